This design comes from an exercise in tuning for small area on the open sky130 flow, not from production work.
Where RTL was checked, it was by simulation tests only, not by an equivalence proof against the original.
Order is by start time. A run may have started before the one above it ended, and the first run may already hold edits.
Not every run is shown, and edits may drop behaviour that the tests do not exercise.
Function not checked in runs 5, 19, 22, 23 and 25: the RTL went through the layout flow alone.
No driver is modelled on the clock port, so clocking that relies on it looks cheaper here than on a real chip.
No activity file was given, so power comes from the tool's default toggle rates.

**run.sh**
```bash
#!/bin/bash
# synth_recipe.tcl (not shown) runs the flow's synth.tcl, then flattens the netlist and writes it again
# the make line also repeats each setting of config.mk as NAME=value (left out here)
make -C /OpenROAD-flow-scripts/flow DESIGN_CONFIG=/design/flow/config.mk WORK_HOME=/design/flow/orfs CLKGATE_MAP_FILE= SYNTH_SCRIPT=/design/flow/synth_recipe.tcl finish
```
**config.mk**
```make
export PLATFORM = sky130hd
export DESIGN_NAME = warmup
export DESIGN_NICKNAME = warmup
export VERILOG_FILES = /design/flow/design.v
export SDC_FILE = /design/flow/constraint.sdc
export NUM_CORES = 4
export LEC_CHECK = 0
export CAP_MARGIN = 20
export CORE_MARGIN = 2
export CORE_UTILIZATION = 40
export SLEW_MARGIN = 20
```
**constraint.sdc**
```tcl
create_clock -name core_clock -period 30.0 [get_ports {clk}]
set_input_delay 6.0000 -clock core_clock [delete_from_list [all_inputs] [get_ports {clk}]]
set_output_delay 6.0000 -clock core_clock [all_outputs]
set_load 0.01 [all_outputs]
```
**design.v**
```verilog
module uart #(
	parameter CLK_FREQ = 50,		 
	parameter SER_FREQ = 9600		 
) (
	input  wire       clk,			 
	input  wire       rst,			 
	input  wire       rx,			 
	output reg        rx_ready,		 
	output reg  [7:0] rx_data		 
);
	localparam integer DIV = (CLK_FREQ*1000000)/SER_FREQ-1;
	localparam IDLE = 1'b0;
	localparam DATA = 1'b1;
	reg        rx_fsm;				 
	reg        rx_clk_en;			 
	reg        rx_rcv_init;			 
	reg        rx_data_deb;			 
	reg  [7:0] rx_data_tmp;			 
	reg  [2:0] rx_data_cnt;			 
	reg  [3:0] deb_buf;
	reg        rx_data_old;
	reg [12:0] counter;
	always @(posedge clk) begin
		if (deb_buf == 4'b0000)
			rx_data_deb <= 1'b0;
		else if (deb_buf == 4'b1111)
			rx_data_deb <= 1'b1;
		deb_buf <= {deb_buf[2:0], rx};
	end
	always @(posedge clk) begin
		if (!rst) begin
			rx_data_old <= 1'b0;
			rx_rcv_init <= 1'b0;
		end else begin
			rx_rcv_init <= rx_data_old && !rx_data_deb && (rx_fsm == IDLE);
			rx_data_old <= rx_data_deb;
		end
	end
	always @(posedge clk) begin
		if (!rst) begin
			rx_clk_en <= 1'b0;
			counter   <= 13'd0;
		end else if (counter == DIV || rx_rcv_init) begin
			rx_clk_en <= 1'b1;
			counter   <= 13'd0;
		end else begin
			rx_clk_en <= 1'b0;
			counter   <= counter + 13'd1;
		end
	end
	always @(posedge clk) begin
		if (!rst) begin
			rx_fsm      <= IDLE;
			rx_ready    <= 1'b0;
			rx_data     <= 8'd0;
			rx_data_tmp <= 8'd0;
			rx_data_cnt <= 3'd0;
		end else begin
			rx_ready <= 1'b0;
			if (rx_clk_en) begin
				case (rx_fsm)
					IDLE: begin
						if (rx_data_deb == 1'b0)
							rx_fsm <= DATA;
						rx_data_cnt <= 3'd0;
					end
					DATA: begin
						if (rx_data_cnt == 3'd7) begin
							rx_data  <= {rx, rx_data_tmp[0], rx_data_tmp[1], rx_data_tmp[2],
							             rx_data_tmp[3], rx_data_tmp[4], rx_data_tmp[5], rx_data_tmp[6]};
							rx_ready <= 1'b1;
							rx_fsm   <= IDLE;
						end
						rx_data_tmp <= {rx_data_tmp[6:0], rx};
						rx_data_cnt <= rx_data_cnt + 3'd1;
					end
				endcase
			end
		end
	end
endmodule
module interfaceControl(
	input clk, 
	input reset, 
	input rx_data_ready, 
	input [7:0] rx_data, 
	output reg[7:0] data_a, 
	output reg[7:0] data_b,
	output reg[7:0] operation
	); 
	reg [7:0] data_a_temp; 
	reg [7:0] data_b_temp; 
	reg [7:0] operation_temp; 
	reg [1:0] state;
	wire rx_data_temp; 
	always_ff @(posedge clk)
		if(!reset)
			begin
				state <= 2'b00; 
			end
		else if(state == 2'b11)
			begin 
				state <= 2'b00; 
			end
		else if(rx_data_ready)
			begin 
				state <= state + 1; 
			end
	 always_ff @(posedge clk) 
		if(!reset)
			begin 
				data_a <= 8'b0; 
				data_b <= 8'b0; 
				operation <= 8'b0; 
			end
		else 
		  begin 
		    case(state)
			   2'b00: operation_temp <= rx_data;
			   2'b01: data_a_temp <= rx_data; 
			   2'b10: data_b_temp <= rx_data;
			   2'b11:
			     begin 
			       operation <= operation_temp;
				     data_a <= data_a_temp;
				     data_b <= data_b_temp; 
			     end   
		    endcase
		  end 
endmodule 
module Processing_Unit(
	input wire reset,
	input wire clock,
	input wire unsigned [7:0] data_a, 
	input wire unsigned [7:0] data_b, 
	input wire [7:0] operation,
	output logic unsigned[7:0] result_data,
	output reg overflow
);
	reg [15:0] result_reg;
	logic unsigned[15:0] outAlu;
	always_ff @(posedge clock, negedge reset)
		begin
			if(~reset) 
				begin
					result_reg <= 16'd0;
					result_data <= 8'd0;
				end
			else
			begin
			   result_reg <= outAlu; 
			   result_data <= result_reg[7:0]; 
		    end
		end
	always_comb 
	begin 
		case(operation[7:0])
			8'b00101011: 
					outAlu = data_a + data_b;
			8'b00101101: 
					outAlu = data_a - data_b;
			8'b00101010:
					outAlu = data_a * data_b;
			8'b00101111:
					outAlu = (data_b == 8'd0) ? 16'hFFFF : data_a / data_b;
			8'b00100110:
					outAlu = data_a & data_b;
			8'b01111100: 
					outAlu = data_a | data_b;
			default
					outAlu = 16'd0;
		endcase
	end
	always_comb
	begin
		if (outAlu > 255 )
			overflow = 0;  
		else
			overflow = 1;  
	end
endmodule
module warmup(
input clk,
input rst,
input rx,
output reg [7:0] result_data,
output overflow
);
wire _rx_ready;
wire [7:0]_rx_data;
wire [7:0]_data_a;
wire [7:0]_data_b;
wire [7:0]_operation;
uart BLOCO1 (
  .clk (clk),
  .rst (rst),
  .rx (rx),
  .rx_ready (_rx_ready),
  .rx_data (_rx_data) 
  );
 interfaceControl BLOCO2 (
.clk(clk),
.reset(rst),
.rx_data_ready(_rx_ready),
.rx_data(_rx_data),
.data_a (_data_a),
.data_b(_data_b),
.operation(_operation) 
 );
 Processing_Unit BLOCO3 (
.clock(clk),
.reset(rst),
.data_a (_data_a),
.data_b(_data_b),
.operation(_operation),
.result_data(result_data),
.overflow(overflow)
 );
 endmodule
```
==> results of run 1 <==
==> critical path, delay by kind of cell, from the launching register on <==
family                   cells  cell delay, ns
multiplexers                 7            1.96
AO/OA/AOI/OAI               62           12.73
buffers and inverters        5            0.87
flip-flops                   1            0.45
adder cells (fa/ha/maj)     14            4.25
AND/OR/NAND/NOR             40            6.88
==> layout make-up <==
type / count / area, µm²
repair buffers: 27 / 225
well taps: 390 / 488
clock inverters: 6 / 56.3
clock buffers: 10 / 229
fillers: 2989 / 16700
inverters: 96 / 360
multi-input cells: 1214 / 9150
flip-flops and latches: 107 / 2460
==> how the worst max path moves through the flow <==
stage	from	end	slack (ns)	cells past startpoint
floorplan	BLOCO2.data_b[2]$_SDFFE_PN0P_	BLOCO3.result_reg[0]$_DFF_PN0_	3.55	133
global placement	BLOCO2.data_b[0]$_SDFFE_PN0P_	BLOCO3.result_reg[0]$_DFF_PN0_	1.82	124
detailed placement	BLOCO2.data_b[0]$_SDFFE_PN0P_	BLOCO3.result_reg[0]$_DFF_PN0_	1.00	125
CTS	BLOCO2.data_b[0]$_SDFFE_PN0P_	BLOCO3.result_reg[0]$_DFF_PN0_	0.83	125
global route	BLOCO2.data_b[0]$_SDFFE_PN0P_	BLOCO3.result_reg[0]$_DFF_PN0_	0.05	128
finish	BLOCO2.data_b[0]$_SDFFE_PN0P_	BLOCO3.result_reg[0]$_DFF_PN0_	2.65	128
==> cells in the final DEF (no fill, tap or decap), drive strengths merged, types with 12 or more instances in the layout <==
cell type and n:
a21boi 20, a21o 20, a21oi 81, and2 24, and3 12, buf 17, dfrtp 16, dfxtp 67
edfxtp 24, fa 38, ha 170, inv 98, mux2 23, mux2i 38, nand2 121, nand2b 16
nand3 35, nor2 162, nor2b 42, nor3 40, nor4 16, o211ai 12, o21a 37, o21ai 72
o21bai 12, o31ai 14, or2 13, or3 18, xnor2 37, xor2 23
==> metal layers <==
metal  vias to the layer above  wire, µm  track usage [%]
met5                         -         0                0
met4                         0       459             4.34
met1                      4815     13800             24.8
li1                       5202         -                -
met2                       148     14100             33.2
met3                        33       685             1.46
==> cell families (layout without fill, tap and decap cells) <==
family / Yosys count / in the layout / share of synthesized area (%)
AOI/OAI and AO/OA: 345 / 346 / 19.4
adders and majority gates: 208 / 208 / 24.0
xor gates and xnor gates: 60 / 60 / 4.37
DFF: 107 / 107 / 20.5
and+or+nand+nor: 531 / 531 / 21.9
muxes: 61 / 61 / 5.35
other: 1 / 8 / 0.0312
buffers and inverters: 135 / 139 / 4.36
==> per-stage QoR <==
stage               cells  util [%]  hold slack, ns  setup slack (ns)  instance area [µm²]
floorplan            1455         -           0.331              3.55                12000
global placement     1832      42.5           0.336              1.82                12600
detailed placement   1832      42.5           0.335              1.00                12600
CTS                  1848      43.5           0.352             0.832                12900
global route         1850      43.8           0.356            0.0486                13000
finish               1850      43.8           0.348              2.65                13000
==> what timing repair did <==
action,CTS,global route
endpoints found under the hold margin,0,0
gates resized for setup,0,18
setup buffers,0,1
hold buffers,0,0
endpoints found under the setup margin,0,2
==> notes.md, run 1 <==
Seq/Total Area, Yosys 20.5%; area overhead of the layout relative to synthesis 7.96%; number of port buffers 11; NumNets Final 1666; via count of the first global-routing pass 9985; Total Neg Setup Slack 0 ns; minimum clock period 27.35 ns; post-detailed-route via-to-cell ratio 5.51; max frequency 36.6 MHz; deepest clock path buffer count 2; Worst Path Class, Setup reg -> reg; list of most frequent post-synthesis cells sky130_fd_sc_hd__ha_1 (170), sky130_fd_sc_hd__nor2_1 (162), sky130_fd_sc_hd__nand2_1 (121); Reg-to-Reg Start BLOCO2.data_b[0]$_SDFFE_PN0P_; I/O pin count 12; status complete, no violations; Placeable Area 29600 µm²; cell accounting for the most synthesized area sky130_fd_sc_hd__ha_1; length in cells of the worst reg-to-reg path 128; Setup violations, final 0; Worst Setup Start Kind flip-flop; most common cell in the synthesized netlist sky130_fd_sc_hd__ha_1; vias after detailed routing 10200; fraction of final layout cells sized beyond drive strength 1 7.26%; Slowest Stage Delay on Critical Path 0.48 ns; TritonCTS clock tree done; critical hold path startpoint BLOCO3.result_reg[3]$_DFF_PN0_; Final ANT Viol Nets 0; number of buffers inserted during clock tree synthesis 9; Worst Path Arrival 27.56 ns; worst reg-to-reg setup slack 2.65 ns; final wirelength 29.0 mm; terminus of the critical flop-to-flop path BLOCO3.result_reg[0]$_DFF_PN0_; number of endpoints with negative hold slack in the final report 0; element type at the critical path end flip-flop; post-synth top area share approximately 18%; wire length of the first global-routing pass 48.6 mm; post-DR wirelength/cell 15.7 µm; final setup skew 0.00850 ns; setup repair after global routing missed its margin false; actual transition at the worst max-transition pin 0.997 ns; critical path required time 30.21 ns; post-route clock period utilization between 90% and 100%; mapped cell area 12000 µm²; largest register by flop count BLOCO1.counter; headroom to the max-slew limit 33.4%; critical path fanouts, max 18; max-slew violation count 0; max-cap violations 0; floorplan die width 177 µm; Syn Area/Cell between 8 and 9 µm²; master cell of the clock root buffer sky130_fd_sc_hd__clkbuf_16; H-Tree Depth 3; clk slew on worst S/H paths 0.07 ns; synthesized instance count around 1400; critical path's most frequent cell sky130_fd_sc_hd__o21a_1; slowest stage cell on the critical path sky130_fd_sc_hd__a2111oi_2; number of standard-cell rows in the floorplan 63; Min-Delay Endpoint BLOCO3.result_data[3]$_DFF_PN0_; weighted congestion reported at the end of routability-driven placement 0.880; post-DP HPWL ~22 mm; die footprint about 31000 µm²; initial cell density of the core roughly 41%; Die Y 177 µm; number of clock sinks 107; count of routing violations after the opening detailed-route iteration ~520; initial antenna violation count 0; drt drc 0; number of synthesized flops with an enable pin 24; overall global routing resource usage around a fifth; Synth cell types 88; Seq cells post-synth 107; First-pass DRT Iterations 5; hold path cells 0; class of the worst hold path reg -> reg; Top FF cell, synth sky130_fd_sc_hd__dfxtp_1; share of synthesized registers carrying an async set or reset 15.0%; leading post-synthesis cells by cell area sky130_fd_sc_hd__ha_1 (18%), sky130_fd_sc_hd__dfxtp_1 (11%), sky130_fd_sc_hd__fa_1 (6.3%), sky130_fd_sc_hd__edfxtp_1 (6.0%), sky130_fd_sc_hd__nor2_1 (5.1%); Congestion Overflow GR 0; Skew-Pair Late Insertion Delay 0.34 ns; flip-flop count of the largest register, all copies and words added 13; count of antenna diodes in the layout 0; Warnings, synthesis 3; maximum number of pins on one net before global-route repair 70
Power of run 1 is left out: the tool's default activity adds up to more than one toggle a clock period on the data nets, which glitch-free logic cannot reach.
==> run 2, diff against run 1 <==
==> design.v (replaced) <==
module warmup(
	input        clk,
	input        rst,
	input        rx,
	output [7:0] result_data,
	output       overflow
);
	reg [2:0] t8;
	reg [1:0] t3;
	reg [2:0] t7;
	reg [4:0] t31;
	always @(posedge clk) begin
		t8  <= t8 + 3'd1;
		t3  <= {t3[0], ~(t3[1] & t3[0])};
		t7  <= {t7[1:0], (t7[2] ^ t7[1]) | ~rst};
		t31 <= {t31[3:0], (t31[4] ^ t31[2]) | ~rst};
	end
	wire tick = (&t8) & (&t3) & (&t7) & (&t31);
	reg [1:0] idx;
	reg       busy;
	reg [2:0] j;
	reg       valid;
	reg [2:0] k;           
	reg [7:0] A, B, W;
	reg       c;
	localparam K_OTHER = 3'd0, K_ADD = 3'd1, K_SUB = 3'd2, K_AND = 3'd3,
	           K_OR = 3'd4, K_MUL = 3'd5, K_DIV = 3'd6;
	wire is_add = (k == K_ADD);
	wire is_sub = (k == K_SUB);
	wire is_and = (k == K_AND);
	wire is_or  = (k == K_OR);
	wire is_mul = (k == K_MUL);
	wire is_div = (k == K_DIV);
	wire md     = is_mul | is_div;
	wire comp  = (idx == 2'd3);
	wire last  = (j == 3'd7);
	wire dtick = tick & busy & ~comp;
	wire stick = tick & ~busy & ~comp & ~rx;
	wire btick = dtick & (idx == 2'd2);
	wire [7:0] op = {rx, A[7:1]};
	reg  [2:0] kn;
	always @* begin
		case (op)
			8'h2B: kn = K_ADD;
			8'h2D: kn = K_SUB;
			8'h2A: kn = K_MUL;
			8'h2F: kn = K_DIV;
			8'h26: kn = K_AND;
			8'h7C: kn = K_OR;
			default: kn = K_OTHER;
		endcase
	end
	wire a = A[0];
	wire b = rx;
	reg  r, cn;
	always @* begin
		r  = 1'b0;
		cn = 1'b0;
		if (is_add | is_sub) begin
			r  = a ^ b ^ c;
			cn = ((a ^ is_sub) & b) | (((a ^ is_sub) | b) & c);
		end else if (is_and) r = a & b;
		else if (is_or) r = a | b;
		else if (is_div) cn = c & ~b;
	end
	wire [7:0] X   = {B[6:0], A[7] & is_div};
	wire [8:0] S   = {1'b0, X} + {1'b0, W} + {8'd0, is_div};
	wire       sel = is_div ? (~busy & (B[7] | S[8])) : A[7];
	always @(posedge clk) begin
		if (!rst) begin
			idx   <= 2'd0;
			busy  <= 1'b0;
			j     <= 3'd0;
			valid <= 1'b0;
		end else if (comp) begin
			j <= j + 3'd1;
			if (last) begin
				if (is_div & ~busy)
					busy <= 1'b1;
				else begin
					busy  <= 1'b0;
					idx   <= 2'd0;
					valid <= 1'b1;
				end
			end
		end else if (stick) begin
			busy <= 1'b1;
		end else if (dtick) begin
			j <= j + 3'd1;
			if (last) begin
				busy <= 1'b0;
				idx  <= idx + 2'd1;
			end
		end
	end
	always @(posedge clk) begin
		if (dtick)
			A <= {(idx == 2'd2) ? A[0] : rx, A[7:1]};
		else if (comp & md)
			A <= {A[6:0], sel};
		if (dtick & (idx == 2'd0) & last)
			k <= kn;
		if (btick) begin
			B <= {r, B[7:1]};
			W <= {rx ^ is_div, W[7:1]};
		end else if (comp & md)
			B <= sel ? S[7:0] : X;
		if (stick & (idx == 2'd2))
			c <= is_div;
		else if (btick)
			c <= cn;
		else if (comp & is_mul)
			c <= c | B[7] | (A[7] & S[8]);
	end
	assign result_data = B & {8{valid}};
	assign overflow    = ~(c & valid);
endmodule
==> run 2 against run 1 <==
Still clean. Cell area fell by 78%. Synthesized area fell by 78%. Clock skew rose by 0.0063 ns.
==> notes.md, run 2 <==
Final ANT Viol Nets 0 (unchanged); Seq/Total Area, Yosys 47.4% (+27 points); minimum clock period 7.64 ns (-19.71 ns); Die Y 85.0 µm (-52%); deepest clock path buffer count 2 (unchanged); Worst Path Arrival 7.67 ns (-19.89 ns); number of clock sinks 48 (-55%); overall global routing resource usage 14.0% (-4.7 points); mapped cell area 2620 µm² (-78%); share of the synthesized netlist area taken by xor and xnor gates 3.01% (-1.4 points); Worst Setup Start Kind primary input; clk slew on worst S/H paths 0.09 ns (+0.02 ns); synthesized-area fraction occupied by and/or/nand/nor cells 15.6% (-6.3 points); drt drc 0 (unchanged); post-DR wirelength/cell 14.5 µm (-7.7%); Total Neg Setup Slack 0 ns (unchanged); total leakage power roughly 1.1 nW; post-synth top area share 32.1% (+14 points); commonest non-fill, non-tap cell in the layout sky130_fd_sc_hd__edfxtp_1; Setup violations, final 0 (unchanged); commonest cells after routing, fill and taps aside sky130_fd_sc_hd__edfxtp_1 (28), sky130_fd_sc_hd__dfxtp_1 (20), sky130_fd_sc_hd__nand2_1 (19); Synth cell types 53 (-40%); combinational family with the most area after synthesis simple AND/OR/NAND/NOR gates; Worst Path Class, Setup in -> reg; number of synthesized flops with an enable pin 28 (+17%); First-pass DRT Iterations 4 (-1); count of routing violations after the opening detailed-route iteration 91 (-82%); Seq cells post-synth 48 (-55%); maximum number of pins on one net before global-route repair 18 (-74%); leading post-synthesis cells by cell area sky130_fd_sc_hd__edfxtp_1 (32%), sky130_fd_sc_hd__dfxtp_1 (15%), sky130_fd_sc_hd__ha_1 (7.6%), sky130_fd_sc_hd__mux2i_1 (3.4%), sky130_fd_sc_hd__a21oi_1 (2.9%); max-slew violation count 0 (unchanged); post-route clock period utilization 25.5% (-66 points); critical path required time 30.03 ns (-0.18 ns); vias after detailed routing 1748 (-83%); number of port buffers 11 (unchanged); count of antenna diodes in the layout 0 (unchanged); class of the worst hold path reg -> reg; critical path fanouts, max 9 (-9); area overhead of the layout relative to synthesis 10.4%; post-synthesis compound-gate area fraction 14.4% (-5.1 points); die footprint 7220 µm² (-77%); number of endpoints with negative hold slack in the final report 0 (unchanged); initial cell density of the core 41.3% (+0.75 points); I/O pin count 12 (unchanged); number of buffers inserted for hold repair after clock tree synthesis 0 (unchanged); element type at the critical path end flip-flop; status complete, no violations; wire length of the first global-routing pass 7.90 mm (-84%); setup repair bufs after CTS 0 (unchanged); headroom to the max-slew limit 55.4% (+22 points); H-Tree Depth 2 (-1); number of buffers inserted during clock tree synthesis 5 (-4); list of most frequent post-synthesis cells sky130_fd_sc_hd__edfxtp_1 (28), sky130_fd_sc_hd__dfxtp_1 (20), sky130_fd_sc_hd__nand2_1 (19); weighted congestion reported at the end of routability-driven placement 0.770 (-13%); most common cell in the synthesized netlist sky130_fd_sc_hd__edfxtp_1; TritonCTS clock tree done; Top FF cell, synth sky130_fd_sc_hd__edfxtp_1; final setup skew 0.0148 ns (+0.00635 ns); synthesized-area fraction occupied by adder cells 9.16% (-15 points); actual transition at the worst max-transition pin 0.669 ns (-0.327 ns); largest registers A: 8 flops, B: 8 flops, W: 8 flops; cell accounting for the most synthesized area sky130_fd_sc_hd__edfxtp_1; via count of the first global-routing pass 1570 (-84%); multiplexer fraction of the synthesized cell area 6.01% (+0.66 points); floorplan die width 85.0 µm (-52%); CTS resizes 0 (unchanged); Warnings, synthesis 1 (-2); share of synthesized registers carrying an async set or reset 0% (-15 points); max-cap violations 0 (unchanged); FF/Latch Area 1240 µm² (-50%); Syn Area/Cell 10.7 µm² (+29%); Placeable Area 6350 µm² (-79%); setup repair after global routing missed its margin false; area occupied by multi-input gates 1260 µm² (-86%); post-detailed-route via-to-cell ratio 5.27 (-4.5%); initial antenna violation count 0 (unchanged); power density cells between 40 and 50 nW/µm²; Congestion Overflow GR 0 (unchanged); Fin Hold WS 0.356 ns (+0.00769 ns); synthesized instance count 245 (-83%); Filler cells 584 (-80%); fraction of final layout cells sized beyond drive strength 1 7.45% (+0.19 points); Skew-Pair Late Insertion Delay 0.31 ns (-0.03 ns); max frequency 131 MHz (+260%); largest vdd supply drop about 49 µV; master cell of the clock root buffer sky130_fd_sc_hd__clkbuf_8; number of standard-cell rows in the floorplan 29 (-54%); final wirelength 4.80 mm (-83%); post-DP HPWL 3.44 mm (-84%); NumNets Final 275 (-83%)
## run 2: report_power, final
part           internal (mW)  switching [mW]
Combinational        0.00268         0.00209
Sequential            0.0735         0.00285
Clock                 0.0269          0.0229
Total                  0.103          0.0278
## run 2: through the flow
stage	worst slack [ns]	area, µm²	utilization (%)	total power [mW]	cells
after floorplan	22.63	2620	-	0.0810	245
after global placement	22.10	2770	43.6	0.0824	324
after detailed placement	22.03	2770	43.6	0.0825	324
after CTS	22.36	2890	45.6	0.133	332
after global routing	22.28	2890	45.6	0.136	332
final	22.36	2890	45.6	0.131	332
## run 2: final timing paths
| check | from | to | slack (ns) | cells after the start |
|---|---|---|---|---|
| worst max register to register | k[0]$_DFFE_PP_ | B[1]$_DFFE_PP_ | 26.01 | 12 |
| worst max-delay path | rx | B[7]$_DFFE_PP_ | 22.36 | 8 |
| worst min-delay path | t31[0]$_DFF_P_ | t31[1]$_DFF_P_ | 0.36 | 0 |
| worst min register to register | t31[0]$_DFF_P_ | t31[1]$_DFF_P_ | 0.36 | 0 |
## run 2: cell families (layout without fill, tap and decap cells)
kind of cell / after synthesis / after routing
multiplexers: 15 / 15
AND/OR/NAND/NOR: 75 / 75
XOR/XNOR: 9 / 9
flip-flops: 48 / 48
AO/OA/AOI/OAI: 56 / 56
buffers and inverters: 24 / 34
adder cells (fa/ha/maj): 18 / 18
## run 2: worst max-delay path, cell delays in order
cell and delay [ns]:
sky130_fd_sc_hd__clkdlybuf4s50_1 0.69, sky130_fd_sc_hd__inv_1 0.08, sky130_fd_sc_hd__ha_1 0.29, sky130_fd_sc_hd__xor2_1 0.16, sky130_fd_sc_hd__o211ai_1 0.16, sky130_fd_sc_hd__o211ai_1 0.11
sky130_fd_sc_hd__o21ai_0 0.09, sky130_fd_sc_hd__o22ai_1 0.09
## run 2: layout make-up
type | instances | share of cell area (%)
Timing Repair Buffer | 11 | 3.80
Multi-Input combinational cell | 173 | 43.6
Clock buffer | 7 | 4.11
Clock inverter | 1 | 0.303
Tap cell | 77 | 3.33
Sequential cell | 48 | 42.9
Inverter | 15 | 1.95
## run 2: per-layer routing
| layer | GRT usage [%] | part of all wire (%) | up-vias |
|---|---|---|---|
| met5 | 0 | 0 | - |
| li1 | - | - | 905 |
| met4 | 4.76 | 1.1 | 0 |
| met3 | 3.21 | 3.3 | 5 |
| met1 | 21.0 | 53 | 811 |
| met2 | 20.0 | 42 | 27 |
==> run 3, diff against run 2 <==
--- a/design.v
+++ b/design.v
@@ -66,3 +66,11 @@
 	wire [7:0] X   = {B[6:0], A[7] & is_div};
-	wire [8:0] S   = {1'b0, X} + {1'b0, W} + {8'd0, is_div};
+	wire [8:0] cy;
+	wire [8:0] S;
+	assign cy[0] = is_div;
+	genvar g;
+	generate for (g = 0; g < 8; g = g + 1) begin : add
+		assign S[g]    = X[g] ^ W[g] ^ cy[g];
+		assign cy[g+1] = (X[g] & W[g]) | (cy[g] & (X[g] | W[g]));
+	end endgenerate
+	assign S[8] = cy[8];
 	wire       sel = is_div ? (~busy & (B[7] | S[8])) : A[7];
--- a/config.mk
+++ b/config.mk
@@ -10,2 +10,5 @@
 export CORE_UTILIZATION = 40
+export CTS_BUF_LIST = sky130_fd_sc_hd__clkbuf_8
+export CTS_CLUSTER_DIAMETER = 200
+export CTS_CLUSTER_SIZE = 60
 export SLEW_MARGIN = 20
==> run 3 against run 2 <==
Core utilization grew 1.3 points. Register-to-register slack lost 1.2 ns. Maximum frequency shrank 0.52%. Cell count fell by 9.3%. Critical path type unchanged. Largest power group unchanged.
==> notes.md, run 3 <==
floorplan die width 83.0 µm (-2.3%); Worst Path Class, Setup in -> reg; Min-Delay Endpoint t8[0]$_DFF_P_; number of synthesized flops with an enable pin 28 (unchanged); Worst Setup Start Kind primary input; number of endpoints with negative hold slack in the final report 0 (unchanged); Skew-Pair Late Insertion Delay 0.30 ns (about the same); number of clock sinks 48 (unchanged); setup repair after global routing missed its margin false; Total Neg Setup Slack 0 ns (unchanged); Die Y 83.0 µm (-2.3%); leading post-synthesis cells by cell area sky130_fd_sc_hd__edfxtp_1 (34%), sky130_fd_sc_hd__dfxtp_1 (16%), sky130_fd_sc_hd__fa_1 (6.4%), sky130_fd_sc_hd__mux2i_1 (5.2%), sky130_fd_sc_hd__ha_1 (4.5%); minimum clock period 7.67 ns (+0.0396 ns); FF/Latch Area 1240 µm² (unchanged); commonest cells after routing, fill and taps aside sky130_fd_sc_hd__edfxtp_1 (28), sky130_fd_sc_hd__nand2_1 (24), sky130_fd_sc_hd__dfxtp_1 (20); max-slew violation count 0 (unchanged); headroom to the max-slew limit 56.5% (+1.1 points); final setup skew 0.00858 ns (-0.00626 ns); hold path cells 1 (+1); share of the synthesized netlist area taken by xor and xnor gates 2.10% (-0.90 points); largest vdd supply drop 39.3 µV (-20%); Placeable Area 5990 µm² (-5.7%); number of buffers inserted during clock tree synthesis 5 (unchanged); status complete, no violations; vias after detailed routing 1534 (-12%); critical hold path startpoint t8[0]$_DFF_P_; Net Switching 30.5 µW (+9.5%); list of most frequent post-synthesis cells sky130_fd_sc_hd__edfxtp_1 (28), sky130_fd_sc_hd__nand2_1 (24), sky130_fd_sc_hd__dfxtp_1 (20); class of the worst hold path reg -> reg; master cell of the clock root buffer sky130_fd_sc_hd__clkbuf_8; element type at the critical path end flip-flop; length in cells of the worst reg-to-reg path 19 (+7); CTS resizes 0 (unchanged); max-cap violations 0 (unchanged); overall global routing resource usage 12.9% (-1.1 points); deepest clock path buffer count 2 (unchanged); actual transition at the worst max-transition pin 0.647 ns (-0.0223 ns); wire length of the first global-routing pass 7.16 mm (-9.4%); post-detailed-route via-to-cell ratio 5.10 (-3.2%); post-synth top area share 33.7% (+1.6 points); Setup violations, final 0 (unchanged); count of antenna diodes in the layout 0 (unchanged); combinational share of power 6.4% (+2.8 points); NumNets Final 245 (-11%); clock network fraction of design power 35.9% (-2.1 points); Seq/Total Area, Yosys 49.7% (+2.3 points); First-pass DRT Iterations 4 (unchanged); placed inst area 2690 µm² (-2.9%); terminus of the critical flop-to-flop path B[6]$_DFFE_PP_; setup repair bufs after CTS 0 (unchanged); number of standard-cell rows in the floorplan 28 (-3.4%); post-DP HPWL 3.15 mm (-8.5%); overall power of the completed layout 136 µW (+3.8%); post-synthesis compound-gate area fraction 7.01% (-7.4 points); combinational family with the most area after synthesis simple AND/OR/NAND/NOR gates; Congestion Overflow GR 0 (unchanged); Sequential Power Share 57.8% (-0.5 points); area occupied by multi-input gates 1180 µm² (-6.5%); Seq cells post-synth 48 (unchanged); post-route clock period utilization 25.6% (+0.13 points); final wirelength 4.22 mm (-12%); area overhead of the layout relative to synthesis 12.3%; most common cell in the synthesized netlist sky130_fd_sc_hd__edfxtp_1; Warnings, synthesis 1 (unchanged); synthesized instance count 210 (-14%); count of routing violations after the opening detailed-route iteration 83 (-8.8%); number of buffers inserted for hold repair after clock tree synthesis 0 (unchanged); post-route cell area 2810 µm² (-3.0%); critical path fanouts, max 7 (-2); die footprint 6890 µm² (-4.5%); share of synthesized registers carrying an async set or reset 0% (unchanged); via count of the first global-routing pass 1445 (-8.0%); synthesized-area fraction occupied by and/or/nand/nor cells 18.2% (+2.6 points); synthesized-area fraction occupied by adder cells 10.9% (+1.8 points); weighted congestion reported at the end of routability-driven placement 0.796 (+3.4%); Top FF cell, synth sky130_fd_sc_hd__edfxtp_1; Syn Area/Cell 11.9 µm² (+11%); worst reg-to-reg setup slack 24.80 ns (-1.21 ns); initial cell density of the core 41.7% (+0.43 points); utilization after layout 46.8% (+1.3 points); switching power as a share of total power 22.4% (+1.2 points); max frequency 130 MHz (-0.52%); Cell Int Power 105 µW (+2.2%); Worst Path Arrival 7.73 ns (+0.06 ns); TritonCTS clock tree done; multiplexer fraction of the synthesized cell area 8.96% (+2.9 points); number of port buffers 11 (unchanged); post-DR wirelength/cell 14.0 µm (-3.0%); total leakage power 1.08 nW (-3.7%); cell accounting for the most synthesized area sky130_fd_sc_hd__edfxtp_1; fraction of final layout cells sized beyond drive strength 1 10.6% (+3.2 points); Synth cell types 48 (-9.4%); mapped cell area 2500 µm² (-4.7%); Final ANT Viol Nets 0 (unchanged); largest registers A: 8 flops, B: 8 flops, W: 8 flops; Filler cells 554 (-5.1%); maximum number of pins on one net before global-route repair 25 (+7); power density cells 48.4 nW/µm² (+7.0%); initial antenna violation count 0 (unchanged); Reg-to-Reg Start k[1]$_DFFE_PP_; H-Tree Depth 2 (unchanged); drt drc 0 (unchanged); I/O pin count 12 (unchanged); commonest non-fill, non-tap cell in the layout sky130_fd_sc_hd__edfxtp_1; critical path required time 30.05 ns (+0.02 ns); clk slew on worst S/H paths 0.08 ns (about the same)
run 3: cell families (layout without fill, tap and decap cells):
kind of cell / count (synthesis) / count (layout)
compound gates: 27 / 27
xor+xnor: 6 / 6
fa+ha+maj: 17 / 17
buf+inv: 18 / 34
flops: 48 / 48
mux: 20 / 20
simple gates: 74 / 74
run 3: power groups by stage:
stage	clock network, mW	logic [mW]	registers [mW]
6_report	0.0487	0.00862	0.0784
5_1_grt	0.0539	0.00988	0.0790
4_1_cts	0.0506	0.00877	0.0786
3_5_place_dp	0	0.00863	0.0801
3_3_place_gp	0	0.00879	0.0799
2_1_floorplan	0	0.00736	0.0790
run 3: worst max-delay path, stage by stage:
cell,delay (ns)
sky130_fd_sc_hd__clkdlybuf4s50_1,0.63
sky130_fd_sc_hd__inv_1,0.13
sky130_fd_sc_hd__ha_1,0.30
sky130_fd_sc_hd__xor2_1,0.16
sky130_fd_sc_hd__o211ai_1,0.17
sky130_fd_sc_hd__a21oi_1,0.08
sky130_fd_sc_hd__o21ai_0,0.17
sky130_fd_sc_hd__o21ai_0,0.09
run 3: worst max-delay path by stage:
stage	startpoint	to	slack (ns)	cells past startpoint
3_3_place_gp	rx	B[7]$_DFFE_PP_	22.09	8
4_1_cts	rx	B[7]$_DFFE_PP_	22.37	8
6_report	rx	B[7]$_DFFE_PP_	22.33	8
5_1_grt	rx	B[7]$_DFFE_PP_	22.20	8
2_1_floorplan	rx	B[7]$_DFFE_PP_	22.83	7
3_5_place_dp	rx	B[7]$_DFFE_PP_	22.03	8
run 3: area by class of cell:
| type | instances | share of cell area, % |
|---|---|---|
| Sequential cell | 48 | 44.2 |
| Timing Repair Buffer | 12 | 4.19 |
| Inverter | 14 | 1.87 |
| Tap cell | 75 | 3.34 |
| Clock buffer | 6 | 2.94 |
| Clock inverter | 2 | 1.38 |
| Multi-Input combinational cell | 144 | 42.0 |
run 3: per-layer routing:
metal	vias up	share of wire (%)	track usage, %
met5	-	0	0
met4	0	1.3	3.58
met3	6	3.0	2.98
met2	17	48	20.4
met1	729	48	17.8
li1	782	-	-
run 3: metrics by stage:
stage                     cells  worst slack (ns)  hold slack (ns)
after global placement      293             22.09            0.367
after detailed placement    293             22.03            0.369
final                       301             22.33            0.385
after global routing        301             22.20            0.399
after CTS                   301             22.37            0.389
after floorplan             210             22.83            0.357
==> run 4, diff against run 3 <==
--- a/config.mk
+++ b/config.mk
@@ -10,5 +10,2 @@
 export CORE_UTILIZATION = 40
-export CTS_BUF_LIST = sky130_fd_sc_hd__clkbuf_8
-export CTS_CLUSTER_DIAMETER = 200
-export CTS_CLUSTER_SIZE = 60
 export SLEW_MARGIN = 20
==> run 4 against run 3 <==
Non-clock buffer count did not move. Routed wire length rose by 1.3%. Flip-flop and latch count did not move. Cell area fell by 0.18%. Worst hold slack barely moved. Clock-buffer cell count rose by 1. Sequential share of layout area rose by 0.079 points. Critical path depth did not move. Clock power fell by 6.2%.
==> notes.md, run 4 <==
most common cell in the synthesized netlist sky130_fd_sc_hd__edfxtp_1; slowest stage cell on the critical path sky130_fd_sc_hd__clkdlybuf4s50_1; final setup skew 0.00680 ns (-0.00178 ns); post-DP HPWL 3.15 mm (unchanged); First-pass DRT Iterations 4 (unchanged); number of synthesized flops with an enable pin 28 (unchanged); number of buffers inserted for hold repair after clock tree synthesis 0 (unchanged); fraction of final layout cells sized beyond drive strength 1 10.6% (unchanged); commonest non-fill, non-tap cell in the layout sky130_fd_sc_hd__edfxtp_1; post-DR wirelength/cell 14.2 µm (+1.3%); Final ANT Viol Nets 0 (unchanged); status complete, no violations; setup repair after global routing missed its margin false; clock network fraction of design power 34.4% (-1.5 points); die footprint 6890 µm² (unchanged); final wirelength 4.28 mm (+1.3%); Net Switching 30.8 µW (+1.1%); clk slew on worst S/H paths 0.09 ns (about the same); headroom to the max-slew limit 56.6% (+0.15 points); post-detailed-route via-to-cell ratio 5.11 (+0.26%); vias after detailed routing 1538 (+0.26%); max frequency 130 MHz (about the same); length in cells of the worst reg-to-reg path 19 (unchanged); Worst Setup Start Kind primary input; floorplan die width 83.0 µm (unchanged); Filler cells 555 (+0.18%); initial cell density of the core 41.7% (unchanged); setup repair bufs after CTS 0 (unchanged); Top FF cell, synth sky130_fd_sc_hd__edfxtp_1; power density cells 47.4 nW/µm² (-2.0%); wire length of the first global-routing pass 7.16 mm (about the same); Syn Area/Cell 11.9 µm² (unchanged); element type at the critical path end flip-flop; Skew-Pair Late Insertion Delay 0.30 ns (about the same); hold path cells 1 (unchanged); CTS resizes 0 (unchanged); number of buffers inserted during clock tree synthesis 5 (unchanged); NumNets Final 245 (unchanged); TritonCTS clock tree done; number of endpoints with negative hold slack in the final report 0 (unchanged); max-cap violations 0 (unchanged); critical path fanouts, max 7 (unchanged); count of routing violations after the opening detailed-route iteration 96 (+16%); critical path required time 30.05 ns (about the same); total leakage power 1.08 nW (-0.17%); leading post-synthesis cells by cell area sky130_fd_sc_hd__edfxtp_1 (34%), sky130_fd_sc_hd__dfxtp_1 (16%), sky130_fd_sc_hd__fa_1 (6.4%), sky130_fd_sc_hd__mux2i_1 (5.2%), sky130_fd_sc_hd__ha_1 (4.5%); H-Tree Depth 2 (unchanged); number of port buffers 11 (unchanged); Congestion Overflow GR 0 (unchanged); Setup violations, final 0 (unchanged); class of the worst hold path reg -> reg; Seq cells post-synth 48 (unchanged); deepest clock path buffer count 2 (unchanged); drt drc 0 (unchanged); via count of the first global-routing pass 1460 (+1.0%); initial antenna violation count 0 (unchanged); Placeable Area 5990 µm² (unchanged); Seq/Total Area, Yosys 49.7% (unchanged); post-route clock period utilization 25.6% (about the same); Die Y 83.0 µm (unchanged); actual transition at the worst max-transition pin 0.645 ns (-0.00226 ns); Slowest Stage Delay on Critical Path 0.62 ns (about the same); post-synth top area share 33.7% (unchanged); minimum clock period 7.68 ns (+0.00570 ns); combinational share of power 6.5% (about the same); Worst Path Class, Setup in -> reg; Fin Hold WS 0.385 ns (+0.000361 ns); largest registers A: 8 flops, B: 8 flops, W: 8 flops; Synth cell types 48 (unchanged); worst reg-to-reg setup slack 24.80 ns (about the same); largest vdd supply drop 39.4 µV (+0.23%); number of standard-cell rows in the floorplan 28 (unchanged); max-slew violation count 0 (unchanged); count of antenna diodes in the layout 0 (unchanged); overall power of the completed layout 133 µW (-2.2%); Sequential Power Share 59.1% (+1.3 points); list of most frequent post-synthesis cells sky130_fd_sc_hd__edfxtp_1 (28), sky130_fd_sc_hd__nand2_1 (24), sky130_fd_sc_hd__dfxtp_1 (20); Cell Int Power 102 µW (-3.2%); mapped cell area 2500 µm² (unchanged); critical path's most frequent cell sky130_fd_sc_hd__o21ai_0; area overhead of the layout relative to synthesis 12.1%; Worst Path Arrival 7.73 ns (about the same); share of synthesized registers carrying an async set or reset 0% (unchanged); master cell of the clock root buffer sky130_fd_sc_hd__clkbuf_8; Reg-to-Reg Start k[1]$_DFFE_PP_; critical hold path startpoint t8[0]$_DFF_P_; commonest cells after routing, fill and taps aside sky130_fd_sc_hd__edfxtp_1 (28), sky130_fd_sc_hd__nand2_1 (24), sky130_fd_sc_hd__dfxtp_1 (20); worst setup path startpoint rx; sequence of cells on the critical path clkdlybuf4s50_1 -> inv_1 -> ha_1 -> xor2_1 -> o211ai_1 -> a21oi_1 -> o21ai_0 -> o21ai_0; Total Neg Setup Slack 0 ns (unchanged); overall global routing resource usage 12.9% (-0.024 points); number of clock sinks 48 (unchanged); Min-Delay Endpoint t8[0]$_DFF_P_; terminus of the critical flop-to-flop path B[6]$_DFFE_PP_; synthesized instance count 210 (unchanged); maximum number of pins on one net before global-route repair 25 (unchanged); Warnings, synthesis 1 (unchanged); I/O pin count 12 (unchanged); switching power as a share of total power 23.2% (+0.76 points); cell accounting for the most synthesized area sky130_fd_sc_hd__edfxtp_1; weighted congestion reported at the end of routability-driven placement 0.796 (unchanged)
[run 4: routing by layer]
| metal | global-route usage [%] | vias up | wire length, µm |
|---|---|---|---|
| met5 | 0 | - | 0 |
| met4 | 3.58 | 0 | 38 |
| met3 | 2.68 | 4 | 98 |
| met2 | 20.6 | 18 | 2030 |
| met1 | 17.8 | 736 | 2110 |
| li1 | - | 780 | - |
[run 4: per-stage QoR]
stage / utilization, % / worst slack [ns] / std cells / area (µm²)
3_3_place_gp: 44.8 / 22.09 / 293 / 2690
6_report: 46.8 / 22.32 / 301 / 2800
4_1_cts: 46.8 / 22.37 / 301 / 2800
5_1_grt: 46.8 / 22.20 / 301 / 2800
2_1_floorplan: - / 22.83 / 210 / 2500
3_5_place_dp: 44.8 / 22.03 / 293 / 2690
[run 4: final cells by class]
cell class	count	area, µm²	area share, %
clock buffers	7	108	3.84
clock inverters	1	8.76	0.313
inverters	14	52.6	1.88
multi-input cells	144	1180	42.1
flip-flops and latches	48	1240	44.3
well taps	75	93.8	3.35
repair buffers	12	118	4.20
[run 4: kinds of logic (layout without fill, tap and decap cells)]
logic type      after synthesis  count (layout)  share of synthesized area, %
xor+xnor                      6               6                          2.10
flops                        48              48                          49.7
fa+ha+maj                    17              17                          10.9
buf+inv                      18              34                          3.10
compound gates               27              27                          7.01
mux                          20              20                          8.96
simple gates                 74              74                          18.2
[run 4: power groups by stage]
stage | sequential [mW] | clock (mW) | combinational (mW)
6_report | 0.0784 | 0.0457 | 0.00861
5_1_grt | 0.0790 | 0.0504 | 0.00988
4_1_cts | 0.0786 | 0.0472 | 0.00877
3_5_place_dp | 0.0801 | 0 | 0.00863
3_3_place_gp | 0.0799 | 0 | 0.00879
2_1_floorplan | 0.0790 | 0 | 0.00736
[run 4: critical path, delay by kind of cell]
family	cells	cell delay, ns
buf+inv	2	0.75
compound gates	4	0.52
fa+ha+maj	1	0.30
xor+xnor	1	0.16
[run 4: worst max-delay path by stage]
| stage | end | cells past startpoint |
|---|---|---|
| 6_report | B[7]$_DFFE_PP_ | 8 |
| 5_1_grt | B[7]$_DFFE_PP_ | 8 |
| 4_1_cts | B[7]$_DFFE_PP_ | 8 |
| 3_5_place_dp | B[7]$_DFFE_PP_ | 8 |
| 3_3_place_gp | B[7]$_DFFE_PP_ | 8 |
| 2_1_floorplan | B[7]$_DFFE_PP_ | 7 |
==> run 5, diff against run 4 <==
==> design.v (replaced) <==
module warmup(
	input        clk,
	input        rst,
	input        rx,
	output [7:0] result_data,
	output       overflow
);
	reg [2:0] t8;
	reg [1:0] t3;
	reg [2:0] t7;
	reg [4:0] t31;
	always @(posedge clk) begin
		t8  <= t8 + 3'd1;
		t3  <= {t3[0], ~(t3[1] & t3[0])};
		t7  <= {t7[1:0], (t7[2] ^ t7[1]) | ~rst};
		t31 <= {t31[3:0], (t31[4] ^ t31[2]) | ~rst};
	end
	wire tick = (&t8) & (&t3) & (&t7) & (&t31);
	wire [2:0] p = t8;
	wire p0 = (p == 3'd0);
	wire p7 = (p == 3'd7);
	reg [1:0] idx;
	reg       busy;
	reg [2:0] j;
	reg       valid;
	reg [2:0] k;           
	reg       rxs;         
	reg [7:0] A, W, B;
	reg       dA, dB;      
	reg       c;           
	reg       dec;         
	reg       ov;          
	localparam K_OTHER = 3'd0, K_ADD = 3'd1, K_SUB = 3'd2, K_AND = 3'd3,
	           K_OR = 3'd4, K_MUL = 3'd5, K_DIV = 3'd6;
	wire is_add = (k == K_ADD);
	wire is_sub = (k == K_SUB);
	wire is_and = (k == K_AND);
	wire is_or  = (k == K_OR);
	wire is_mul = (k == K_MUL);
	wire is_div = (k == K_DIV);
	wire md     = is_mul | is_div;
	wire comp  = (idx == 2'd3);
	wire dtick = tick & busy & ~comp;
	wire stick = tick & ~busy & ~comp & ~rx;
	wire trial = comp & ~busy;
	wire write = comp & busy;
	wire first = trial & (j == 3'd0);
	wire lastw = write & (j == 3'd7);
	wire [7:0] op = {rx, A[7:1]};
	reg  [2:0] kn;
	always @* begin
		case (op)
			8'h2B: kn = K_ADD;
			8'h2D: kn = K_SUB;
			8'h2A: kn = K_MUL;
			8'h2F: kn = K_DIV;
			8'h26: kn = K_AND;
			8'h7C: kn = K_OR;
			default: kn = K_OTHER;
		endcase
	end
	wire ins  = busy & ~comp & ((p + 3'd1 == j) | (tick & (j == 3'd7)));
	wire insv = tick ? rx : rxs;
	wire dec_e = dec | (is_div & trial);
	wire x     = md ? (p0 ? (is_div & A[7]) : dB) : A[0];
	wire y     = md ? (dec_e & (W[0] ^ is_div)) : (W[0] ^ is_sub);
	wire ci    = p0 ? (md ? (is_div & dec_e) : is_sub) : c;
	wire s     = x ^ y ^ ci;
	wire co    = (x & y) | (ci & (x | y));
	reg r;
	always @* begin
		if (is_add | is_sub) r = s;
		else if (is_and)     r = A[0] & W[0];
		else if (is_or)      r = A[0] | W[0];
		else                 r = 1'b0;
	end
	wire a_in = (ins & ~idx[1]) ? insv :
	            (write & md) ? (p0 ? (is_div & dec) : dA) : A[0];
	wire w_in = (ins & idx[1]) ? insv : W[0];
	wire b_in = ~comp ? 1'b0 :
	            ~md ? (first ? r : B[0]) :
	            ~busy ? B[0] :
	            (lastw & is_div) ? a_in : s;
	always @(posedge clk) begin
		if (!rst) begin
			idx   <= 2'd0;
			busy  <= 1'b0;
			j     <= 3'd0;
			valid <= 1'b0;
		end else if (comp) begin
			if (p7) begin
				busy <= ~busy;
				if (busy) begin
					j <= j + 3'd1;
					if (j == 3'd7) begin
						idx   <= 2'd0;
						valid <= 1'b1;
					end
				end
			end
		end else if (stick) begin
			busy <= 1'b1;
		end else if (dtick) begin
			j <= j + 3'd1;
			if (j == 3'd7) begin
				busy <= 1'b0;
				idx  <= idx + 2'd1;
			end
		end
	end
	always @(posedge clk) begin
		A  <= {a_in, A[7:1]};
		W  <= {w_in, W[7:1]};
		dA <= A[0];
		dB <= B[0];
		c  <= co;
		if (tick)
			rxs <= rx;
		if (dtick & (idx == 2'd0) & (j == 3'd7))
			k <= kn;
		if (comp | (idx[1] & busy))
			B <= {b_in, B[7:1]};
		if (trial & is_div & p7)
			dec <= B[0] | co;
		else if (trial & is_mul & p0)
			dec <= A[7];
		if (first) begin
			if (is_div)
				ov <= (p0 | ov) & ~W[0];
			else if (is_mul)
				ov <= 1'b0;
			else if (p7)
				ov <= (is_add | is_sub) & (co ^ is_sub);
		end else if (write & is_mul & (p0 | p7))
			ov <= ov | (p0 ? dB : co);
	end
	assign result_data = B & {8{valid}};
	assign overflow    = ~(ov & valid);
endmodule
==> run 5 against run 4 <==
Critical path depth is 6 lower. Critical path type is now reg -> out. Routed wire length is 7.1% lower. Synthesized cell count is 3.3% higher. Clock skew hardly changed. Still clean on timing, DRC and antenna.
==> notes.md, run 5 <==
status complete, no violations; wire length of the first global-routing pass 6.73 mm (-6.0%); Reg-to-Reg Start idx[1]$_SDFFE_PN0P_; commonest non-fill, non-tap cell in the layout sky130_fd_sc_hd__dfxtp_1; most common cell in the synthesized netlist sky130_fd_sc_hd__dfxtp_1; number of clock sinks 53 (+10%); Warnings, synthesis 1 (unchanged); element type at the critical path end primary output; sequence of cells on the critical path and2_1 -> clkdlybuf4s50_1; post-DR wirelength/cell 13.2 µm (-7.1%); TritonCTS clock tree done; Placed Cells incl. Taps 293 (unchanged); headroom to the max-slew limit 64.0% (+7.4 points); buffers and inverters on the worst path 1 (-1); worst reg-to-reg setup slack 26.88 ns (+2.08 ns); number of stages on the worst setup path 2 (-6); Total Neg Setup Slack 0 ns (unchanged); number of endpoints with negative hold slack in the final report 0 (unchanged); Worst Path Arrival 1.50 ns (-6.23 ns); Placeable Area 5510 µm² (-8.1%); mapped cell area 2270 µm² (-9.2%); M2 GR Usage 21.3% (+0.67 points); master cell of the clock root buffer sky130_fd_sc_hd__clkbuf_8; total leakage power 0.934 nW (-13%); number of non-filler instances in the completed layout 301 (unchanged); Top FF cell, synth sky130_fd_sc_hd__dfxtp_1; Slowest Stage Delay on Critical Path 0.52 ns (-0.10 ns); count of routing violations after the opening detailed-route iteration 96 (unchanged); Final ANT Viol Nets 0 (unchanged); setup repair after global routing missed its margin false; critical path fanouts, max 10 (+3); Skew-Pair Late Insertion Delay 0.31 ns (about the same); vias after detailed routing 1532 (-0.39%); cell accounting for the most synthesized area sky130_fd_sc_hd__dfxtp_1; commonest cells after routing, fill and taps aside sky130_fd_sc_hd__dfxtp_1 (40), sky130_fd_sc_hd__nand2_1 (20), sky130_fd_sc_hd__edfxtp_1 (13); actual transition at the worst max-transition pin 0.539 ns (-0.106 ns); worst setup path startpoint valid$_SDFFE_PN0P_; gate family responsible for the most delay along the worst path buffers and inverters; critical path required time 24.00 ns (-6.05 ns); H-Tree Depth 2 (unchanged); synthesized instance count 217 (+3.3%); list of most frequent post-synthesis cells sky130_fd_sc_hd__dfxtp_1 (40), sky130_fd_sc_hd__nand2_1 (20), sky130_fd_sc_hd__edfxtp_1 (13); max-slew violation count 0 (unchanged); setup repair bufs after CTS 0 (unchanged); count of antenna diodes in the layout 0 (unchanged); end point of the critical path result_data[6]; largest vdd supply drop 33.3 µV (-15%); power density cells 50.1 nW/µm² (+5.7%); I/O pin count 12 (unchanged); post-DP HPWL 2.81 mm (-11%); weighted congestion reported at the end of routability-driven placement 0.830 (+4.3%); post-synth top area share 35.3% (+1.6 points); length in cells of the worst reg-to-reg path 11 (-8); First-pass DRT Iterations 4 (unchanged); fraction of final layout cells sized beyond drive strength 1 5.24% (-5.4 points); global routing met1 resource utilization 19.0% (+1.3 points); initial antenna violation count 0 (unchanged); drt drc 0 (unchanged); overall power of the completed layout 126 µW (-5.0%); final setup skew 0.00641 ns (-0.000394 ns); post-route clock period utilization 25.0% (-0.60 points); Worst Setup Start Kind flip-flop; overall global routing resource usage 13.9% (+1.0 points); share of synthesized registers carrying an async set or reset 0% (unchanged); max-cap violations 0 (unchanged); NumNets Final 240 (-2.0%); post-detailed-route via-to-cell ratio 5.09 (-0.39%); number of synthesized flops with an enable pin 13 (-54%); area overhead of the layout relative to synthesis 10.9%; met3 Usage GRT 3.75% (+1.1 points); terminus of the critical flop-to-flop path B[7]$_SDFFCE_PP0P_; deepest clock path buffer count 2 (unchanged); minimum clock period 7.50 ns (-0.180 ns); Setup violations, final 0 (unchanged); maximum number of pins on one net before global-route repair 17 (-32%); number of buffers inserted during clock tree synthesis 5 (unchanged); Congestion Overflow GR 0 (unchanged); via count of the first global-routing pass 1394 (-4.5%); Worst Path Class, Setup reg -> out; CTS resizes 0 (unchanged); initial cell density of the core 41.2% (-0.49 points); number of standard-cell rows in the floorplan 27 (-3.6%); final wirelength 3.97 mm (-7.1%); max frequency 133 MHz (+2.4%); Synth cell types 46 (-4.2%); slowest stage cell on the critical path sky130_fd_sc_hd__clkdlybuf4s50_1; largest registers A: 8 flops, B: 8 flops, W: 8 flops; die footprint 6290 µm² (-8.7%); number of buffers inserted for hold repair after clock tree synthesis 0 (unchanged); number of port buffers 11 (unchanged); class of the worst hold path reg -> reg; Die Y 79.3 µm (-4.5%); leading post-synthesis cells by cell area sky130_fd_sc_hd__dfxtp_1 (35%), sky130_fd_sc_hd__edfxtp_1 (17%), sky130_fd_sc_hd__ha_1 (4.4%), sky130_fd_sc_hd__nand2_1 (3.3%), sky130_fd_sc_hd__and2_1 (2.8%); Syn Area/Cell 10.5 µm² (-12%); clk slew on worst S/H paths 0.09 ns (about the same); Most Crowded Layer GR met2; Seq cells post-synth 53 (+10%); Seq/Total Area, Yosys 52.5% (+2.8 points); floorplan die width 79.3 µm (-4.5%)
run 5: cell types whose count changed after synthesis, sizes merged, moves of 5 or more:
cell | before | now
mux2i | 13 | 2
dfxtp | 20 | 40
nor2b | 3 | 10
fa | 8 | 1
a21o | 0 | 5
inv | 14 | 9
mux2 | 7 | 1
edfxtp | 28 | 13
run 5: kinds of logic (layout without fill, tap and decap cells):
logic type / count (synthesis) / in the layout / share of synthesized area [%]
fa+ha+maj: 9 / 9 / 5.29
xor+xnor: 7 / 7 / 2.70
flops: 53 / 53 / 52.5
mux: 3 / 3 / 1.38
simple gates: 85 / 85 / 22.1
compound gates: 44 / 44 / 13.0
buf+inv: 16 / 28 / 3.09
run 5: cell type report:
cell class / instances / area, µm²
clock inverters: 1 / 7.51
well taps: 72 / 90.1
repair buffers: 11 / 110
flip-flops and latches: 53 / 1190
inverters: 9 / 33.8
multi-input cells: 148 / 1010
fillers: 527 / 2990
clock buffers: 7 / 76.3
run 5: power by group:
| group | switching, mW | leakage, nW | internal, mW | total (mW) |
|---|---|---|---|---|
| clock | 0.0218 | 0.0385 | 0.0165 | 0.0384 |
| sequential | 0.00360 | 0.432 | 0.0774 | 0.0810 |
| combinational | 0.00356 | 0.464 | 0.00311 | 0.00667 |
| total | 0.0290 | 0.934 | 0.0970 | 0.126 |
run 5: how the worst min path moves through the flow:
| stage | from | end | slack [ns] | cells past startpoint |
|---|---|---|---|---|
| 2_1_floorplan | W[1]$_DFF_P_ | W[0]$_DFF_P_ | 0.31 | 0 |
| 3_3_place_gp | W[6]$_DFF_P_ | W[5]$_DFF_P_ | 0.31 | 0 |
| 3_5_place_dp | W[2]$_DFF_P_ | W[1]$_DFF_P_ | 0.31 | 0 |
| 4_1_cts | W[2]$_DFF_P_ | W[1]$_DFF_P_ | 0.34 | 0 |
| 5_1_grt | W[3]$_DFF_P_ | W[2]$_DFF_P_ | 0.34 | 0 |
| 6_report | W[3]$_DFF_P_ | W[2]$_DFF_P_ | 0.33 | 0 |
run 5: worst reg2reg max path, delay by kind of cell (launching register included):
family	cells	cell delay, ns
simple gates	5	0.99
fa+ha+maj	2	1.06
compound gates	4	0.46
flops	1	0.46
run 5: metrics by stage:
| step | area (µm²) | utilization, % | worst slack, ns | hold WS [ns] |
|---|---|---|---|---|
| after CTS | 2520 | 45.7 | 22.49 | 0.335 |
| after global placement | 2430 | 44.2 | 22.59 | 0.310 |
| after floorplan | 2270 | - | 23.18 | 0.310 |
| after global routing | 2520 | 45.7 | 22.37 | 0.340 |
| final | 2520 | 45.7 | 22.50 | 0.333 |
| after detailed placement | 2430 | 44.2 | 22.52 | 0.315 |
run 5: routing by layer:
layer	vias to the layer above	part of all wire, %
li1	796	-
met1	703	50
met2	27	44
met3	6	4.3
met4	0	1.5
met5	-	0
==> run 6, diff against run 5 <==
--- a/design.v
+++ b/design.v
@@ -8,2 +8,6 @@
 	reg [2:0] t8;
+	function [2:0] succ(input [2:0] v);
+		succ = {v[1:0], v[2] ^ (v[0] | ~v[1])};
+	endfunction
+	wire [2:0] n8 = succ(t8);
 	reg [1:0] t3;
@@ -12,3 +16,3 @@
 	always @(posedge clk) begin
-		t8  <= t8 + 3'd1;
+		t8  <= n8;
 		t3  <= {t3[0], ~(t3[1] & t3[0])};
@@ -19,4 +23,5 @@
 	wire [2:0] p = t8;
-	wire p0 = (p == 3'd0);
-	wire p7 = (p == 3'd7);
+	localparam [2:0] P0 = 3'd6, P7 = 3'd7;
+	wire p0 = (p == P0);
+	wire p7 = (p == P7);
 	reg [1:0] idx;
@@ -46,4 +51,5 @@
 	wire write = comp & busy;
-	wire first = trial & (j == 3'd0);
-	wire lastw = write & (j == 3'd7);
+	wire jl    = (j == P7);
+	wire first = trial & (j == P0);
+	wire lastw = write & jl;
 	wire [7:0] op = {rx, A[7:1]};
@@ -61,3 +67,3 @@
 	end
-	wire ins  = busy & ~comp & ((p + 3'd1 == j) | (tick & (j == 3'd7)));
+	wire ins  = busy & ~comp & ((n8 == j) | (tick & jl));
 	wire insv = tick ? rx : rxs;
@@ -87,3 +93,3 @@
 			busy  <= 1'b0;
-			j     <= 3'd0;
+			j     <= P0;
 			valid <= 1'b0;
@@ -93,4 +99,4 @@
 				if (busy) begin
-					j <= j + 3'd1;
-					if (j == 3'd7) begin
+					j <= succ(j);
+					if (jl) begin
 						idx   <= 2'd0;
@@ -103,4 +109,4 @@
 		end else if (dtick) begin
-			j <= j + 3'd1;
-			if (j == 3'd7) begin
+			j <= succ(j);
+			if (jl) begin
 				busy <= 1'b0;
@@ -118,3 +124,3 @@
 			rxs <= rx;
-		if (dtick & (idx == 2'd0) & (j == 3'd7))
+		if (dtick & (idx == 2'd0) & jl)
 			k <= kn;
==> run 6 against run 5 <==
Still clean on timing, DRC and antenna. Flip-flop and latch count unchanged. Routed wire length hardly changed. Highest routed layer unchanged. Largest power group unchanged. Setup slack improved by 0.029 ns.
==> notes.md, run 6 <==
class of the worst hold path reg -> reg; Placeable Area 5470 µm² (-0.61%); FF/Latch Area 1190 µm² (unchanged); initial antenna violation count 0 (unchanged); die footprint 6210 µm² (-1.3%); Filler cells 519 (-1.5%); area overhead of the layout relative to synthesis 10.5%; commonest non-fill, non-tap cell in the layout sky130_fd_sc_hd__dfxtp_1; buffers and inverters on the worst path 1 (unchanged); overall global routing resource usage 14.6% (+0.70 points); Die Y 78.8 µm (-0.63%); most common cell in the synthesized netlist sky130_fd_sc_hd__dfxtp_1; count of routing violations after the opening detailed-route iteration 81 (-16%); actual transition at the worst max-transition pin 0.808 ns (+0.269 ns); max frequency 134 MHz (+0.39%); TritonCTS clock tree done; number of buffers inserted during clock tree synthesis 5 (unchanged); CTS resizes 0 (unchanged); Net Switching 30.9 µW (+6.6%); number of port buffers 11 (unchanged); master cell of the clock root buffer sky130_fd_sc_hd__clkbuf_8; Worst Setup Start Kind flip-flop; combinational share of power 7.9% (+2.6 points); fraction of final layout cells sized beyond drive strength 1 10.0% (+4.8 points); post-route clock period utilization 24.9% (-0.098 points); Warnings, synthesis 1 (unchanged); via count of the first global-routing pass 1444 (+3.6%); list of most frequent post-synthesis cells sky130_fd_sc_hd__dfxtp_1 (40), sky130_fd_sc_hd__nand2_1 (16), sky130_fd_sc_hd__edfxtp_1 (13), sky130_fd_sc_hd__inv_1 (13), sky130_fd_sc_hd__nor2_1 (12); area occupied by multi-input gates 951 µm² (-5.7%); number of buffers inserted for hold repair after clock tree synthesis 0 (unchanged); Congestion Overflow GR 0 (unchanged); commonest cells after routing, fill and taps aside sky130_fd_sc_hd__dfxtp_1 (40), sky130_fd_sc_hd__nand2_1 (16), sky130_fd_sc_hd__edfxtp_1 (13), sky130_fd_sc_hd__inv_1 (13), sky130_fd_sc_hd__nor2_1 (12); placed inst area 2390 µm² (-1.6%); critical path fanouts, max 10 (unchanged); Cell Int Power 99.3 µW (+2.4%); Syn Area/Cell 10.9 µm² (+4.5%); number of non-filler instances in the completed layout 291 (-3.3%); number of clock sinks 53 (unchanged); I/O pin count 12 (unchanged); post-detailed-route via-to-cell ratio 5.06 (-0.61%); leading post-synthesis cells by cell area sky130_fd_sc_hd__dfxtp_1 (36%), sky130_fd_sc_hd__edfxtp_1 (17%), sky130_fd_sc_hd__mux2i_1 (3.1%), sky130_fd_sc_hd__nand2_1 (2.7%), sky130_fd_sc_hd__a21oi_1 (2.5%); cell accounting for the most synthesized area sky130_fd_sc_hd__dfxtp_1; sequence of cells on the critical path and2_1 -> clkdlybuf4s50_1; post-synth top area share 35.8% (+0.47 points); gate family responsible for the most delay along the worst path buffers and inverters; number of endpoints with negative hold slack in the final report 0 (unchanged); Worst Path Arrival 1.47 ns (-0.03 ns); clock network fraction of design power 28.7% (-1.8 points); max-cap violations 0 (unchanged); slowest stage cell on the critical path sky130_fd_sc_hd__clkdlybuf4s50_1; final setup skew 0.00629 ns (-0.000117 ns); power density cells 52.6 nW/µm² (+5.1%); Worst Path Class, Setup reg -> out; synthesized instance count 205 (-5.5%); First-pass DRT Iterations 4 (unchanged); post-DP HPWL 2.94 mm (+4.4%); minimum clock period 7.47 ns (-0.0294 ns); Synth cell types 62 (+35%); initial cell density of the core 40.9% (-0.29 points); weighted congestion reported at the end of routability-driven placement 0.771 (-7.0%); Placed Cells incl. Taps 283 (-3.4%); drt drc 0 (unchanged); number of standard-cell rows in the floorplan 27 (unchanged); switching power as a share of total power 23.7% (+0.72 points); Total Neg Setup Slack 0 ns (unchanged); critical path required time 24.00 ns (about the same); Seq/Total Area, Yosys 53.2% (+0.70 points); clk slew on worst S/H paths 0.09 ns (about the same); NumNets Final 226 (-5.8%); Final ANT Viol Nets 0 (unchanged); Sequential Power Share 63.4% (-0.9 points); setup repair bufs after CTS 0 (unchanged); wire length of the first global-routing pass 7.00 mm (+4.0%); final wirelength 3.97 mm (about the same); share of synthesized registers carrying an async set or reset 0% (unchanged); setup repair after global routing missed its margin false; vias after detailed routing 1472 (-3.9%); maximum number of pins on one net before global-route repair 15 (-2); Skew-Pair Late Insertion Delay 0.30 ns (about the same); max-slew violation count 0 (unchanged); Seq cells post-synth 53 (unchanged); post-route cell area 2470 µm² (-1.7%); largest registers A: 8 flops, B: 8 flops, W: 8 flops; deepest clock path buffer count 2 (unchanged); count of antenna diodes in the layout 0 (unchanged); headroom to the max-slew limit 45.7% (-18 points); total leakage power 0.869 nW (-7.0%); Slowest Stage Delay on Critical Path 0.53 ns (about the same); status complete, no violations; element type at the critical path end primary output; H-Tree Depth 2 (unchanged); largest vdd supply drop 40.6 µV (+22%); number of synthesized flops with an enable pin 13 (unchanged); floorplan die width 78.8 µm (-0.63%); Top FF cell, synth sky130_fd_sc_hd__dfxtp_1; Setup violations, final 0 (unchanged); post-DR wirelength/cell 13.6 µm (+3.4%); mapped cell area 2240 µm² (-1.3%)
run 6: cell type report:
class	instances	share of cell area [%]
well taps	72	3.64
inverters	14	2.12
multi-input cells	133	38.4
flip-flops and latches	53	48.1
repair buffers	11	4.45
clock buffers	8	3.24
run 6: worst paths after layout:
path                                    startpoint                  to  slack, ns  cells past startpoint
worst max-delay path            valid$_SDFFE_PN0P_      result_data[5]      22.53                      2
worst min-delay path                  W[6]$_DFF_P_        W[5]$_DFF_P_       0.33                      0
worst max register to register       t8[1]$_DFF_P_  B[7]$_SDFFCE_PP0P_      26.83                     12
worst min register to register        W[6]$_DFF_P_        W[5]$_DFF_P_       0.33                      0
run 6: power groups by stage:
stage	sequential, mW	combinational (mW)	clock, mW
6_report	0.0825	0.0103	0.0374
3_5_place_dp	0.0842	0.0102	0
2_1_floorplan	0.0834	0.00851	0
3_3_place_gp	0.0841	0.0101	0
4_1_cts	0.0826	0.0103	0.0393
5_1_grt	0.0833	0.0113	0.0419
run 6: per-layer routing:
metal | vias to the layer above | global-route usage (%) | routed length (µm)
li1 | 758 | - | -
met2 | 28 | 22.9 | 1750
met5 | - | 0 | 0
met4 | 0 | 6.55 | 79
met3 | 9 | 3.07 | 143
met1 | 677 | 19.4 | 2000
run 6: worst reg2reg max path: stages, from the launching register on:
cell and delay (ns):
sky130_fd_sc_hd__dfxtp_1 0.42, sky130_fd_sc_hd__nor2b_1 0.16, sky130_fd_sc_hd__ha_1 0.32, sky130_fd_sc_hd__inv_1 0.14, sky130_fd_sc_hd__or3_1 0.36, sky130_fd_sc_hd__a21oi_1 0.15
sky130_fd_sc_hd__a21oi_1 0.08, sky130_fd_sc_hd__fa_1 0.56, sky130_fd_sc_hd__nor3b_1 0.21, sky130_fd_sc_hd__a21oi_1 0.06, sky130_fd_sc_hd__o221ai_1 0.19, sky130_fd_sc_hd__o21ai_0 0.14
sky130_fd_sc_hd__a221oi_2 0.23
run 6: stage by stage:
stage,hold WS [ns],power [mW],worst slack [ns],utilization [%]
2_1_floorplan,0.310,0.0919,23.26,-
3_3_place_gp,0.310,0.0943,22.68,43.8
3_5_place_dp,0.312,0.0944,22.64,43.8
4_1_cts,0.333,0.132,22.48,45.2
5_1_grt,0.339,0.136,22.44,45.2
6_report,0.326,0.130,22.53,45.2
run 6: cell families (layout without fill, tap and decap cells):
logic type | after synthesis | count (layout) | synth area share [%]
buffers and inverters | 19 | 33 | 4.36
flip-flops | 53 | 53 | 53.2
XOR/XNOR | 6 | 6 | 2.35
AO/OA/AOI/OAI | 46 | 46 | 14.4
adder cells (fa/ha/maj) | 5 | 5 | 3.13
multiplexers | 8 | 8 | 3.80
AND/OR/NAND/NOR | 68 | 68 | 18.8
==> run 7, diff against run 6 <==
==> flow/run.sh (new file) <==
#!/bin/bash
# Standard layout, with the port buffers made from the smallest buffer.
set -euo pipefail
export BUFFER_PORTS_ARGS="-buffer_cell sky130_fd_sc_hd__buf_1"
bash standard.sh > layout.log 2>&1
==> standard.sh (new file) <==
#!/bin/bash
# synth_recipe.tcl (not shown) runs the flow's synth.tcl, then flattens the netlist and writes it again
# the make line also repeats each setting of config.mk as NAME=value (left out here)
make -C /OpenROAD-flow-scripts/flow DESIGN_CONFIG=/design/flow/config.mk WORK_HOME=/design/flow/orfs CLKGATE_MAP_FILE= SYNTH_SCRIPT=/design/flow/synth_recipe.tcl "${@:-finish}"
removed: run.sh
==> run 7 against run 6 <==
Critical endpoint is now result_data[6]. Sequential power barely moved. Register-to-register slack got worse by 0.05 ns. Flip-flop and latch count is the same. Still clean on timing, DRC and antenna. Highest routed layer unchanged. Die area did not move. Cell count is the same. Synthesized area is the same. Total power increased by 5.4%. Maximum frequency is 5.1% higher. Synthesized cell count unchanged. Core utilization fell by 0.73 points. Critical path depth unchanged. Clock power rose by about 20%.
==> notes.md, run 7 <==
status complete, no violations; Seq cells post-synth 53 (unchanged); overall global routing resource usage 14.0% (-0.58 points); post-DP HPWL 2.91 mm (-1.0%); Skew-Pair Late Insertion Delay 0.31 ns (about the same); sequence of cells on the critical path and2_1 -> buf_1; Total Neg Setup Slack 0 ns (unchanged); headroom to the max-slew limit 46.4% (+0.68 points); total leakage power 0.859 nW (-1.1%); commonest non-fill, non-tap cell in the layout sky130_fd_sc_hd__dfxtp_1; setup repair bufs after CTS 0 (unchanged); actual transition at the worst max-transition pin 0.798 ns (-0.0101 ns); number of synthesized flops with an enable pin 13 (unchanged); leading post-synthesis cells by cell area sky130_fd_sc_hd__dfxtp_1 (36%), sky130_fd_sc_hd__edfxtp_1 (17%), sky130_fd_sc_hd__mux2i_1 (3.1%), sky130_fd_sc_hd__nand2_1 (2.7%), sky130_fd_sc_hd__a21oi_1 (2.5%); slowest stage cell on the critical path sky130_fd_sc_hd__dfxtp_1; Slowest Stage Delay on Critical Path 0.48 ns (-0.05 ns); post-synth top area share 35.8% (unchanged); synthesized instance count 205 (unchanged); wire length of the first global-routing pass 6.74 mm (-3.7%); minimum clock period 7.11 ns (-0.361 ns); gate family responsible for the most delay along the worst path flip-flops; Warnings, synthesis 1 (unchanged); floorplan die width 78.8 µm (unchanged); via count of the first global-routing pass 1464 (+1.4%); critical path required time 24.00 ns (about the same); largest vdd supply drop 44.6 µV (+9.9%); die footprint 6210 µm² (unchanged); final setup skew 0.00856 ns (+0.00226 ns); Worst Setup Start Kind flip-flop; Seq/Total Area, Yosys 53.2% (unchanged); most common cell in the synthesized netlist sky130_fd_sc_hd__dfxtp_1; Placed Cells incl. Taps 283 (unchanged); power density cells 56.4 nW/µm² (+7.1%); Die Y 78.8 µm (unchanged); vias after detailed routing 1500 (+1.9%); number of buffers inserted during clock tree synthesis 5 (unchanged); area overhead of the layout relative to synthesis 8.72%; Top FF cell, synth sky130_fd_sc_hd__dfxtp_1; Reg-to-Reg Start t8[1]$_DFF_P_; number of buffers inserted for hold repair after clock tree synthesis 0 (unchanged); number of standard-cell rows in the floorplan 27 (unchanged); setup repair after global routing missed its margin false; Setup violations, final 0 (unchanged); deepest clock path buffer count 2 (unchanged); CTS resizes 0 (unchanged); Fin Hold WS 0.333 ns (+0.00629 ns); Synth cell types 62 (unchanged); Placeable Area 5470 µm² (unchanged); count of routing violations after the opening detailed-route iteration 130 (+60%); max-slew violation count 0 (unchanged); Worst Path Arrival 1.11 ns (-0.36 ns); buffers and inverters on the worst path 1 (unchanged); post-route clock period utilization 23.7% (-1.2 points); master cell of the clock root buffer sky130_fd_sc_hd__clkbuf_8; number of clock sinks 53 (unchanged); fraction of final layout cells sized beyond drive strength 1 11.0% (+0.91 points); post-detailed-route via-to-cell ratio 5.15 (+1.9%); initial cell density of the core 40.9% (unchanged); commonest cells after routing, fill and taps aside sky130_fd_sc_hd__dfxtp_1 (40), sky130_fd_sc_hd__nand2_1 (16), sky130_fd_sc_hd__edfxtp_1 (13), sky130_fd_sc_hd__inv_1 (13), sky130_fd_sc_hd__nor2_1 (12); clk slew on worst S/H paths 0.09 ns (about the same); weighted congestion reported at the end of routability-driven placement 0.803 (+4.0%); mapped cell area 2240 µm² (unchanged); max-cap violations 0 (unchanged); Congestion Overflow GR 0 (unchanged); largest registers A: 8 flops, B: 8 flops, W: 8 flops; maximum number of pins on one net before global-route repair 18 (+3); number of port buffers 11 (unchanged); list of most frequent post-synthesis cells sky130_fd_sc_hd__dfxtp_1 (40), sky130_fd_sc_hd__nand2_1 (16), sky130_fd_sc_hd__edfxtp_1 (13), sky130_fd_sc_hd__inv_1 (13), sky130_fd_sc_hd__nor2_1 (12); drt drc 0 (unchanged); number of non-filler instances in the completed layout 291 (unchanged); share of synthesized registers carrying an async set or reset 0% (unchanged); Worst Path Class, Setup reg -> out; H-Tree Depth 2 (unchanged); initial antenna violation count 0 (unchanged); First-pass DRT Iterations 4 (unchanged); max frequency 141 MHz (+5.1%); element type at the critical path end primary output; NumNets Final 226 (unchanged); final wirelength 3.99 mm (+0.45%); number of endpoints with negative hold slack in the final report 0 (unchanged); cell accounting for the most synthesized area sky130_fd_sc_hd__dfxtp_1; worst setup path startpoint valid$_SDFFE_PN0P_; I/O pin count 12 (unchanged); post-DR wirelength/cell 13.7 µm (+0.45%); TritonCTS clock tree done; count of antenna diodes in the layout 0 (unchanged); Syn Area/Cell 10.9 µm² (unchanged); class of the worst hold path reg -> reg; Final ANT Viol Nets 0 (unchanged); critical path fanouts, max 10 (unchanged); critical hold path startpoint W[1]$_DFF_P_
run 7: cell counts after synthesis:
Identical to the previous run, type by type.
run 7: logic make-up after synthesis:
family | after synthesis | synth area share [%]
buffers and inverters | 19 | 4.36
XOR/XNOR | 6 | 2.35
flip-flops | 53 | 53.2
adder cells (fa/ha/maj) | 5 | 3.13
AND/OR/NAND/NOR | 68 | 18.8
AO/OA/AOI/OAI | 46 | 14.4
multiplexers | 8 | 3.80
run 7: layout make-up:
class / count / area (µm²)
fillers: 531 / 3040
multi-input cells: 133 / 951
repair buffers: 11 / 41.3
clock inverters: 2 / 15.0
inverters: 14 / 52.6
well taps: 72 / 90.1
flip-flops and latches: 53 / 1190
clock buffers: 6 / 93.8
run 7: stage by stage:
stage / instance area (µm²) / utilization, % / setup slack (ns) / power, mW
6_report: 2430 / 44.5 / 22.89 / 0.137
3_3_place_gp: 2330 / 42.5 / 23.06 / 0.0941
2_1_floorplan: 2240 / - / 23.26 / 0.0919
3_5_place_dp: 2330 / 42.5 / 23.03 / 0.0942
5_1_grt: 2430 / 44.5 / 22.75 / 0.144
4_1_cts: 2430 / 44.5 / 22.86 / 0.139
run 7: worst register-to-register path: cells and delay by family, from the launching register on:
family          cells  cell delay (ns)
flops               1             0.43
buf+inv             1             0.14
simple gates        3             0.74
compound gates      6             0.87
fa+ha+maj           2             0.89
run 7: where the power goes:
part,switching [mW],internal (mW)
clock network,0.0230,0.0218
registers,0.00445,0.0780
logic,0.00548,0.00454
run 7: path summary, 6_finish.rpt:
kind	slack [ns]	depth (start not counted)	end
worst max-delay path	22.89	2	result_data[6]
worst min-delay path	0.33	0	W[0]$_DFF_P_
worst max register to register	26.78	12	B[7]$_SDFFCE_PP0P_
worst min register to register	0.33	0	W[0]$_DFF_P_
run 7: layer usage:
metal | up-vias | routed length [µm] | GRT usage [%]
li1 | 753 | - | -
met1 | 716 | 2040 | 19.0
met2 | 24 | 1750 | 21.5
met3 | 7 | 145 | 3.52
met4 | 0 | 61 | 5.69
met5 | - | 0 | 0
==> run 8, diff against run 7 <==
==> flow/run.sh (replaced) <==
#!/bin/bash
set -euo pipefail
export BUFFER_PORTS_ARGS="-buffer_cell sky130_fd_sc_hd__buf_1"
export CTS_ARGS="-sink_clustering_enable -repair_clock_nets -dont_use_dummy_load -sink_clustering_size 60 -sink_clustering_max_diameter 500 -buf_list sky130_fd_sc_hd__clkbuf_16 -root_buf sky130_fd_sc_hd__clkbuf_16"
bash standard.sh > layout.log 2>&1
==> run 8 against run 7 <==
Setup slack better by 0.034 ns. Still clean on timing, DRC and antenna. Core utilization up 0.30 points. First-iteration DRC count down 22%. Flip-flop and latch count unchanged.
==> notes.md, run 8 <==
sequence of cells on the critical path and2_1 -> buf_1; critical path required time 24.00 ns (about the same); Total Neg Setup Slack 0 ns (unchanged); overall global routing resource usage 14.1% (+0.073 points); worst reg-to-reg setup slack 26.83 ns (+0.05 ns); setup repair bufs after CTS 0 (unchanged); area overhead of the layout relative to synthesis 9.44%; wire length of the first global-routing pass 6.71 mm (-0.42%); number of synthesized flops with an enable pin 13 (unchanged); number of endpoints with negative hold slack in the final report 0 (unchanged); Congestion Overflow GR 0 (unchanged); Worst Path Class, Setup reg -> out; number of clock sinks 53 (unchanged); commonest cells after routing, fill and taps aside sky130_fd_sc_hd__dfxtp_1 (40), sky130_fd_sc_hd__nand2_1 (16), sky130_fd_sc_hd__edfxtp_1 (13), sky130_fd_sc_hd__inv_1 (13), sky130_fd_sc_hd__nor2_1 (12); Setup violations, final 0 (unchanged); deepest clock path buffer count 2 (unchanged); Top FF cell, synth sky130_fd_sc_hd__dfxtp_1; NumNets Final 226 (unchanged); share of synthesized registers carrying an async set or reset 0% (unchanged); headroom to the max-slew limit 46.3% (-0.13 points); Seq/Total Area, Yosys 53.2% (unchanged); length in cells of the worst reg-to-reg path 12 (unchanged); maximum number of pins on one net before global-route repair 18 (unchanged); vias after detailed routing 1488 (-0.80%); power density cells 58.7 nW/µm² (+4.2%); Syn Area/Cell 10.9 µm² (unchanged); Seq cells post-synth 53 (unchanged); H-Tree Depth 2 (unchanged); largest registers A: 8 flops, B: 8 flops, W: 8 flops; fraction of final layout cells sized beyond drive strength 1 10.2% (-0.77 points); count of routing violations after the opening detailed-route iteration 101 (-22%); clk slew on worst S/H paths 0.06 ns (-0.03 ns); Warnings, synthesis 1 (unchanged); post-detailed-route via-to-cell ratio 5.17 (+0.23%); number of standard-cell rows in the floorplan 27 (unchanged); initial antenna violation count 0 (unchanged); terminus of the critical flop-to-flop path B[7]$_SDFFCE_PP0P_; Placed Cells incl. Taps 283 (unchanged); total leakage power 0.865 nW (+0.67%); slowest stage cell on the critical path sky130_fd_sc_hd__dfxtp_1; minimum clock period 7.08 ns (-0.0345 ns); setup repair after global routing missed its margin false; max-cap violations 0 (unchanged); master cell of the clock root buffer sky130_fd_sc_hd__clkbuf_16; count of antenna diodes in the layout 0 (unchanged); final wirelength 3.99 mm (-0.10%); post-DR wirelength/cell 13.8 µm (+0.94%); class of the worst hold path reg -> reg; post-synth top area share 35.8% (unchanged); critical path fanouts, max 10 (unchanged); initial cell density of the core 40.9% (unchanged); TritonCTS clock tree done; via count of the first global-routing pass 1451 (-0.89%); status complete, no violations; weighted congestion reported at the end of routability-driven placement 0.803 (unchanged); number of buffers inserted for hold repair after clock tree synthesis 0 (unchanged); final setup skew 0.0201 ns (+0.0116 ns); Die Y 78.8 µm (unchanged); Placeable Area 5470 µm² (unchanged); floorplan die width 78.8 µm (unchanged); max-slew violation count 0 (unchanged); element type at the critical path end primary output; leading post-synthesis cells by cell area sky130_fd_sc_hd__dfxtp_1 (36%), sky130_fd_sc_hd__edfxtp_1 (17%), sky130_fd_sc_hd__mux2i_1 (3.1%), sky130_fd_sc_hd__nand2_1 (2.7%), sky130_fd_sc_hd__a21oi_1 (2.5%); number of stages on the worst setup path 2 (unchanged); commonest non-fill, non-tap cell in the layout sky130_fd_sc_hd__dfxtp_1; drt drc 0 (unchanged); cell accounting for the most synthesized area sky130_fd_sc_hd__dfxtp_1; buffers and inverters on the worst path 1 (unchanged); critical hold path startpoint W[1]$_DFF_P_; Worst Path Arrival 1.08 ns (-0.03 ns); max frequency 141 MHz (+0.49%); number of non-filler instances in the completed layout 288 (-1.0%); Min-Delay Endpoint W[0]$_DFF_P_; post-route clock period utilization 23.6% (-0.11 points); list of most frequent post-synthesis cells sky130_fd_sc_hd__dfxtp_1 (40), sky130_fd_sc_hd__nand2_1 (16), sky130_fd_sc_hd__edfxtp_1 (13), sky130_fd_sc_hd__inv_1 (13), sky130_fd_sc_hd__nor2_1 (12); gate family responsible for the most delay along the worst path flip-flops; post-DP HPWL 2.91 mm (unchanged); actual transition at the worst max-transition pin 0.800 ns (+0.00188 ns); I/O pin count 12 (unchanged); worst-case setup margin in the final layout 22.92 ns (+0.0345 ns); Fin Hold WS 0.323 ns (-0.00969 ns); Final ANT Viol Nets 0 (unchanged); number of buffers inserted during clock tree synthesis 5 (unchanged); Reg-to-Reg Start t8[1]$_DFF_P_; First-pass DRT Iterations 4 (unchanged); number of port buffers 11 (unchanged); largest vdd supply drop 44.8 µV (+0.52%); hold path cells 0 (unchanged); Skew-Pair Late Insertion Delay 0.29 ns (-0.02 ns); mapped cell area 2240 µm² (unchanged); most common cell in the synthesized netlist sky130_fd_sc_hd__dfxtp_1; synthesized instance count 205 (unchanged); Slowest Stage Delay on Critical Path 0.47 ns (about the same); CTS resizes 0 (unchanged); post-place setup slack 23.03 ns (unchanged); Worst Setup Start Kind flip-flop; die footprint 6210 µm² (unchanged); Synth cell types 62 (unchanged)
## run 8: cell types whose count changed in the layout (fill, tap and decap cells not counted), sizes merged
cell,previous run,this run
inv,15,14
clkbuf,6,5
clkinv,1,0
## run 8: final cells by class
cell class                 instances  area [µm²]
clock buffer                       5         125
timing repair buffer              11        41.3
fill                             526        3020
sequential                        53        1190
tap                               72        90.1
inverter                          14        52.6
multi-input combinational        133         951
## run 8: stage by stage
step	area [µm²]	power (mW)	utilization, %
after floorplan	2240	0.0919	-
after global placement	2330	0.0941	42.5
after detailed placement	2330	0.0942	42.5
after CTS	2450	0.145	44.8
after global routing	2450	0.150	44.8
final	2450	0.144	44.8
## run 8: power by group
| group | switching (mW) | leakage, nW | internal, mW |
|---|---|---|---|
| Combinational | 0.00546 | 0.355 | 0.00454 |
| Sequential | 0.00449 | 0.449 | 0.0781 |
| Clock | 0.0219 | 0.0616 | 0.0295 |
| Total | 0.0318 | 0.865 | 0.112 |
## run 8: worst max-delay path by stage
stage / startpoint / to
final: valid$_SDFFE_PN0P_ / result_data[6]
after global routing: valid$_SDFFE_PN0P_ / result_data[5]
after CTS: valid$_SDFFE_PN0P_ / result_data[7]
after detailed placement: rx / B[7]$_SDFFCE_PP0P_
after global placement: rx / B[7]$_SDFFCE_PP0P_
after floorplan: rx / B[7]$_SDFFCE_PP0P_
## run 8: logic make-up after synthesis
family	count (synthesis)	synth area share, %
AO/OA/AOI/OAI	46	14.4
XOR/XNOR	6	2.35
adder cells (fa/ha/maj)	5	3.13
buffers and inverters	19	4.36
flip-flops	53	53.2
multiplexers	8	3.80
AND/OR/NAND/NOR	68	18.8
## run 8: worst register-to-register path: stages, from the launching register on
cell                       delay [ns]
sky130_fd_sc_hd__dfxtp_1         0.40
sky130_fd_sc_hd__nor2b_1         0.15
sky130_fd_sc_hd__ha_1            0.31
sky130_fd_sc_hd__inv_1           0.14
sky130_fd_sc_hd__or3_1           0.36
sky130_fd_sc_hd__a21oi_1         0.15
sky130_fd_sc_hd__a21oi_1         0.08
sky130_fd_sc_hd__fa_1            0.57
sky130_fd_sc_hd__nor3b_1         0.21
sky130_fd_sc_hd__a21oi_1         0.07
sky130_fd_sc_hd__o221ai_1        0.20
sky130_fd_sc_hd__o21ai_0         0.14
sky130_fd_sc_hd__a221oi_2        0.23
## run 8: layer usage
metal | wire length (µm) | GRT usage (%) | part of all wire, % | vias up
li1 | - | - | - | 750
met1 | 2010 | 18.7 | 50 | 704
met2 | 1740 | 21.4 | 44 | 30
met3 | 182 | 4.20 | 4.6 | 4
met4 | 52 | 6.21 | 1.3 | 0
met5 | 0 | 0 | 0 | -
==> run 9, diff against run 8 <==
==> flow/run.sh (replaced) <==
#!/bin/bash
set -euo pipefail
export BUFFER_PORTS_ARGS="-buffer_cell sky130_fd_sc_hd__buf_1"
export CTS_ARGS="-sink_clustering_enable -repair_clock_nets -dont_use_dummy_load -sink_clustering_size 60 -sink_clustering_max_diameter 500 -buf_list sky130_fd_sc_hd__clkbuf_8"
bash standard.sh > layout.log 2>&1
==> run 9 against run 8 <==
Still clean on timing, DRC and antenna. Maximum frequency shrank 0.36%. Combinational power is essentially flat. Synthesized area is the same. Total power shrank 11%. Synthesized cell count is the same. Largest cell class unchanged. Highest routed layer unchanged.
==> notes.md, run 9 <==
most common cell in the synthesized netlist sky130_fd_sc_hd__dfxtp_1; TritonCTS clock tree done; max frequency 141 MHz (-0.36%); commonest cells after routing, fill and taps aside sky130_fd_sc_hd__dfxtp_1 (40), sky130_fd_sc_hd__nand2_1 (16), sky130_fd_sc_hd__edfxtp_1 (13), sky130_fd_sc_hd__inv_1 (13), sky130_fd_sc_hd__nor2_1 (12); Skew-Pair Late Insertion Delay 0.31 ns (+0.02 ns); die footprint 6210 µm² (unchanged); overall global routing resource usage 14.1% (+0.049 points); total leakage power 0.839 nW (-3.0%); post-DP HPWL 2.91 mm (unchanged); largest vdd supply drop 44.5 µV (-0.68%); critical path required time 24.00 ns (about the same); post-DR wirelength/cell 13.9 µm (+0.63%); master cell of the clock root buffer sky130_fd_sc_hd__clkbuf_8; post-synth top area share 35.8% (unchanged); class of the worst hold path reg -> reg; post-detailed-route via-to-cell ratio 5.15 (-0.34%); number of synthesized flops with an enable pin 13 (unchanged); via count of the first global-routing pass 1461 (+0.69%); post-synthesis compound-gate area fraction 14.4% (unchanged); area overhead of the layout relative to synthesis 6.93%; clk slew on worst S/H paths 0.08 ns (+0.02 ns); Die Y 78.8 µm (unchanged); post-route cell area 2390 µm² (-2.3%); list of most frequent post-synthesis cells sky130_fd_sc_hd__dfxtp_1 (40), sky130_fd_sc_hd__nand2_1 (16), sky130_fd_sc_hd__edfxtp_1 (13), sky130_fd_sc_hd__inv_1 (13), sky130_fd_sc_hd__nor2_1 (12); synthesized-area fraction occupied by adder cells 3.13% (unchanged); Warnings, synthesis 1 (unchanged); sequence of cells on the critical path and2_1 -> buf_1; Final ANT Viol Nets 0 (unchanged); Total Neg Setup Slack 0 ns (unchanged); Most Crowded Layer GR met2; final wirelength 4.01 mm (+0.63%); global routing met1 resource utilization 19.2% (+0.58 points); fraction of final layout cells sized beyond drive strength 1 10.2% (unchanged); synthesized instance count 205 (unchanged); Placeable Area 5470 µm² (unchanged); worst reg-to-reg setup slack 26.79 ns (-0.04 ns); Worst Setup Start Kind flip-flop; share of the synthesized netlist area taken by xor and xnor gates 2.35% (unchanged); share of synthesized registers carrying an async set or reset 0% (unchanged); setup repair after global routing missed its margin false; maximum number of pins on one net before global-route repair 18 (unchanged); minimum clock period 7.10 ns (+0.0252 ns); headroom to the max-slew limit 49.2% (+2.9 points); placed inst area 2330 µm² (unchanged); setup repair bufs after CTS 0 (unchanged); critical path fanouts, max 10 (unchanged); Syn Area/Cell 10.9 µm² (unchanged); number of standard-cell rows in the floorplan 27 (unchanged); M2 GR Usage 21.4% (unchanged); met3 Usage GRT 3.52% (-0.68 points); combinational family with the most area after synthesis simple AND/OR/NAND/NOR gates; Congestion Overflow GR 0 (unchanged); I/O pin count 12 (unchanged); commonest non-fill, non-tap cell in the layout sky130_fd_sc_hd__dfxtp_1; Synth cell types 62 (unchanged); buffers and inverters on the worst path 1 (unchanged); count of antenna diodes in the layout 0 (unchanged); number of buffers inserted for hold repair after clock tree synthesis 0 (unchanged); CTS resizes 0 (unchanged); Slowest Stage Delay on Critical Path 0.48 ns (about the same); Setup violations, final 0 (unchanged); element type at the critical path end primary output; Top FF cell, synth sky130_fd_sc_hd__dfxtp_1; vias after detailed routing 1483 (-0.34%); post-route clock period utilization 23.7% (+0.084 points); status complete, no violations; drt drc 0 (unchanged); mapped cell area 2240 µm² (unchanged); number of endpoints with negative hold slack in the final report 0 (unchanged); final setup skew 0.0308 ns (+0.0107 ns); number of port buffers 11 (unchanged); actual transition at the worst max-transition pin 0.757 ns (-0.0436 ns); slowest stage cell on the critical path sky130_fd_sc_hd__dfxtp_1; initial antenna violation count 0 (unchanged); multiplexer fraction of the synthesized cell area 3.80% (unchanged); wire length of the first global-routing pass 6.76 mm (+0.73%); synthesized-area fraction occupied by and/or/nand/nor cells 18.8% (unchanged); number of buffers inserted during clock tree synthesis 5 (unchanged); initial cell density of the core 40.9% (unchanged); Seq cells post-synth 53 (unchanged); number of clock sinks 53 (unchanged); floorplan die width 78.8 µm (unchanged); largest registers A: 8 flops, B: 8 flops, W: 8 flops; NumNets Final 226 (unchanged); Worst Path Class, Setup reg -> out; gate family responsible for the most delay along the worst path flip-flops; cell accounting for the most synthesized area sky130_fd_sc_hd__dfxtp_1; First-pass DRT Iterations 4 (unchanged); Worst Path Arrival 1.10 ns (+0.02 ns); max-slew violation count 0 (unchanged); Seq/Total Area, Yosys 53.2% (unchanged); count of routing violations after the opening detailed-route iteration 89 (-12%); deepest clock path buffer count 2 (unchanged); H-Tree Depth 2 (unchanged); weighted congestion reported at the end of routability-driven placement 0.803 (unchanged); power density cells 53.6 nW/µm² (-8.7%); leading post-synthesis cells by cell area sky130_fd_sc_hd__dfxtp_1 (36%), sky130_fd_sc_hd__edfxtp_1 (17%), sky130_fd_sc_hd__mux2i_1 (3.1%), sky130_fd_sc_hd__nand2_1 (2.7%), sky130_fd_sc_hd__a21oi_1 (2.5%); max-cap violations 0 (unchanged)
[run 9: final cells by class]
cell class | instances | area, µm²
sequential | 53 | 1190
inverter | 14 | 52.6
multi-input combinational | 133 | 951
tap | 72 | 90.1
clock buffer | 5 | 68.8
fill | 534 | 3080
timing repair buffer | 11 | 41.3
[run 9: cells by family (layout without fill, tap and decap cells)]
| kind of cell | after synthesis | in the layout |
|---|---|---|
| flip-flops | 53 | 53 |
| multiplexers | 8 | 8 |
| AND/OR/NAND/NOR | 68 | 68 |
| buffers and inverters | 19 | 30 |
| AO/OA/AOI/OAI | 46 | 46 |
| XOR/XNOR | 6 | 6 |
| adder cells (fa/ha/maj) | 5 | 5 |
[run 9: final timing paths]
kind / startpoint / endpoint / cells after the start
max: valid$_SDFFE_PN0P_ / result_data[6] / 2
min: W[1]$_DFF_P_ / W[0]$_DFF_P_ / 0
max reg2reg: t8[1]$_DFF_P_ / B[7]$_SDFFCE_PP0P_ / 12
min reg2reg: W[1]$_DFF_P_ / W[0]$_DFF_P_ / 0
[run 9: metrics by stage]
stage | power (mW) | instances | hold WS (ns) | setup slack [ns] | util [%]
finish | 0.128 | 288 | 0.326 | 22.90 | 43.8
global route | 0.134 | 288 | 0.331 | 22.76 | 43.8
CTS | 0.129 | 288 | 0.326 | 22.88 | 43.8
detailed placement | 0.0942 | 283 | 0.312 | 23.03 | 42.5
global placement | 0.0941 | 283 | 0.311 | 23.06 | 42.5
floorplan | 0.0919 | 205 | 0.310 | 23.26 | -
[run 9: report_power, final]
part | internal [mW] | switching (mW) | leakage (nW)
registers | 0.0780 | 0.00447 | 0.449
clock network | 0.0151 | 0.0207 | 0.0359
logic | 0.00454 | 0.00550 | 0.355
[run 9: routing by layer]
| metal | routed length [µm] | vias up | part of all wire (%) |
|---|---|---|---|
| met5 | 0 | - | 0 |
| met3 | 153 | 6 | 3.8 |
| met2 | 1740 | 28 | 43 |
| met4 | 63 | 0 | 1.6 |
| met1 | 2060 | 699 | 51 |
| li1 | - | 750 | - |
[run 9: worst register-to-register path, delay by kind of cell (launching register included)]
| kind | cells | cell delay (ns) |
|---|---|---|
| AND/OR/NAND/NOR | 3 | 0.73 |
| adder cells (fa/ha/maj) | 2 | 0.89 |
| buffers and inverters | 1 | 0.14 |
| AO/OA/AOI/OAI | 6 | 0.87 |
| flip-flops | 1 | 0.42 |
==> run 10, diff against run 9 <==
--- a/design.v
+++ b/design.v
@@ -37,4 +37,4 @@
 	reg       ov;          
-	localparam K_OTHER = 3'd0, K_ADD = 3'd1, K_SUB = 3'd2, K_AND = 3'd3,
-	           K_OR = 3'd4, K_MUL = 3'd5, K_DIV = 3'd6;
+	localparam K_OTHER = 3'd0, K_AND = 3'd2, K_OR = 3'd3,
+	           K_ADD = 3'd4, K_SUB = 3'd5, K_MUL = 3'd6, K_DIV = 3'd7;
 	wire is_add = (k == K_ADD);
==> run 10 against run 9 <==
Worst hold slack about the same. Global-route usage decreased by 1.5 points. Cell area down 5.9%. Die area fell by 6.4%. Clock skew decreased by 0.00085 ns. Sequential share of layout area grew 3.1 points. Via count down 10%. Clock power decreased by 4%. Critical endpoint is now result_data[7]. Core utilization rose by 0.67 points. Largest cell class unchanged. Register-to-register slack better by 0.63 ns. Non-clock buffer count did not move.
==> notes.md, run 10 <==
status complete, no violations; overall global routing resource usage 12.6% (-1.5 points); post-DR wirelength/cell 13.0 µm (-6.5%); critical path required time 24.00 ns (about the same); synthesized-area fraction occupied by and/or/nand/nor cells 19.5% (+0.63 points); multiplexer fraction of the synthesized cell area 6.23% (+2.4 points); floorplan die width 76.3 µm (-3.2%); post-place setup slack 23.00 ns (-0.0307 ns); commonest cells after routing, fill and taps aside sky130_fd_sc_hd__dfxtp_1 (40), sky130_fd_sc_hd__nand2_1 (20), sky130_fd_sc_hd__edfxtp_1 (13); post-detailed-route via-to-cell ratio 4.95 (-3.9%); Die Y 76.3 µm (-3.2%); share of synthesized registers carrying an async set or reset 0% (unchanged); Synth cell types 41 (-34%); class of the worst hold path reg -> reg; Placed Cells incl. Taps 264 (-6.7%); clock network fraction of design power 28.2% (+0.3 points); Worst Path Class, Setup reg -> out; maximum number of pins on one net before global-route repair 19 (+1); initial cell density of the core 41.2% (+0.25 points); via count of the first global-routing pass 1194 (-18%); element type at the critical path end primary output; Top FF cell, synth sky130_fd_sc_hd__dfxtp_1; utilization after layout 44.4% (+0.67 points); Skew-Pair Late Insertion Delay 0.30 ns (about the same); largest registers A: 8 flops, B: 8 flops, W: 8 flops; Fin Hold WS 0.326 ns (+0.000317 ns); total leakage power 0.778 nW (-7.3%); number of buffers inserted for hold repair after clock tree synthesis 0 (unchanged); synthesized-area fraction occupied by adder cells 3.35% (+0.22 points); post-synthesis compound-gate area fraction 8.80% (-5.6 points); Syn Area/Cell 11.0 µm² (+0.66%); initial antenna violation count 0 (unchanged); Seq/Total Area, Yosys 57.0% (+3.8 points); Setup violations, final 0 (unchanged); FF/Latch Area 1190 µm² (unchanged); commonest non-fill, non-tap cell in the layout sky130_fd_sc_hd__dfxtp_1; number of port buffers 11 (unchanged); number of synthesized flops with an enable pin 13 (unchanged); headroom to the max-slew limit 64.6% (+15 points); switching power as a share of total power 21.3% (-2.6 points); master cell of the clock root buffer sky130_fd_sc_hd__clkbuf_8; share of the synthesized netlist area taken by xor and xnor gates 2.51% (+0.17 points); power density cells 53.9 nW/µm² (+0.52%); Filler cells 505 (-5.4%); final wirelength 3.50 mm (-13%); setup repair after global routing missed its margin false; number of standard-cell rows in the floorplan 26 (-3.7%); First-pass DRT Iterations 4 (unchanged); wire length of the first global-routing pass 5.81 mm (-14%); mapped cell area 2090 µm² (-6.7%); area occupied by multi-input gates 843 µm² (-11%); number of endpoints with negative hold slack in the final report 0 (unchanged); Net Switching 25.9 µW (-16%); largest vdd supply drop 33.6 µV (-24%); Cell Int Power 95.6 µW (-2.2%); clk slew on worst S/H paths 0.08 ns (about the same); CTS resizes 0 (unchanged); worst setup path startpoint valid$_SDFFE_PN0P_; setup repair bufs after CTS 0 (unchanged); Reg-to-Reg Start t8[1]$_DFF_P_; area overhead of the layout relative to synthesis 7.90%; synthesized instance count 190 (-7.3%); post-route clock period utilization 23.6% (-0.045 points); cell accounting for the most synthesized area sky130_fd_sc_hd__dfxtp_1; count of routing violations after the opening detailed-route iteration 104 (+17%); H-Tree Depth 2 (unchanged); Seq cells post-synth 53 (unchanged); minimum clock period 7.09 ns (-0.0136 ns); fraction of final layout cells sized beyond drive strength 1 7.54% (-2.6 points); Final ANT Viol Nets 0 (unchanged); weighted congestion reported at the end of routability-driven placement 0.858 (+6.9%); Congestion Overflow GR 0 (unchanged); number of non-filler instances in the completed layout 269 (-6.6%); number of buffers inserted during clock tree synthesis 5 (unchanged); count of antenna diodes in the layout 0 (unchanged); Placeable Area 5070 µm² (-7.3%); max-slew violation count 0 (unchanged); Worst Path Arrival 1.09 ns (about the same); max frequency 141 MHz (+0.19%); Worst Setup Start Kind flip-flop; Sequential Power Share 66.3% (+2.0 points); post-DP HPWL 2.48 mm (-15%); actual transition at the worst max-transition pin 0.524 ns (-0.233 ns); combinational family with the most area after synthesis simple AND/OR/NAND/NOR gates; NumNets Final 209 (-7.5%); max-cap violations 0 (unchanged); vias after detailed routing 1331 (-10%); critical path fanouts, max 10 (unchanged); number of clock sinks 53 (unchanged); die footprint 5820 µm² (-6.4%); leading post-synthesis cells by cell area sky130_fd_sc_hd__dfxtp_1 (38%), sky130_fd_sc_hd__edfxtp_1 (19%), sky130_fd_sc_hd__nand2_1 (3.6%), sky130_fd_sc_hd__mux2i_1 (3.4%), sky130_fd_sc_hd__and2_1 (3.0%); TritonCTS clock tree done; post-synth top area share 38.3% (+2.6 points); worst-case setup margin in the final layout 22.91 ns (+0.0136 ns); Total Neg Setup Slack 0 ns (unchanged); final setup skew 0.0299 ns (-0.000853 ns); list of most frequent post-synthesis cells sky130_fd_sc_hd__dfxtp_1 (40), sky130_fd_sc_hd__nand2_1 (20), sky130_fd_sc_hd__edfxtp_1 (13); critical hold path startpoint W[2]$_DFF_P_; drt drc 0 (unchanged); most common cell in the synthesized netlist sky130_fd_sc_hd__dfxtp_1; I/O pin count 12 (unchanged); combinational share of power 5.5% (-2.3 points); deepest clock path buffer count 2 (unchanged); Warnings, synthesis 1 (unchanged)
==> run 10: critical path, cell delays in order, from the launching register on <==
cell	delay [ns]
sky130_fd_sc_hd__dfxtp_1	0.48
sky130_fd_sc_hd__and2_1	0.17
sky130_fd_sc_hd__buf_1	0.14
==> run 10: final timing paths <==
kind | cells past startpoint | endpoint | slack [ns]
worst min-delay path | 0 | W[1]$_DFF_P_ | 0.33
worst max register to register | 11 | B[7]$_SDFFCE_PP0P_ | 27.42
worst min register to register | 0 | W[1]$_DFF_P_ | 0.33
worst max-delay path | 2 | result_data[7] | 22.91
==> run 10: final cells by class <==
class	instances	share of cell area [%]
multi-input cells	124	37.4
clock buffers	5	3.05
repair buffers	11	1.83
flip-flops and latches	53	52.8
inverters	6	0.999
well taps	70	3.88
==> run 10: metal layers <==
metal / global-route usage [%] / vias up / wire length, µm
li1: - / 686 / -
met1: 18.0 / 620 / 1740
met2: 17.7 / 20 / 1580
met3: 3.67 / 5 / 134
met4: 5.45 / 0 / 51
met5: 0 / - / 0
==> run 10: cell families after synthesis <==
| kind of cell | count (synthesis) |
|---|---|
| AOI/OAI and AO/OA | 31 |
| muxes | 12 |
| DFF | 53 |
| buffers and inverters | 13 |
| and+or+nand+nor | 70 |
| adders and majority gates | 5 |
| xor gates and xnor gates | 6 |
==> run 10: power by group through the flow <==
stage                     Sequential (mW)  Clock, mW  Combinational (mW)
final                              0.0805     0.0343             0.00666
after global routing               0.0812     0.0386             0.00761
after CTS                          0.0807     0.0364             0.00682
after detailed placement           0.0823          0             0.00671
after global placement             0.0821          0             0.00690
after floorplan                    0.0815          0             0.00573
==> run 10: per-stage QoR <==
stage,instance area (µm²),total power [mW]
2_1_floorplan,2090,0.0872
3_3_place_gp,2190,0.0890
3_5_place_dp,2190,0.0890
4_1_cts,2250,0.124
5_1_grt,2250,0.127
6_report,2250,0.121
==> run 11, diff against run 10 <==
--- a/flow/run.sh
+++ b/flow/run.sh
@@ -1,3 +1,11 @@
 #!/bin/bash
+# Standard layout with three changes: an area-oriented ABC mapping script,
+# port buffers made from the smallest buffer, and a clock tree without
+# dummy loads. Each tool's output goes to layout.log.
 set -euo pipefail
+here=$(pwd)
+rm -rf "$here/scripts"
+cp -r "$FLOW_HOME/scripts" "$here/scripts"
+cp "$here/flow/abc.script" "$here/scripts/abc_speed.script"
+export SCRIPTS_DIR="$here/scripts"
 export BUFFER_PORTS_ARGS="-buffer_cell sky130_fd_sc_hd__buf_1"
==> flow/abc.script (new file) <==
&get -n
&st
&dch -f
&nf -a
&st
&syn2
&dch -f
&nf -a
&st
&syn2
&dch -f
&nf -a
&put
==> run 11 against run 10 <==
First-iteration DRC count decreased by 13%. Combinational power rose by 6.3%. Routed wire length decreased by 5.7%. Largest power group unchanged. Still clean on timing, DRC and antenna. Critical path type unchanged. Synthesized cell count down 2.6%.
==> notes.md, run 11 <==
status complete, no violations; overall global routing resource usage 14.0% (+1.4 points); drt drc 0 (unchanged); maximum number of pins on one net before global-route repair 15 (-4); max frequency 141 MHz (-0.12%); most common cell in the synthesized netlist sky130_fd_sc_hd__dfxtp_1; number of buffers inserted during clock tree synthesis 5 (unchanged); number of clock sinks 53 (unchanged); wire length of the first global-routing pass 5.76 mm (-0.83%); post-route cell area 2180 µm² (-3.2%); I/O pin count 12 (unchanged); number of buffers inserted for hold repair after clock tree synthesis 0 (unchanged); utilization after layout 45.9% (+1.5 points); post-DR wirelength/cell 12.3 µm (-5.7%); die footprint 5540 µm² (-4.8%); area overhead of the layout relative to synthesis 10.0%; setup repair bufs after CTS 0 (unchanged); total leakage power 0.774 nW (-0.52%); clk slew on worst S/H paths 0.08 ns (about the same); synthesized instance count 185 (-2.6%); Setup violations, final 0 (unchanged); floorplan die width 74.4 µm (-2.4%); count of antenna diodes in the layout 0 (unchanged); fraction of final layout cells sized beyond drive strength 1 2.97% (-4.6 points); Seq/Total Area, Yosys 60.0% (+3.0 points); Placeable Area 4750 µm² (-6.3%); largest registers A: 8 flops, B: 8 flops, W: 8 flops; Worst Path Arrival 1.10 ns (about the same); leading post-synthesis cells by cell area sky130_fd_sc_hd__dfxtp_1 (40%), sky130_fd_sc_hd__edfxtp_1 (20%), sky130_fd_sc_hd__a21oi_1 (3.8%), sky130_fd_sc_hd__o21ai_0 (3.3%), sky130_fd_sc_hd__nand2_1 (3.2%); Top FF cell, synth sky130_fd_sc_hd__dfxtp_1; mapped cell area 1980 µm² (-5.0%); master cell of the clock root buffer sky130_fd_sc_hd__clkbuf_8; post-route clock period utilization 23.7% (+0.028 points); Worst Setup Start Kind flip-flop; Final ANT Viol Nets 0 (unchanged); vias after detailed routing 1375 (+3.3%); element type at the critical path end primary output; Total Neg Setup Slack 0 ns (unchanged); TritonCTS clock tree done; Warnings, synthesis 1 (unchanged); commonest non-fill, non-tap cell in the layout sky130_fd_sc_hd__dfxtp_1; headroom to the max-slew limit 53.3% (-11 points); CTS resizes 0 (unchanged); max-cap violations 0 (unchanged); Placed Cells incl. Taps 264 (unchanged); setup repair after global routing missed its margin false; list of most frequent post-synthesis cells sky130_fd_sc_hd__dfxtp_1 (40), sky130_fd_sc_hd__nand2_1 (17), sky130_fd_sc_hd__a21oi_1 (15); commonest cells after routing, fill and taps aside sky130_fd_sc_hd__dfxtp_1 (40), sky130_fd_sc_hd__nand2_1 (17), sky130_fd_sc_hd__a21oi_1 (15); number of port buffers 11 (unchanged); minimum clock period 7.10 ns (+0.00840 ns); weighted congestion reported at the end of routability-driven placement 0.828 (-3.5%); number of non-filler instances in the completed layout 269 (unchanged); initial antenna violation count 0 (unchanged); number of standard-cell rows in the floorplan 25 (-3.8%); final setup skew 0.0123 ns (-0.0176 ns); critical path fanouts, max 10 (unchanged); largest vdd supply drop 39.4 µV (+17%); Seq cells post-synth 53 (unchanged); number of synthesized flops with an enable pin 13 (unchanged); deepest clock path buffer count 2 (unchanged); Worst Path Class, Setup reg -> out; power density cells 56.7 nW/µm² (+5.2%); via count of the first global-routing pass 1242 (+4.0%); initial cell density of the core 41.7% (+0.56 points); Synth cell types 36 (-12%); class of the worst hold path reg -> reg; max-slew violation count 0 (unchanged); Skew-Pair Late Insertion Delay 0.30 ns (about the same); cell accounting for the most synthesized area sky130_fd_sc_hd__dfxtp_1; Syn Area/Cell 10.7 µm² (-2.5%); share of synthesized registers carrying an async set or reset 0% (unchanged); critical path required time 24.00 ns (about the same); final wirelength 3.30 mm (-5.7%); First-pass DRT Iterations 4 (unchanged); NumNets Final 212 (+1.4%); count of routing violations after the opening detailed-route iteration 90 (-13%); post-synth top area share 40.4% (+2.0 points); Congestion Overflow GR 0 (unchanged); post-detailed-route via-to-cell ratio 5.11 (+3.3%); actual transition at the worst max-transition pin 0.694 ns (+0.170 ns); H-Tree Depth 2 (unchanged); placed inst area 2110 µm² (-3.3%); Die Y 74.4 µm (-2.4%); number of endpoints with negative hold slack in the final report 0 (unchanged); post-DP HPWL 2.47 mm (-0.39%)
==> run 11: cell count changes after synthesis, sizes merged, moves of 3 or more <==
cell and delta:
a21oi +4, clkbuf -5, clkinv +9, inv -6, mux2 -3, mux2i -5, nand2 -4, nand3 +4
nor2 +6
==> run 11: path summary, 6_finish.rpt <==
path	depth (start not counted)	slack (ns)	end	start
worst max register to register	12	27.23	ov$_DFFE_PP_	idx[1]$_SDFFE_PN0P_
worst max-delay path	2	22.90	result_data[7]	valid$_SDFFE_PN0P_
worst min-delay path	0	0.33	W[5]$_DFF_P_	W[6]$_DFF_P_
worst min register to register	0	0.33	W[5]$_DFF_P_	W[6]$_DFF_P_
==> run 11: cells by family (layout without fill, tap and decap cells) <==
family | Yosys count | count (layout) | share of synthesized area, %
flops | 53 | 53 | 60.0
simple gates | 68 | 68 | 17.8
xor+xnor | 7 | 7 | 3.09
fa+ha+maj | 5 | 5 | 3.53
buf+inv | 9 | 26 | 1.70
mux | 4 | 4 | 2.14
compound gates | 39 | 39 | 11.7
==> run 11: worst max-delay path, stage by stage, from the launching register on <==
cell	delay, ns
sky130_fd_sc_hd__dfxtp_1	0.48
sky130_fd_sc_hd__and2_0	0.17
sky130_fd_sc_hd__buf_1	0.16
==> run 11: routing by layer <==
metal  vias up  global-route usage [%]  part of all wire (%)
met5         -                       0                     0
met4         0                    6.55                   2.2
met3         8                    4.34                   3.9
met2        21                    19.8                    43
met1       644                    19.6                    51
li1        702                       -                     -
==> run 11: area by class of cell <==
cell class / count / area (µm²)
flip-flops and latches: 53 / 1190
repair buffers: 12 / 46.3
inverters: 9 / 33.8
multi-input cells: 123 / 759
well taps: 67 / 83.8
clock buffers: 5 / 68.8
fillers: 467 / 2570
==> run 11: per-stage QoR <==
step	setup slack (ns)	total power, mW	hold WS (ns)
after floorplan	23.07	0.0880	0.310
after global placement	22.90	0.0903	0.312
after detailed placement	22.88	0.0903	0.312
after CTS	22.89	0.125	0.333
after global routing	22.81	0.130	0.340
final	22.90	0.124	0.332
==> run 11: report_power, final <==
group	switching, mW	leakage, nW	internal (mW)	total (mW)
combinational	0.00378	0.296	0.00329	0.00708
sequential	0.00346	0.442	0.0781	0.0816
clock	0.0200	0.0359	0.0151	0.0351
total	0.0272	0.774	0.0965	0.124
==> run 12, diff against run 11 <==
--- a/flow/run.sh
+++ b/flow/run.sh
@@ -11,3 +11,3 @@
 export BUFFER_PORTS_ARGS="-buffer_cell sky130_fd_sc_hd__buf_1"
-export CTS_ARGS="-sink_clustering_enable -repair_clock_nets -dont_use_dummy_load -sink_clustering_size 60 -sink_clustering_max_diameter 500 -buf_list sky130_fd_sc_hd__clkbuf_8"
+export CTS_ARGS="-sink_clustering_enable -repair_clock_nets -dont_use_dummy_load -sink_clustering_size 10 -sink_clustering_max_diameter 500 -buf_list sky130_fd_sc_hd__clkbuf_4 -root_buf sky130_fd_sc_hd__clkbuf_8"
 bash standard.sh > layout.log 2>&1
==> run 12 against run 11 <==
Via count unchanged. Clock skew unchanged. Setup slack unchanged. Routed wire length unchanged. Combinational power about the same. Sequential share of layout area unchanged. Sequential power about the same. Register-to-register slack about the same. Total power unchanged. Global-route usage unchanged. Critical endpoint unchanged. Maximum frequency unchanged. Still clean.
==> notes.md, run 12 <==
mapped cell area 1980 µm² (unchanged); initial cell density of the core 41.7% (unchanged); final wirelength 3.30 mm (unchanged); setup repair after global routing missed its margin false; die footprint 5540 µm² (unchanged); share of synthesized registers carrying an async set or reset 0% (unchanged); largest registers A: 8 flops, B: 8 flops, W: 8 flops; maximum number of pins on one net before global-route repair 15 (unchanged); Setup violations, final 0 (unchanged); count of routing violations after the opening detailed-route iteration 90 (unchanged); Congestion Overflow GR 0 (unchanged); critical path required time 24.00 ns (about the same); Final ANT Viol Nets 0 (unchanged); post-detailed-route via-to-cell ratio 5.11 (unchanged); sequence of cells on the critical path and2_0 -> buf_1; commonest non-fill, non-tap cell in the layout sky130_fd_sc_hd__dfxtp_1; Sequential Power Share 65.9% (about the same); status complete, no violations; element type at the critical path end primary output; synthesized instance count 185 (unchanged); cell accounting for the most synthesized area sky130_fd_sc_hd__dfxtp_1; leading post-synthesis cells by cell area sky130_fd_sc_hd__dfxtp_1 (40%), sky130_fd_sc_hd__edfxtp_1 (20%), sky130_fd_sc_hd__a21oi_1 (3.8%), sky130_fd_sc_hd__o21ai_0 (3.3%), sky130_fd_sc_hd__nand2_1 (3.2%); critical path fanouts, max 10 (unchanged); most common cell in the synthesized netlist sky130_fd_sc_hd__dfxtp_1; Worst Path Class, Setup reg -> out; overall global routing resource usage 14.0% (unchanged); minimum clock period 7.10 ns (unchanged); Total Neg Setup Slack 0 ns (unchanged); via count of the first global-routing pass 1242 (unchanged); Filler cells 467 (unchanged); post-route cell area 2180 µm² (unchanged); wire length of the first global-routing pass 5.76 mm (unchanged); hold path cells 0 (unchanged); number of port buffers 11 (unchanged); Warnings, synthesis 1 (unchanged); NumNets Final 212 (unchanged); number of clock sinks 53 (unchanged); Worst Path Arrival 1.10 ns (about the same); Synth cell types 36 (unchanged); master cell of the clock root buffer sky130_fd_sc_hd__clkbuf_8; overall power of the completed layout 124 µW (unchanged); Slowest Stage Delay on Critical Path 0.48 ns (about the same); slowest stage cell on the critical path sky130_fd_sc_hd__dfxtp_1; initial antenna violation count 0 (unchanged); post-DP HPWL 2.47 mm (unchanged); clock network fraction of design power 28.3% (about the same); floorplan die width 74.4 µm (unchanged); Fin Hold WS 0.332 ns (unchanged); actual transition at the worst max-transition pin 0.694 ns (unchanged); number of buffers inserted for hold repair after clock tree synthesis 0 (unchanged); largest vdd supply drop 39.4 µV (unchanged); Die Y 74.4 µm (unchanged); max-cap violations 0 (unchanged); deepest clock path buffer count 2 (unchanged); post-synth top area share 40.4% (unchanged); worst setup path startpoint valid$_SDFFE_PN0P_; Skew-Pair Late Insertion Delay 0.30 ns (about the same); number of standard-cell rows in the floorplan 25 (unchanged); Reg-to-Reg Start idx[1]$_SDFFE_PN0P_; number of stages on the worst setup path 2 (unchanged); weighted congestion reported at the end of routability-driven placement 0.828 (unchanged); max frequency 141 MHz (unchanged); class of the worst hold path reg -> reg; number of synthesized flops with an enable pin 13 (unchanged); gate family responsible for the most delay along the worst path flip-flops; switching power as a share of total power 22.0% (unchanged); max-slew violation count 0 (unchanged); total leakage power 0.774 nW (unchanged); headroom to the max-slew limit 53.3% (unchanged); Worst Setup Start Kind flip-flop; placed inst area 2110 µm² (unchanged); final setup skew 0.0123 ns (unchanged); power density cells 56.7 nW/µm² (unchanged); drt drc 0 (unchanged); number of endpoints with negative hold slack in the final report 0 (unchanged); Placeable Area 4750 µm² (unchanged); list of most frequent post-synthesis cells sky130_fd_sc_hd__dfxtp_1 (40), sky130_fd_sc_hd__nand2_1 (17), sky130_fd_sc_hd__a21oi_1 (15); CTS resizes 0 (unchanged); post-route clock period utilization 23.7% (unchanged); area overhead of the layout relative to synthesis 10.0% (unchanged); vias after detailed routing 1375 (unchanged); setup repair bufs after CTS 0 (unchanged); Syn Area/Cell 10.7 µm² (unchanged); Seq/Total Area, Yosys 60.0% (unchanged); Seq cells post-synth 53 (unchanged); TritonCTS clock tree done; number of buffers inserted during clock tree synthesis 5 (unchanged); critical hold path startpoint W[6]$_DFF_P_; clk slew on worst S/H paths 0.08 ns (about the same); fraction of final layout cells sized beyond drive strength 1 2.97% (unchanged); Top FF cell, synth sky130_fd_sc_hd__dfxtp_1; Cell Int Power 96.5 µW (unchanged); worst-case setup margin in the final layout 22.90 ns (unchanged); H-Tree Depth 2 (unchanged); buffers and inverters on the worst path 1 (unchanged); post-place setup slack 22.88 ns (unchanged); combinational share of power 5.7% (about the same); First-pass DRT Iterations 4 (unchanged); I/O pin count 12 (unchanged); Net Switching 27.2 µW (unchanged); count of antenna diodes in the layout 0 (unchanged); commonest cells after routing, fill and taps aside sky130_fd_sc_hd__dfxtp_1 (40), sky130_fd_sc_hd__nand2_1 (17), sky130_fd_sc_hd__a21oi_1 (15); length in cells of the worst reg-to-reg path 12 (unchanged); post-DR wirelength/cell 12.3 µm (unchanged)
==> run 12: cell counts in the layout (fill, tap and decap cells not counted) <==
Identical to the previous run, type by type.
==> run 12: layer usage <==
metal | share of wire (%) | global-route usage (%) | vias up
met5 | 0 | 0 | -
met4 | 2.2 | 6.55 | 0
met3 | 3.9 | 4.34 | 8
met2 | 43 | 19.8 | 21
met1 | 51 | 19.6 | 644
li1 | - | - | 702
==> run 12: path summary, 6_finish.rpt <==
check / to / slack (ns)
setup reg to reg: ov$_DFFE_PP_ / 27.23
hold / removal: W[5]$_DFF_P_ / 0.33
setup / recovery: result_data[7] / 22.90
hold reg to reg: W[5]$_DFF_P_ / 0.33
==> run 12: power by group through the flow <==
stage / clock [mW] / sequential (mW) / combinational [mW]
6_report: 0.0351 / 0.0816 / 0.00708
5_1_grt: 0.0395 / 0.0822 / 0.00837
4_1_cts: 0.0366 / 0.0816 / 0.00720
3_5_place_dp: 0 / 0.0832 / 0.00709
3_3_place_gp: 0 / 0.0831 / 0.00726
2_1_floorplan: 0 / 0.0823 / 0.00572
==> run 12: cell families after synthesis <==
logic type      count (synthesis)  synth area share [%]
flops                          53                  60.0
xor+xnor                        7                  3.09
buf+inv                         9                  1.70
compound gates                 39                  11.7
simple gates                   68                  17.8
mux                             4                  2.14
fa+ha+maj                       5                  3.53
==> run 12: area by class of cell <==
class	count	area [µm²]	area share, %
Sequential cell	53	1190	54.6
Clock buffer	5	68.8	3.15
Multi-Input combinational cell	123	759	34.8
Timing Repair Buffer	12	46.3	2.12
Inverter	9	33.8	1.55
Tap cell	67	83.8	3.84
==> run 12: worst reg2reg max path, cell delays in order (launching register included) <==
cell                       delay (ns)
sky130_fd_sc_hd__dfxtp_1         0.40
sky130_fd_sc_hd__ha_1            0.32
sky130_fd_sc_hd__clkinv_1        0.20
sky130_fd_sc_hd__nor2_1          0.29
sky130_fd_sc_hd__o311ai_0        0.15
sky130_fd_sc_hd__nand2_1         0.09
sky130_fd_sc_hd__o21ai_0         0.10
sky130_fd_sc_hd__fa_1            0.42
sky130_fd_sc_hd__clkinv_1        0.10
sky130_fd_sc_hd__a21oi_1         0.07
sky130_fd_sc_hd__a21oi_1         0.14
sky130_fd_sc_hd__o21ai_0         0.09
sky130_fd_sc_hd__and2_0          0.16
==> run 12: through the flow <==
step | util, % | cells
after floorplan | - | 185
after global placement | 44.4 | 263
after detailed placement | 44.5 | 264
after CTS | 45.9 | 269
after global routing | 45.9 | 269
final | 45.9 | 269
==> run 13, diff against run 12 <==
--- a/design.v
+++ b/design.v
@@ -31,3 +31,2 @@
 	reg [2:0] k;           
-	reg       rxs;         
 	reg [7:0] A, W, B;
@@ -36,2 +35,3 @@
 	reg       dec;         
+	wire      rxs = dec;
 	reg       ov;          
@@ -122,4 +122,2 @@
 		c  <= co;
-		if (tick)
-			rxs <= rx;
 		if (dtick & (idx == 2'd0) & jl)
@@ -128,3 +126,5 @@
 			B <= {b_in, B[7:1]};
-		if (trial & is_div & p7)
+		if (tick)
+			dec <= rx;
+		else if (trial & is_div & p7)
 			dec <= B[0] | co;
--- a/flow/run.sh
+++ b/flow/run.sh
@@ -11,3 +11,3 @@
 export BUFFER_PORTS_ARGS="-buffer_cell sky130_fd_sc_hd__buf_1"
-export CTS_ARGS="-sink_clustering_enable -repair_clock_nets -dont_use_dummy_load -sink_clustering_size 10 -sink_clustering_max_diameter 500 -buf_list sky130_fd_sc_hd__clkbuf_4 -root_buf sky130_fd_sc_hd__clkbuf_8"
+export CTS_ARGS="-sink_clustering_enable -repair_clock_nets -dont_use_dummy_load -sink_clustering_size 60 -sink_clustering_max_diameter 500 -buf_list sky130_fd_sc_hd__clkbuf_8"
 bash standard.sh > layout.log 2>&1
--- a/flow/abc.script
+++ b/flow/abc.script
@@ -2,2 +2,5 @@
 &st
+&synch2
+&if -g -K 6
+&synch2
 &dch -f
==> run 13 against run 12 <==
Via count is 0.73% lower. Routed wire length up 4.5%. Sequential share of layout area decreased by 0.48 points. Highest routed layer unchanged. Worst hold slack hardly changed. Critical path depth unchanged. Critical endpoint is now result_data[2]. Synthesized cell count is 2.2% lower. Die area shrank 0.60%. Largest cell class unchanged.
==> notes.md, run 13 <==
max-cap violations 0 (unchanged); floorplan die width 74.2 µm (-0.30%); post-DR wirelength/cell 13.1 µm (+6.5%); wire length of the first global-routing pass 5.85 mm (+1.6%); overall global routing resource usage 13.9% (-0.033 points); actual transition at the worst max-transition pin 0.590 ns (-0.105 ns); area overhead of the layout relative to synthesis 9.84%; Congestion Overflow GR 0 (unchanged); total leakage power 0.813 nW (+5.0%); Worst Path Class, Setup reg -> out; largest vdd supply drop 31.9 µV (-19%); sequence of cells on the critical path and2_0 -> buf_1; class of the worst hold path reg -> reg; largest registers A: 8 flops, B: 8 flops, W: 8 flops; post-route clock period utilization 23.6% (about the same); Worst Path Arrival 1.09 ns (about the same); number of endpoints with negative hold slack in the final report 0 (unchanged); initial cell density of the core 41.7% (about the same); slowest stage cell on the critical path sky130_fd_sc_hd__dfxtp_1; critical path required time 24.00 ns (about the same); number of stages on the worst setup path 2 (unchanged); via count of the first global-routing pass 1227 (-1.2%); initial antenna violation count 0 (unchanged); drt drc 0 (unchanged); cell accounting for the most synthesized area sky130_fd_sc_hd__dfxtp_1; max-slew violation count 0 (unchanged); Seq cells post-synth 52 (-1.9%); number of buffers inserted during clock tree synthesis 5 (unchanged); max frequency 141 MHz (about the same); mapped cell area 1970 µm² (-0.63%); synthesized instance count 181 (-2.2%); worst setup path startpoint valid$_SDFFE_PN0P_; Warnings, synthesis 1 (unchanged); Total Neg Setup Slack 0 ns (unchanged); die footprint 5510 µm² (-0.60%); headroom to the max-slew limit 60.3% (+7.0 points); post-detailed-route via-to-cell ratio 5.17 (+1.2%); fraction of final layout cells sized beyond drive strength 1 2.54% (-0.43 points); buffers and inverters on the worst path 1 (unchanged); Top FF cell, synth sky130_fd_sc_hd__dfxtp_1; Synth cell types 34 (-5.6%); Final ANT Viol Nets 0 (unchanged); number of port buffers 11 (unchanged); overall power of the completed layout 118 µW (-4.9%); count of antenna diodes in the layout 0 (unchanged); Setup violations, final 0 (unchanged); commonest cells after routing, fill and taps aside sky130_fd_sc_hd__dfxtp_1 (39), sky130_fd_sc_hd__nand2_1 (17), sky130_fd_sc_hd__edfxtp_1 (13), sky130_fd_sc_hd__o21ai_0 (13), sky130_fd_sc_hd__and2_0 (12); Worst Setup Start Kind flip-flop; critical hold path startpoint W[7]$_DFF_P_; Seq/Total Area, Yosys 59.4% (-0.63 points); most common cell in the synthesized netlist sky130_fd_sc_hd__dfxtp_1; TritonCTS clock tree done; Reg-to-Reg Start idx[1]$_SDFFE_PN0P_; length in cells of the worst reg-to-reg path 10 (-2); share of synthesized registers carrying an async set or reset 0% (unchanged); master cell of the clock root buffer sky130_fd_sc_hd__clkbuf_8; NumNets Final 207 (-2.4%); Slowest Stage Delay on Critical Path 0.47 ns (about the same); Most Crowded Layer GR met2; number of buffers inserted for hold repair after clock tree synthesis 0 (unchanged); First-pass DRT Iterations 4 (unchanged); element type at the critical path end primary output; minimum clock period 7.09 ns (-0.00700 ns); met3 Usage GRT 3.66% (-0.68 points); gate family responsible for the most delay along the worst path flip-flops; clk slew on worst S/H paths 0.09 ns (about the same); deepest clock path buffer count 2 (unchanged); setup repair after global routing missed its margin false; weighted congestion reported at the end of routability-driven placement 0.812 (-1.9%); final wirelength 3.45 mm (+4.5%); global routing met1 resource utilization 19.2% (-0.39 points); H-Tree Depth 2 (unchanged); leading post-synthesis cells by cell area sky130_fd_sc_hd__dfxtp_1 (40%), sky130_fd_sc_hd__edfxtp_1 (20%), sky130_fd_sc_hd__and2_0 (3.8%), sky130_fd_sc_hd__o21ai_0 (3.3%), sky130_fd_sc_hd__nand2_1 (3.2%); M2 GR Usage 21.1% (+1.4 points); number of standard-cell rows in the floorplan 25 (unchanged); Die Y 74.2 µm (-0.30%); post-DP HPWL 2.50 mm (+1.3%); status complete, no violations; number of clock sinks 52 (-1.9%); count of routing violations after the opening detailed-route iteration 97 (+7.8%); setup repair bufs after CTS 0 (unchanged); post-synth top area share 39.6% (-0.76 points); final setup skew 0.0125 ns (+0.000173 ns); Skew-Pair Late Insertion Delay 0.30 ns (about the same); vias after detailed routing 1365 (-0.73%); number of synthesized flops with an enable pin 13 (unchanged); I/O pin count 12 (unchanged); CTS resizes 0 (unchanged); Placeable Area 4720 µm² (-0.66%); maximum number of pins on one net before global-route repair 16 (+1); hold path cells 0 (unchanged); power density cells 54.3 nW/µm² (-4.1%); Syn Area/Cell 10.9 µm² (+1.6%); commonest non-fill, non-tap cell in the layout sky130_fd_sc_hd__dfxtp_1; list of most frequent post-synthesis cells sky130_fd_sc_hd__dfxtp_1 (39), sky130_fd_sc_hd__nand2_1 (17), sky130_fd_sc_hd__edfxtp_1 (13), sky130_fd_sc_hd__o21ai_0 (13), sky130_fd_sc_hd__and2_0 (12); critical path fanouts, max 10 (unchanged)
==> run 13: changes by cell type after synthesis, sizes merged, moves of 3 or more <==
cell	change
a21oi	-8
and2	+3
mux2i	+3
nand3	+3
nor3	-4
==> run 13: power by group <==
group          leakage [nW]  internal, mW  switching, mW  total (mW)
Clock                0.0359        0.0151         0.0195      0.0346
Sequential            0.461        0.0760        0.00273      0.0787
Combinational         0.315       0.00222        0.00216     0.00438
==> run 13: final timing paths <==
| kind | slack (ns) | end |
|---|---|---|
| setup / recovery | 22.91 | result_data[2] |
| hold / removal | 0.33 | W[6]$_DFF_P_ |
| hold reg to reg | 0.33 | W[6]$_DFF_P_ |
| setup reg to reg | 27.32 | B[7]$_SDFFCE_PP0P_ |
==> run 13: metrics by stage <==
| stage | utilization [%] | hold WS [ns] | worst slack (ns) | instances | instance area [µm²] |
|---|---|---|---|---|---|
| after floorplan | - | 0.310 | 23.17 | 181 | 1970 |
| after global placement | 44.4 | 0.311 | 22.99 | 259 | 2100 |
| after detailed placement | 44.4 | 0.312 | 22.92 | 259 | 2100 |
| after CTS | 45.9 | 0.332 | 22.85 | 264 | 2170 |
| after global routing | 45.9 | 0.343 | 22.81 | 264 | 2170 |
| final | 45.9 | 0.332 | 22.91 | 264 | 2170 |
==> run 13: cell families after synthesis <==
| group | Yosys count | synth area share [%] |
|---|---|---|
| AND/OR/NAND/NOR | 68 | 18.0 |
| flip-flops | 52 | 59.4 |
| AO/OA/AOI/OAI | 38 | 12.5 |
| buffers and inverters | 7 | 1.33 |
| XOR/XNOR | 6 | 2.66 |
| multiplexers | 5 | 2.54 |
| adder cells (fa/ha/maj) | 5 | 3.55 |
==> run 13: cell type report <==
cell class                 count  area [µm²]
clock buffer                   5        68.8
fill                         448        2560
inverter                       7        26.3
multi-input combinational    122         774
sequential                    52        1170
tap                           67        83.8
timing repair buffer          11        41.3
==> run 13: worst register-to-register path: stages, from the launching register on <==
cell                       delay [ns]
sky130_fd_sc_hd__dfxtp_1         0.38
sky130_fd_sc_hd__ha_1            0.29
sky130_fd_sc_hd__nor2b_1         0.19
sky130_fd_sc_hd__o311ai_0        0.40
sky130_fd_sc_hd__nor2_1          0.07
sky130_fd_sc_hd__a21oi_1         0.18
sky130_fd_sc_hd__fa_1            0.48
sky130_fd_sc_hd__nor2b_1         0.12
sky130_fd_sc_hd__o22ai_1         0.08
sky130_fd_sc_hd__o21ai_0         0.18
sky130_fd_sc_hd__o311a_1         0.19
==> run 13: routing by layer <==
layer	wire length, µm	part of all wire, %	up-vias
met4	41	1.2	0
met1	1660	48	646
met5	0	0	-
li1	-	-	684
met3	150	4.3	4
met2	1600	46	31
==> run 14, diff against run 13 <==
==> flow/abc.script (replaced) <==
&get -n
&deepsyn -T 20
&dch -f
&nf -a
&put
==> run 14 against run 13 <==
Routed wire length is 3.7% higher. Still clean. Register-to-register slack worse by 0.10 ns. Maximum frequency barely moved. Die area shrank 0.35%. Sequential power about the same.
==> notes.md, run 14 <==
post-DR wirelength/cell 13.4 µm (+2.5%); most common cell in the synthesized netlist sky130_fd_sc_hd__dfxtp_1; Seq/Total Area, Yosys 59.6% (+0.23 points); fraction of final layout cells sized beyond drive strength 1 2.50% (-0.038 points); final setup skew 0.0235 ns (+0.0110 ns); leading post-synthesis cells by cell area sky130_fd_sc_hd__dfxtp_1 (40%), sky130_fd_sc_hd__edfxtp_1 (20%), sky130_fd_sc_hd__o21ai_0 (3.3%), sky130_fd_sc_hd__and2_0 (3.2%), sky130_fd_sc_hd__nand2_1 (3.1%); post-route cell area 2160 µm² (-0.35%); initial cell density of the core 41.6% (-0.16 points); weighted congestion reported at the end of routability-driven placement 0.860 (+5.9%); list of most frequent post-synthesis cells sky130_fd_sc_hd__dfxtp_1 (39), sky130_fd_sc_hd__nand2_1 (16), sky130_fd_sc_hd__nor2_1 (15); Worst Setup Start Kind flip-flop; post-route clock period utilization 23.6% (about the same); Setup violations, final 0 (unchanged); die footprint 5490 µm² (-0.35%); element type at the critical path end primary output; number of endpoints with negative hold slack in the final report 0 (unchanged); commonest cells after routing, fill and taps aside sky130_fd_sc_hd__dfxtp_1 (39), sky130_fd_sc_hd__nand2_1 (16), sky130_fd_sc_hd__nor2_1 (15); drt drc 0 (unchanged); count of routing violations after the opening detailed-route iteration 107 (+10%); wire length of the first global-routing pass 6.09 mm (+4.1%); Congestion Overflow GR 0 (unchanged); setup repair bufs after CTS 0 (unchanged); largest registers A: 8 flops, B: 8 flops, W: 8 flops; headroom to the max-slew limit 54.8% (-5.5 points); critical path required time 24.00 ns (about the same); Warnings, synthesis 1 (unchanged); number of standard-cell rows in the floorplan 25 (unchanged); First-pass DRT Iterations 4 (unchanged); Skew-Pair Late Insertion Delay 0.31 ns (about the same); initial antenna violation count 0 (unchanged); global routing met1 resource utilization 18.5% (-0.70 points); switching power as a share of total power 20.7% (-0.071 points); combinational share of power 3.3% (-0.4 points); Final ANT Viol Nets 0 (unchanged); TritonCTS clock tree done; Worst Path Arrival 1.09 ns (about the same); Synth cell types 37 (+8.8%); floorplan die width 74.1 µm (-0.18%); vias after detailed routing 1382 (+1.2%); number of clock sinks 52 (unchanged); Cell Int Power 93.3 µW (about the same); met3 Usage GRT 3.66% (unchanged); deepest clock path buffer count 2 (unchanged); power density cells 54.5 nW/µm² (+0.29%); post-DP HPWL 2.59 mm (+3.7%); Syn Area/Cell 10.7 µm² (-2.0%); post-detailed-route via-to-cell ratio 5.18 (+0.11%); max-cap violations 0 (unchanged); class of the worst hold path reg -> reg; area overhead of the layout relative to synthesis 9.87% (about the same); Top FF cell, synth sky130_fd_sc_hd__dfxtp_1; sequence of cells on the critical path and2_0 -> buf_1; max frequency 141 MHz (about the same); Die Y 74.1 µm (-0.18%); actual transition at the worst max-transition pin 0.671 ns (+0.0816 ns); cell accounting for the most synthesized area sky130_fd_sc_hd__dfxtp_1; Total Neg Setup Slack 0 ns (unchanged); H-Tree Depth 2 (unchanged); total leakage power 0.709 nW (-13%); synthesized instance count 184 (+1.7%); CTS resizes 0 (unchanged); setup repair after global routing missed its margin false; I/O pin count 12 (unchanged); status complete, no violations; utilization after layout 45.7% (-0.16 points); Most Crowded Layer GR met2; number of buffers inserted for hold repair after clock tree synthesis 0 (unchanged); number of synthesized flops with an enable pin 13 (unchanged); post-synth top area share 39.7% (+0.15 points); clk slew on worst S/H paths 0.07 ns (-0.02 ns); clock network fraction of design power 29.6% (+0.2 points); gate family responsible for the most delay along the worst path flip-flops; buffers and inverters on the worst path 1 (unchanged); post-place setup slack 22.69 ns (-0.224 ns); number of buffers inserted during clock tree synthesis 5 (unchanged); overall global routing resource usage 14.7% (+0.77 points); via count of the first global-routing pass 1305 (+6.4%); commonest non-fill, non-tap cell in the layout sky130_fd_sc_hd__dfxtp_1; M2 GR Usage 23.8% (+2.7 points); max-slew violation count 0 (unchanged); Seq cells post-synth 52 (unchanged); Net Switching 24.3 µW (-0.40%); number of port buffers 11 (unchanged); Worst Path Class, Setup reg -> out; largest vdd supply drop 36.5 µV (+14%); overall power of the completed layout 118 µW (about the same); Slowest Stage Delay on Critical Path 0.47 ns (about the same); slowest stage cell on the critical path sky130_fd_sc_hd__dfxtp_1; maximum number of pins on one net before global-route repair 20 (+4); minimum clock period 7.09 ns (-0.00180 ns); master cell of the clock root buffer sky130_fd_sc_hd__clkbuf_8; mapped cell area 1960 µm² (-0.38%); count of antenna diodes in the layout 0 (unchanged); final wirelength 3.58 mm (+3.7%); Placeable Area 4720 µm² (unchanged); critical path fanouts, max 10 (unchanged); placed inst area 2090 µm² (-0.36%); Sequential Power Share 67.1% (+0.2 points); worst-case setup margin in the final layout 22.91 ns (+0.00180 ns); NumNets Final 210 (+1.4%); share of synthesized registers carrying an async set or reset 0% (unchanged)
-- run 14: worst paths after layout --
path / start / endpoint / slack [ns] / depth (start not counted)
max: valid$_SDFFE_PN0P_ / result_data[2] / 22.91 / 2
min: W[4]$_DFF_P_ / W[3]$_DFF_P_ / 0.33 / 0
max reg2reg: idx[1]$_SDFFE_PN0P_ / B[7]$_SDFFCE_PP0P_ / 27.22 / 9
min reg2reg: W[4]$_DFF_P_ / W[3]$_DFF_P_ / 0.33 / 0
-- run 14: power by group through the flow --
stage	sequential (mW)	clock, mW	combinational, mW
after floorplan	0.0797	0	0.00304
after global placement	0.0803	0	0.00386
after detailed placement	0.0806	0	0.00394
after CTS	0.0790	0.0358	0.00401
after global routing	0.0798	0.0386	0.00462
final	0.0789	0.0348	0.00385
-- run 14: cells by family (layout without fill, tap and decap cells) --
logic type / Yosys count / after routing / synth area share (%)
adders and majority gates: 5 / 5 / 3.57
muxes: 2 / 2 / 1.02
AOI/OAI and AO/OA: 41 / 41 / 13.7
and+or+nand+nor: 69 / 69 / 18.0
DFF: 52 / 52 / 59.6
buffers and inverters: 10 / 26 / 1.91
xor gates and xnor gates: 5 / 5 / 2.23
-- run 14: cell type report --
class,instances,area [µm²]
timing repair buffer,11,41.3
fill,455,2560
clock buffer,5,68.8
tap,67,83.8
sequential,52,1170
multi-input combinational,122,756
inverter,10,37.5
-- run 14: metal layers --
layer / part of all wire, % / vias to the layer above
met5: 0 / -
met4: 2.0 / 0
met3: 4.0 / 8
met2: 48 / 31
met1: 46 / 647
li1: - / 696
-- run 14: per-stage QoR --
| step | hold slack [ns] | cells |
|---|---|---|
| 3_5_place_dp | 0.312 | 262 |
| 2_1_floorplan | 0.310 | 184 |
| 5_1_grt | 0.336 | 267 |
| 4_1_cts | 0.330 | 267 |
| 3_3_place_gp | 0.311 | 262 |
| 6_report | 0.327 | 267 |
-- run 14: worst reg2reg max path, stage by stage (launching register included) --
cell and delay (ns):
sky130_fd_sc_hd__dfxtp_1 0.48, sky130_fd_sc_hd__ha_1 0.43, sky130_fd_sc_hd__nor2b_1 0.41, sky130_fd_sc_hd__nor2_1 0.10, sky130_fd_sc_hd__nor2_1 0.11, sky130_fd_sc_hd__o21ai_0 0.12
sky130_fd_sc_hd__fa_1 0.57, sky130_fd_sc_hd__clkinv_1 0.07, sky130_fd_sc_hd__a21oi_1 0.12, sky130_fd_sc_hd__o211ai_1 0.10
==> run 15, diff against run 14 <==
==> flow/run.sh (replaced) <==
#!/bin/bash
# Standard layout with three changes: synthesis maps the logic with several
# ABC scripts and keeps the smallest result, port buffers use the smallest
# buffer, and the clock tree has no dummy loads. The flow's output goes to
# layout.log (ORFS keeps each step's log under orfs/logs).
set -euo pipefail
here=$(pwd)
rm -rf "$here/scripts"
cp -r "$FLOW_HOME/scripts" "$here/scripts"
python3 - "$here/scripts/synth.tcl" <<'PY'
import sys
p = sys.argv[1]
s = open(p).read()
old = "  log_cmd abc {*}$abc_args\n"
assert s.count(old) == 1
s = s.replace(old, "  source $::env(FLOW_FLOW_DIR)/multi_abc.tcl\n")
open(p, "w").write(s)
PY
export SCRIPTS_DIR="$here/scripts"
export FLOW_FLOW_DIR="$here/flow"
export BUFFER_PORTS_ARGS="-buffer_cell sky130_fd_sc_hd__buf_1"
export CTS_ARGS="-sink_clustering_enable -repair_clock_nets -dont_use_dummy_load -sink_clustering_size 60 -sink_clustering_max_diameter 500 -buf_list sky130_fd_sc_hd__clkbuf_8"
bash standard.sh > layout.log 2>&1
==> flow/abc_amap.script (new file) <==
strash
dch -f
amap
&get -n
&st
&dch -f
&nf -a
&put
==> flow/abc_nfa2.script (new file) <==
&get -n
&st
&dch -f
&nf -a
&st
&syn2
&dch -f
&nf -a
&st
&syn2
&dch -f
&nf -a
&put
==> flow/abc_nfa3.script (new file) <==
&get -n
&st
&dch -f
&nf -a -p
&st
&syn2
&dch -f
&nf -a -p
&st
&syn2
&dch -f
&nf -a -p
&st
&syn2
&dch -f
&nf -a -p
&put
==> flow/abc_r1.script (new file) <==
&get -n
&st
&synch2
&if -g -K 6
&synch2
&dch -f
&nf -a
&st
&syn2
&dch -f
&nf -a
&st
&syn2
&dch -f
&nf -a
&put
==> flow/abc_r4.script (new file) <==
&get -n
&st
&dch -f
&nf -a -R 1000
&st
&syn2
&dch -f
&nf -a -R 1000
&st
&syn2
&dch -f
&nf -a -R 1000
&put
==> flow/abc_r5.script (new file) <==
&get -n
&st
&dch -f
&nf -a
&st
&syn2
&dch -f
&nf -a
&st
&syn3
&dch -f
&nf -a
&st
&syn4
&dch -f
&nf -a
&put
==> flow/abc_speed.script (new file) <==
&get -n
&st
&dch
&nf
&st
&syn2
&if -g -K 6
&synch2
&nf
&st
&syn2
&if -g -K 6
&synch2
&nf
&st
&syn2
&if -g -K 6
&synch2
&nf
&st
&syn2
&if -g -K 6
&synch2
&nf
&st
&syn2
&if -g -K 6
&synch2
&nf
&put
buffer -c
topo
stime -c
upsize -c
dnsize -c
==> flow/multi_abc.tcl (new file) <==
# Sourced by synth.tcl in place of its single abc call: maps the design
# with each ABC script in flow/ and keeps the mapping with the least area.
design -save my_pre_abc
set best_area ""
set best_script ""
foreach scr [lsort [glob $::env(FLOW_FLOW_DIR)/abc_*.script]] {
  design -load my_pre_abc
  set args $abc_args
  lset args 1 $scr
  log_cmd abc {*}$args
  set st [tee -q -s result.string stat {*}$lib_args]
  if { [regexp {Chip area for module[^:]*: ([0-9.]+)} $st -> area] } {
    puts "multi_abc: $scr area $area"
    if { $best_area eq "" || $area < $best_area } {
      set best_area $area
      set best_script $scr
      design -save my_best_abc
    }
  }
}
puts "multi_abc: chose $best_script area $best_area"
design -load my_best_abc
removed: flow/abc.script
==> run 15 against run 14 <==
Maximum frequency barely moved. Via count down 1.2%. Register-to-register slack gained 0.10 ns. Total power about the same. Synthesized cell count shrank 1.6%. Cell area grew 0.35%. First-iteration DRC count decreased by 9.3%. Critical endpoint unchanged. Setup slack lost 0.0018 ns. Combinational power is 14% higher. Highest routed layer unchanged. Core utilization increased by 0.16 points.
==> notes.md, run 15 <==
status complete, no violations; post-DP HPWL 2.50 mm (-3.5%); commonest cells after routing, fill and taps aside sky130_fd_sc_hd__dfxtp_1 (39), sky130_fd_sc_hd__nand2_1 (17), sky130_fd_sc_hd__edfxtp_1 (13), sky130_fd_sc_hd__o21ai_0 (13), sky130_fd_sc_hd__and2_0 (12); initial antenna violation count 0 (unchanged); minimum clock period 7.09 ns (+0.00180 ns); number of standard-cell rows in the floorplan 25 (unchanged); Warnings, synthesis 1 (unchanged); Seq cells post-synth 52 (unchanged); number of endpoints with negative hold slack in the final report 0 (unchanged); overall global routing resource usage 13.9% (-0.77 points); vias after detailed routing 1365 (-1.2%); Syn Area/Cell 10.9 µm² (+2.0%); Reg-to-Reg Start idx[1]$_SDFFE_PN0P_; cell accounting for the most synthesized area sky130_fd_sc_hd__dfxtp_1; Seq/Total Area, Yosys 59.4% (-0.23 points); initial cell density of the core 41.7% (+0.16 points); die footprint 5510 µm² (+0.35%); Cell Int Power 93.3 µW (about the same); critical path fanouts, max 10 (unchanged); list of most frequent post-synthesis cells sky130_fd_sc_hd__dfxtp_1 (39), sky130_fd_sc_hd__nand2_1 (17), sky130_fd_sc_hd__edfxtp_1 (13), sky130_fd_sc_hd__o21ai_0 (13), sky130_fd_sc_hd__and2_0 (12); via count of the first global-routing pass 1227 (-6.0%); power density cells 54.3 nW/µm² (-0.28%); clock network fraction of design power 29.4% (-0.2 points); clk slew on worst S/H paths 0.09 ns (+0.02 ns); setup repair after global routing missed its margin false; Filler cells 448 (-1.5%); drt drc 0 (unchanged); number of port buffers 11 (unchanged); leading post-synthesis cells by cell area sky130_fd_sc_hd__dfxtp_1 (40%), sky130_fd_sc_hd__edfxtp_1 (20%), sky130_fd_sc_hd__and2_0 (3.8%), sky130_fd_sc_hd__o21ai_0 (3.3%), sky130_fd_sc_hd__nand2_1 (3.2%); headroom to the max-slew limit 60.3% (+5.5 points); post-route clock period utilization 23.6% (about the same); total leakage power 0.813 nW (+15%); Synth cell types 34 (-8.1%); post-DR wirelength/cell 13.1 µm (-2.5%); First-pass DRT Iterations 4 (unchanged); CTS resizes 0 (unchanged); maximum number of pins on one net before global-route repair 16 (-20%); count of routing violations after the opening detailed-route iteration 97 (-9.3%); Sequential Power Share 66.9% (-0.2 points); synthesized instance count 181 (-1.6%); actual transition at the worst max-transition pin 0.590 ns (-0.0816 ns); Die Y 74.2 µm (+0.18%); commonest non-fill, non-tap cell in the layout sky130_fd_sc_hd__dfxtp_1; Worst Path Arrival 1.09 ns (about the same); I/O pin count 12 (unchanged); Total Neg Setup Slack 0 ns (unchanged); post-detailed-route via-to-cell ratio 5.17 (-0.11%); worst setup path startpoint valid$_SDFFE_PN0P_; share of synthesized registers carrying an async set or reset 0% (unchanged); Congestion Overflow GR 0 (unchanged); element type at the critical path end primary output; number of synthesized flops with an enable pin 13 (unchanged); final setup skew 0.0125 ns (-0.0110 ns); floorplan die width 74.2 µm (+0.18%); final wirelength 3.45 mm (-3.5%); Final ANT Viol Nets 0 (unchanged); count of antenna diodes in the layout 0 (unchanged); deepest clock path buffer count 2 (unchanged); largest vdd supply drop 31.9 µV (-13%); switching power as a share of total power 20.7% (+0.071 points); fraction of final layout cells sized beyond drive strength 1 2.54% (+0.038 points); NumNets Final 207 (-1.4%); number of clock sinks 52 (unchanged); Worst Setup Start Kind flip-flop; area overhead of the layout relative to synthesis 9.84% (about the same); largest registers A: 8 flops, B: 8 flops, W: 8 flops; master cell of the clock root buffer sky130_fd_sc_hd__clkbuf_8; mapped cell area 1970 µm² (+0.38%); placed inst area 2100 µm² (+0.36%); post-route cell area 2170 µm² (+0.35%); Worst Path Class, Setup reg -> out; post-synth top area share 39.6% (-0.15 points); combinational share of power 3.7% (+0.4 points); setup repair bufs after CTS 0 (unchanged); Net Switching 24.4 µW (+0.41%); TritonCTS clock tree done; max-slew violation count 0 (unchanged); max-cap violations 0 (unchanged); critical hold path startpoint W[7]$_DFF_P_; most common cell in the synthesized netlist sky130_fd_sc_hd__dfxtp_1; H-Tree Depth 2 (unchanged); Placeable Area 4720 µm² (unchanged); Top FF cell, synth sky130_fd_sc_hd__dfxtp_1; Setup violations, final 0 (unchanged); Skew-Pair Late Insertion Delay 0.30 ns (about the same); number of buffers inserted during clock tree synthesis 5 (unchanged); class of the worst hold path reg -> reg; number of buffers inserted for hold repair after clock tree synthesis 0 (unchanged); wire length of the first global-routing pass 5.85 mm (-4.0%); weighted congestion reported at the end of routability-driven placement 0.812 (-5.6%); critical path required time 24.00 ns (about the same); max frequency 141 MHz (about the same)
==> run 15: changes by cell type in the layout (fill, tap and decap cells not counted), moves of 2 or more <==
cell / change
sky130_fd_sc_hd__o211a_1: +3
sky130_fd_sc_hd__a22o_1: -2
sky130_fd_sc_hd__nor2_1: -5
sky130_fd_sc_hd__clkinv_1: -3
sky130_fd_sc_hd__and2_0: +2
sky130_fd_sc_hd__mux2i_1: +3
sky130_fd_sc_hd__nand4b_1: +2
sky130_fd_sc_hd__nand4_1: -4
sky130_fd_sc_hd__o22a_1: -2
==> run 15: metal layers <==
| metal | vias up | track usage (%) | wire, µm |
|---|---|---|---|
| met5 | - | 0 | 0 |
| met4 | 0 | 5.56 | 41 |
| met3 | 4 | 3.66 | 150 |
| met2 | 31 | 21.1 | 1600 |
| met1 | 646 | 19.2 | 1660 |
| li1 | 684 | - | - |
==> run 15: final timing paths <==
check	endpoint	slack [ns]	cells past startpoint
worst min register to register	W[6]$_DFF_P_	0.33	0
worst min-delay path	W[6]$_DFF_P_	0.33	0
worst max register to register	B[7]$_SDFFCE_PP0P_	27.32	10
worst max-delay path	result_data[2]	22.91	2
==> run 15: layout make-up <==
| cell class | instances | area (µm²) | share of cell area (%) |
|---|---|---|---|
| Clock buffer | 5 | 68.8 | 3.18 |
| Inverter | 7 | 26.3 | 1.21 |
| Multi-Input combinational cell | 122 | 774 | 35.8 |
| Sequential cell | 52 | 1170 | 54.1 |
| Tap cell | 67 | 83.8 | 3.87 |
| Timing Repair Buffer | 11 | 41.3 | 1.91 |
==> run 15: worst max-delay path, stage by stage, from the launching register on <==
cell and delay [ns]:
sky130_fd_sc_hd__dfxtp_1 0.47, sky130_fd_sc_hd__and2_0 0.17, sky130_fd_sc_hd__buf_1 0.15
==> run 15: power by group through the flow <==
stage | sequential, mW | combinational, mW | clock, mW
floorplan | 0.0797 | 0.00344 | 0
global placement | 0.0801 | 0.00413 | 0
detailed placement | 0.0803 | 0.00437 | 0
CTS | 0.0788 | 0.00441 | 0.0360
global route | 0.0795 | 0.00531 | 0.0387
finish | 0.0787 | 0.00438 | 0.0346
==> run 15: cell families after synthesis <==
kind of cell	Yosys count	synth area share, %
adder cells (fa/ha/maj)	5	3.55
flip-flops	52	59.4
AND/OR/NAND/NOR	68	18.0
AO/OA/AOI/OAI	38	12.5
multiplexers	5	2.54
buffers and inverters	7	1.33
XOR/XNOR	6	2.66
==> run 15: metrics by stage <==
| stage | hold WS [ns] | util (%) | power (mW) | std cells | worst slack (ns) |
|---|---|---|---|---|---|
| global placement | 0.311 | 44.4 | 0.0842 | 259 | 22.99 |
| floorplan | 0.310 | - | 0.0831 | 181 | 23.17 |
| finish | 0.332 | 45.9 | 0.118 | 264 | 22.91 |
| detailed placement | 0.312 | 44.4 | 0.0847 | 259 | 22.92 |
| global route | 0.343 | 45.9 | 0.124 | 264 | 22.81 |
| CTS | 0.332 | 45.9 | 0.119 | 264 | 22.85 |
==> run 16, diff against run 15 <==
==> flow/run.sh (replaced) <==
#!/bin/bash
# Standard layout with these changes: synthesis maps the logic with several
# ABC scripts and keeps the smallest result; port buffers use the smallest
# buffer; after placement a few clock buffers, each driving one strip of
# flip-flops, make the clock tree, so CTS has
# nothing left to build. Output goes to layout.log and clock_buffer.log
# (ORFS keeps each step's log under orfs/logs).
set -euo pipefail
here=$(pwd)
rm -rf "$here/scripts"
cp -r "$FLOW_HOME/scripts" "$here/scripts"
python3 - "$here/scripts/synth.tcl" <<'PY'
import sys
p = sys.argv[1]
s = open(p).read()
old = "  log_cmd abc {*}$abc_args\n"
assert s.count(old) == 1
s = s.replace(old, "  source $::env(FLOW_FLOW_DIR)/multi_abc.tcl\n")
open(p, "w").write(s)
PY
export SCRIPTS_DIR="$here/scripts"
export FLOW_FLOW_DIR="$here/flow"
export BUFFER_PORTS_ARGS="-buffer_cell sky130_fd_sc_hd__buf_1"
export CTS_ARGS="-clk_nets clk -dont_use_dummy_load"
bash standard.sh synth floorplan place > layout.log 2>&1
export PLACE_ODB="$(ls -d "$here"/orfs/results/*/*/base)/3_place.odb"
export CLOCK_BUFFER_CELL="${CLOCK_BUFFER_CELL:-sky130_fd_sc_hd__clkbuf_8}"
export CLOCK_GROUPS="${CLOCK_GROUPS:-3}"
openroad -no_init -exit "$here/flow/clock_buffer.tcl" > clock_buffer.log 2>&1
bash standard.sh >> layout.log 2>&1
==> flow/clock_buffer.tcl (new file) <==
# Split the flip-flops into CLOCK_GROUPS vertical strips of equal size and
# drive each strip's clock pins from one CLOCK_BUFFER_CELL placed at the
# strip's centroid; the clock port drives only these buffers. Then legalize.
# Reads and writes the placed design given by PLACE_ODB.
read_db $::env(PLACE_ODB)
set block [ord::get_db_block]
set clknet [$block findNet clk]
set master [[ord::get_db] findMaster $::env(CLOCK_BUFFER_CELL)]
set groups $::env(CLOCK_GROUPS)
set sinks {}
foreach it [$clknet getITerms] {
  set bb [[$it getInst] getBBox]
  lappend sinks [list [expr { ([$bb xMin] + [$bb xMax]) / 2 }] [expr { ([$bb yMin] + [$bb yMax]) / 2 }] $it]
}
set sinks [lsort -integer -index 0 $sinks]
set n [llength $sinks]
for { set g 0 } { $g < $groups } { incr g } {
  set lo [expr { $g * $n / $groups }]
  set hi [expr { ($g + 1) * $n / $groups - 1 }]
  set buf [odb::dbInst_create $block $master clkbuf_leaf_$g]
  set net [odb::dbNet_create $block clk_leaf_$g]
  $net setSigType CLOCK
  set sx 0
  set sy 0
  foreach s [lrange $sinks $lo $hi] {
    lassign $s x y it
    set sx [expr { $sx + $x }]
    set sy [expr { $sy + $y }]
    $it disconnect
    $it connect $net
  }
  set m [expr { $hi - $lo + 1 }]
  [$buf findITerm A] connect $clknet
  [$buf findITerm X] connect $net
  $buf setLocation [expr { $sx / $m }] [expr { $sy / $m }]
  $buf setPlacementStatus PLACED
  puts "clock_buffer: clkbuf_leaf_$g drives $m clock pins"
}
detailed_placement
check_placement -verbose
write_db $::env(PLACE_ODB)
==> run 16 against run 15 <==
Still clean on timing, DRC and antenna. Routed wire length increased by 0.90%. Synthesized cell count unchanged. Worst hold slack improved by 0.0078 ns. Clock skew increased by 0.0075 ns. Die area unchanged.
==> notes.md, run 16 <==
commonest non-fill, non-tap cell in the layout sky130_fd_sc_hd__dfxtp_1; NumNets Final 208 (+0.48%); post-route clock period utilization 24.0% (+0.39 points); number of standard-cell rows in the floorplan 25 (unchanged); floorplan die width 74.2 µm (unchanged); CTS resizes 0 (unchanged); critical path required time 24.00 ns (about the same); weighted congestion reported at the end of routability-driven placement 0.812 (unchanged); power density cells 55.7 nW/µm² (+2.6%); Worst Path Class, Setup reg -> out; status complete, no violations; max-cap violations 0 (unchanged); post-DP HPWL 2.50 mm (unchanged); list of most frequent post-synthesis cells sky130_fd_sc_hd__dfxtp_1 (39), sky130_fd_sc_hd__nand2_1 (17), sky130_fd_sc_hd__edfxtp_1 (13), sky130_fd_sc_hd__o21ai_0 (13), sky130_fd_sc_hd__and2_0 (12); clk slew on worst S/H paths 0.10 ns (about the same); Setup violations, final 0 (unchanged); headroom to the max-slew limit 60.6% (+0.25 points); class of the worst hold path reg -> reg; initial antenna violation count 0 (unchanged); initial cell density of the core 41.7% (unchanged); element type at the critical path end primary output; Final ANT Viol Nets 0 (unchanged); I/O pin count 12 (unchanged); number of buffers inserted for hold repair after clock tree synthesis 0 (unchanged); wire length of the first global-routing pass 5.97 mm (+2.0%); Top FF cell, synth sky130_fd_sc_hd__dfxtp_1; share of synthesized registers carrying an async set or reset 0% (unchanged); Synth cell types 34 (unchanged); Warnings, synthesis 1 (unchanged); Metal-1 WL 1.66 mm (+0.30%); Worst Setup Start Kind flip-flop; synthesized instance count 181 (unchanged); commonest cells after routing, fill and taps aside sky130_fd_sc_hd__dfxtp_1 (39), sky130_fd_sc_hd__nand2_1 (17), sky130_fd_sc_hd__edfxtp_1 (13), sky130_fd_sc_hd__o21ai_0 (13), sky130_fd_sc_hd__and2_0 (12); mapped cell area 1970 µm² (unchanged); post-synth top area share 39.6% (unchanged); TritonCTS clock tree done; overall power of the completed layout 121 µW (+3.2%); overall global routing resource usage 13.9% (unchanged); FF/Latch Area 1170 µm² (unchanged); number of endpoints with negative hold slack in the final report 0 (unchanged); Placeable Area 4720 µm² (unchanged); setup repair after global routing missed its margin false; Total Neg Setup Slack 0 ns (unchanged); wire length on met2 1.63 mm (+1.7%); die footprint 5510 µm² (unchanged); number of port buffers 11 (unchanged); count of routing violations after the opening detailed-route iteration 105 (+8.2%); via count of the first global-routing pass 1247 (+1.6%); Skew-Pair Late Insertion Delay 0.41 ns (+0.11 ns); Syn Area/Cell 10.9 µm² (unchanged); post-DR wirelength/cell 13.1 µm (+0.52%); most common cell in the synthesized netlist sky130_fd_sc_hd__dfxtp_1; post-detailed-route via-to-cell ratio 5.18 (+0.13%); maximum number of pins on one net before global-route repair 19 (+3); largest vdd supply drop 32.4 µV (+1.5%); cell accounting for the most synthesized area sky130_fd_sc_hd__dfxtp_1; Filler cells 441 (-1.6%); max-slew violation count 0 (unchanged); number of synthesized flops with an enable pin 13 (unchanged); count of antenna diodes in the layout 0 (unchanged); final setup skew 0.0200 ns (+0.00751 ns); Die Y 74.2 µm (unchanged); area overhead of the layout relative to synthesis 10.5%; area occupied by multi-input gates 774 µm² (unchanged); drt drc 0 (unchanged); Worst Path Arrival 1.21 ns (+0.12 ns); Seq/Total Area, Yosys 59.4% (unchanged); total leakage power 0.820 nW (+0.88%); vias after detailed routing 1372 (+0.51%); leading post-synthesis cells by cell area sky130_fd_sc_hd__dfxtp_1 (40%), sky130_fd_sc_hd__edfxtp_1 (20%), sky130_fd_sc_hd__and2_0 (3.8%), sky130_fd_sc_hd__o21ai_0 (3.3%), sky130_fd_sc_hd__nand2_1 (3.2%); final wirelength 3.48 mm (+0.90%); highest metal used met4; largest registers A: 8 flops, B: 8 flops, W: 8 flops; max frequency 139 MHz (-1.6%); Seq cells post-synth 52 (unchanged); routed length on met3 141 µm (-6.0%); actual transition at the worst max-transition pin 0.586 ns (-0.00378 ns); fraction of final layout cells sized beyond drive strength 1 3.03% (+0.49 points); First-pass DRT Iterations 4 (unchanged); setup repair bufs after CTS 0 (unchanged); utilization after layout 46.1% (+0.29 points); Congestion Overflow GR 0 (unchanged); critical path fanouts, max 10 (unchanged); minimum clock period 7.21 ns (+0.117 ns); number of buffers inserted during clock tree synthesis 3 (-2)
## run 16: final timing paths
path                  startpoint                  to  slack [ns]  cells after the start
min                 W[5]$_DFF_P_        W[4]$_DFF_P_        0.34                      0
max           valid$_SDFFE_PN0P_      result_data[2]       22.79                      2
max reg2reg  idx[1]$_SDFFE_PN0P_  B[7]$_SDFFCE_PP0P_       27.29                     10
min reg2reg         W[5]$_DFF_P_        W[4]$_DFF_P_        0.34                      0
## run 16: logic make-up (layout without fill, tap and decap cells)
logic type / Yosys count / in the layout / share of synthesized area (%)
adders and majority gates: 5 / 5 / 3.55
and+or+nand+nor: 68 / 68 / 18.0
DFF: 52 / 52 / 59.4
xor gates and xnor gates: 6 / 6 / 2.66
muxes: 5 / 5 / 2.54
buffers and inverters: 7 / 24 / 1.33
AOI/OAI and AO/OA: 38 / 38 / 12.5
## run 16: per-stage QoR
step / setup WS (ns) / hold WS [ns] / cell area [µm²] / instances
2_1_floorplan: 23.17 / 0.310 / 1970 / 181
4_1_cts: 22.73 / 0.344 / 2180 / 265
5_1_grt: 22.69 / 0.350 / 2180 / 265
6_report: 22.79 / 0.340 / 2180 / 265
3_3_place_gp: 22.99 / 0.311 / 2100 / 259
3_5_place_dp: 22.92 / 0.312 / 2100 / 259
## run 16: routing by layer
metal	up-vias	track usage (%)
li1	685	-
met1	654	18.6
met2	26	22.1
met3	7	3.39
met4	0	5.16
met5	-	0
## run 16: where the power goes
| part | internal, mW | switching, mW | leakage [nW] |
|---|---|---|---|
| Sequential | 0.0760 | 0.00274 | 0.461 |
| Combinational | 0.00222 | 0.00217 | 0.315 |
| Clock | 0.0179 | 0.0205 | 0.0431 |
| Total | 0.0961 | 0.0254 | 0.820 |
## run 16: cell type report
type	count	share of cell area (%)
flip-flops and latches	52	53.7
repair buffers	11	1.89
plain buffers	3	1.89
clock buffers	3	1.89
multi-input cells	122	35.5
inverters	7	1.21
well taps	67	3.85
## run 16: critical path: stages (launching register included)
cell	delay (ns)
sky130_fd_sc_hd__dfxtp_1	0.48
sky130_fd_sc_hd__and2_0	0.17
sky130_fd_sc_hd__buf_1	0.15
==> run 17, diff against run 16 <==
--- a/flow/run.sh
+++ b/flow/run.sh
@@ -26,4 +26,4 @@
 export PLACE_ODB="$(ls -d "$here"/orfs/results/*/*/base)/3_place.odb"
-export CLOCK_BUFFER_CELL="${CLOCK_BUFFER_CELL:-sky130_fd_sc_hd__clkbuf_8}"
-export CLOCK_GROUPS="${CLOCK_GROUPS:-3}"
+export CLOCK_BUFFER_CELL="${CLOCK_BUFFER_CELL:-sky130_fd_sc_hd__clkbuf_16}"
+export CLOCK_GROUPS="${CLOCK_GROUPS:-2}"
 openroad -no_init -exit "$here/flow/clock_buffer.tcl" > clock_buffer.log 2>&1
==> run 17 against run 16 <==
Core utilization rose by 0.19 points. Die area is the same. Total power rose by 2.1%. Clock skew down 0.013 ns. Flip-flop and latch count unchanged. Non-clock buffer count down 1. Combinational power decreased by 1%. Via count down 1.0%. Cell area grew 0.40%. Clock power is 6.5% higher. Largest power group unchanged. Highest routed layer is now met3. Setup slack improved by 0.018 ns. Clock-buffer cell count is the same.
==> notes.md, run 17 <==
status complete, no violations; class of the worst hold path reg -> reg; number of port buffers 11 (unchanged); synthesized instance count 181 (unchanged); hold path cells 0 (unchanged); vias after detailed routing 1358 (-1.0%); Placed Cells incl. Taps 259 (unchanged); floorplan die width 74.2 µm (unchanged); sequence of cells on the critical path and2_0 -> buf_1; Filler cells 440 (-0.23%); area occupied by multi-input gates 774 µm² (unchanged); length in cells of the worst reg-to-reg path 10 (unchanged); count of antenna diodes in the layout 0 (unchanged); share of synthesized registers carrying an async set or reset 0% (unchanged); worst setup path startpoint valid$_SDFFE_PN0P_; TritonCTS clock tree done; synthesized-area fraction occupied by adder cells 3.55% (unchanged); number of non-filler instances in the completed layout 264 (-0.38%); Congestion Overflow GR 0 (unchanged); most common cell in the synthesized netlist sky130_fd_sc_hd__dfxtp_1; commonest non-fill, non-tap cell in the layout sky130_fd_sc_hd__dfxtp_1; wire length of the first global-routing pass 5.91 mm (-1.0%); post-place setup slack 22.92 ns (unchanged); list of most frequent post-synthesis cells sky130_fd_sc_hd__dfxtp_1 (39), sky130_fd_sc_hd__nand2_1 (17), sky130_fd_sc_hd__edfxtp_1 (13), sky130_fd_sc_hd__o21ai_0 (13), sky130_fd_sc_hd__and2_0 (12); Worst Path Class, Setup reg -> out; drt drc 0 (unchanged); end point of the critical path result_data[2]; Worst Path Arrival 1.19 ns (-0.02 ns); multiplexer fraction of the synthesized cell area 2.54% (unchanged); total leakage power 0.823 nW (+0.38%); post-synth top area share 39.6% (unchanged); Seq/Total Area, Yosys 59.4% (unchanged); Net Switching 25.0 µW (-1.7%); overall global routing resource usage 13.6% (-0.40 points); Warnings, synthesis 1 (unchanged); worst-case setup margin in the final layout 22.81 ns (+0.0183 ns); Total Neg Setup Slack 0 ns (unchanged); Sequential Power Share 63.5% (-1.3 points); synthesized-area fraction occupied by and/or/nand/nor cells 18.0% (unchanged); switching power as a share of total power 20.2% (-0.76 points); minimum clock period 7.19 ns (-0.0183 ns); initial cell density of the core 41.7% (unchanged); number of synthesized flops with an enable pin 13 (unchanged); Seq cells post-synth 52 (unchanged); max-cap violations 0 (unchanged); Fin Hold WS 0.336 ns (-0.00367 ns); count of routing violations after the opening detailed-route iteration 120 (+14%); Cell Int Power 99.0 µW (+3.1%); share of the synthesized netlist area taken by xor and xnor gates 2.66% (unchanged); post-DR wirelength/cell 13.0 µm (-1.2%); post-route clock period utilization 24.0% (-0.061 points); terminus of the critical flop-to-flop path B[7]$_SDFFCE_PP0P_; slowest stage cell on the critical path sky130_fd_sc_hd__dfxtp_1; Skew-Pair Late Insertion Delay 0.39 ns (-0.02 ns); setup repair after global routing missed its margin false; CTS resizes 0 (unchanged); critical path required time 24.00 ns (about the same); fraction of final layout cells sized beyond drive strength 1 2.54% (-0.49 points); Placeable Area 4720 µm² (unchanged); combinational family with the most area after synthesis simple AND/OR/NAND/NOR gates; maximum number of pins on one net before global-route repair 27 (+8); NumNets Final 207 (-0.48%); I/O pin count 12 (unchanged); Slowest Stage Delay on Critical Path 0.48 ns (about the same); First-pass DRT Iterations 4 (unchanged); Top FF cell, synth sky130_fd_sc_hd__dfxtp_1; area overhead of the layout relative to synthesis 11.0%; die footprint 5510 µm² (unchanged); mapped cell area 1970 µm² (unchanged); Syn Area/Cell 10.9 µm² (unchanged); actual transition at the worst max-transition pin 0.618 ns (+0.0325 ns); combinational share of power 3.5% (about the same); headroom to the max-slew limit 58.4% (-2.2 points); final wirelength 3.43 mm (-1.6%); post-detailed-route via-to-cell ratio 5.14 (-0.65%); number of standard-cell rows in the floorplan 25 (unchanged); commonest cells after routing, fill and taps aside sky130_fd_sc_hd__dfxtp_1 (39), sky130_fd_sc_hd__nand2_1 (17), sky130_fd_sc_hd__edfxtp_1 (13), sky130_fd_sc_hd__o21ai_0 (13), sky130_fd_sc_hd__and2_0 (12); post-DP HPWL 2.50 mm (unchanged); max frequency 139 MHz (+0.25%); power density cells 56.7 nW/µm² (+1.7%); number of buffers inserted during clock tree synthesis 3 (unchanged); largest registers A: 8 flops, B: 8 flops, W: 8 flops; via count of the first global-routing pass 1262 (+1.2%); post-synthesis compound-gate area fraction 12.5% (unchanged); number of endpoints with negative hold slack in the final report 0 (unchanged); clock network fraction of design power 33.0% (+1.4 points); clk slew on worst S/H paths 0.10 ns (about the same); Reg-to-Reg Start idx[1]$_SDFFE_PN0P_; element type at the critical path end primary output; number of buffers inserted for hold repair after clock tree synthesis 0 (unchanged); critical path fanouts, max 10 (unchanged); leading post-synthesis cells by cell area sky130_fd_sc_hd__dfxtp_1 (40%), sky130_fd_sc_hd__edfxtp_1 (20%), sky130_fd_sc_hd__and2_0 (3.8%), sky130_fd_sc_hd__o21ai_0 (3.3%), sky130_fd_sc_hd__nand2_1 (3.2%); setup repair bufs after CTS 0 (unchanged); worst reg-to-reg setup slack 27.23 ns (-0.06 ns); Die Y 74.2 µm (unchanged); initial antenna violation count 0 (unchanged); Worst Setup Start Kind flip-flop; FF/Latch Area 1170 µm² (unchanged); largest vdd supply drop 31.9 µV (-1.6%); Setup violations, final 0 (unchanged); max-slew violation count 0 (unchanged); weighted congestion reported at the end of routability-driven placement 0.812 (unchanged); cell accounting for the most synthesized area sky130_fd_sc_hd__dfxtp_1; final setup skew 0.00677 ns (-0.0133 ns); Synth cell types 34 (unchanged); Final ANT Viol Nets 0 (unchanged)
[run 17: kinds of logic (layout without fill, tap and decap cells)]
group / Yosys count / in the layout
AOI/OAI and AO/OA: 38 / 38
xor gates and xnor gates: 6 / 6
adders and majority gates: 5 / 5
buffers and inverters: 7 / 23
DFF: 52 / 52
muxes: 5 / 5
and+or+nand+nor: 68 / 68
[run 17: final cells by class]
class | count | area share (%)
clock buffers | 3 | 1.89
repair buffers | 11 | 1.89
plain buffers | 2 | 2.29
flip-flops and latches | 52 | 53.5
multi-input cells | 122 | 35.4
inverters | 7 | 1.20
well taps | 67 | 3.83
[run 17: critical path, delay by kind of cell (launching register included)]
family / cells / cell delay (ns)
DFF: 1 / 0.48
buffers and inverters: 1 / 0.15
and+or+nand+nor: 1 / 0.17
[run 17: power by group through the flow]
stage,logic (mW),clock network [mW],registers [mW]
after floorplan,0.00344,0,0.0797
after global placement,0.00413,0,0.0801
after detailed placement,0.00437,0,0.0803
after CTS,0.00441,0.0425,0.0788
after global routing,0.00531,0.0450,0.0796
final,0.00433,0.0409,0.0787
[run 17: worst min-delay path by stage]
stage | start | endpoint | slack, ns
2_1_floorplan | W[1]$_DFF_P_ | W[0]$_DFF_P_ | 0.31
3_3_place_gp | W[7]$_DFF_P_ | W[6]$_DFF_P_ | 0.31
6_report | W[7]$_DFF_P_ | W[6]$_DFF_P_ | 0.34
5_1_grt | W[7]$_DFF_P_ | W[6]$_DFF_P_ | 0.35
3_5_place_dp | W[7]$_DFF_P_ | W[6]$_DFF_P_ | 0.31
4_1_cts | W[7]$_DFF_P_ | W[6]$_DFF_P_ | 0.34
[run 17: layer usage]
metal  track usage (%)  routed length (µm)  vias to the layer above
met3              3.12                 131                        0
li1                  -                   -                      681
met2              21.5                1630                       28
met1              19.2                1670                      649
met5                 0                   0                        -
met4              2.78                   0                        0
[run 17: per-stage QoR]
| step | utilization, % | instance area, µm² | total power, mW |
|---|---|---|---|
| floorplan | - | 1970 | 0.0831 |
| global placement | 44.4 | 2100 | 0.0842 |
| detailed placement | 44.4 | 2100 | 0.0847 |
| CTS | 46.3 | 2190 | 0.126 |
| global route | 46.3 | 2190 | 0.130 |
| finish | 46.3 | 2190 | 0.124 |
==> run 18, diff against run 17 <==
--- a/flow/run.sh
+++ b/flow/run.sh
@@ -26,4 +26,5 @@
 export PLACE_ODB="$(ls -d "$here"/orfs/results/*/*/base)/3_place.odb"
-export CLOCK_BUFFER_CELL="${CLOCK_BUFFER_CELL:-sky130_fd_sc_hd__clkbuf_16}"
-export CLOCK_GROUPS="${CLOCK_GROUPS:-2}"
+export CLOCK_BUFFER_CELL="${CLOCK_BUFFER_CELL:-sky130_fd_sc_hd__clkbuf_8}"
+export CLOCK_ROOT_CELL="${CLOCK_ROOT_CELL:-sky130_fd_sc_hd__clkbuf_2}"
+export CLOCK_GROUPS="${CLOCK_GROUPS:-3}"
 openroad -no_init -exit "$here/flow/clock_buffer.tcl" > clock_buffer.log 2>&1
--- a/flow/clock_buffer.tcl
+++ b/flow/clock_buffer.tcl
@@ -2,3 +2,5 @@
 # drive each strip's clock pins from one CLOCK_BUFFER_CELL placed at the
-# strip's centroid; the clock port drives only these buffers. Then legalize.
+# strip's centroid. The clock port drives a single root buffer
+# (CLOCK_ROOT_CELL) at the centroid of all sinks, which drives the strip
+# buffers. Then legalize.
 # Reads and writes the placed design given by PLACE_ODB.
@@ -16,2 +18,15 @@
 set n [llength $sinks]
+set root [odb::dbInst_create $block [[ord::get_db] findMaster $::env(CLOCK_ROOT_CELL)] clkbuf_root]
+set rootnet [odb::dbNet_create $block clk_root]
+$rootnet setSigType CLOCK
+set rx 0
+set ry 0
+foreach s $sinks {
+  set rx [expr { $rx + [lindex $s 0] }]
+  set ry [expr { $ry + [lindex $s 1] }]
+}
+[$root findITerm A] connect $clknet
+[$root findITerm X] connect $rootnet
+$root setLocation [expr { $rx / $n }] [expr { $ry / $n }]
+$root setPlacementStatus PLACED
 for { set g 0 } { $g < $groups } { incr g } {
@@ -32,3 +47,3 @@
   set m [expr { $hi - $lo + 1 }]
-  [$buf findITerm A] connect $clknet
+  [$buf findITerm A] connect $rootnet
   [$buf findITerm X] connect $net
==> run 18 against run 17 <==
Still clean. Clock power fell by 29%. Cell count fell by 0.38%. Via count about the same. Routed wire length up 2.2%. Critical path depth did not move. Synthesized area did not move. Setup slack gained 0.021 ns. Highest routed layer is now met4. Maximum frequency rose by 0.29%. Combinational power up 1%. Core utilization is 0.95 points lower. Die area stayed put.
==> notes.md, run 18 <==
number of synthesized flops with an enable pin 13 (unchanged); critical path required time 24.00 ns (about the same); clk slew on worst S/H paths 0.10 ns (about the same); overall global routing resource usage 13.2% (-0.37 points); slowest stage cell on the critical path sky130_fd_sc_hd__dfxtp_1; NumNets Final 206 (-0.48%); Slowest Stage Delay on Critical Path 0.48 ns (about the same); Filler cells 444 (+0.91%); post-route cell area 2140 µm² (-2.1%); actual transition at the worst max-transition pin 0.607 ns (-0.0113 ns); worst reg-to-reg setup slack 27.29 ns (+0.06 ns); post-DR wirelength/cell 13.3 µm (+2.5%); CTS resizes 0 (unchanged); initial antenna violation count 0 (unchanged); post-place setup slack 22.92 ns (unchanged); number of non-filler instances in the completed layout 263 (-0.38%); post-DP HPWL 2.50 mm (unchanged); count of antenna diodes in the layout 0 (unchanged); maximum number of pins on one net before global-route repair 19 (-30%); number of endpoints with negative hold slack in the final report 0 (unchanged); sequence of cells on the critical path and2_0 -> buf_1; class of the worst hold path reg -> reg; buffers and inverters on the worst path 1 (unchanged); Worst Setup Start Kind flip-flop; share of synthesized registers carrying an async set or reset 0% (unchanged); Final ANT Viol Nets 0 (unchanged); final wirelength 3.50 mm (+2.2%); Placeable Area 4720 µm² (unchanged); number of standard-cell rows in the floorplan 25 (unchanged); count of routing violations after the opening detailed-route iteration 93 (-23%); Congestion Overflow GR 0 (unchanged); Top FF cell, synth sky130_fd_sc_hd__dfxtp_1; fraction of final layout cells sized beyond drive strength 1 2.04% (-0.50 points); largest registers A: 8 flops, B: 8 flops, W: 8 flops; leading post-synthesis cells by cell area sky130_fd_sc_hd__dfxtp_1 (40%), sky130_fd_sc_hd__edfxtp_1 (20%), sky130_fd_sc_hd__and2_0 (3.8%), sky130_fd_sc_hd__o21ai_0 (3.3%), sky130_fd_sc_hd__nand2_1 (3.2%); mapped cell area 1970 µm² (unchanged); commonest cells after routing, fill and taps aside sky130_fd_sc_hd__dfxtp_1 (39), sky130_fd_sc_hd__nand2_1 (17), sky130_fd_sc_hd__edfxtp_1 (13), sky130_fd_sc_hd__o21ai_0 (13), sky130_fd_sc_hd__and2_0 (12); worst-case setup margin in the final layout 22.83 ns (+0.0206 ns); wire length of the first global-routing pass 5.97 mm (+1.0%); placed inst area 2100 µm² (unchanged); floorplan die width 74.2 µm (unchanged); gate family responsible for the most delay along the worst path flip-flops; drt drc 0 (unchanged); Worst Path Class, Setup reg -> out; post-synth top area share 39.6% (unchanged); setup repair after global routing missed its margin false; setup repair bufs after CTS 0 (unchanged); status complete, no violations; total leakage power 0.802 nW (-2.5%); First-pass DRT Iterations 4 (unchanged); Seq/Total Area, Yosys 59.4% (unchanged); minimum clock period 7.17 ns (-0.0206 ns); initial cell density of the core 41.7% (unchanged); Syn Area/Cell 10.9 µm² (unchanged); Setup violations, final 0 (unchanged); cell accounting for the most synthesized area sky130_fd_sc_hd__dfxtp_1; area occupied by multi-input gates 774 µm² (unchanged); power density cells 52.4 nW/µm² (-7.6%); number of buffers inserted for hold repair after clock tree synthesis 0 (unchanged); post-detailed-route via-to-cell ratio 5.16 (+0.31%); post-route clock period utilization 23.9% (-0.069 points); number of port buffers 11 (unchanged); Synth cell types 34 (unchanged); via count of the first global-routing pass 1242 (-1.6%); weighted congestion reported at the end of routability-driven placement 0.812 (unchanged); max-cap violations 0 (unchanged); overall power of the completed layout 112 µW (-9.5%); vias after detailed routing 1357 (-0.074%); area overhead of the layout relative to synthesis 8.69%; Most Crowded Layer GR met2; Skew-Pair Late Insertion Delay 0.37 ns (-0.02 ns); final setup skew 0.00945 ns (+0.00268 ns); met3 Usage GRT 1.49% (-1.6 points); global routing met1 resource utilization 18.7% (-0.43 points); max frequency 140 MHz (+0.29%); Seq cells post-synth 52 (unchanged); critical path fanouts, max 10 (unchanged); max-slew violation count 0 (unchanged); Placed Cells incl. Taps 259 (unchanged); FF/Latch Area 1170 µm² (unchanged); commonest non-fill, non-tap cell in the layout sky130_fd_sc_hd__dfxtp_1; Worst Path Arrival 1.17 ns (-0.02 ns); die footprint 5510 µm² (unchanged); Warnings, synthesis 1 (unchanged); element type at the critical path end primary output; M2 GR Usage 22.4% (+0.89 points); list of most frequent post-synthesis cells sky130_fd_sc_hd__dfxtp_1 (39), sky130_fd_sc_hd__nand2_1 (17), sky130_fd_sc_hd__edfxtp_1 (13), sky130_fd_sc_hd__o21ai_0 (13), sky130_fd_sc_hd__and2_0 (12); synthesized instance count 181 (unchanged); most common cell in the synthesized netlist sky130_fd_sc_hd__dfxtp_1; I/O pin count 12 (unchanged); headroom to the max-slew limit 59.2% (+0.76 points); largest vdd supply drop 32.4 µV (+1.7%); Total Neg Setup Slack 0 ns (unchanged); Die Y 74.2 µm (unchanged)
-- run 18: per-stage QoR --
step | hold WS [ns] | utilization, %
floorplan | 0.310 | -
global placement | 0.311 | 44.4
detailed placement | 0.312 | 44.4
CTS | 0.312 | 45.4
global route | 0.337 | 45.4
finish | 0.336 | 45.4
-- run 18: power breakdown --
part / switching, mW / leakage, nW / internal [mW]
logic: 0.00218 / 0.315 / 0.00222
clock network: 0.0192 / 0.0257 / 0.00995
registers: 0.00274 / 0.461 / 0.0760
total: 0.0241 / 0.802 / 0.0882
-- run 18: path summary, 6_finish.rpt --
| kind | startpoint | end | cells after the start |
|---|---|---|---|
| setup reg to reg | idx[1]$_SDFFE_PN0P_ | B[7]$_SDFFCE_PP0P_ | 10 |
| setup / recovery | valid$_SDFFE_PN0P_ | result_data[2] | 2 |
| hold / removal | W[7]$_DFF_P_ | W[6]$_DFF_P_ | 0 |
| hold reg to reg | W[7]$_DFF_P_ | W[6]$_DFF_P_ | 0 |
-- run 18: cell families after synthesis --
group	Yosys count	share of synthesized area [%]
simple gates	68	18.0
flops	52	59.4
compound gates	38	12.5
buf+inv	7	1.33
xor+xnor	6	2.66
mux	5	2.54
fa+ha+maj	5	3.55
-- run 18: routing by layer --
metal | vias up | routed length, µm
li1 | 678 | -
met1 | 642 | 1650
met2 | 31 | 1630
met5 | - | 0
met4 | 0 | 51
met3 | 6 | 167
-- run 18: cell type report --
type / count / area share (%)
multi-input combinational: 122 / 36.1
timing repair buffer: 11 / 1.93
inverter: 7 / 1.23
buffer: 4 / 2.16
tap: 67 / 3.91
sequential: 52 / 54.6
==> run 19, diff against run 18 <==
--- a/design.v
+++ b/design.v
@@ -132,11 +132,14 @@
 			dec <= A[7];
-		if (first) begin
-			if (is_div)
-				ov <= (p0 | ov) & ~W[0];
-			else if (is_mul)
-				ov <= 1'b0;
-			else if (p7)
-				ov <= (is_add | is_sub) & (co ^ is_sub);
-		end else if (write & is_mul & (p0 | p7))
-			ov <= ov | (p0 ? dB : co);
+		if (stick & idx[1])
+			ov <= 1'b0;
+		else if (comp) begin
+			if (is_div) begin
+				if (trial)
+					ov <= (p0 | ov) & ~W[0];
+			end else if (is_mul) begin
+				if (write & (p0 | p7))
+					ov <= ov | (p0 ? dB : co);
+			end else if (p7 & k[2])
+				ov <= co ^ is_sub;
+		end
 	end
==> flow/abc_q2.script (new file) <==
&get -n
&st
&synch2
&if -g -K 6
&synch2
&dch -f
&nf -a
&st
&synch2
&dch -f
&nf -a
&st
&syn2
&dch -f
&nf -a
&put
==> flow/abc_q4.script (new file) <==
&get -n
&st
&synch2
&if -g -K 6
&synch2
&dch -f
&nf -a -p
&st
&syn2
&dch -f
&nf -a -p
&st
&syn2
&dch -f
&nf -a -p
&put
==> run 19 against run 18 <==
Via count is 4.0% higher. Synthesized cell count increased by 5.0%. Worst hold slack is essentially flat. Cell count grew 3.4%. Register-to-register slack gained 0.07 ns.
==> notes.md, run 19 <==
Worst Path Class, Setup reg -> out; element type at the critical path end primary output; commonest cells after routing, fill and taps aside sky130_fd_sc_hd__dfxtp_1 (40), sky130_fd_sc_hd__nand2_1 (21), sky130_fd_sc_hd__nor2_1 (14); post-route cell area 2160 µm² (+0.64%); First-pass DRT Iterations 4 (unchanged); setup repair after global routing missed its margin false; Die Y 74.5 µm (+0.33%); count of routing violations after the opening detailed-route iteration 64 (-31%); vias after detailed routing 1411 (+4.0%); Placed Cells incl. Taps 268 (+3.5%); post-DP HPWL 2.61 mm (+4.6%); largest vdd supply drop 41.5 µV (+28%); number of endpoints with negative hold slack in the final report 0 (unchanged); post-route clock period utilization 23.9% (-0.029 points); placed inst area 2110 µm² (+0.66%); hold path cells 0 (unchanged); switching power as a share of total power 21.2% (-0.29 points); overall global routing resource usage 12.8% (-0.39 points); number of buffers inserted for hold repair after clock tree synthesis 0 (unchanged); Final ANT Viol Nets 0 (unchanged); clock network fraction of design power 25.9% (about the same); post-detailed-route via-to-cell ratio 5.19 (+0.54%); Setup violations, final 0 (unchanged); die footprint 5540 µm² (+0.66%); area overhead of the layout relative to synthesis 8.63% (about the same); actual transition at the worst max-transition pin 0.764 ns (+0.157 ns); floorplan die width 74.5 µm (+0.33%); total leakage power 0.687 nW (-14%); Warnings, synthesis 1 (unchanged); Worst Path Arrival 1.16 ns (about the same); post-place setup slack 22.94 ns (+0.0261 ns); final setup skew 0.0122 ns (+0.00275 ns); Worst Setup Start Kind flip-flop; mapped cell area 1990 µm² (+0.70%); Top FF cell, synth sky130_fd_sc_hd__dfxtp_1; Seq cells post-synth 52 (unchanged); FF/Latch Area 1160 µm² (-0.85%); Synth cell types 36 (+5.9%); share of synthesized registers carrying an async set or reset 0% (unchanged); overall power of the completed layout 112 µW (-0.30%); Filler cells 471 (+6.1%); headroom to the max-slew limit 48.7% (-10 points); post-synthesis compound-gate area fraction 12.8% (+0.29 points); Congestion Overflow GR 0 (unchanged); synthesized-area fraction occupied by and/or/nand/nor cells 19.1% (+1.1 points); Sequential Power Share 70.2% (about the same); post-DR wirelength/cell 13.0 µm (-2.5%); cell accounting for the most synthesized area sky130_fd_sc_hd__dfxtp_1; max-slew violation count 0 (unchanged); area occupied by multi-input gates 802 µm² (+3.6%); fraction of final layout cells sized beyond drive strength 1 1.95% (-0.090 points); final wirelength 3.53 mm (+0.86%); max-cap violations 0 (unchanged); initial antenna violation count 0 (unchanged); worst-case setup margin in the final layout 22.84 ns (+0.00870 ns); critical path required time 24.00 ns (about the same); Seq/Total Area, Yosys 58.5% (-0.92 points); commonest non-fill, non-tap cell in the layout sky130_fd_sc_hd__dfxtp_1; weighted congestion reported at the end of routability-driven placement 0.891 (+9.7%); combinational share of power 3.9% (about the same); Syn Area/Cell 10.5 µm² (-4.1%); Net Switching 23.7 µW (-1.6%); Cell Int Power 88.2 µW (about the same); minimum clock period 7.16 ns (-0.00870 ns); share of the synthesized netlist area taken by xor and xnor gates 3.09% (+0.42 points); multiplexer fraction of the synthesized cell area 2.02% (-0.52 points); status complete, no violations; list of most frequent post-synthesis cells sky130_fd_sc_hd__dfxtp_1 (40), sky130_fd_sc_hd__nand2_1 (21), sky130_fd_sc_hd__nor2_1 (14), sky130_fd_sc_hd__o21ai_0 (14), sky130_fd_sc_hd__edfxtp_1 (12); initial cell density of the core 41.8% (about the same); synthesized instance count 190 (+5.0%); via count of the first global-routing pass 1252 (+0.81%); number of synthesized flops with an enable pin 12 (-1); worst reg-to-reg setup slack 27.36 ns (+0.07 ns); Skew-Pair Late Insertion Delay 0.36 ns (about the same); combinational family with the most area after synthesis simple AND/OR/NAND/NOR gates; count of antenna diodes in the layout 0 (unchanged); max frequency 140 MHz (+0.12%); post-synth top area share 40.3% (+0.73 points); wire length of the first global-routing pass 5.79 mm (-3.0%); number of standard-cell rows in the floorplan 25 (unchanged); power density cells 51.9 nW/µm² (-0.93%); number of port buffers 11 (unchanged); setup repair bufs after CTS 0 (unchanged); drt drc 0 (unchanged); CTS resizes 0 (unchanged); critical path fanouts, max 10 (unchanged); maximum number of pins on one net before global-route repair 19 (unchanged); Placeable Area 4750 µm² (+0.66%); class of the worst hold path reg -> reg; utilization after layout 45.4% (about the same); largest registers A: 8 flops, B: 8 flops, W: 8 flops; Fin Hold WS 0.336 ns (-0.000413 ns); leading post-synthesis cells by cell area sky130_fd_sc_hd__dfxtp_1 (40%), sky130_fd_sc_hd__edfxtp_1 (18%), sky130_fd_sc_hd__nand2_1 (4.0%), sky130_fd_sc_hd__o21ai_0 (3.5%), sky130_fd_sc_hd__xnor2_1 (3.1%); clk slew on worst S/H paths 0.11 ns (about the same); number of non-filler instances in the completed layout 272 (+3.4%); I/O pin count 12 (unchanged); synthesized-area fraction occupied by adder cells 3.40% (-0.15 points); most common cell in the synthesized netlist sky130_fd_sc_hd__dfxtp_1; NumNets Final 214 (+3.9%); Total Neg Setup Slack 0 ns (unchanged); length in cells of the worst reg-to-reg path 9 (-1)
run 19: cell count changes after synthesis, sizes merged, moves of 3 or more:
| cell | before | now |
|---|---|---|
| a21oi | 7 | 11 |
| and2 | 12 | 8 |
| nand2 | 17 | 21 |
| nor2 | 10 | 14 |
| or3 | 0 | 3 |
run 19: power groups by stage:
stage / Clock, mW / Combinational [mW] / Sequential (mW)
after floorplan: 0 / 0.00357 / 0.0795
after global placement: 0 / 0.00442 / 0.0801
after detailed placement: 0 / 0.00439 / 0.0801
after CTS: 0.0219 / 0.00440 / 0.0803
after global routing: 0.0322 / 0.00492 / 0.0794
final: 0.0290 / 0.00431 / 0.0786
run 19: path summary, 6_finish.rpt:
path,endpoint,start
hold reg to reg,W[3]$_DFF_P_,W[4]$_DFF_P_
setup / recovery,result_data[5],valid$_SDFFE_PN0P_
hold / removal,W[3]$_DFF_P_,W[4]$_DFF_P_
setup reg to reg,B[7]$_SDFFCE_PP0P_,idx[1]$_SDFFE_PN0P_
run 19: critical path: stages (launching register included):
cell and delay [ns]:
sky130_fd_sc_hd__dfxtp_1 0.48, sky130_fd_sc_hd__and2_0 0.17, sky130_fd_sc_hd__buf_1 0.15
run 19: logic make-up (layout without fill, tap and decap cells):
logic type                 after synthesis  count (layout)
AOI/OAI and AO/OA                       41              41
DFF                                     52              52
muxes                                    4               4
adders and majority gates                5               5
buffers and inverters                    6              21
xor gates and xnor gates                 7               7
and+or+nand+nor                         75              75
run 19: routing by layer:
metal | share of wire, % | up-vias | track usage [%]
met4 | 0.45 | 0 | 0.794
met3 | 5.3 | 2 | 1.49
met5 | 0 | - | 0
met1 | 50 | 662 | 18.5
li1 | - | 716 | -
met2 | 45 | 31 | 21.6
run 19: cell type report:
| type | count | area share [%] |
|---|---|---|
| repair buffers | 11 | 1.91 |
| well taps | 67 | 3.89 |
| multi-input cells | 132 | 37.2 |
| inverters | 6 | 1.04 |
| plain buffers | 4 | 2.15 |
| flip-flops and latches | 52 | 53.8 |
==> run 20, diff against run 19 <==
--- a/design.v
+++ b/design.v
@@ -31,4 +31,5 @@
 	reg [2:0] k;           
-	reg [7:0] A, W, B;
-	reg       dA, dB;      
+	reg [7:0] A, R;        
+	reg [7:0] W;           
+	reg       dA, dR;      
 	reg       c;           
@@ -67,6 +68,6 @@
 	end
-	wire ins  = busy & ~comp & ((n8 == j) | (tick & jl));
+	wire ins  = busy & ~idx[1] & ((n8 == j) | (tick & jl));
 	wire insv = tick ? rx : rxs;
 	wire dec_e = dec | (is_div & trial);
-	wire x     = md ? (p0 ? (is_div & A[7]) : dB) : A[0];
+	wire x     = md ? (p0 ? (is_div & A[7]) : dR) : A[0];
 	wire y     = md ? (dec_e & (W[0] ^ is_div)) : (W[0] ^ is_sub);
@@ -82,9 +83,9 @@
 	end
-	wire a_in = (ins & ~idx[1]) ? insv :
+	wire a_in = ins ? insv :
 	            (write & md) ? (p0 ? (is_div & dec) : dA) : A[0];
-	wire w_in = (ins & idx[1]) ? insv : W[0];
-	wire b_in = ~comp ? 1'b0 :
-	            ~md ? (first ? r : B[0]) :
-	            ~busy ? B[0] :
-	            (lastw & is_div) ? a_in : s;
+	wire w_in = ~comp ? rx :
+	            ~lastw ? W[0] :
+	            ~md ? r :
+	            is_div ? a_in : s;
+	wire r_in = comp & ((write & md) ? s : R[0]);
 	always @(posedge clk) begin
@@ -118,5 +119,5 @@
 		A  <= {a_in, A[7:1]};
-		W  <= {w_in, W[7:1]};
+		R  <= {r_in, R[7:1]};
 		dA <= A[0];
-		dB <= B[0];
+		dR <= R[0];
 		c  <= co;
@@ -124,4 +125,4 @@
 			k <= kn;
-		if (comp | (idx[1] & busy))
-			B <= {b_in, B[7:1]};
+		if (comp | (dtick & idx[1]))
+			W <= {w_in, W[7:1]};
 		if (tick)
@@ -129,19 +130,16 @@
 		else if (trial & is_div & p7)
-			dec <= B[0] | co;
+			dec <= R[0] | co;
 		else if (trial & is_mul & p0)
 			dec <= A[7];
-		if (stick & idx[1])
-			ov <= 1'b0;
-		else if (comp) begin
-			if (is_div) begin
-				if (trial)
-					ov <= (p0 | ov) & ~W[0];
-			end else if (is_mul) begin
-				if (write & (p0 | p7))
-					ov <= ov | (p0 ? dB : co);
-			end else if (p7 & k[2])
-				ov <= co ^ is_sub;
-		end
+		if (first) begin
+			if (is_div)
+				ov <= (p0 | ov) & ~W[0];
+			else if (is_mul)
+				ov <= 1'b0;
+			else if (p7)
+				ov <= (is_add | is_sub) & (co ^ is_sub);
+		end else if (write & is_mul & (p0 | p7))
+			ov <= ov | (p0 ? dR : co);
 	end
-	assign result_data = B & {8{valid}};
+	assign result_data = W & {8{valid}};
 	assign overflow    = ~(ov & valid);
==> run 20 against run 19 <==
Setup slack got worse by 0.014 ns. Synthesized cell count decreased by 4.2%. Register-to-register slack got worse by 0.12 ns. Die area fell by 1.0%. First-iteration DRC count increased to 2.7 times the previous value. Clock skew up 0.0022 ns. Sequential power up 2%. Core utilization about the same. Clock power about the same. Still clean on timing, DRC and antenna. Via count is 4.0% lower.
==> notes.md, run 20 <==
status complete, no violations; Slowest Stage Delay on Critical Path 0.49 ns (about the same); number of synthesized flops with an enable pin 13 (+1); clk slew on worst S/H paths 0.11 ns (about the same); I/O pin count 12 (unchanged); critical path required time 24.00 ns (about the same); number of standard-cell rows in the floorplan 25 (unchanged); largest vdd supply drop 34.8 µV (-16%); count of routing violations after the opening detailed-route iteration 174 (+170%); area overhead of the layout relative to synthesis 9.11%; Seq cells post-synth 52 (unchanged); First-pass DRT Iterations 4 (unchanged); fraction of final layout cells sized beyond drive strength 1 2.53% (+0.57 points); Total Neg Setup Slack 0 ns (unchanged); largest registers A: 8 flops, R: 8 flops, W: 8 flops; number of buffers inserted for hold repair after clock tree synthesis 0 (unchanged); overall global routing resource usage 13.7% (+0.86 points); final wirelength 3.49 mm (-1.1%); Filler cells 449 (-4.7%); total leakage power 0.779 nW (+13%); Synth cell types 37 (+2.8%); wire length of the first global-routing pass 6.12 mm (+5.7%); element type at the critical path end primary output; vias after detailed routing 1354 (-4.0%); initial cell density of the core 41.6% (-0.17 points); CTS resizes 0 (unchanged); class of the worst hold path reg -> reg; die footprint 5490 µm² (-1.0%); Top FF cell, synth sky130_fd_sc_hd__dfxtp_1; maximum number of pins on one net before global-route repair 19 (unchanged); overall power of the completed layout 117 µW (+4.9%); Die Y 74.1 µm (-0.50%); synthesized instance count 182 (-4.2%); gate family responsible for the most delay along the worst path flip-flops; Final ANT Viol Nets 0 (unchanged); worst reg-to-reg setup slack 27.24 ns (-0.12 ns); drt drc 0 (unchanged); initial antenna violation count 0 (unchanged); minimum clock period 7.17 ns (+0.0142 ns); count of antenna diodes in the layout 0 (unchanged); final setup skew 0.0144 ns (+0.00216 ns); max-cap violations 0 (unchanged); list of most frequent post-synthesis cells sky130_fd_sc_hd__dfxtp_1 (39), sky130_fd_sc_hd__nand2_1 (22), sky130_fd_sc_hd__edfxtp_1 (13); commonest cells after routing, fill and taps aside sky130_fd_sc_hd__dfxtp_1 (39), sky130_fd_sc_hd__nand2_1 (22), sky130_fd_sc_hd__edfxtp_1 (13); utilization after layout 45.4% (about the same); setup repair after global routing missed its margin false; actual transition at the worst max-transition pin 0.505 ns (-0.259 ns); max frequency 139 MHz (-0.20%); Worst Setup Start Kind flip-flop; Syn Area/Cell 10.8 µm² (+3.3%); post-DP HPWL 2.57 mm (-1.8%); buffers and inverters on the worst path 1 (unchanged); leading post-synthesis cells by cell area sky130_fd_sc_hd__dfxtp_1 (40%), sky130_fd_sc_hd__edfxtp_1 (20%), sky130_fd_sc_hd__nand2_1 (4.2%), sky130_fd_sc_hd__and2_0 (3.5%), sky130_fd_sc_hd__nor2b_1 (2.9%); Seq/Total Area, Yosys 59.6% (+1.1 points); headroom to the max-slew limit 65.9% (+17 points); post-place setup slack 22.98 ns (+0.0318 ns); commonest non-fill, non-tap cell in the layout sky130_fd_sc_hd__dfxtp_1; share of synthesized registers carrying an async set or reset 0% (unchanged); Skew-Pair Late Insertion Delay 0.35 ns (about the same); most common cell in the synthesized netlist sky130_fd_sc_hd__dfxtp_1; worst-case setup margin in the final layout 22.83 ns (-0.0142 ns); sequence of cells on the critical path and2_0 -> buf_1; NumNets Final 208 (-2.8%); post-route clock period utilization 23.9% (+0.047 points); Worst Path Arrival 1.17 ns (about the same); max-slew violation count 0 (unchanged); Worst Path Class, Setup reg -> out; Congestion Overflow GR 0 (unchanged); post-synth top area share 39.7% (-0.58 points); number of endpoints with negative hold slack in the final report 0 (unchanged); number of port buffers 11 (unchanged); Placeable Area 4720 µm² (-0.66%); via count of the first global-routing pass 1329 (+6.2%); mapped cell area 1960 µm² (-1.1%); power density cells 54.8 nW/µm² (+5.6%); cell accounting for the most synthesized area sky130_fd_sc_hd__dfxtp_1; floorplan die width 74.1 µm (-0.50%); Warnings, synthesis 1 (unchanged); weighted congestion reported at the end of routability-driven placement 0.812 (-8.8%); post-detailed-route via-to-cell ratio 5.11 (-1.5%); post-DR wirelength/cell 13.2 µm (+1.5%); Fin Hold WS 0.329 ns (-0.00688 ns); critical path fanouts, max 10 (unchanged); Setup violations, final 0 (unchanged); setup repair bufs after CTS 0 (unchanged); slowest stage cell on the critical path sky130_fd_sc_hd__dfxtp_1
-- run 20: worst paths after layout --
kind,start,endpoint,cells past startpoint
setup reg to reg,idx[1]$_SDFFE_PN0P_,W[7]$_DFFE_PP_,9
setup / recovery,valid$_SDFFE_PN0P_,result_data[7],2
hold reg to reg,R[1]$_DFF_P_,R[0]$_DFF_P_,0
hold / removal,R[1]$_DFF_P_,R[0]$_DFF_P_,0
-- run 20: worst reg2reg max path, delay by kind of cell (launching register included) --
| kind | cells | cell delay, ns |
|---|---|---|
| adders and majority gates | 2 | 0.87 |
| AOI/OAI and AO/OA | 5 | 0.82 |
| and+or+nand+nor | 2 | 0.47 |
| DFF | 1 | 0.38 |
-- run 20: through the flow --
| stage | instance area [µm²] | cells |
|---|---|---|
| 2_1_floorplan | 1960 | 182 |
| 3_3_place_gp | 2100 | 261 |
| 3_5_place_dp | 2100 | 261 |
| 4_1_cts | 2140 | 265 |
| 5_1_grt | 2140 | 265 |
| 6_report | 2140 | 265 |
-- run 20: cell families after synthesis --
group           synth area share [%]
compound gates                  11.0
xor+xnor                        3.12
fa+ha+maj                       3.57
buf+inv                        0.956
flops                           59.6
mux                             1.53
simple gates                    20.3
-- run 20: metal layers --
metal | global-route usage [%] | up-vias | wire length (µm)
met5 | 0 | - | 0
met4 | 1.21 | 0 | 31
met3 | 1.36 | 4 | 181
met2 | 23.3 | 33 | 1610
met1 | 19.6 | 633 | 1670
li1 | - | 684 | -
-- run 20: cell type report --
type	instances	area, µm²	share of cell area, %
sequential	52	1170	54.6
tap	67	83.8	3.91
timing repair buffer	12	48.8	2.28
inverter	5	18.8	0.876
multi-input combinational	125	774	36.1
buffer	4	46.3	2.16
-- run 20: power by group --
group	switching [mW]	leakage, nW	total, mW	internal [mW]
clock network	0.0188	0.0257	0.0287	0.00997
logic	0.00415	0.325	0.00846	0.00431
registers	0.00362	0.429	0.0803	0.0767
==> run 21, diff against run 20 <==
--- a/design.v
+++ b/design.v
@@ -31,5 +31,4 @@
 	reg [2:0] k;           
-	reg [7:0] A, R;        
-	reg [7:0] W;           
-	reg       dA, dR;      
+	reg [7:0] A, W, B;
+	reg       dA, dB;      
 	reg       c;           
@@ -68,6 +67,6 @@
 	end
-	wire ins  = busy & ~idx[1] & ((n8 == j) | (tick & jl));
+	wire ins  = busy & ~comp & ((n8 == j) | (tick & jl));
 	wire insv = tick ? rx : rxs;
 	wire dec_e = dec | (is_div & trial);
-	wire x     = md ? (p0 ? (is_div & A[7]) : dR) : A[0];
+	wire x     = md ? (p0 ? (is_div & A[7]) : dB) : A[0];
 	wire y     = md ? (dec_e & (W[0] ^ is_div)) : (W[0] ^ is_sub);
@@ -83,9 +82,9 @@
 	end
-	wire a_in = ins ? insv :
+	wire a_in = (ins & ~idx[1]) ? insv :
 	            (write & md) ? (p0 ? (is_div & dec) : dA) : A[0];
-	wire w_in = ~comp ? rx :
-	            ~lastw ? W[0] :
-	            ~md ? r :
-	            is_div ? a_in : s;
-	wire r_in = comp & ((write & md) ? s : R[0]);
+	wire w_in = (ins & idx[1]) ? insv : W[0];
+	wire b_in = ~comp ? 1'b0 :
+	            ~md ? (first ? r : B[0]) :
+	            ~busy ? B[0] :
+	            (lastw & is_div) ? a_in : s;
 	always @(posedge clk) begin
@@ -119,5 +118,5 @@
 		A  <= {a_in, A[7:1]};
-		R  <= {r_in, R[7:1]};
+		W  <= {w_in, W[7:1]};
 		dA <= A[0];
-		dR <= R[0];
+		dB <= B[0];
 		c  <= co;
@@ -125,4 +124,4 @@
 			k <= kn;
-		if (comp | (dtick & idx[1]))
-			W <= {w_in, W[7:1]};
+		if (comp | (idx[1] & busy))
+			B <= {b_in, B[7:1]};
 		if (tick)
@@ -130,3 +129,3 @@
 		else if (trial & is_div & p7)
-			dec <= R[0] | co;
+			dec <= B[0] | co;
 		else if (trial & is_mul & p0)
@@ -141,5 +140,5 @@
 		end else if (write & is_mul & (p0 | p7))
-			ov <= ov | (p0 ? dR : co);
+			ov <= ov | (p0 ? dB : co);
 	end
-	assign result_data = W & {8{valid}};
+	assign result_data = B & {8{valid}};
 	assign overflow    = ~(ov & valid);
--- a/flow/run.sh
+++ b/flow/run.sh
@@ -21,2 +21,3 @@
 export SCRIPTS_DIR="$here/scripts"
+export ADDER_MAP_FILE=
 export FLOW_FLOW_DIR="$here/flow"
==> run 21 against run 20 <==
Core utilization fell by 0.29 points. Register-to-register slack improved by 0.08 ns. Routed wire length rose by 3.6%. Sequential share of layout area rose by 0.35 points. Via count rose by 3.7%. Worst hold slack improved by 0.0070 ns. Total power rose by 0.76%. Critical path depth did not move. Global-route usage rose by 0.32 points. Critical path type unchanged. Synthesized cell count rose by 4.4%. Synthesized area fell by 0.32%. Cell count rose by 2.6%.
==> notes.md, run 21 <==
highest metal used met4; commonest non-fill, non-tap cell in the layout sky130_fd_sc_hd__dfxtp_1; post-DP HPWL 2.57 mm (+0.19%); critical path required time 24.00 ns (about the same); CTS resizes 0 (unchanged); max-cap violations 0 (unchanged); overall global routing resource usage 14.0% (+0.32 points); list of most frequent post-synthesis cells sky130_fd_sc_hd__dfxtp_1 (39), sky130_fd_sc_hd__nand2_1 (26), sky130_fd_sc_hd__nor2_1 (14), sky130_fd_sc_hd__o21ai_0 (14), sky130_fd_sc_hd__edfxtp_1 (13); Min-Delay Endpoint W[0]$_DFF_P_; synthesized-area fraction occupied by and/or/nand/nor cells 20.7% (+0.45 points); Placeable Area 4720 µm² (unchanged); Worst Path Class, Setup reg -> out; final setup skew 0.00777 ns (-0.00659 ns); status complete, no violations; Net Switching 27.5 µW (+3.6%); sequence of cells on the critical path and2_0 -> buf_1; headroom to the max-slew limit 52.1% (-14 points); synthesized-area fraction occupied by adder cells 0% (-3.6 points); length in cells of the worst reg-to-reg path 7 (-2); vias after detailed routing 1404 (+3.7%); share of synthesized registers carrying an async set or reset 0% (unchanged); clk slew on worst S/H paths 0.10 ns (about the same); Worst Path Arrival 1.15 ns (-0.02 ns); Synth cell types 36 (-2.7%); worst-case setup margin in the final layout 22.85 ns (+0.0257 ns); routed length on met3 147 µm (-19%); cell accounting for the most synthesized area sky130_fd_sc_hd__dfxtp_1; fraction of final layout cells sized beyond drive strength 1 1.95% (-0.57 points); Cell Int Power 90.9 µW (about the same); final wirelength 3.62 mm (+3.6%); post-route clock period utilization 23.8% (-0.086 points); floorplan die width 74.0 µm (-0.16%); number of port buffers 11 (unchanged); hold path cells 0 (unchanged); commonest cells after routing, fill and taps aside sky130_fd_sc_hd__dfxtp_1 (39), sky130_fd_sc_hd__nand2_1 (26), sky130_fd_sc_hd__nor2_1 (14), sky130_fd_sc_hd__o21ai_0 (14), sky130_fd_sc_hd__edfxtp_1 (13); largest vdd supply drop 24.3 µV (-30%); total leakage power 0.747 nW (-4.1%); count of antenna diodes in the layout 0 (unchanged); number of non-filler instances in the completed layout 272 (+2.6%); gate family responsible for the most delay along the worst path flip-flops; wire length on met2 1.61 mm (-0.19%); I/O pin count 12 (unchanged); Final ANT Viol Nets 0 (unchanged); combinational family with the most area after synthesis simple AND/OR/NAND/NOR gates; leading post-synthesis cells by cell area sky130_fd_sc_hd__dfxtp_1 (40%), sky130_fd_sc_hd__edfxtp_1 (20%), sky130_fd_sc_hd__nand2_1 (5.0%), sky130_fd_sc_hd__o21ai_0 (3.6%), sky130_fd_sc_hd__and2_0 (2.9%); Worst Setup Start Kind flip-flop; post-synthesis compound-gate area fraction 12.6% (+1.6 points); post-synth top area share 39.9% (+0.13 points); via count of the first global-routing pass 1280 (-3.7%); critical path fanouts, max 10 (unchanged); class of the worst hold path reg -> reg; Slowest Stage Delay on Critical Path 0.48 ns (about the same); setup repair bufs after CTS 0 (unchanged); Seq cells post-synth 52 (unchanged); mapped cell area 1960 µm² (-0.32%); actual transition at the worst max-transition pin 0.711 ns (+0.207 ns); Seq/Total Area, Yosys 59.8% (+0.19 points); max-slew violation count 0 (unchanged); maximum number of pins on one net before global-route repair 19 (unchanged); area overhead of the layout relative to synthesis 8.75%; initial antenna violation count 0 (unchanged); number of buffers inserted for hold repair after clock tree synthesis 0 (unchanged); Reg-to-Reg Start t8[0]$_DFF_P_; Die Y 74.0 µm (-0.16%); NumNets Final 210 (+0.96%); critical hold path startpoint W[1]$_DFF_P_; number of standard-cell rows in the floorplan 25 (unchanged); Total Neg Setup Slack 0 ns (unchanged); element type at the critical path end primary output; count of routing violations after the opening detailed-route iteration 86 (-51%); Setup violations, final 0 (unchanged); Skew-Pair Late Insertion Delay 0.35 ns (about the same); post-place setup slack 22.88 ns (-0.0971 ns); utilization after layout 45.1% (-0.29 points); worst reg-to-reg setup slack 27.32 ns (+0.08 ns); minimum clock period 7.15 ns (-0.0257 ns); setup repair after global routing missed its margin false; terminus of the critical flop-to-flop path B[7]$_SDFFCE_PP0P_; First-pass DRT Iterations 4 (unchanged); most common cell in the synthesized netlist sky130_fd_sc_hd__dfxtp_1; post-detailed-route via-to-cell ratio 5.16 (+1.0%); synthesized instance count 190 (+4.4%); Syn Area/Cell 10.3 µm² (-4.5%); drt drc 0 (unchanged); Congestion Overflow GR 0 (unchanged); Warnings, synthesis 1 (unchanged); post-DR wirelength/cell 13.3 µm (+0.97%); Placed Cells incl. Taps 268 (+2.7%); wire length of the first global-routing pass 6.20 mm (+1.2%); Top FF cell, synth sky130_fd_sc_hd__dfxtp_1; largest registers A: 8 flops, B: 8 flops, W: 8 flops; initial cell density of the core 41.5% (-0.13 points); power density cells 55.6 nW/µm² (+1.4%); switching power as a share of total power 23.2% (+0.63 points); Metal-1 WL 1.83 mm (+10%); slowest stage cell on the critical path sky130_fd_sc_hd__dfxtp_1; clock network fraction of design power 24.8% (+0.3 points); max frequency 140 MHz (+0.36%); multiplexer fraction of the synthesized cell area 2.56% (+1.0 points); number of endpoints with negative hold slack in the final report 0 (unchanged); buffers and inverters on the worst path 1 (unchanged); overall power of the completed layout 118 µW (+0.76%); Sequential Power Share 68.3% (about the same); weighted congestion reported at the end of routability-driven placement 0.791 (-2.6%); combinational share of power 6.9% (-0.3 points); share of the synthesized netlist area taken by xor and xnor gates 3.58% (+0.46 points); die footprint 5470 µm² (-0.31%); number of synthesized flops with an enable pin 13 (unchanged)
run 21: cell count changes after synthesis, moves of 4 or more:
cell                      previous run  this run
sky130_fd_sc_hd__nor2b_1             9         2
sky130_fd_sc_hd__o21ai_0             9        14
sky130_fd_sc_hd__ha_1                4         0
sky130_fd_sc_hd__nand2_1            22        26
sky130_fd_sc_hd__or3_1               0         4
run 21: cell families after synthesis:
logic type,count (synthesis)
simple gates,81
compound gates,40
xor+xnor,8
flops,52
mux,5
buf+inv,4
run 21: worst reg2reg max path, delay by kind of cell, from the launching register on:
| kind | cells | cell delay (ns) |
|---|---|---|
| AND/OR/NAND/NOR | 3 | 1.12 |
| AO/OA/AOI/OAI | 3 | 0.68 |
| multiplexers | 1 | 0.26 |
| flip-flops | 1 | 0.45 |
run 21: area by class of cell:
type / instances / area, µm²
fillers: 461 / 2590
flip-flops and latches: 52 / 1170
multi-input cells: 134 / 772
well taps: 67 / 83.8
plain buffers: 4 / 46.3
repair buffers: 11 / 41.3
inverters: 4 / 15.0
run 21: through the flow:
step                      area (µm²)  hold slack (ns)
after global placement          2080            0.311
after detailed placement        2080            0.314
after global routing            2130            0.344
after CTS                       2130            0.315
final                           2130            0.336
after floorplan                 1960            0.310
run 21: per-layer routing:
layer  up-vias  track usage [%]
li1        719                -
met1       656             20.7
met2        27             23.0
met3         2             1.63
met4         0             1.41
met5         -                0
run 21: worst max path at each step:
stage | startpoint | endpoint | slack (ns) | depth (start not counted)
6_report | valid$_SDFFE_PN0P_ | result_data[7] | 22.85 | 2
5_1_grt | valid$_SDFFE_PN0P_ | result_data[4] | 22.71 | 2
4_1_cts | rx | k[1]$_DFFE_PP_ | 22.87 | 4
3_5_place_dp | rx | k[1]$_DFFE_PP_ | 22.88 | 4
3_3_place_gp | rx | B[7]$_SDFFCE_PP0P_ | 22.94 | 5
2_1_floorplan | rx | B[7]$_SDFFCE_PP0P_ | 23.18 | 4
run 21: power by group through the flow:
| stage | Clock, mW | Sequential (mW) | Combinational (mW) |
|---|---|---|---|
| after CTS | 0.0219 | 0.0824 | 0.00829 |
| after detailed placement | 0 | 0.0823 | 0.00825 |
| after global placement | 0 | 0.0820 | 0.00816 |
| after floorplan | 0 | 0.0812 | 0.00671 |
| after global routing | 0.0333 | 0.0818 | 0.00943 |
| final | 0.0293 | 0.0808 | 0.00821 |
==> run 22, diff against run 21 <==
--- a/design.v
+++ b/design.v
@@ -46,3 +46,3 @@
 	wire md     = is_mul | is_div;
-	wire comp  = (idx == 2'd3);
+	wire comp  = (idx == 2'b10);
 	wire dtick = tick & busy & ~comp;
@@ -112,3 +112,3 @@
 				busy <= 1'b0;
-				idx  <= idx + 2'd1;
+				idx  <= {idx[0], ~idx[1]};
 			end
==> run 22 against run 21 <==
Critical path depth stayed put. Still clean on timing, DRC and antenna. First-iteration DRC count fell by 8.1%. Sequential share of layout area decreased by 0.58 points. Routed wire length shrank 5.9%. Global-route usage fell by 1.1 points. Core utilization rose by 0.18 points.
==> notes.md, run 22 <==
post-route clock period utilization 24.0% (+0.21 points); largest vdd supply drop 32.8 µV (+35%); max-slew violation count 0 (unchanged); maximum number of pins on one net before global-route repair 19 (unchanged); actual transition at the worst max-transition pin 0.938 ns (+0.226 ns); final setup skew 0.00997 ns (+0.00221 ns); die footprint 5530 µm² (+1.1%); commonest cells after routing, fill and taps aside sky130_fd_sc_hd__dfxtp_1 (39), sky130_fd_sc_hd__nand2_1 (25), sky130_fd_sc_hd__nor2_1 (14); First-pass DRT Iterations 4 (unchanged); Filler cells 478 (+3.7%); leading post-synthesis cells by cell area sky130_fd_sc_hd__dfxtp_1 (39%), sky130_fd_sc_hd__edfxtp_1 (20%), sky130_fd_sc_hd__nand2_1 (4.7%), sky130_fd_sc_hd__and2_0 (3.5%), sky130_fd_sc_hd__xnor2_1 (3.1%); initial cell density of the core 41.7% (+0.20 points); Total Neg Setup Slack 0 ns (unchanged); NumNets Final 213 (+1.4%); placed inst area 2110 µm² (+1.1%); Congestion Overflow GR 0 (unchanged); share of synthesized registers carrying an async set or reset 0% (unchanged); mapped cell area 1980 µm² (+1.2%); via count of the first global-routing pass 1229 (-4.0%); post-DP HPWL 2.52 mm (-1.8%); overall global routing resource usage 12.9% (-1.1 points); count of routing violations after the opening detailed-route iteration 79 (-8.1%); Top FF cell, synth sky130_fd_sc_hd__dfxtp_1; setup repair after global routing missed its margin false; clk slew on worst S/H paths 0.10 ns (about the same); Placeable Area 4750 µm² (+0.66%); Final ANT Viol Nets 0 (unchanged); CTS resizes 0 (unchanged); setup repair bufs after CTS 0 (unchanged); status complete, no violations; fraction of final layout cells sized beyond drive strength 1 1.92% (-0.028 points); Synth cell types 35 (-2.8%); vias after detailed routing 1396 (-0.57%); Warnings, synthesis 1 (unchanged); headroom to the max-slew limit 36.9% (-15 points); final wirelength 3.40 mm (-5.9%); critical path fanouts, max 10 (unchanged); Worst Setup Start Kind flip-flop; Seq cells post-synth 52 (unchanged); number of port buffers 11 (unchanged); commonest non-fill, non-tap cell in the layout sky130_fd_sc_hd__dfxtp_1; critical path required time 24.00 ns (about the same); Syn Area/Cell 10.3 µm² (-0.42%); max frequency 139 MHz (-0.87%); weighted congestion reported at the end of routability-driven placement 0.822 (+3.9%); wire length of the first global-routing pass 5.83 mm (-5.9%); number of buffers inserted for hold repair after clock tree synthesis 0 (unchanged); list of most frequent post-synthesis cells sky130_fd_sc_hd__dfxtp_1 (39), sky130_fd_sc_hd__nand2_1 (25), sky130_fd_sc_hd__nor2_1 (14); area overhead of the layout relative to synthesis 8.65% (about the same); Skew-Pair Late Insertion Delay 0.37 ns (+0.02 ns); Seq/Total Area, Yosys 59.1% (-0.68 points); drt drc 0 (unchanged); post-route cell area 2150 µm² (+1.1%); number of synthesized flops with an enable pin 13 (unchanged); total leakage power 0.731 nW (-2.2%); floorplan die width 74.4 µm (+0.54%); utilization after layout 45.3% (+0.18 points); class of the worst hold path reg -> reg; number of standard-cell rows in the floorplan 25 (unchanged); element type at the critical path end primary output; cell accounting for the most synthesized area sky130_fd_sc_hd__dfxtp_1; post-detailed-route via-to-cell ratio 5.08 (-1.7%); I/O pin count 12 (unchanged); post-synth top area share 39.4% (-0.45 points); Die Y 74.4 µm (+0.54%); initial antenna violation count 0 (unchanged); max-cap violations 0 (unchanged); number of endpoints with negative hold slack in the final report 0 (unchanged); post-DR wirelength/cell 12.4 µm (-7.0%); count of antenna diodes in the layout 0 (unchanged); Worst Path Class, Setup reg -> out; power density cells 55.5 nW/µm² (-0.16%); worst-case setup margin in the final layout 22.79 ns (-0.0631 ns); most common cell in the synthesized netlist sky130_fd_sc_hd__dfxtp_1; minimum clock period 7.21 ns (+0.0631 ns); post-place setup slack 22.79 ns (-0.0902 ns); Setup violations, final 0 (unchanged); largest registers A: 8 flops, B: 8 flops, W: 8 flops; synthesized instance count 193 (+1.6%); Worst Path Arrival 1.21 ns (+0.06 ns)
run 22: metrics by stage:
step           cells  hold WS (ns)  power [mW]
6_report         275         0.335       0.119
5_1_grt          275         0.348       0.126
4_1_cts          275         0.313       0.114
3_5_place_dp     271         0.313      0.0924
3_3_place_gp     271         0.311      0.0924
2_1_floorplan    193         0.310      0.0897
run 22: worst paths after layout:
kind                                    startpoint                  to  slack, ns  cells after the start
worst max-delay path            valid$_SDFFE_PN0P_      result_data[6]      22.79                      2
worst min-delay path                  W[6]$_DFF_P_        W[5]$_DFF_P_       0.34                      0
worst min register to register        W[6]$_DFF_P_        W[5]$_DFF_P_       0.34                      0
worst max register to register       t8[0]$_DFF_P_  B[7]$_SDFFCE_PP0P_      27.10                      6
run 22: layout make-up:
class                   count  area [µm²]  area share [%]
plain buffers               4        46.3            2.15
repair buffers             11        41.3            1.92
flip-flops and latches     52        1170            54.4
well taps                  67        83.8            3.90
multi-input cells         138         798            37.1
inverters                   3        11.3           0.523
run 22: per-layer routing:
metal | vias to the layer above | global-route usage [%] | wire [µm]
li1 | 731 | - | -
met5 | - | 0 | 0
met1 | 634 | 19.0 | 1710
met4 | 0 | 1.39 | 24
met3 | 2 | 1.49 | 187
met2 | 29 | 21.1 | 1480
run 22: logic make-up (layout without fill, tap and decap cells):
group           Yosys count  after routing  share of synthesized area, %
xor+xnor                  9              9                          3.98
fa+ha+maj                 2              2                          1.01
flops                    52             52                          59.1
compound gates           38             38                          12.2
simple gates             86             86                          21.6
mux                       3              3                          1.52
buf+inv                   3             18                         0.569
run 22: where the power goes:
group          switching, mW  leakage, nW  internal, mW
logic                0.00494        0.274       0.00488
clock network         0.0188       0.0257       0.00993
registers            0.00423        0.431        0.0767
run 22: critical path: stages, from the launching register on:
cell,delay (ns)
sky130_fd_sc_hd__dfxtp_1,0.49
sky130_fd_sc_hd__and2_0,0.19
sky130_fd_sc_hd__buf_1,0.16
==> run 23, diff against run 22 <==
==> flow/abc_w1.script (new file) <==
&get -n
&st
&synch2
&if -g -K 6
&synch2
&dch -f
&nf -a -p -R 1000
&st
&syn2
&dch -f
&nf -a -p -R 1000
&st
&syn2
&dch -f
&nf -a -p -R 1000
&put
==> flow/abc_w2.script (new file) <==
&get -n
&st
&syn2
&if -g -K 6
&synch2
&if -g -K 6
&synch2
&dch -f
&nf -a -p
&st
&syn2
&dch -f
&nf -a -p
&put
==> flow/abc_w4.script (new file) <==
&get -n
&st
&synch2
&if -g -K 5
&synch2
&dch -f
&nf -a -p
&st
&syn2
&dch -f
&nf -a -p
&put
==> flow/abc_w5.script (new file) <==
&get -n
&st
&synch2
&if -g -K 6
&synch2
&dch
&nf -a -p
&st
&syn2
&dch
&nf -a -p
&st
&syn2
&dch
&nf -a -p
&put
==> flow/abc_w6.script (new file) <==
&get -n
&st
&synch2
&if -g -K 6
&synch2
&dch -f
&nf -a -p -F 20 -A 20
&st
&syn2
&dch -f
&nf -a -p -F 20 -A 20
&put
==> flow/abc_w7.script (new file) <==
&get -n
&st
&synch2
&if -g -K 6
&synch2
&dch -f
&nf -a -p
&st
&syn2
&dch -f
&nf -a -p
&st
&syn2
&dch -f
&nf -a -p
&st
&syn2
&dch -f
&nf -a -p
&put
==> flow/abc_w8.script (new file) <==
&get -n
&st
&dc2
&synch2
&if -g -K 6
&synch2
&dch -f
&nf -a -p
&st
&syn2
&dch -f
&nf -a -p
&put
==> run 23 against run 22 <==
Routed wire length did not move. Core utilization unchanged. Global-route usage stayed put. Sequential share of layout area is the same. Critical path type unchanged. Highest routed layer unchanged.
==> notes.md, run 23 <==
status complete, no violations; floorplan die width 74.4 µm (unchanged); length in cells of the worst reg-to-reg path 6 (unchanged); list of most frequent post-synthesis cells sky130_fd_sc_hd__dfxtp_1 (39), sky130_fd_sc_hd__nand2_1 (25), sky130_fd_sc_hd__nor2_1 (14); Total Neg Setup Slack 0 ns (unchanged); power density cells 55.5 nW/µm² (unchanged); Min-Delay Endpoint W[5]$_DFF_P_; Syn Area/Cell 10.3 µm² (unchanged); I/O pin count 12 (unchanged); NumNets Final 213 (unchanged); CTS resizes 0 (unchanged); Worst Path Class, Setup reg -> out; element type at the critical path end primary output; Worst Setup Start Kind flip-flop; initial cell density of the core 41.7% (unchanged); Seq cells post-synth 52 (unchanged); class of the worst hold path reg -> reg; critical hold path startpoint W[6]$_DFF_P_; most common cell in the synthesized netlist sky130_fd_sc_hd__dfxtp_1; drt drc 0 (unchanged); number of buffers inserted for hold repair after clock tree synthesis 0 (unchanged); post-route cell area 2150 µm² (unchanged); post-detailed-route via-to-cell ratio 5.08 (unchanged); Seq/Total Area, Yosys 59.1% (unchanged); share of synthesized registers carrying an async set or reset 0% (unchanged); mapped cell area 1980 µm² (unchanged); Setup violations, final 0 (unchanged); post-place setup slack 22.79 ns (unchanged); actual transition at the worst max-transition pin 0.938 ns (unchanged); number of standard-cell rows in the floorplan 25 (unchanged); minimum clock period 7.21 ns (unchanged); wire length on met2 1.48 mm (unchanged); post-DR wirelength/cell 12.4 µm (unchanged); die footprint 5530 µm² (unchanged); Warnings, synthesis 1 (unchanged); Final ANT Viol Nets 0 (unchanged); number of port buffers 11 (unchanged); headroom to the max-slew limit 36.9% (unchanged); leading post-synthesis cells by cell area sky130_fd_sc_hd__dfxtp_1 (39%), sky130_fd_sc_hd__edfxtp_1 (20%), sky130_fd_sc_hd__nand2_1 (4.7%), sky130_fd_sc_hd__and2_0 (3.5%), sky130_fd_sc_hd__xnor2_1 (3.1%); post-route clock period utilization 24.0% (unchanged); max frequency 139 MHz (unchanged); synthesized instance count 193 (unchanged); setup repair after global routing missed its margin false; terminus of the critical flop-to-flop path B[7]$_SDFFCE_PP0P_; number of synthesized flops with an enable pin 13 (unchanged); max-cap violations 0 (unchanged); placed inst area 2110 µm² (unchanged); Worst Path Arrival 1.21 ns (about the same); highest metal used met4; worst reg-to-reg setup slack 27.10 ns (about the same); via count of the first global-routing pass 1229 (unchanged); Placeable Area 4750 µm² (unchanged); Placed Cells incl. Taps 271 (unchanged); final wirelength 3.40 mm (unchanged); Metal-1 WL 1.71 mm (unchanged); First-pass DRT Iterations 4 (unchanged); post-synth top area share 39.4% (unchanged); Congestion Overflow GR 0 (unchanged); largest vdd supply drop 32.8 µV (unchanged); post-DP HPWL 2.52 mm (unchanged); final setup skew 0.00997 ns (unchanged); worst-case setup margin in the final layout 22.79 ns (unchanged); number of endpoints with negative hold slack in the final report 0 (unchanged); count of routing violations after the opening detailed-route iteration 79 (unchanged); Reg-to-Reg Start t8[0]$_DFF_P_; maximum number of pins on one net before global-route repair 19 (unchanged); fraction of final layout cells sized beyond drive strength 1 1.92% (unchanged); total leakage power 0.731 nW (unchanged); largest registers A: 8 flops, B: 8 flops, W: 8 flops; commonest non-fill, non-tap cell in the layout sky130_fd_sc_hd__dfxtp_1; critical path fanouts, max 10 (unchanged); hold path cells 0 (unchanged); count of antenna diodes in the layout 0 (unchanged); routed length on met3 187 µm (unchanged); area overhead of the layout relative to synthesis 8.65% (unchanged); cell accounting for the most synthesized area sky130_fd_sc_hd__dfxtp_1; commonest cells after routing, fill and taps aside sky130_fd_sc_hd__dfxtp_1 (39), sky130_fd_sc_hd__nand2_1 (25), sky130_fd_sc_hd__nor2_1 (14); Skew-Pair Late Insertion Delay 0.37 ns (about the same); clk slew on worst S/H paths 0.10 ns (about the same); max-slew violation count 0 (unchanged); initial antenna violation count 0 (unchanged); setup repair bufs after CTS 0 (unchanged); vias after detailed routing 1396 (unchanged); Die Y 74.4 µm (unchanged); overall global routing resource usage 12.9% (unchanged); number of non-filler instances in the completed layout 275 (unchanged); Synth cell types 35 (unchanged); wire length of the first global-routing pass 5.83 mm (unchanged); critical path required time 24.00 ns (about the same); weighted congestion reported at the end of routability-driven placement 0.822 (unchanged); Top FF cell, synth sky130_fd_sc_hd__dfxtp_1
run 23: cell counts in the layout (fill, tap and decap cells not counted):
Identical to the previous run, type by type.
run 23: report_power, final:
part / internal, mW / switching (mW)
Combinational: 0.00488 / 0.00494
Clock: 0.00993 / 0.0188
Sequential: 0.0767 / 0.00423
run 23: area by class of cell:
type / instances / area, µm²
Buffer: 4 / 46.3
Fill cell: 478 / 2600
Inverter: 3 / 11.3
Multi-Input combinational cell: 138 / 798
Sequential cell: 52 / 1170
Tap cell: 67 / 83.8
Timing Repair Buffer: 11 / 41.3
run 23: kinds of logic after synthesis:
group | after synthesis | synth area share (%)
fa+ha+maj | 2 | 1.01
simple gates | 86 | 21.6
xor+xnor | 9 | 3.98
compound gates | 38 | 12.2
flops | 52 | 59.1
mux | 3 | 1.52
buf+inv | 3 | 0.569
run 23: routing by layer:
layer	vias to the layer above	track usage, %
met5	-	0
met2	29	21.1
met1	634	19.0
met3	2	1.49
met4	0	1.39
li1	731	-
run 23: metrics by stage:
stage	utilization, %	power [mW]	hold WS, ns
after floorplan	-	0.0897	0.310
after global placement	44.3	0.0924	0.311
after detailed placement	44.3	0.0924	0.313
after CTS	45.3	0.114	0.313
after global routing	45.3	0.126	0.348
final	45.3	0.119	0.335
run 23: critical path: stages, from the launching register on:
cell and delay (ns):
sky130_fd_sc_hd__dfxtp_1 0.49, sky130_fd_sc_hd__and2_0 0.19, sky130_fd_sc_hd__buf_1 0.16
run 23: how the worst max path moves through the flow:
stage                       start                  to  slack [ns]  cells after the start
6_report       valid$_SDFFE_PN0P_      result_data[6]       22.79                      2
5_1_grt        valid$_SDFFE_PN0P_      result_data[6]       22.69                      2
4_1_cts                        rx  B[7]$_SDFFCE_PP0P_       22.78                      5
3_5_place_dp                   rx  B[7]$_SDFFCE_PP0P_       22.79                      5
3_3_place_gp                   rx  B[7]$_SDFFCE_PP0P_       22.83                      5
2_1_floorplan                  rx  B[7]$_SDFFCE_PP0P_       23.04                      4
==> run 24, diff against run 23 <==
--- a/design.v
+++ b/design.v
@@ -46,3 +46,3 @@
 	wire md     = is_mul | is_div;
-	wire comp  = (idx == 2'b10);
+	wire comp  = (idx == 2'd3);
 	wire dtick = tick & busy & ~comp;
@@ -112,3 +112,3 @@
 				busy <= 1'b0;
-				idx  <= {idx[0], ~idx[1]};
+				idx  <= idx + 2'd1;
 			end
==> run 24 against run 23 <==
Critical path depth unchanged. Cell area decreased by 1.0%. Synthesized cell count decreased by 1.6%. Synthesized area decreased by 1.1%.
==> notes.md, run 24 <==
Top FF cell, synth sky130_fd_sc_hd__dfxtp_1; Net Switching 27.5 µW (-1.7%); critical path required time 24.00 ns (about the same); Slowest Stage Delay on Critical Path 0.48 ns (about the same); leading post-synthesis cells by cell area sky130_fd_sc_hd__dfxtp_1 (40%), sky130_fd_sc_hd__edfxtp_1 (20%), sky130_fd_sc_hd__nand2_1 (5.0%), sky130_fd_sc_hd__o21ai_0 (3.6%), sky130_fd_sc_hd__and2_0 (2.9%); Seq cells post-synth 52 (unchanged); post-place setup slack 22.88 ns (+0.0902 ns); clk slew on worst S/H paths 0.10 ns (about the same); most common cell in the synthesized netlist sky130_fd_sc_hd__dfxtp_1; Syn Area/Cell 10.3 µm² (+0.42%); Synth cell types 36 (+2.9%); commonest cells after routing, fill and taps aside sky130_fd_sc_hd__dfxtp_1 (39), sky130_fd_sc_hd__nand2_1 (26), sky130_fd_sc_hd__nor2_1 (14), sky130_fd_sc_hd__o21ai_0 (14), sky130_fd_sc_hd__edfxtp_1 (13); Cell Int Power 90.9 µW (-0.64%); post-synth top area share 39.9% (+0.45 points); vias after detailed routing 1404 (+0.57%); worst-case setup margin in the final layout 22.85 ns (+0.0631 ns); list of most frequent post-synthesis cells sky130_fd_sc_hd__dfxtp_1 (39), sky130_fd_sc_hd__nand2_1 (26), sky130_fd_sc_hd__nor2_1 (14), sky130_fd_sc_hd__o21ai_0 (14), sky130_fd_sc_hd__edfxtp_1 (13); headroom to the max-slew limit 52.1% (+15 points); sequence of cells on the critical path and2_0 -> buf_1; die footprint 5470 µm² (-1.1%); combinational share of power 6.9% (-1.3 points); drt drc 0 (unchanged); utilization after layout 45.1% (-0.18 points); overall power of the completed layout 118 µW (-0.88%); maximum number of pins on one net before global-route repair 19 (unchanged); overall global routing resource usage 14.0% (+1.1 points); Setup violations, final 0 (unchanged); post-route clock period utilization 23.8% (-0.21 points); max frequency 140 MHz (+0.88%); First-pass DRT Iterations 4 (unchanged); critical path fanouts, max 10 (unchanged); setup repair bufs after CTS 0 (unchanged); highest metal used met4; Warnings, synthesis 1 (unchanged); number of buffers inserted for hold repair after clock tree synthesis 0 (unchanged); clock network fraction of design power 24.8% (+0.8 points); Filler cells 461 (-3.6%); Sequential Power Share 68.3% (+0.6 points); synthesized instance count 190 (-1.6%); wire length on met2 1.61 mm (+8.4%); weighted congestion reported at the end of routability-driven placement 0.791 (-3.8%); NumNets Final 210 (-1.4%); I/O pin count 12 (unchanged); initial cell density of the core 41.5% (-0.20 points); routed length on met3 147 µm (-21%); fraction of final layout cells sized beyond drive strength 1 1.95% (+0.028 points); area overhead of the layout relative to synthesis 8.75% (about the same); Worst Path Arrival 1.15 ns (-0.06 ns); number of endpoints with negative hold slack in the final report 0 (unchanged); number of synthesized flops with an enable pin 13 (unchanged); Congestion Overflow GR 0 (unchanged); largest vdd supply drop 24.3 µV (-26%); actual transition at the worst max-transition pin 0.711 ns (-0.226 ns); post-DR wirelength/cell 13.3 µm (+7.5%); power density cells 55.6 nW/µm² (+0.16%); mapped cell area 1960 µm² (-1.1%); max-slew violation count 0 (unchanged); Final ANT Viol Nets 0 (unchanged); count of routing violations after the opening detailed-route iteration 86 (+8.9%); Skew-Pair Late Insertion Delay 0.35 ns (-0.02 ns); Metal-1 WL 1.83 mm (+7.3%); initial antenna violation count 0 (unchanged); status complete, no violations; switching power as a share of total power 23.2% (-0.19 points); final wirelength 3.62 mm (+6.3%); via count of the first global-routing pass 1280 (+4.1%); Fin Hold WS 0.336 ns (+0.000745 ns); max-cap violations 0 (unchanged); element type at the critical path end primary output; number of port buffers 11 (unchanged); Seq/Total Area, Yosys 59.8% (+0.68 points); total leakage power 0.747 nW (+2.2%); floorplan die width 74.0 µm (-0.54%); Placeable Area 4720 µm² (-0.66%); CTS resizes 0 (unchanged); wire length of the first global-routing pass 6.20 mm (+6.3%); number of standard-cell rows in the floorplan 25 (unchanged); Total Neg Setup Slack 0 ns (unchanged); share of synthesized registers carrying an async set or reset 0% (unchanged); largest registers A: 8 flops, B: 8 flops, W: 8 flops; Die Y 74.0 µm (-0.54%); class of the worst hold path reg -> reg; setup repair after global routing missed its margin false; cell accounting for the most synthesized area sky130_fd_sc_hd__dfxtp_1; slowest stage cell on the critical path sky130_fd_sc_hd__dfxtp_1; commonest non-fill, non-tap cell in the layout sky130_fd_sc_hd__dfxtp_1; post-DP HPWL 2.57 mm (+1.9%); count of antenna diodes in the layout 0 (unchanged); Worst Setup Start Kind flip-flop; Worst Path Class, Setup reg -> out; post-detailed-route via-to-cell ratio 5.16 (+1.7%); final setup skew 0.00777 ns (-0.00221 ns); minimum clock period 7.15 ns (-0.0631 ns)
==> run 24: logic make-up (layout without fill, tap and decap cells) <==
group           Yosys count  after routing  share of synthesized area (%)
simple gates             81             81                           20.7
xor+xnor                  8              8                           3.58
flops                    52             52                           59.8
compound gates           40             40                           12.6
mux                       5              5                           2.56
buf+inv                   4             19                          0.767
==> run 24: final cells by class <==
cell class	instances	area, µm²	share of cell area [%]
buffer	4	46.3	2.17
multi-input combinational	134	772	36.3
inverter	4	15.0	0.705
timing repair buffer	11	41.3	1.94
sequential	52	1170	55.0
tap	67	83.8	3.94
==> run 24: worst paths after layout <==
path | endpoint | from | slack, ns | cells after the start
setup / recovery | result_data[7] | valid$_SDFFE_PN0P_ | 22.85 | 2
hold / removal | W[0]$_DFF_P_ | W[1]$_DFF_P_ | 0.34 | 0
setup reg to reg | B[7]$_SDFFCE_PP0P_ | t8[0]$_DFF_P_ | 27.32 | 7
hold reg to reg | W[0]$_DFF_P_ | W[1]$_DFF_P_ | 0.34 | 0
==> run 24: power groups by stage <==
| stage | registers [mW] | clock network [mW] | logic, mW |
|---|---|---|---|
| 4_1_cts | 0.0824 | 0.0219 | 0.00829 |
| 5_1_grt | 0.0818 | 0.0333 | 0.00943 |
| 6_report | 0.0808 | 0.0293 | 0.00821 |
| 2_1_floorplan | 0.0812 | 0 | 0.00671 |
| 3_3_place_gp | 0.0820 | 0 | 0.00816 |
| 3_5_place_dp | 0.0823 | 0 | 0.00825 |
==> run 24: layer usage <==
layer  global-route usage, %  vias to the layer above
li1                        -                      719
met1                    20.7                      656
met2                    23.0                       27
met3                    1.63                        2
met4                    1.41                        0
met5                       0                        -
==> run 24: critical path, delay by kind of cell (launching register included) <==
kind	cells	cell delay [ns]
buf+inv	1	0.15
flops	1	0.48
simple gates	1	0.17
==> run 24: per-stage QoR <==
step                cell area (µm²)  std cells
global placement               2080        268
CTS                            2130        272
detailed placement             2080        268
floorplan                      1960        190
global route                   2130        272
finish                         2130        272
==> run 25, diff against run 24 <==
--- a/design.v
+++ b/design.v
@@ -132,11 +132,14 @@
 			dec <= A[7];
-		if (first) begin
-			if (is_div)
-				ov <= (p0 | ov) & ~W[0];
-			else if (is_mul)
-				ov <= 1'b0;
-			else if (p7)
-				ov <= (is_add | is_sub) & (co ^ is_sub);
-		end else if (write & is_mul & (p0 | p7))
-			ov <= ov | (p0 ? dB : co);
+		if (stick & idx[1])
+			ov <= 1'b0;
+		else if (comp) begin
+			if (is_div) begin
+				if (trial)
+					ov <= (p0 | ov) & ~W[0];
+			end else if (is_mul) begin
+				if (write & (p0 | p7))
+					ov <= ov | (p0 ? dB : co);
+			end else if (p7 & k[2])
+				ov <= co ^ is_sub;
+		end
 	end
==> run 25 against run 24 <==
Synthesized cell count grew 1.1%. Sequential share of layout area shrank 0.44 points. Sequential power shrank 0.6%. Global-route usage grew 0.065 points. Total power grew 1.1%. Still clean. Critical endpoint is now result_data[0]. Largest cell class unchanged. Flip-flop and latch count is the same. Cell count grew 0.74%. Core utilization is essentially flat. Maximum frequency is essentially flat. Die area shrank 0.36%. Critical path type unchanged.
==> notes.md, run 25 <==
most common cell in the synthesized netlist sky130_fd_sc_hd__dfxtp_1; Worst Path Class, Setup reg -> out; max-cap violations 0 (unchanged); First-pass DRT Iterations 4 (unchanged); post-synthesis compound-gate area fraction 13.9% (+1.3 points); number of port buffers 11 (unchanged); sequence of cells on the critical path and2_0 -> buf_1; setup repair after global routing missed its margin false; Placed Cells incl. Taps 270 (+0.75%); largest registers A: 8 flops, B: 8 flops, W: 8 flops; area overhead of the layout relative to synthesis 9.11%; critical path required time 24.00 ns (about the same); Final ANT Viol Nets 0 (unchanged); critical path fanouts, max 5 (-5); synthesized-area fraction occupied by adder cells 0.513% (+0.51 points); Skew-Pair Late Insertion Delay 0.35 ns (about the same); buffers and inverters on the worst path 1 (unchanged); largest vdd supply drop 32.6 µV (+34%); clock network fraction of design power 24.4% (-0.4 points); combinational share of power 8.6% (+1.7 points); Seq/Total Area, Yosys 59.5% (-0.28 points); CTS resizes 0 (unchanged); via count of the first global-routing pass 1291 (+0.86%); post-DR wirelength/cell 13.3 µm (about the same); share of synthesized registers carrying an async set or reset 0% (unchanged); leading post-synthesis cells by cell area sky130_fd_sc_hd__dfxtp_1 (41%), sky130_fd_sc_hd__edfxtp_1 (18%), sky130_fd_sc_hd__nor2_1 (4.2%), sky130_fd_sc_hd__nand2_1 (3.8%), sky130_fd_sc_hd__xnor2_1 (3.1%); element type at the critical path end primary output; Worst Path Arrival 1.14 ns (about the same); minimum clock period 7.14 ns (-0.00550 ns); Slowest Stage Delay on Critical Path 0.49 ns (about the same); Synth cell types 36 (unchanged); class of the worst hold path reg -> reg; slowest stage cell on the critical path sky130_fd_sc_hd__edfxtp_1; gate family responsible for the most delay along the worst path flip-flops; Placeable Area 4720 µm² (unchanged); I/O pin count 12 (unchanged); final setup skew 0.0110 ns (+0.00327 ns); overall power of the completed layout 120 µW (+1.1%); mapped cell area 1950 µm² (-0.38%); clk slew on worst S/H paths 0.11 ns (about the same); max frequency 140 MHz (about the same); post-route clock period utilization 23.8% (about the same); overall global routing resource usage 14.0% (+0.065 points); total leakage power 0.738 nW (-1.3%); count of antenna diodes in the layout 0 (unchanged); weighted congestion reported at the end of routability-driven placement 0.855 (+8.1%); final wirelength 3.64 mm (+0.69%); NumNets Final 212 (+0.95%); setup repair bufs after CTS 0 (unchanged); post-synth top area share 41.1% (+1.2 points); Seq cells post-synth 52 (unchanged); post-DP HPWL 2.55 mm (-0.68%); switching power as a share of total power 23.7% (+0.46 points); commonest non-fill, non-tap cell in the layout sky130_fd_sc_hd__dfxtp_1; Setup violations, final 0 (unchanged); floorplan die width 73.8 µm (-0.18%); Cell Int Power 91.4 µW (+0.53%); combinational family with the most area after synthesis simple AND/OR/NAND/NOR gates; Die Y 73.8 µm (-0.18%); headroom to the max-slew limit 53.9% (+1.8 points); initial antenna violation count 0 (unchanged); multiplexer fraction of the synthesized cell area 0% (-2.6 points); Net Switching 28.3 µW (+3.2%); drt drc 0 (unchanged); cell accounting for the most synthesized area sky130_fd_sc_hd__dfxtp_1; synthesized instance count 192 (+1.1%); power density cells 56.2 nW/µm² (+1.2%); list of most frequent post-synthesis cells sky130_fd_sc_hd__dfxtp_1 (40), sky130_fd_sc_hd__nor2_1 (22), sky130_fd_sc_hd__nand2_1 (20); share of the synthesized netlist area taken by xor and xnor gates 4.04% (+0.46 points); count of routing violations after the opening detailed-route iteration 81 (-5.8%); post-detailed-route via-to-cell ratio 5.12 (-0.87%); Worst Setup Start Kind flip-flop; vias after detailed routing 1402 (-0.14%); Total Neg Setup Slack 0 ns (unchanged); commonest cells after routing, fill and taps aside sky130_fd_sc_hd__dfxtp_1 (40), sky130_fd_sc_hd__nor2_1 (22), sky130_fd_sc_hd__nand2_1 (20); Warnings, synthesis 1 (unchanged); number of buffers inserted for hold repair after clock tree synthesis 0 (unchanged); fraction of final layout cells sized beyond drive strength 1 2.42% (+0.46 points); Top FF cell, synth sky130_fd_sc_hd__dfxtp_1; synthesized-area fraction occupied by and/or/nand/nor cells 21.3% (+0.59 points); initial cell density of the core 41.3% (-0.16 points); number of endpoints with negative hold slack in the final report 0 (unchanged); number of standard-cell rows in the floorplan 25 (unchanged); actual transition at the worst max-transition pin 0.685 ns (-0.0264 ns); die footprint 5450 µm² (-0.36%); post-place setup slack 22.62 ns (-0.260 ns); Congestion Overflow GR 0 (unchanged); Syn Area/Cell 10.2 µm² (-1.4%); status complete, no violations; worst-case setup margin in the final layout 22.86 ns (+0.00550 ns); number of non-filler instances in the completed layout 274 (+0.74%); max-slew violation count 0 (unchanged); Sequential Power Share 67.1% (-1.2 points); number of synthesized flops with an enable pin 12 (-1); maximum number of pins on one net before global-route repair 19 (unchanged); wire length of the first global-routing pass 6.18 mm (-0.23%)
run 25: final cells by class:
cell class                      count  area (µm²)
Buffer                              4        46.3
Fill cell                         457        2590
Inverter                            4        15.0
Multi-Input combinational cell    136         781
Sequential cell                    52        1160
Tap cell                           67        83.8
Timing Repair Buffer               11        41.3
run 25: power groups by stage:
stage / clock network [mW] / registers, mW / logic [mW]
final: 0.0292 / 0.0803 / 0.0103
after global routing: 0.0334 / 0.0812 / 0.0116
after floorplan: 0 / 0.0808 / 0.00791
after CTS: 0.0219 / 0.0819 / 0.00995
after global placement: 0 / 0.0816 / 0.00974
after detailed placement: 0 / 0.0818 / 0.00986
run 25: worst register-to-register path: stages, from the launching register on:
cell                       delay, ns
sky130_fd_sc_hd__dfxtp_1        0.44
sky130_fd_sc_hd__nand3_1        0.29
sky130_fd_sc_hd__nor4_2         0.70
sky130_fd_sc_hd__nand2_1        0.15
sky130_fd_sc_hd__o21a_1         0.19
sky130_fd_sc_hd__o221ai_1       0.19
sky130_fd_sc_hd__o31ai_1        0.12
sky130_fd_sc_hd__o21ai_0        0.16
sky130_fd_sc_hd__a21oi_1        0.06
sky130_fd_sc_hd__nor3_1         0.20
sky130_fd_sc_hd__nor3_1         0.07
run 25: through the flow:
| step | util, % | cell area (µm²) | hold slack [ns] |
|---|---|---|---|
| 2_1_floorplan | - | 1950 | 0.310 |
| 3_3_place_gp | 43.9 | 2080 | 0.311 |
| 3_5_place_dp | 43.9 | 2080 | 0.314 |
| 4_1_cts | 44.9 | 2120 | 0.314 |
| 5_1_grt | 45.1 | 2130 | 0.347 |
| 6_report | 45.1 | 2130 | 0.337 |
run 25: kinds of logic after synthesis:
family	after synthesis
AND/OR/NAND/NOR	83
flip-flops	52
AO/OA/AOI/OAI	43
XOR/XNOR	9
buffers and inverters	4
adder cells (fa/ha/maj)	1
run 25: path summary, 6_finish.rpt:
path / from / end / slack [ns] / cells past startpoint
max: B[0]$_DFFE_PP_ / result_data[0] / 22.86 / 2
min: W[5]$_DFF_P_ / W[4]$_DFF_P_ / 0.34 / 0
max reg2reg: t8[0]$_DFF_P_ / B[7]$_SDFFCE_PP0P_ / 27.21 / 10
min reg2reg: W[5]$_DFF_P_ / W[4]$_DFF_P_ / 0.34 / 0
run 25: per-layer routing:
| layer | global-route usage (%) | vias to the layer above | part of all wire [%] |
|---|---|---|---|
| li1 | - | 722 | - |
| met1 | 20.5 | 638 | 49 |
| met3 | 1.92 | 4 | 5.4 |
| met5 | 0 | - | 0 |
| met4 | 2.22 | 0 | 1.0 |
| met2 | 22.5 | 38 | 44 |
==> run 26, diff against run 25 <==
--- a/design.v
+++ b/design.v
@@ -31,4 +31,5 @@
 	reg [2:0] k;           
-	reg [7:0] A, W, B;
-	reg       dA, dB;      
+	reg [7:0] A, R;        
+	reg [7:0] W;           
+	reg       dA, dR;      
 	reg       c;           
@@ -67,6 +68,6 @@
 	end
-	wire ins  = busy & ~comp & ((n8 == j) | (tick & jl));
+	wire ins  = busy & ~idx[1] & ((n8 == j) | (tick & jl));
 	wire insv = tick ? rx : rxs;
 	wire dec_e = dec | (is_div & trial);
-	wire x     = md ? (p0 ? (is_div & A[7]) : dB) : A[0];
+	wire x     = md ? (p0 ? (is_div & A[7]) : dR) : A[0];
 	wire y     = md ? (dec_e & (W[0] ^ is_div)) : (W[0] ^ is_sub);
@@ -82,9 +83,9 @@
 	end
-	wire a_in = (ins & ~idx[1]) ? insv :
+	wire a_in = ins ? insv :
 	            (write & md) ? (p0 ? (is_div & dec) : dA) : A[0];
-	wire w_in = (ins & idx[1]) ? insv : W[0];
-	wire b_in = ~comp ? 1'b0 :
-	            ~md ? (first ? r : B[0]) :
-	            ~busy ? B[0] :
-	            (lastw & is_div) ? a_in : s;
+	wire w_in = ~comp ? rx :
+	            ~lastw ? W[0] :
+	            ~md ? r :
+	            is_div ? a_in : s;
+	wire r_in = comp & ((write & md) ? s : R[0]);
 	always @(posedge clk) begin
@@ -118,5 +119,5 @@
 		A  <= {a_in, A[7:1]};
-		W  <= {w_in, W[7:1]};
+		R  <= {r_in, R[7:1]};
 		dA <= A[0];
-		dB <= B[0];
+		dR <= R[0];
 		c  <= co;
@@ -124,4 +125,4 @@
 			k <= kn;
-		if (comp | (idx[1] & busy))
-			B <= {b_in, B[7:1]};
+		if (comp | (dtick & idx[1]))
+			W <= {w_in, W[7:1]};
 		if (tick)
@@ -129,19 +130,16 @@
 		else if (trial & is_div & p7)
-			dec <= B[0] | co;
+			dec <= R[0] | co;
 		else if (trial & is_mul & p0)
 			dec <= A[7];
-		if (stick & idx[1])
-			ov <= 1'b0;
-		else if (comp) begin
-			if (is_div) begin
-				if (trial)
-					ov <= (p0 | ov) & ~W[0];
-			end else if (is_mul) begin
-				if (write & (p0 | p7))
-					ov <= ov | (p0 ? dB : co);
-			end else if (p7 & k[2])
-				ov <= co ^ is_sub;
-		end
+		if (first) begin
+			if (is_div)
+				ov <= (p0 | ov) & ~W[0];
+			else if (is_mul)
+				ov <= 1'b0;
+			else if (p7)
+				ov <= (is_add | is_sub) & (co ^ is_sub);
+		end else if (write & is_mul & (p0 | p7))
+			ov <= ov | (p0 ? dR : co);
 	end
-	assign result_data = B & {8{valid}};
+	assign result_data = W & {8{valid}};
 	assign overflow    = ~(ov & valid);
==> run 26 against run 25 <==
Setup slack worse by 0.016 ns. Worst hold slack better by 0.00088 ns. Cell count fell by 5.5%. Synthesized area fell by 0.71%. Combinational power decreased by 25%. Flip-flop and latch count unchanged. Still clean. Synthesized cell count is 1.6% lower. Die area down 0.66%. Maximum frequency down 0.23%.
==> notes.md, run 26 <==
number of endpoints with negative hold slack in the final report 0 (unchanged); synthesized instance count 189 (-1.6%); number of buffers inserted for hold repair after clock tree synthesis 0 (unchanged); worst reg-to-reg setup slack 27.44 ns (+0.23 ns); number of port buffers 11 (unchanged); class of the worst hold path reg -> reg; commonest non-fill, non-tap cell in the layout sky130_fd_sc_hd__dfxtp_1; share of synthesized registers carrying an async set or reset 0% (unchanged); clk slew on worst S/H paths 0.10 ns (about the same); weighted congestion reported at the end of routability-driven placement 0.817 (-4.5%); list of most frequent post-synthesis cells sky130_fd_sc_hd__dfxtp_1 (39), sky130_fd_sc_hd__nand2_1 (31), sky130_fd_sc_hd__nor2_1 (18); Net Switching 26.7 µW (-5.9%); commonest cells after routing, fill and taps aside sky130_fd_sc_hd__dfxtp_1 (39), sky130_fd_sc_hd__nand2_1 (31), sky130_fd_sc_hd__nor2_1 (18); via count of the first global-routing pass 1207 (-6.5%); utilization after layout 44.7% (-0.31 points); Placeable Area 4690 µm² (-0.66%); Slowest Stage Delay on Critical Path 0.50 ns (about the same); highest metal used met4; Total Neg Setup Slack 0 ns (unchanged); max-cap violations 0 (unchanged); count of routing violations after the opening detailed-route iteration 69 (-15%); largest vdd supply drop 29.2 µV (-11%); CTS resizes 0 (unchanged); Seq cells post-synth 52 (unchanged); initial cell density of the core 41.3% (about the same); Setup violations, final 0 (unchanged); Worst Setup Start Kind flip-flop; number of standard-cell rows in the floorplan 25 (unchanged); cell accounting for the most synthesized area sky130_fd_sc_hd__dfxtp_1; length in cells of the worst reg-to-reg path 9 (-1); Cell Int Power 90.9 µW (-0.48%); Synth cell types 35 (-2.8%); combinational share of power 6.6% (-2.0 points); Syn Area/Cell 10.2 µm² (+0.87%); clock network fraction of design power 25.1% (+0.7 points); Metal-1 WL 1.76 mm (-1.6%); Placed Cells incl. Taps 255 (-5.6%); max-slew violation count 0 (unchanged); largest registers A: 8 flops, R: 8 flops, W: 8 flops; number of stages on the worst setup path 2 (unchanged); total leakage power 0.715 nW (-3.1%); number of synthesized flops with an enable pin 13 (+1); NumNets Final 210 (-0.94%); die footprint 5410 µm² (-0.66%); Final ANT Viol Nets 0 (unchanged); element type at the critical path end primary output; critical path required time 24.00 ns (about the same); mapped cell area 1940 µm² (-0.71%); hold path cells 0 (unchanged); final setup skew 0.00992 ns (-0.00112 ns); area overhead of the layout relative to synthesis 8.40%; post-detailed-route via-to-cell ratio 5.25 (+2.6%); slowest stage cell on the critical path sky130_fd_sc_hd__edfxtp_1; Sequential Power Share 68.3% (+1.2 points); number of non-filler instances in the completed layout 259 (-5.5%); setup repair after global routing missed its margin false; status complete, no violations; minimum clock period 7.16 ns (+0.0163 ns); final wirelength 3.42 mm (-6.1%); Worst Path Class, Setup reg -> out; floorplan die width 73.6 µm (-0.33%); actual transition at the worst max-transition pin 0.640 ns (-0.0446 ns); setup repair bufs after CTS 0 (unchanged); Top FF cell, synth sky130_fd_sc_hd__dfxtp_1; post-DR wirelength/cell 13.2 µm (-0.71%); critical path fanouts, max 6 (+1); First-pass DRT Iterations 4 (unchanged); initial antenna violation count 0 (unchanged); buffers and inverters on the worst path 1 (unchanged); fraction of final layout cells sized beyond drive strength 1 2.44% (+0.024 points); gate family responsible for the most delay along the worst path flip-flops; post-DP HPWL 2.43 mm (-4.7%); Worst Path Arrival 1.16 ns (+0.02 ns); power density cells 56.0 nW/µm² (-0.41%); vias after detailed routing 1360 (-3.0%); sequence of cells on the critical path and2_0 -> buf_1; Skew-Pair Late Insertion Delay 0.35 ns (about the same); Die Y 73.6 µm (-0.33%); headroom to the max-slew limit 56.9% (+3.0 points); Warnings, synthesis 1 (unchanged); count of antenna diodes in the layout 0 (unchanged); Seq/Total Area, Yosys 60.5% (+0.94 points); leading post-synthesis cells by cell area sky130_fd_sc_hd__dfxtp_1 (40%), sky130_fd_sc_hd__edfxtp_1 (20%), sky130_fd_sc_hd__nand2_1 (6.0%), sky130_fd_sc_hd__nor2_1 (3.5%), sky130_fd_sc_hd__and2_0 (2.9%); most common cell in the synthesized netlist sky130_fd_sc_hd__dfxtp_1; switching power as a share of total power 22.7% (-0.99 points); wire length on met2 1.50 mm (-7.2%); overall global routing resource usage 13.1% (-0.93 points); Congestion Overflow GR 0 (unchanged); drt drc 0 (unchanged); post-route clock period utilization 23.9% (+0.054 points); I/O pin count 12 (unchanged); routed length on met3 127 µm (-36%); wire length of the first global-routing pass 5.79 mm (-6.4%); maximum number of pins on one net before global-route repair 19 (unchanged); max frequency 140 MHz (-0.23%); post-synth top area share 40.3% (-0.74 points)
## run 26: worst register-to-register path: stages, from the launching register on
cell and delay (ns):
sky130_fd_sc_hd__dfxtp_1 0.44, sky130_fd_sc_hd__nand3_1 0.22, sky130_fd_sc_hd__nor4_1 0.31, sky130_fd_sc_hd__buf_4 0.21, sky130_fd_sc_hd__nand4_1 0.10, sky130_fd_sc_hd__o21a_1 0.13, sky130_fd_sc_hd__nor3b_1 0.32, sky130_fd_sc_hd__a31oi_1 0.17
sky130_fd_sc_hd__a221oi_1 0.30, sky130_fd_sc_hd__o21ai_0 0.12
## run 26: cell type report
cell class,instances,area [µm²]
fill,468,2590
sequential,52,1170
multi-input combinational,135,758
tap,54,67.6
timing repair buffer,12,48.8
buffer,4,46.3
inverter,2,7.51
## run 26: logic make-up (layout without fill, tap and decap cells)
family	Yosys count	after routing	synth area share, %
flip-flops	52	52	60.5
XOR/XNOR	8	8	3.62
AND/OR/NAND/NOR	86	86	21.5
AO/OA/AOI/OAI	39	39	13.0
buffers and inverters	2	18	0.388
multiplexers	2	2	1.03
## run 26: final timing paths
check	startpoint	end
max	W[0]$_DFFE_PP_	result_data[0]
min	R[1]$_DFF_P_	R[0]$_DFF_P_
max reg2reg	t8[1]$_DFF_P_	W[7]$_DFFE_PP_
min reg2reg	R[1]$_DFF_P_	R[0]$_DFF_P_
## run 26: through the flow
step,cell area (µm²),worst slack [ns],total power [mW],hold WS [ns]
2_1_floorplan,1940,23.18,0.0869,0.310
3_3_place_gp,2050,22.96,0.0896,0.311
3_5_place_dp,2050,22.88,0.0897,0.315
4_1_cts,2100,22.87,0.112,0.314
5_1_grt,2100,22.74,0.123,0.347
6_report,2100,22.84,0.118,0.338
## run 26: power by group through the flow
stage	sequential (mW)	clock, mW	combinational [mW]
global route	0.0811	0.0329	0.00868
CTS	0.0820	0.0219	0.00788
detailed placement	0.0819	0	0.00781
global placement	0.0819	0	0.00775
finish	0.0803	0.0295	0.00776
floorplan	0.0810	0	0.00589
## run 26: layer usage
layer / up-vias / global-route usage [%]
li1: 717 / -
met2: 21 / 20.6
met4: 0 / 1.41
met5: - / 0
met1: 620 / 20.0
met3: 2 / 1.51
==> run 27, diff against run 26 <==
--- a/flow/run.sh
+++ b/flow/run.sh
@@ -1,8 +1,12 @@
 #!/bin/bash
-# Standard layout with these changes: synthesis maps the logic with several
-# ABC scripts and keeps the smallest result; port buffers use the smallest
-# buffer; after placement a few clock buffers, each driving one strip of
-# flip-flops, make the clock tree, so CTS has
-# nothing left to build. Output goes to layout.log and clock_buffer.log
-# (ORFS keeps each step's log under orfs/logs).
+# The standard layout (standard.sh) with these changes:
+#  - synthesis skips the full-adder extraction and maps the logic with each
+#    ABC script in flow/ (abc_*.script), keeping the smallest result
+#    (flow/multi_abc.tcl); registers are the standard synthesis's;
+#  - port buffers use the smallest buffer (buf_1);
+#  - after placement, flow/clock_buffer.tcl builds the clock tree: a root
+#    buffer driving one buffer per strip of flip-flops; CTS is pointed at the
+#    clock port's net, which then has a single sink, so it adds nothing.
+# The ORFS steps log to orfs/logs; the make output goes to layout.log and the
+# clock tree step's to clock_buffer.log.
 set -euo pipefail
==> run 27 against run 26 <==
Still clean on timing, DRC and antenna. Clock skew is the same. Worst hold slack stayed put. Setup slack is the same. Critical path depth unchanged. Synthesized cell count unchanged. Die area unchanged. Total power did not move. Maximum frequency is the same. Cell count is the same. Critical path type unchanged. Critical endpoint unchanged. Largest power group unchanged.
==> notes.md, run 27 <==
vias after detailed routing 1360 (unchanged); post-detailed-route via-to-cell ratio 5.25 (unchanged); number of endpoints with negative hold slack in the final report 0 (unchanged); commonest non-fill, non-tap cell in the layout sky130_fd_sc_hd__dfxtp_1; Synth cell types 35 (unchanged); class of the worst hold path reg -> reg; via count of the first global-routing pass 1207 (unchanged); commonest cells after routing, fill and taps aside sky130_fd_sc_hd__dfxtp_1 (39), sky130_fd_sc_hd__nand2_1 (31), sky130_fd_sc_hd__nor2_1 (18); Skew-Pair Late Insertion Delay 0.35 ns (about the same); Warnings, synthesis 1 (unchanged); total leakage power 0.715 nW (unchanged); drt drc 0 (unchanged); Placed Cells incl. Taps 255 (unchanged); weighted congestion reported at the end of routability-driven placement 0.817 (unchanged); CTS resizes 0 (unchanged); critical path required time 24.00 ns (about the same); power density cells 56.0 nW/µm² (unchanged); Slowest Stage Delay on Critical Path 0.50 ns (about the same); post-DR wirelength/cell 13.2 µm (unchanged); Die Y 73.6 µm (unchanged); number of port buffers 11 (unchanged); count of antenna diodes in the layout 0 (unchanged); largest registers A: 8 flops, R: 8 flops, W: 8 flops; Placeable Area 4690 µm² (unchanged); number of non-filler instances in the completed layout 259 (unchanged); wire length of the first global-routing pass 5.79 mm (unchanged); overall power of the completed layout 118 µW (unchanged); hold path cells 0 (unchanged); Worst Path Arrival 1.16 ns (about the same); headroom to the max-slew limit 56.9% (unchanged); final setup skew 0.00992 ns (unchanged); floorplan die width 73.6 µm (unchanged); sequence of cells on the critical path and2_0 -> buf_1; fraction of final layout cells sized beyond drive strength 1 2.44% (unchanged); number of buffers inserted for hold repair after clock tree synthesis 0 (unchanged); area overhead of the layout relative to synthesis 8.40% (unchanged); largest vdd supply drop 29.2 µV (unchanged); element type at the critical path end primary output; Syn Area/Cell 10.2 µm² (unchanged); slowest stage cell on the critical path sky130_fd_sc_hd__edfxtp_1; Congestion Overflow GR 0 (unchanged); mapped cell area 1940 µm² (unchanged); post-DP HPWL 2.43 mm (unchanged); post-synth top area share 40.3% (unchanged); most common cell in the synthesized netlist sky130_fd_sc_hd__dfxtp_1; number of stages on the worst setup path 2 (unchanged); Setup violations, final 0 (unchanged); Top FF cell, synth sky130_fd_sc_hd__dfxtp_1; max frequency 140 MHz (unchanged); minimum clock period 7.16 ns (unchanged); Worst Setup Start Kind flip-flop; First-pass DRT Iterations 4 (unchanged); Seq cells post-synth 52 (unchanged); number of synthesized flops with an enable pin 13 (unchanged); I/O pin count 12 (unchanged); die footprint 5410 µm² (unchanged); number of standard-cell rows in the floorplan 25 (unchanged); share of synthesized registers carrying an async set or reset 0% (unchanged); length in cells of the worst reg-to-reg path 9 (unchanged); post-route clock period utilization 23.9% (unchanged); critical path fanouts, max 6 (unchanged); Final ANT Viol Nets 0 (unchanged); maximum number of pins on one net before global-route repair 19 (unchanged); max-slew violation count 0 (unchanged); cell accounting for the most synthesized area sky130_fd_sc_hd__dfxtp_1; final wirelength 3.42 mm (unchanged); setup repair after global routing missed its margin false; NumNets Final 210 (unchanged); clk slew on worst S/H paths 0.10 ns (about the same); initial antenna violation count 0 (unchanged); overall global routing resource usage 13.1% (unchanged); synthesized instance count 189 (unchanged); actual transition at the worst max-transition pin 0.640 ns (unchanged); gate family responsible for the most delay along the worst path flip-flops; list of most frequent post-synthesis cells sky130_fd_sc_hd__dfxtp_1 (39), sky130_fd_sc_hd__nand2_1 (31), sky130_fd_sc_hd__nor2_1 (18); setup repair bufs after CTS 0 (unchanged); initial cell density of the core 41.3% (unchanged); Seq/Total Area, Yosys 60.5% (unchanged); buffers and inverters on the worst path 1 (unchanged); Worst Path Class, Setup reg -> out; max-cap violations 0 (unchanged); status complete, no violations; count of routing violations after the opening detailed-route iteration 69 (unchanged); Total Neg Setup Slack 0 ns (unchanged); leading post-synthesis cells by cell area sky130_fd_sc_hd__dfxtp_1 (40%), sky130_fd_sc_hd__edfxtp_1 (20%), sky130_fd_sc_hd__nand2_1 (6.0%), sky130_fd_sc_hd__nor2_1 (3.5%), sky130_fd_sc_hd__and2_0 (2.9%)
run 27: cell counts after synthesis:
No cell type changed its count.
run 27: kinds of logic after synthesis:
family,Yosys count,synth area share (%)
DFF,52,60.5
xor gates and xnor gates,8,3.62
AOI/OAI and AO/OA,39,13.0
and+or+nand+nor,86,21.5
buffers and inverters,2,0.388
muxes,2,1.03
run 27: path summary, 6_finish.rpt:
path / startpoint / to / slack, ns
worst max-delay path: W[0]$_DFFE_PP_ / result_data[0] / 22.84
worst min-delay path: R[1]$_DFF_P_ / R[0]$_DFF_P_ / 0.34
worst max register to register: t8[1]$_DFF_P_ / W[7]$_DFFE_PP_ / 27.44
worst min register to register: R[1]$_DFF_P_ / R[0]$_DFF_P_ / 0.34
run 27: layer usage:
metal	GRT usage (%)	wire, µm
met1	20.0	1760
met2	20.6	1500
met3	1.51	127
met4	1.41	29
met5	0	0
run 27: power by group:
part / total (mW) / switching, mW / internal [mW]
Clock: 0.0295 / 0.0195 / 0.0100
Sequential: 0.0803 / 0.00355 / 0.0768
Combinational: 0.00776 / 0.00361 / 0.00415
run 27: per-stage QoR:
stage / utilization, % / cell area, µm² / setup WS [ns] / hold slack (ns)
floorplan: - / 1940 / 23.18 / 0.310
global placement: 43.8 / 2050 / 22.96 / 0.311
detailed placement: 43.8 / 2050 / 22.88 / 0.315
CTS: 44.7 / 2100 / 22.87 / 0.314
global route: 44.7 / 2100 / 22.74 / 0.347
finish: 44.7 / 2100 / 22.84 / 0.338
run 27: cell type report:
type / count / area (µm²)
tap: 54 / 67.6
multi-input combinational: 135 / 758
fill: 468 / 2590
buffer: 4 / 46.3
sequential: 52 / 1170
inverter: 2 / 7.51
timing repair buffer: 12 / 48.8

## port drivers added, routing unchanged
The results above use ideal ports. As a check the final layouts listed here were re-extracted and re-timed, cells and wires unchanged. Step 1 (the two cells are an assumption about what drives the block):
set clk [get_ports {clk}]
set_driving_cell -lib_cell sky130_fd_sc_hd__clkbuf_16 $clk
set_driving_cell -lib_cell sky130_fd_sc_hd__buf_2 [delete_from_list [all_inputs] $clk]
Step 2 times the ports against the registers' clock, not the clock port: input delays grow and output delays shrink by t, the midpoint of the rising clock arrivals with the driver on. a / b / c = ideal / step 1 / step 2; a / b = the first two.
| run | shift t [ns] | setup slack, ns | worst setup path at the end | cell pins on the clock port's net |
|---|---|---|---|---|
| run 1 | 0.378 | 2.652 / 2.652 / 2.652 | register to register | 1 |
| run 2 | 0.330 | 22.365 / 22.368 / 22.038 | input to register | 1 |
| run 3 | 0.324 | 22.325 / 22.321 / 21.997 | input to register | 1 |
| run 4 | 0.324 | 22.320 / 22.315 / 21.992 | input to register | 1 |
| run 5 | 0.329 | 22.499 / 22.474 / 22.510 | input to register | 1 |
| run 6 | 0.323 | 22.529 / 22.503 / 22.641 | input to register | 1 |
| run 7 | 0.333 | 22.890 / 22.861 / 23.038 | input to register | 1 |
| run 8 | 0.313 | 22.925 / 22.890 / 23.037 | input to register | 1 |
| run 9 | 0.321 | 22.899 / 22.871 / 23.045 | input to register | 1 |
| run 10 | 0.318 | 22.913 / 22.884 / 22.989 | input to register | 1 |
| run 11 | 0.321 | 22.905 / 22.880 / 22.881 | input to register | 1 |
| run 12 | 0.321 | 22.905 / 22.880 / 22.881 | input to register | 1 |
| run 13 | 0.311 | 22.912 / 22.889 / 22.843 | input to register | 1 |
| run 14 | 0.326 | 22.913 / 22.885 / 22.661 | input to register | 1 |
| run 15 | 0.311 | 22.912 / 22.889 / 22.843 | input to register | 1 |
| run 16 | 0.425 | 22.794 / 22.766 / 22.850 | input to register | 1 |
| run 17 | 0.411 | 22.812 / 22.790 / 22.867 | input to register | 1 |
| run 18 | 0.386 | 22.833 / 22.808 / 22.870 | input to register | 1 |
| run 19 | 0.377 | 22.842 / 22.819 / 22.931 | input to register | 1 |
| run 20 | 0.369 | 22.828 / 22.805 / 22.950 | input to register | 1 |
| run 21 | 0.373 | 22.853 / 22.829 / 22.850 | input to register | 1 |
| run 22 | 0.390 | 22.790 / 22.767 / 22.782 | input to register | 1 |
| run 23 | 0.390 | 22.790 / 22.767 / 22.782 | input to register | 1 |
| run 24 | 0.373 | 22.853 / 22.829 / 22.850 | input to register | 1 |
| run 25 | 0.370 | 22.859 / 22.834 / 22.622 | input to register | 1 |
| run 26 | 0.371 | 22.842 / 22.817 / 22.863 | input to register | 1 |
| run 27 | 0.371 | 22.842 / 22.817 / 22.863 | input to register | 1 |
After both steps every run listed still meets setup and hold.
